This design comes from an exercise in tuning for small area on the open sky130 flow, not from production work.
At most, simulation tests tie the RTL to the original design; equivalence was not proved.
The runs stand in the order in which they began. Some may have run side by side, so a run need not build on the results above it, and the first need not be the original design.
The series may have gaps, and a smaller design here may also do less where the tests do not look.
No functional check of the RTL was part of runs 2 to 7 and 15. The flow treats the clock pin as an ideal source, which a real chip does not have.

`flow/config.mk`:
```
export PLATFORM = sky130hd
export DESIGN_NAME = led_matrix_top
export DESIGN_NICKNAME = led_matrix_top
export VERILOG_FILES = /design/flow/design.v
export SDC_FILE = /design/flow/constraint.sdc
export NUM_CORES = 4
export LEC_CHECK = 0
export CAP_MARGIN = 20
export CORE_MARGIN = 2
export CORE_UTILIZATION = 50
export PLACE_DENSITY = 0.6
export SLEW_MARGIN = 20
```
`flow/constraint.sdc`:
```
create_clock -name core_clock -period 10.0 [get_ports {clk}]
set_input_delay 2.0000 -clock core_clock [delete_from_list [all_inputs] [get_ports {clk}]]
set_output_delay 2.0000 -clock core_clock [all_outputs]
set_load 0.01 [all_outputs]
```
`flow/design.v`:
```
module EBRController(input  logic clk,
                     input  logic reset,
                     input  logic w_enable,
                     input  logic r_enable,
                     input  logic get_buffer,
                     input  logic [63:0][5:0] y_in,
                     input  logic [4:0] addr,
                     output logic row_valid,
                     output logic [5:0] row_0_pos,
                     output logic [5:0] row_1_pos);
	logic st_clear, st_write;
	logic [63:0][5:0] w_pos, o_pos, d_pos;
	logic w_valid, o_valid, d_valid;
	always_ff @(posedge clk) begin
		if (reset) begin
			st_clear <= 1'b0;
			st_write <= 1'b0;
		end else begin
			st_clear <= ~st_clear & ~st_write & w_enable;
			st_write <= st_clear;
		end
	end
	always_ff @(posedge clk) begin
		if (st_clear) w_valid <= 1'b0;
		if (st_write) begin
			w_valid <= 1'b1;
			w_pos   <= y_in;
		end
	end
	always_ff @(posedge clk)
		if (~st_clear & ~st_write & get_buffer) begin
			o_valid <= w_valid;
			o_pos   <= w_pos;
		end
	always_ff @(posedge clk) begin
		if (r_enable) begin
			row_valid <= d_valid;
			row_0_pos <= d_pos[{1'b0, addr}];
			row_1_pos <= d_pos[{1'b1, addr}];
		end else if (get_buffer) begin
			d_valid <= o_valid;
			d_pos   <= o_pos;
		end
	end
endmodule
module DisplayController(input  logic clk,
                         input  logic reset,
                         input  logic row_valid,
                         input  logic [5:0] row_0_pos,
                         input  logic [5:0] row_1_pos,
                         output logic [4:0] current_addr,
                         output logic blank,
                         output logic latch,
                         output logic r0_out,
                         output logic r1_out,
                         output logic g0_out,
                         output logic g1_out,
                         output logic b0_out,
                         output logic b1_out,
                         output logic out_clk,
                         output logic read_en);
	localparam logic [2:0] M_RESET = 3'd0, M_MEMREAD = 3'd1, M_PWM = 3'd2,
	                       M_INC = 3'd3, M_WAIT = 3'd4, M_MWAIT = 3'd5;
	localparam logic [3:0] C_RESET = 4'd0, C_SHIFT = 4'd1, C_BLANK = 4'd2, C_ADDR = 4'd3,
	                       C_LATCH = 4'd4, C_UNBLANK = 4'd5, C_WAIT = 4'd6, C_INC = 4'd7,
	                       C_CHECK = 4'd8, C_OVF = 4'd9, C_MWAIT = 4'd10;
	logic [2:0] m_state, m_next;
	logic [3:0] c_state, c_next;
	logic [4:0] next_addr;
	logic [3:0] pwm_cnt;
	logic [5:0] count;
	logic col_shift;
	logic pwm_en, pwm_overflow, col_cnt_overflow, col_cnt_en;
	always_comb
		case (m_state)
			M_RESET:   m_next = M_MEMREAD;
			M_MEMREAD: m_next = M_PWM;
			M_PWM:     m_next = pwm_overflow ? M_INC : M_PWM;
			M_INC:     m_next = M_WAIT;
			M_WAIT:    m_next = M_MWAIT;
			M_MWAIT:   m_next = M_MEMREAD;
			default:   m_next = M_RESET;
		endcase
	always_comb
		case (c_state)
			C_RESET:   c_next = pwm_en ? C_ADDR : C_RESET;
			C_ADDR:    c_next = C_SHIFT;
			C_SHIFT:   c_next = col_cnt_overflow ? C_BLANK : C_SHIFT;
			C_BLANK:   c_next = C_LATCH;
			C_LATCH:   c_next = C_UNBLANK;
			C_UNBLANK: c_next = C_WAIT;
			C_WAIT:    c_next = C_INC;
			C_INC:     c_next = C_CHECK;
			C_CHECK:   c_next = (pwm_cnt == 4'd0) ? C_OVF : C_SHIFT;
			C_OVF:     c_next = C_MWAIT;
			C_MWAIT:   c_next = C_ADDR;
			default:   c_next = C_RESET;
		endcase
	assign pwm_en       = m_state == M_PWM;
	assign read_en      = m_state == M_MEMREAD;
	assign pwm_overflow = c_state == C_OVF;
	assign col_cnt_en   = c_state == C_SHIFT;
	assign col_cnt_overflow = count == 6'd63;
	assign latch        = c_state == C_LATCH;
	assign blank        = ~(c_state == C_UNBLANK || c_state == C_WAIT);
	assign out_clk      = col_shift & ~(~blank || c_state == C_LATCH || c_state == C_ADDR);
	always_ff @(posedge clk) begin
		if (reset) begin
			m_state   <= M_RESET;
			c_state   <= C_RESET;
			col_shift <= 1'b0;
			next_addr <= '0;
			pwm_cnt   <= '0;
			count     <= '0;
		end else begin
			m_state   <= m_next;
			c_state   <= c_next;
			col_shift <= col_shift ? ~col_cnt_overflow : col_cnt_en;
			next_addr <= next_addr + (m_state == M_INC);
			pwm_cnt   <= pwm_cnt + (c_state == C_INC);
			count     <= count + col_shift;
		end
	end
	always_ff @(posedge clk) begin
		if (c_state == C_ADDR) current_addr <= next_addr;
		else if (c_state == C_RESET) current_addr <= '0;
	end
	logic hit0, hit1, r_on, g_on, b_on;
	assign hit0 = row_valid & (row_0_pos == count);
	assign hit1 = row_valid & (row_1_pos == count);
	assign r_on = pwm_cnt != 4'd15;
	assign g_on = pwm_cnt < 4'd14;
	assign b_on = pwm_cnt < 4'd5;
	assign r0_out = hit0 & r_on;
	assign r1_out = hit1 & r_on;
	assign g0_out = hit0 & g_on;
	assign g1_out = hit1 & g_on;
	assign b0_out = hit0 & b_on;
	assign b1_out = hit1 & b_on;
endmodule
module led_matrix_top(input  logic clk,
                      input  logic r,
                      input  logic w_enable,
                      input  logic get_buffer,
                      input  logic [383:0] y_in,
                      output logic r0_out,
                      output logic r1_out,
                      output logic g0_out,
                      output logic g1_out,
                      output logic b0_out,
                      output logic b1_out,
                      output logic latch,
                      output logic OE,
                      output logic sck,
                      output logic [4:0] addr);
	logic reset, read_en, row_valid;
	logic [5:0] row_0_pos, row_1_pos;
	assign reset = ~r;
	EBRController FrameBuffer(.clk(clk), .reset(reset), .w_enable(w_enable), .r_enable(read_en),
		.get_buffer(get_buffer), .y_in(y_in), .addr(addr),
		.row_valid(row_valid), .row_0_pos(row_0_pos), .row_1_pos(row_1_pos));
	DisplayController Display(.clk(clk), .reset(reset), .row_valid(row_valid),
		.row_0_pos(row_0_pos), .row_1_pos(row_1_pos), .current_addr(addr), .blank(OE),
		.latch(latch), .r0_out(r0_out), .r1_out(r1_out), .g0_out(g0_out), .g1_out(g1_out),
		.b0_out(b0_out), .b1_out(b1_out), .out_clk(sck), .read_en(read_en));
endmodule
```
`flow/run.sh`:
```
#!/bin/bash
# synth_recipe.tcl (not shown) runs the flow's synth.tcl, then flattens the netlist and writes it again
# the make line also repeats each setting of config.mk as NAME=value (left out here)
make -C /OpenROAD-flow-scripts/flow DESIGN_CONFIG=/design/flow/config.mk WORK_HOME=/design/flow/orfs CLKGATE_MAP_FILE= SYNTH_SCRIPT=/design/flow/synth_recipe.tcl finish
```
==> summary.txt, run 1 <==
# TYPE chip_impl_metric gauge
chip_impl_info{name="outcome",value="timing/DRC/antenna clean"} 1
chip_impl_metric{name="timing.final.setup_violations",unit=""} 0
chip_impl_metric{name="all_layer_gr_usage",unit=""} 0.194
chip_impl_metric{name="crit_required",unit="ns"} 8.00
chip_impl_metric{name="final_layout_size_suffix_gt1_frac",unit=""} 0.0927
chip_impl_metric{name="met2_wire_len",unit="mm"} 40.3
chip_impl_metric{name="max-slew-margin-rel",unit=""} 0.215
chip_impl_metric{name="postCtsSetupRepairBufs",unit=""} 0
chip_impl_metric{name="insertedDiodeCount",unit=""} 0
chip_impl_info{name="synth_top_cell_by_area",value="sky130_fd_sc_hd__edfxtp_1"} 1
chip_impl_info{name="cts_tree",value="yes"} 1
chip_impl_metric{name="routed-wl-met3",unit="mm"} 3.92
chip_impl_metric{name="clock_path_buffers",unit=""} 3
chip_impl_metric{name="detailed_place.area",unit="sq um"} 45200
chip_impl_metric{name="via_density",unit=""} 5.13
chip_impl_metric{name="async_reset_ff_frac",unit=""} 0
chip_impl_metric{name="syn-instance-count",unit=""} 1758
chip_impl_metric{name="grt_pass1_wl",unit="mm"} 114
chip_impl_metric{name="syn_to_final_growth",unit="%"} 22.7
chip_impl_info{name="timing.hold.worst.class",value="register to register"} 1
chip_impl_metric{name="design_area",unit="sq um"} 49100
chip_impl_metric{name="worst_skew_pair.late_latency",unit="ns"} 0.66
chip_impl_metric{name="period_utilisation_layout",unit=""} 0.473
chip_impl_metric{name="synth_top_cell_area_share",unit=""} 0.880
chip_impl_metric{name="core_area",unit="sq um"} 79100
chip_impl_metric{name="clock_skew",unit="ns"} 0.0186
chip_impl_metric{name="drtIter0Drc",unit=""} 1406
chip_impl_metric{name="chipWidth",unit="um"} 287
chip_impl_metric{name="hold_viol_final",unit=""} 0
chip_impl_info{name="critPathLaunch",value="Display.count[3]"} 1
chip_impl_metric{name="synth_sequential_area_ratio",unit=""} 0.893
chip_impl_metric{name="routed_wire_length_per_instance",unit="um"} 23.4
chip_impl_info{name="grt_setup_unrepaired",value="no"} 1
chip_impl_metric{name="hold_slack",unit="ns"} 0.413
chip_impl_metric{name="final_stage_net_count",unit=""} 2635
chip_impl_info{name="post-synth-top-count-cell",value="sky130_fd_sc_hd__edfxtp_1"} 1
chip_impl_metric{name="cap_viol_max_count",unit=""} 0
chip_impl_metric{name="clock_input_transition_at_the_sequential_cells_of_the_worst_setup_and_hold_paths",unit="ns"} 0.06
chip_impl_info{name="timing.rr.start",value="Display.current_addr[0]"} 1
chip_impl_metric{name="synth.lib_cells_used.distinct",unit=""} 42
chip_impl_metric{name="num_rows",unit=""} 103
chip_impl_metric{name="crit_path_max_fanout",unit=""} 5
chip_impl_info{name="worstHoldStart",value="FrameBuffer.o_pos[148]"} 1
chip_impl_info{name="yosys-top-cells-count",value="sky130_fd_sc_hd__edfxtp_1 (1172), sky130_fd_sc_hd__mux2i_1 (193), sky130_fd_sc_hd__a22oi_1 (48)"} 1
chip_impl_info{name="worstSetupEndpointType",value="primary output"} 1
chip_impl_metric{name="pin_count",unit=""} 402
chip_impl_metric{name="detail_route.wirelength.met1",unit="mm"} 32.1
chip_impl_info{name="synth.top_cells.by_area",value="sky130_fd_sc_hd__edfxtp_1 (88%), sky130_fd_sc_hd__mux2i_1 (4.8%), sky130_fd_sc_hd__dfxtp_1 (1.3%), sky130_fd_sc_hd__a22oi_1 (0.90%), sky130_fd_sc_hd__a22o_1 (0.53%)"} 1
chip_impl_metric{name="synth_edf_count",unit=""} 1172
chip_impl_info{name="setup.worst_path.start_class",value="register"} 1
chip_impl_metric{name="tightest_slew",unit="ns"} 1.18
chip_impl_metric{name="htree_num_levels",unit=""} 3
chip_impl_metric{name="drtAntennaViolNets",unit=""} 0
chip_impl_metric{name="final.min_clock_period",unit="ns"} 4.73
chip_impl_metric{name="grt_start_max_net_pins",unit=""} 187
chip_impl_metric{name="yosysWarnings",unit=""} 2
chip_impl_metric{name="netlist_area",unit="sq um"} 40000
chip_impl_metric{name="die_area",unit="sq um"} 82200
chip_impl_metric{name="number_of_pins_with_negative_max_slew_slack_in_the_final_report",unit=""} 0
chip_impl_metric{name="detailedRoute.firstPassIterationCount",unit=""} 7
chip_impl_metric{name="dr_total_vias",unit=""} 17400
chip_impl_info{name="worstSetupPathType",value="register to primary output"} 1
chip_impl_metric{name="numClockSinks",unit=""} 1198
chip_impl_metric{name="post_cts_resized",unit=""} 0
chip_impl_metric{name="vias_in_the_first_global_route",unit=""} 18000
chip_impl_metric{name="wl",unit="mm"} 79.3
chip_impl_metric{name="port_bufs",unit=""} 401
chip_impl_metric{name="place_hpwl",unit="mm"} 51.4
chip_impl_metric{name="cp_data_arrival_time",unit="ns"} 2.73
chip_impl_metric{name="antenna_found_initial",unit=""} 2
chip_impl_metric{name="initial_core_util",unit=""} 0.505
chip_impl_metric{name="place.gp.congestion",unit=""} 0.808
chip_impl_metric{name="drt_drc_violations_left",unit=""} 0
chip_impl_info{name="clockRootBuffer",value="sky130_fd_sc_hd__clkbuf_16"} 1
chip_impl_metric{name="die-height",unit="um"} 287
chip_impl_metric{name="fmaxAchievable",unit="MHz"} 211
chip_impl_metric{name="postCtsHoldBufs",unit=""} 0
chip_impl_metric{name="cts_inserted_buffers",unit=""} 114
chip_impl_info{name="dr.max_layer_used",value="met4"} 1
chip_impl_info{name="postSynth.topFlopCell",value="sky130_fd_sc_hd__edfxtp_1"} 1
chip_impl_metric{name="global_route.overflow_total",unit=""} 0
chip_impl_metric{name="post_synth.cell_area_avg",unit="sq um"} 22.7
chip_impl_metric{name="postSynthRegisterBits",unit=""} 1198
==> final timing paths <==
| path | endpoint | slack [ns] | cells past startpoint |
|---|---|---|---|
| worst min register to register | FrameBuffer.d_pos[148] | 0.41 | 0 |
| worst max register to register | FrameBuffer.row_1_pos[3] | 6.50 | 6 |
| worst max-delay path | b0_out | 5.27 | 5 |
| worst min-delay path | FrameBuffer.d_pos[148] | 0.41 | 0 |
==> worst max-delay path, cell delays in order (launching register included) <==
cell and delay, ns:
sky130_fd_sc_hd__dfxtp_1 0.44, sky130_fd_sc_hd__xnor2_1 0.17, sky130_fd_sc_hd__nand4_1 0.10, sky130_fd_sc_hd__or4_1 0.54, sky130_fd_sc_hd__a211oi_1 0.27, sky130_fd_sc_hd__clkdlybuf4s50_1 0.57
==> registers in the layout, indices dropped and copies added, names as in the netlist <==
| register | flops |
|---|---|
| FrameBuffer.row_1_pos | 6 |
| Display.next_addr | 5 |
| Display.count | 6 |
| FrameBuffer.row_valid | 1 |
| FrameBuffer.row_0_pos | 6 |
| FrameBuffer.d_valid | 1 |
| Display.c_state | 4 |
| FrameBuffer.st_clear | 1 |
| FrameBuffer.w_pos | 384 |
| FrameBuffer.o_valid | 1 |
| Display.m_state | 3 |
| FrameBuffer.d_pos | 384 |
| Display.pwm_cnt | 4 |
| FrameBuffer.o_pos | 384 |
| FrameBuffer.st_write | 1 |
| Display.col_shift | 1 |
| FrameBuffer.w_valid | 1 |
| Display.current_addr | 5 |
==> metrics by stage <==
| step | std cells | TNS, ns | worst slack (ns) | utilization |
|---|---|---|---|---|
| 2_1_floorplan | 1758 | -8305.84 | -21.57 | - |
| 3_3_place_gp | 3175 | 0 | 5.06 | 0.571 |
| 3_5_place_dp | 3175 | 0 | 4.94 | 0.571 |
| 4_1_cts | 3391 | 0 | 5.21 | 0.620 |
| 5_1_grt | 3391 | 0 | 5.09 | 0.620 |
| 6_report | 3391 | 0 | 5.27 | 0.620 |
==> placed cells by master (no fill, tap or decap), types with 25 or more instances in the layout <==
cell,n
sky130_fd_sc_hd__edfxtp_1,1172
sky130_fd_sc_hd__clkdlybuf4s50_1,401
sky130_fd_sc_hd__mux2i_1,193
sky130_fd_sc_hd__clkbuf_16,117
sky130_fd_sc_hd__a22oi_1,48
sky130_fd_sc_hd__nand2_1,31
sky130_fd_sc_hd__a21oi_1,31
sky130_fd_sc_hd__nand3_1,30
sky130_fd_sc_hd__clkinv_2,26
sky130_fd_sc_hd__dfxtp_1,25
==> final cells by class <==
class,count,area (sq um)
Sequential cell,1198,35700
Fill cell,5578,30100
Timing Repair Buffer,422,4230
Multi-Input combinational cell,501,3930
Clock buffer,132,3030
Tap cell,1050,1310
Clock inverter,84,831
Inverter,4,15.0
==> per-layer routing <==
layer | vias up | global-route usage
li1 | 8043 | -
met1 | 8738 | 0.251
met2 | 488 | 0.330
met3 | 132 | 0.0334
met4 | 0 | 0.0734
met5 | - | 0
==> cells by family (layout without fill, tap and decap cells) <==
group	Yosys count	in the layout	synth area share
compound gates	127	127	0.0222
mux	193	193	0.0483
fa+ha+maj	6	6	0.00188
buf+inv	59	642	0.00920
flops	1198	1198	0.893
simple gates	152	152	0.0200
xor+xnor	23	23	0.00504
Power of run 1 is not shown: the default activity estimate is doubtful for this run.
==> inputs of run 2 (changes only) <==
--- a/flow/design.v
+++ b/flow/design.v
@@ -32,11 +32,22 @@
 			o_valid <= w_valid;
 			o_pos   <= w_pos;
 		end
+	logic [31:0] sel;
+	logic [5:0] rd0, rd1;
+	always_comb begin
+		rd0 = '0;
+		rd1 = '0;
+		for (int k = 0; k < 32; k++) begin
+			sel[k] = addr == k[4:0];
+			rd0 = rd0 | ({6{sel[k]}} & d_pos[k]);
+			rd1 = rd1 | ({6{sel[k]}} & d_pos[k+32]);
+		end
+	end
 	always_ff @(posedge clk) begin
 		if (r_enable) begin
 			row_valid <= d_valid;
-			row_0_pos <= d_pos[{1'b0, addr}];
-			row_1_pos <= d_pos[{1'b1, addr}];
+			row_0_pos <= rd0;
+			row_1_pos <= rd1;
 		end else if (get_buffer) begin
 			d_valid <= o_valid;
 			d_pos   <= o_pos;
==> flow/flow/run.sh (new file) <==
#!/bin/bash
# Standard ORFS layout with smaller port buffers and a clock tree built from
# small clock buffers without dummy loads.
set -euo pipefail
bash standard.sh \
  BUFFER_PORTS_ARGS="-buffer_cell sky130_fd_sc_hd__buf_1" \
  CTS_ARGS="-sink_clustering_enable -repair_clock_nets -dont_use_dummy_load -buf_list {sky130_fd_sc_hd__clkbuf_4 sky130_fd_sc_hd__clkbuf_8}" \
  finish > flow.log 2>&1
==> flow/standard.sh (new file) <==
#!/bin/bash
# synth_recipe.tcl (not shown) runs the flow's synth.tcl, then flattens the netlist and writes it again
# the make line also repeats each setting of config.mk as NAME=value (left out here)
make -C /OpenROAD-flow-scripts/flow DESIGN_CONFIG=/design/flow/config.mk WORK_HOME=/design/flow/orfs CLKGATE_MAP_FILE= SYNTH_SCRIPT=/design/flow/synth_recipe.tcl "${@:-finish}"
removed: flow/run.sh
==> run 2 against run 1 <==
  * Still clean on timing, DRC and antenna
  * Sequential share of layout area rose by 6.6 points
  * Design area fell by 8.3%
  * Worst setup slack improved by 0.34 ns
  * Non-clock buffer count rose by 8
  * First-iteration DRC count rose by 26%
  * Die area fell by 1.0%
  * Global-route usage rose by 1.3 points
  * Hold slack got worse by 0.036 ns
  * Core utilization fell by 4.8 points
  * Maximum frequency rose by 7.8%
  * Critical path type unchanged
==> summary.txt, run 2 <==
# TYPE chip_impl_metric gauge
chip_impl_info{name="outcome",value="timing/DRC/antenna clean"} 1
chip_impl_metric{name="all_layer_gr_usage",unit=""} 0.207
chip_impl_info{name="r2r-end",value="FrameBuffer.row_1_pos[0]"} 1
chip_impl_metric{name="synth_top_cell_area_share",unit=""} 0.889
chip_impl_metric{name="postCtsSetupRepairBufs",unit=""} 0
chip_impl_info{name="worstHoldStart",value="FrameBuffer.o_pos[236]"} 1
chip_impl_metric{name="antenna_found_initial",unit=""} 2
chip_impl_metric{name="number_of_pins_with_negative_max_slew_slack_in_the_final_report",unit=""} 0
chip_impl_metric{name="chipWidth",unit="um"} 285
chip_impl_metric{name="core_area",unit="sq um"} 78600
chip_impl_info{name="reg.largest.list",value="FrameBuffer.d_pos x384, FrameBuffer.o_pos x384, FrameBuffer.w_pos x384"} 1
chip_impl_metric{name="wl",unit="mm"} 83.1
chip_impl_metric{name="initial_core_util",unit=""} 0.503
chip_impl_metric{name="clock_skew",unit="ns"} 0.0593
chip_impl_metric{name="port_bufs",unit=""} 401
chip_impl_info{name="crit_path_cell_trace",value="xnor2_1 > nand4_1 > or4_1 > a21oi_1 > buf_1"} 1
chip_impl_metric{name="routed_wire_length_per_instance",unit="um"} 24.7
chip_impl_metric{name="rr_worst_depth",unit=""} 6
chip_impl_metric{name="grt_pass1_wl",unit="mm"} 120
chip_impl_metric{name="worst_hold_path_cell_count",unit=""} 0
chip_impl_metric{name="syn_to_final_growth",unit="%"} 13.7
chip_impl_metric{name="vias_in_the_first_global_route",unit=""} 19000
chip_impl_info{name="synth.top_cells.by_area",value="sky130_fd_sc_hd__edfxtp_1 (89%), sky130_fd_sc_hd__a22oi_1 (1.5%), sky130_fd_sc_hd__dfxtp_1 (1.3%), sky130_fd_sc_hd__mux2i_1 (1.0%), sky130_fd_sc_hd__and3_1 (0.66%)"} 1
chip_impl_metric{name="worst_skew_pair.late_latency",unit="ns"} 0.81
chip_impl_metric{name="final.min_clock_period",unit="ns"} 4.39
chip_impl_info{name="layout.cells.most_common",value="sky130_fd_sc_hd__edfxtp_1"} 1
chip_impl_metric{name="final_cells",unit=""} 3370
chip_impl_metric{name="synth_edf_count",unit=""} 1172
chip_impl_metric{name="synth.lib_cells_used.distinct",unit=""} 66
chip_impl_metric{name="async_reset_ff_frac",unit=""} 0
chip_impl_metric{name="period_utilisation_layout",unit=""} 0.439
chip_impl_metric{name="cts_inserted_buffers",unit=""} 184
chip_impl_metric{name="global_route.overflow_total",unit=""} 0
chip_impl_metric{name="die_area",unit="sq um"} 81400
chip_impl_metric{name="numClockSinks",unit=""} 1198
chip_impl_metric{name="crit_path_max_fanout",unit=""} 6
chip_impl_metric{name="place.gp.congestion",unit=""} 0.797
chip_impl_metric{name="pin_count",unit=""} 402
chip_impl_info{name="synth_top_cell_by_area",value="sky130_fd_sc_hd__edfxtp_1"} 1
chip_impl_info{name="worst_hold_path.endpoint",value="FrameBuffer.d_pos[236]"} 1
chip_impl_metric{name="place_hpwl",unit="mm"} 55.4
chip_impl_info{name="clockRootBuffer",value="sky130_fd_sc_hd__clkbuf_8"} 1
chip_impl_info{name="postSynth.topFlopCell",value="sky130_fd_sc_hd__edfxtp_1"} 1
chip_impl_metric{name="drt_drc_violations_left",unit=""} 0
chip_impl_metric{name="clock_input_transition_at_the_sequential_cells_of_the_worst_setup_and_hold_paths",unit="ns"} 0.06
chip_impl_metric{name="dr_total_vias",unit=""} 17900
chip_impl_info{name="worstSetupEndpointType",value="primary output"} 1
chip_impl_metric{name="detailedRoute.firstPassIterationCount",unit=""} 6
chip_impl_info{name="setup.worst_path.start_class",value="register"} 1
chip_impl_metric{name="tightest_slew",unit="ns"} 1.30
chip_impl_info{name="timing.rr.start",value="Display.current_addr[0]"} 1
chip_impl_info{name="mostFrequentLayoutCells",value="sky130_fd_sc_hd__edfxtp_1 (1172), sky130_fd_sc_hd__buf_1 (401), sky130_fd_sc_hd__clkbuf_8 (184)"} 1
chip_impl_info{name="cts_tree",value="yes"} 1
chip_impl_metric{name="die-height",unit="um"} 285
chip_impl_metric{name="worst_r2r_setup_slack",unit="ns"} 5.78
chip_impl_metric{name="drtIter0Drc",unit=""} 1772
chip_impl_metric{name="via_density",unit=""} 5.31
chip_impl_metric{name="postSynthRegisterBits",unit=""} 1198
chip_impl_metric{name="final_stage_net_count",unit=""} 2714
chip_impl_metric{name="htree_num_levels",unit=""} 4
chip_impl_metric{name="syn-instance-count",unit=""} 1749
chip_impl_metric{name="post_cts_resized",unit=""} 0
chip_impl_info{name="worst_path_max_delay_cell",value="sky130_fd_sc_hd__or4_1"} 1
chip_impl_metric{name="cp_slowest_stage_delay",unit="ns"} 0.53
chip_impl_metric{name="netlist_area",unit="sq um"} 39600
chip_impl_metric{name="num_rows",unit=""} 103
chip_impl_metric{name="clock_path_buffers",unit=""} 3
chip_impl_info{name="timing.hold.worst.class",value="register to register"} 1
chip_impl_metric{name="hold_viol_final",unit=""} 0
chip_impl_metric{name="cap_viol_max_count",unit=""} 0
chip_impl_metric{name="max-slew-margin-rel",unit=""} 0.113
chip_impl_metric{name="postCtsHoldBufs",unit=""} 0
chip_impl_info{name="yosys-top-cells-count",value="sky130_fd_sc_hd__edfxtp_1 (1172), sky130_fd_sc_hd__a22oi_1 (81), sky130_fd_sc_hd__nor2_1 (46)"} 1
chip_impl_info{name="grt_setup_unrepaired",value="no"} 1
chip_impl_info{name="worstSetupPathType",value="register to primary output"} 1
chip_impl_metric{name="dpl.cell_count",unit=""} 3184
chip_impl_metric{name="cp_data_arrival_time",unit="ns"} 2.39
chip_impl_metric{name="grt_start_max_net_pins",unit=""} 169
chip_impl_metric{name="post_synth.cell_area_avg",unit="sq um"} 22.6
chip_impl_metric{name="crit_required",unit="ns"} 8.00
chip_impl_metric{name="timing.final.setup_violations",unit=""} 0
chip_impl_metric{name="synth_sequential_area_ratio",unit=""} 0.902
chip_impl_metric{name="fmaxAchievable",unit="MHz"} 228
chip_impl_metric{name="yosysWarnings",unit=""} 2
chip_impl_metric{name="drtAntennaViolNets",unit=""} 0
chip_impl_info{name="post-synth-top-count-cell",value="sky130_fd_sc_hd__edfxtp_1"} 1
chip_impl_metric{name="final_layout_size_suffix_gt1_frac",unit=""} 0.112
## run 2: cell types whose count changed after synthesis, sizes merged, moves of 12 or more
cell | before | now
nor2 | 12 | 47
a2111oi | 1 | 13
a21oi | 31 | 18
and3 | 1 | 43
mux2i | 193 | 40
buf | 35 | 22
a22o | 24 | 2
mux2 | 0 | 19
a221oi | 0 | 12
a22oi | 48 | 81
## run 2: kinds of logic (layout without fill, tap and decap cells)
kind of cell    count (synthesis)  after routing  synth area share
other cells                     0              2                 0
flops                        1198           1198             0.902
compound gates                169            169            0.0330
simple gates                  241            241            0.0346
mux                            60             60            0.0161
xor+xnor                       25             25           0.00553
buf+inv                        50            619           0.00639
fa+ha+maj                       6              6           0.00190
## run 2: area by class of cell
class | count | area, sq um
Multi-Input combinational cell | 501 | 3650
Sequential cell | 1198 | 35700
Fill cell | 5926 | 33600
Inverter | 5 | 18.8
Tap cell | 1050 | 1310
Timing Repair Buffer | 430 | 1750
Clock buffer | 184 | 2530
Antenna cell | 2 | 5.00
## run 2: how the worst max path moves through the flow
| stage | to | slack [ns] | from | cells after the start |
|---|---|---|---|---|
| floorplan | FrameBuffer.o_pos[0] | -21.57 | FrameBuffer.st_write | 1 |
| global route | r1_out | 5.48 | Display.count[3] | 5 |
| CTS | r1_out | 5.55 | Display.count[3] | 5 |
| finish | r1_out | 5.61 | Display.count[3] | 5 |
| detailed placement | FrameBuffer.o_pos[264] | 5.38 | get_buffer | 4 |
| global placement | FrameBuffer.o_pos[98] | 5.45 | get_buffer | 4 |
## run 2: metrics by stage
stage                     setup TNS, ns  worst slack, ns  area, sq um  hold WS [ns]  utilization
after floorplan                -8305.84           -21.57        39600         0.400            -
after global placement                0             5.45        42400         0.400        0.540
after detailed placement              0             5.38        42400         0.405        0.540
after CTS                             0             5.55        45000         0.365        0.572
after global routing                  0             5.48        45000         0.371        0.572
final                                 0             5.61        45000         0.377        0.572
## run 2: critical path, delay by kind of cell (launching register included)
| kind | cells | cell delay [ns] |
|---|---|---|
| AND/OR/NAND/NOR | 2 | 0.65 |
| AO/OA/AOI/OAI | 1 | 0.20 |
| XOR/XNOR | 1 | 0.16 |
| flip-flops | 1 | 0.45 |
| buffers and inverters | 1 | 0.17 |
## run 2: routing by layer
layer / up-vias / GRT usage / routed length (um)
met2: 616 / 0.346 / 42300
met4: 0 / 0.0692 / 1940
met1: 9012 / 0.273 / 34300
met5: - / 0 / 0
li1: 8131 / - / -
met3: 136 / 0.0428 / 4680
Power of run 2 is not shown: the default activity estimate is doubtful for this run.
==> inputs of run 3 (changes only) <==
--- a/flow/config.mk
+++ b/flow/config.mk
@@ -7,6 +7,6 @@
 export LEC_CHECK = 0
 export CAP_MARGIN = 20
 export CORE_MARGIN = 2
-export CORE_UTILIZATION = 50
-export PLACE_DENSITY = 0.6
+export CORE_UTILIZATION = 70
+export PLACE_DENSITY = 0.8
 export SLEW_MARGIN = 20
==> run 3 against run 2 <==
  * Still clean
  * Wire length fell by 7.1%
  * Cell count fell by 9.0%
  * First-iteration DRC count up 4.4%
  * Clock-buffer cell count shrank 10
  * Maximum frequency rose by 0.92%
  * Critical endpoint unchanged
  * Largest cell class unchanged
  * Highest routed layer unchanged
==> summary.txt, run 3 <==
# TYPE chip_impl_metric gauge
chip_impl_metric{name="final_layout_size_suffix_gt1_frac",unit=""} 0.107
chip_impl_metric{name="number_of_pins_with_negative_max_slew_slack_in_the_final_report",unit=""} 0
chip_impl_metric{name="crit_path_max_fanout",unit=""} 6
chip_impl_metric{name="numClockSinks",unit=""} 1198
chip_impl_metric{name="max-slew-margin-rel",unit=""} 0.240
chip_impl_info{name="yosys-top-cells-count",value="sky130_fd_sc_hd__edfxtp_1 (1172), sky130_fd_sc_hd__a22oi_1 (81), sky130_fd_sc_hd__nor2_1 (46)"} 1
chip_impl_metric{name="syn_to_final_growth",unit="%"} 12.4
chip_impl_metric{name="place.gp.congestion",unit=""} 0.835
chip_impl_info{name="r2r-end",value="FrameBuffer.row_1_pos[0]"} 1
chip_impl_metric{name="grt_start_max_net_pins",unit=""} 188
chip_impl_metric{name="chipWidth",unit="um"} 242
chip_impl_metric{name="place_hpwl",unit="mm"} 51.5
chip_impl_metric{name="antenna_found_initial",unit=""} 4
chip_impl_metric{name="detailed_place.area",unit="sq um"} 42100
chip_impl_metric{name="global_route.overflow_total",unit=""} 0
chip_impl_info{name="synth_top_cell_by_area",value="sky130_fd_sc_hd__edfxtp_1"} 1
chip_impl_metric{name="n_fill_cell",unit=""} 2691
chip_impl_metric{name="synth_sequential_area_ratio",unit=""} 0.902
chip_impl_metric{name="drtAntennaViolNets",unit=""} 0
chip_impl_info{name="clockRootBuffer",value="sky130_fd_sc_hd__clkbuf_8"} 1
chip_impl_info{name="mostFrequentLayoutCells",value="sky130_fd_sc_hd__edfxtp_1 (1172), sky130_fd_sc_hd__buf_1 (401), sky130_fd_sc_hd__clkbuf_8 (174)"} 1
chip_impl_metric{name="post_synth.cell_area_avg",unit="sq um"} 22.6
chip_impl_info{name="synth.top_cells.by_area",value="sky130_fd_sc_hd__edfxtp_1 (89%), sky130_fd_sc_hd__a22oi_1 (1.5%), sky130_fd_sc_hd__dfxtp_1 (1.3%), sky130_fd_sc_hd__mux2i_1 (1.0%), sky130_fd_sc_hd__and3_1 (0.66%)"} 1
chip_impl_metric{name="all_layer_gr_usage",unit=""} 0.272
chip_impl_metric{name="worst_r2r_setup_slack",unit="ns"} 6.10
chip_impl_metric{name="postSynthRegisterBits",unit=""} 1198
chip_impl_info{name="worstSetupEndpointType",value="primary output"} 1
chip_impl_metric{name="syn-instance-count",unit=""} 1749
chip_impl_metric{name="worst_hold_path_cell_count",unit=""} 0
chip_impl_info{name="worst_hold_path.endpoint",value="FrameBuffer.o_pos[29]"} 1
chip_impl_metric{name="drtIter0Drc",unit=""} 1850
chip_impl_metric{name="post_cts_resized",unit=""} 0
chip_impl_metric{name="grt_pass1_wl",unit="mm"} 113
chip_impl_info{name="postSynth.topFlopCell",value="sky130_fd_sc_hd__edfxtp_1"} 1
chip_impl_metric{name="tightest_slew",unit="ns"} 1.14
chip_impl_metric{name="htree_num_levels",unit=""} 4
chip_impl_metric{name="synth_edf_count",unit=""} 1172
chip_impl_metric{name="die-height",unit="um"} 242
chip_impl_info{name="setup.worst_path.start_class",value="register"} 1
chip_impl_metric{name="crit_required",unit="ns"} 8.00
chip_impl_metric{name="cts_inserted_buffers",unit=""} 174
chip_impl_metric{name="rr_worst_depth",unit=""} 7
chip_impl_info{name="post-synth-top-count-cell",value="sky130_fd_sc_hd__edfxtp_1"} 1
chip_impl_info{name="grt_setup_unrepaired",value="no"} 1
chip_impl_metric{name="netlist_area",unit="sq um"} 39600
chip_impl_metric{name="drt_drc_violations_left",unit=""} 0
chip_impl_metric{name="design_area",unit="sq um"} 44500
chip_impl_metric{name="multi_input_area",unit="sq um"} 3640
chip_impl_metric{name="cp_data_arrival_time",unit="ns"} 2.35
chip_impl_info{name="timing.hold.worst.class",value="register to register"} 1
chip_impl_info{name="reg.largest.list",value="FrameBuffer.d_pos x384, FrameBuffer.o_pos x384, FrameBuffer.w_pos x384"} 1
chip_impl_info{name="cts_tree",value="yes"} 1
chip_impl_metric{name="timing.final.setup_violations",unit=""} 0
chip_impl_metric{name="synth_top_cell_area_share",unit=""} 0.889
chip_impl_metric{name="regArea",unit="sq um"} 35700
chip_impl_metric{name="detailedRoute.firstPassIterationCount",unit=""} 5
chip_impl_metric{name="hold_slack",unit="ns"} 0.390
chip_impl_info{name="timing.rr.start",value="Display.current_addr[0]"} 1
chip_impl_metric{name="synth.lib_cells_used.distinct",unit=""} 66
chip_impl_metric{name="yosysWarnings",unit=""} 2
chip_impl_metric{name="clock_input_transition_at_the_sequential_cells_of_the_worst_setup_and_hold_paths",unit="ns"} 0.05
chip_impl_metric{name="via_density",unit=""} 5.99
chip_impl_metric{name="worst_skew_pair.late_latency",unit="ns"} 0.79
chip_impl_metric{name="fmaxAchievable",unit="MHz"} 230
chip_impl_metric{name="routed_wire_length_per_instance",unit="um"} 25.2
chip_impl_info{name="worstSetupPathType",value="register to primary output"} 1
chip_impl_metric{name="num_rows",unit=""} 87
chip_impl_metric{name="period_utilisation_layout",unit=""} 0.435
chip_impl_info{name="outcome",value="timing/DRC/antenna clean"} 1
chip_impl_metric{name="async_reset_ff_frac",unit=""} 0
chip_impl_metric{name="clock_skew",unit="ns"} 0.0520
chip_impl_metric{name="hold_viol_final",unit=""} 0
chip_impl_info{name="layout.cells.most_common",value="sky130_fd_sc_hd__edfxtp_1"} 1
chip_impl_metric{name="wl",unit="mm"} 77.2
chip_impl_metric{name="cap_viol_max_count",unit=""} 0
chip_impl_metric{name="clock_path_buffers",unit=""} 3
chip_impl_metric{name="final_stage_net_count",unit=""} 2704
chip_impl_metric{name="core_area",unit="sq um"} 56200
chip_impl_metric{name="die_area",unit="sq um"} 58500
chip_impl_metric{name="initial_core_util",unit=""} 0.705
chip_impl_metric{name="port_bufs",unit=""} 401
chip_impl_metric{name="postCtsSetupRepairBufs",unit=""} 0
chip_impl_metric{name="postCtsHoldBufs",unit=""} 0
chip_impl_metric{name="pin_count",unit=""} 402
chip_impl_info{name="worstHoldStart",value="FrameBuffer.w_pos[29]"} 1
chip_impl_metric{name="final.min_clock_period",unit="ns"} 4.35
chip_impl_metric{name="vias_in_the_first_global_route",unit=""} 18700
chip_impl_metric{name="dr_total_vias",unit=""} 18400
==> run 3: worst max-delay path by stage <==
| stage | from | slack, ns | cells past startpoint | endpoint |
|---|---|---|---|---|
| 3_5_place_dp | get_buffer | 5.54 | 4 | FrameBuffer.o_pos[158] |
| 6_report | Display.count[3] | 5.65 | 5 | r1_out |
| 5_1_grt | Display.count[3] | 5.52 | 5 | r0_out |
| 4_1_cts | Display.count[3] | 5.60 | 5 | r0_out |
| 3_3_place_gp | get_buffer | 5.68 | 4 | FrameBuffer.o_pos[113] |
| 2_1_floorplan | FrameBuffer.st_write | -21.57 | 1 | FrameBuffer.o_pos[0] |
==> run 3: cell families (layout without fill, tap and decap cells) <==
group	Yosys count	after routing	share of synthesized area
compound gates	169	169	0.0330
simple gates	241	241	0.0346
buf+inv	50	609	0.00639
fa+ha+maj	6	6	0.00190
flops	1198	1198	0.902
xor+xnor	25	25	0.00553
other cells	0	2	0
mux	60	60	0.0161
==> run 3: per-stage QoR <==
| step | std cells | worst slack, ns | utilization | TNS, ns |
|---|---|---|---|---|
| after floorplan | 1749 | -21.57 | - | -8305.84 |
| after global placement | 2890 | 5.68 | 0.749 | 0 |
| after detailed placement | 2890 | 5.54 | 0.749 | 0 |
| after CTS | 3064 | 5.60 | 0.792 | 0 |
| after global routing | 3065 | 5.52 | 0.792 | 0 |
| final | 3066 | 5.65 | 0.792 | 0 |
==> run 3: area by class of cell <==
type                       instances  share of cell area
multi-input combinational        501              0.0819
antenna                            2            0.000113
timing repair buffer             430              0.0395
inverter                           5            0.000422
clock buffer                     174              0.0538
tap                              756              0.0213
sequential                      1198               0.803
==> run 3: worst max-delay path, cell delays in order, from the launching register on <==
cell                      delay (ns)
sky130_fd_sc_hd__dfxtp_1        0.46
sky130_fd_sc_hd__xnor2_1        0.18
sky130_fd_sc_hd__nand4_1        0.10
sky130_fd_sc_hd__or4_1          0.53
sky130_fd_sc_hd__a21oi_1        0.17
sky130_fd_sc_hd__buf_1          0.18
==> run 3: routing by layer <==
| metal | vias up | global-route usage | part of all wire |
|---|---|---|---|
| met2 | 1016 | 0.438 | 0.50 |
| met3 | 140 | 0.0558 | 0.088 |
| li1 | 8104 | - | - |
| met1 | 9095 | 0.375 | 0.38 |
| met4 | 0 | 0.106 | 0.032 |
| met5 | - | 0 | 0 |
Power of run 3 is not shown: the default activity estimate is doubtful for this run.
==> inputs of run 4 (changes only) <==
==> flow/flow/run.sh (replaced) <==
#!/bin/bash
# Standard ORFS layout with smaller port buffers and a clock tree built from
# larger sink clusters of small clock buffers, without dummy loads.
set -euo pipefail
bash standard.sh \
  BUFFER_PORTS_ARGS="-buffer_cell sky130_fd_sc_hd__buf_1" \
  CTS_ARGS="-sink_clustering_enable -repair_clock_nets -dont_use_dummy_load -sink_clustering_size 30 -sink_clustering_max_diameter 80 -buf_list {sky130_fd_sc_hd__clkbuf_8 sky130_fd_sc_hd__clkbuf_16}" \
  finish > flow.log 2>&1
--- a/flow/config.mk
+++ b/flow/config.mk
@@ -7,6 +7,6 @@
 export LEC_CHECK = 0
 export CAP_MARGIN = 20
 export CORE_MARGIN = 2
-export CORE_UTILIZATION = 70
-export PLACE_DENSITY = 0.8
+export CORE_UTILIZATION = 50
+export PLACE_DENSITY = 0.6
 export SLEW_MARGIN = 20
==> run 4 against run 3 <==
  * Still clean on timing, DRC and antenna
  * Maximum frequency rose by 1.8%
  * First-iteration DRC count fell by 4.1%
  * Clock skew fell by 0.0036 ns
  * Cell count rose by 5.5%
  * Die area rose by 39%
  * Worst setup slack improved by 0.077 ns
  * Critical path type unchanged
==> summary.txt, run 4 <==
# TYPE chip_impl_metric gauge
chip_impl_info{name="outcome",value="timing/DRC/antenna clean"} 1
chip_impl_metric{name="grt_pass1_wl",unit="mm"} 117
chip_impl_metric{name="place_hpwl",unit="mm"} 55.4
chip_impl_metric{name="cp_data_arrival_time",unit="ns"} 2.27
chip_impl_metric{name="postCtsSetupRepairBufs",unit=""} 0
chip_impl_metric{name="chipWidth",unit="um"} 285
chip_impl_metric{name="synth_sequential_area_ratio",unit=""} 0.902
chip_impl_metric{name="postCtsHoldBufs",unit=""} 0
chip_impl_metric{name="max-slew-margin-rel",unit=""} 0.130
chip_impl_metric{name="synth_edf_count",unit=""} 1172
chip_impl_metric{name="initial_core_util",unit=""} 0.503
chip_impl_metric{name="syn_to_final_growth",unit="%"} 10.5
chip_impl_metric{name="hold_viol_final",unit=""} 0
chip_impl_info{name="worstSetupEndpointType",value="primary output"} 1
chip_impl_metric{name="crit_required",unit="ns"} 8.00
chip_impl_metric{name="clock_input_transition_at_the_sequential_cells_of_the_worst_setup_and_hold_paths",unit="ns"} 0.10
chip_impl_info{name="cts_tree",value="yes"} 1
chip_impl_info{name="synth_top_cell_by_area",value="sky130_fd_sc_hd__edfxtp_1"} 1
chip_impl_metric{name="drt_drc_violations_left",unit=""} 0
chip_impl_metric{name="layout.core_utilization",unit=""} 0.556
chip_impl_metric{name="postSynthRegisterBits",unit=""} 1198
chip_impl_metric{name="cts_inserted_buffers",unit=""} 50
chip_impl_metric{name="synth_top_cell_area_share",unit=""} 0.889
chip_impl_metric{name="wl",unit="mm"} 81.3
chip_impl_metric{name="cap_viol_max_count",unit=""} 0
chip_impl_metric{name="final.min_clock_period",unit="ns"} 4.27
chip_impl_metric{name="period_utilisation_layout",unit=""} 0.427
chip_impl_info{name="timing.hold.worst.class",value="register to register"} 1
chip_impl_metric{name="number_of_pins_with_negative_max_slew_slack_in_the_final_report",unit=""} 0
chip_impl_metric{name="num_rows",unit=""} 103
chip_impl_metric{name="timing.final.setup_violations",unit=""} 0
chip_impl_metric{name="crit_path_max_fanout",unit=""} 6
chip_impl_metric{name="core_area",unit="sq um"} 78600
chip_impl_metric{name="clock_path_buffers",unit=""} 3
chip_impl_metric{name="detailed_place.area",unit="sq um"} 42400
chip_impl_metric{name="drtIter0Drc",unit=""} 1775
chip_impl_metric{name="htree_num_levels",unit=""} 2
chip_impl_metric{name="global_route.overflow_total",unit=""} 0
chip_impl_info{name="yosys-top-cells-count",value="sky130_fd_sc_hd__edfxtp_1 (1172), sky130_fd_sc_hd__a22oi_1 (81), sky130_fd_sc_hd__nor2_1 (46)"} 1
chip_impl_info{name="postSynth.topFlopCell",value="sky130_fd_sc_hd__edfxtp_1"} 1
chip_impl_metric{name="routed_wire_length_per_instance",unit="um"} 25.1
chip_impl_metric{name="worst_skew_pair.late_latency",unit="ns"} 0.62
chip_impl_info{name="synth.top_cells.by_area",value="sky130_fd_sc_hd__edfxtp_1 (89%), sky130_fd_sc_hd__a22oi_1 (1.5%), sky130_fd_sc_hd__dfxtp_1 (1.3%), sky130_fd_sc_hd__mux2i_1 (1.0%), sky130_fd_sc_hd__and3_1 (0.66%)"} 1
chip_impl_info{name="mostFrequentLayoutCells",value="sky130_fd_sc_hd__edfxtp_1 (1172), sky130_fd_sc_hd__buf_1 (401), sky130_fd_sc_hd__a22oi_1 (81)"} 1
chip_impl_metric{name="vias_in_the_first_global_route",unit=""} 18000
chip_impl_info{name="clockRootBuffer",value="sky130_fd_sc_hd__clkbuf_16"} 1
chip_impl_metric{name="port_bufs",unit=""} 401
chip_impl_metric{name="pin_count",unit=""} 402
chip_impl_metric{name="die-height",unit="um"} 285
chip_impl_metric{name="antenna_found_initial",unit=""} 0
chip_impl_metric{name="synth.lib_cells_used.distinct",unit=""} 66
chip_impl_metric{name="post_synth.cell_area_avg",unit="sq um"} 22.6
chip_impl_metric{name="tightest_slew",unit="ns"} 1.27
chip_impl_info{name="post-synth-top-count-cell",value="sky130_fd_sc_hd__edfxtp_1"} 1
chip_impl_metric{name="all_layer_gr_usage",unit=""} 0.200
chip_impl_metric{name="post_cts_resized",unit=""} 0
chip_impl_metric{name="numClockSinks",unit=""} 1198
chip_impl_metric{name="final_layout_size_suffix_gt1_frac",unit=""} 0.0582
chip_impl_metric{name="design_area",unit="sq um"} 43700
chip_impl_metric{name="dr_total_vias",unit=""} 17300
chip_impl_info{name="worstSetupPathType",value="register to primary output"} 1
chip_impl_metric{name="via_density",unit=""} 5.35
chip_impl_metric{name="detailedRoute.firstPassIterationCount",unit=""} 5
chip_impl_info{name="setup.worst_path.start_class",value="register"} 1
chip_impl_info{name="layout.cells.most_common",value="sky130_fd_sc_hd__edfxtp_1"} 1
chip_impl_metric{name="drtAntennaViolNets",unit=""} 0
chip_impl_metric{name="hold_slack",unit="ns"} 0.373
chip_impl_metric{name="place.gp.congestion",unit=""} 0.797
chip_impl_metric{name="netlist_area",unit="sq um"} 39600
chip_impl_metric{name="async_reset_ff_frac",unit=""} 0
chip_impl_info{name="reg.largest.list",value="FrameBuffer.d_pos x384, FrameBuffer.o_pos x384, FrameBuffer.w_pos x384"} 1
chip_impl_metric{name="clock_skew",unit="ns"} 0.0484
chip_impl_info{name="grt_setup_unrepaired",value="no"} 1
chip_impl_metric{name="grt_start_max_net_pins",unit=""} 169
chip_impl_metric{name="final_stage_net_count",unit=""} 2580
chip_impl_metric{name="fmaxAchievable",unit="MHz"} 234
chip_impl_metric{name="syn-instance-count",unit=""} 1749
chip_impl_metric{name="yosysWarnings",unit=""} 2
chip_impl_metric{name="die_area",unit="sq um"} 81400
==> run 4: cell counts after synthesis <==
Identical to the previous run, type by type.
==> run 4: worst max-delay path, stage by stage (launching register included) <==
cell	delay, ns
sky130_fd_sc_hd__dfxtp_1	0.46
sky130_fd_sc_hd__xnor2_1	0.16
sky130_fd_sc_hd__nand4_1	0.12
sky130_fd_sc_hd__or4_1	0.53
sky130_fd_sc_hd__a21oi_1	0.20
sky130_fd_sc_hd__buf_1	0.17
==> run 4: final timing paths <==
| path | from | end | slack [ns] | cells after the start |
|---|---|---|---|---|
| max | Display.count[3] | r1_out | 5.73 | 5 |
| min | FrameBuffer.w_pos[351] | FrameBuffer.o_pos[351] | 0.37 | 0 |
| max reg2reg | Display.current_addr[0] | FrameBuffer.row_1_pos[0] | 5.85 | 6 |
| min reg2reg | FrameBuffer.w_pos[351] | FrameBuffer.o_pos[351] | 0.37 | 0 |
==> run 4: layout make-up <==
class                           count  area (sq um)
Antenna cell                        2          5.00
Sequential cell                  1198         35700
Fill cell                        6034         34900
Clock buffer                       50          1250
Multi-Input combinational cell    501          3660
Inverter                            5          18.8
Timing Repair Buffer              430          1750
Tap cell                         1050          1310
==> run 4: kinds of logic (layout without fill, tap and decap cells) <==
| logic type | after synthesis | count (layout) | share of synthesized area |
|---|---|---|---|
| compound gates | 169 | 169 | 0.0330 |
| xor+xnor | 25 | 25 | 0.00553 |
| fa+ha+maj | 6 | 6 | 0.00190 |
| buf+inv | 50 | 485 | 0.00639 |
| flops | 1198 | 1198 | 0.902 |
| mux | 60 | 60 | 0.0161 |
| other cells | 0 | 2 | 0 |
| simple gates | 241 | 241 | 0.0346 |
==> run 4: metrics by stage <==
stage                      TNS, ns  setup slack, ns  cells
after CTS                        0             5.70   3234
after detailed placement         0             5.38   3184
after floorplan           -8305.84           -21.57   1749
after global placement           0             5.45   3183
after global routing             0             5.61   3234
final                            0             5.73   3236
==> run 4: metal layers <==
| metal | routed length [um] | vias to the layer above | track usage | share of wire |
|---|---|---|---|---|
| met3 | 4000 | 92 | 0.0256 | 0.049 |
| met4 | 1900 | 0 | 0.0488 | 0.023 |
| met1 | 33900 | 8847 | 0.275 | 0.42 |
| met2 | 41500 | 508 | 0.343 | 0.51 |
| met5 | 0 | - | 0 | 0 |
| li1 | - | 7880 | - | - |
Power of run 4 is not shown: the default activity estimate is doubtful for this run.
==> inputs of run 5 (changes only) <==
==> flow/flow/run.sh (replaced) <==
#!/bin/bash
# Standard ORFS layout with smaller port buffers and a clock tree built from
# larger sink clusters of small clock buffers, without dummy loads.
set -euo pipefail
bash standard.sh \
  BUFFER_PORTS_ARGS="-buffer_cell sky130_fd_sc_hd__buf_1" \
  CTS_ARGS="-sink_clustering_enable -repair_clock_nets -dont_use_dummy_load -sink_clustering_size 20 -sink_clustering_max_diameter 50 -buf_list {sky130_fd_sc_hd__clkbuf_4 sky130_fd_sc_hd__clkbuf_8}" \
  finish > flow.log 2>&1
==> run 5 against run 4 <==
  * Still clean on timing, DRC and antenna
  * Register-to-register slack gained 0.05 ns
  * Synthesized cell count is the same
  * Via count grew 1.4%
  * First-iteration DRC count shrank 1.4%
  * Non-clock buffer count is the same
==> summary.txt, run 5 <==
# TYPE chip_impl_metric gauge
chip_impl_metric{name="period_utilisation_layout",unit=""} 0.434
chip_impl_metric{name="cap_viol_max_count",unit=""} 0
chip_impl_metric{name="post_cts_resized",unit=""} 0
chip_impl_info{name="mostFrequentLayoutCells",value="sky130_fd_sc_hd__edfxtp_1 (1172), sky130_fd_sc_hd__buf_1 (401), sky130_fd_sc_hd__clkbuf_8 (106)"} 1
chip_impl_metric{name="pin_count",unit=""} 402
chip_impl_metric{name="timing.final.setup_violations",unit=""} 0
chip_impl_metric{name="final_stage_net_count",unit=""} 2636
chip_impl_metric{name="routed_wire_length_per_instance",unit="um"} 24.9
chip_impl_metric{name="yosysWarnings",unit=""} 2
chip_impl_info{name="synth.top_cells.by_area",value="sky130_fd_sc_hd__edfxtp_1 (89%), sky130_fd_sc_hd__a22oi_1 (1.5%), sky130_fd_sc_hd__dfxtp_1 (1.3%), sky130_fd_sc_hd__mux2i_1 (1.0%), sky130_fd_sc_hd__and3_1 (0.66%)"} 1
chip_impl_metric{name="final_cells",unit=""} 3291
chip_impl_metric{name="syn_to_final_growth",unit="%"} 11.0
chip_impl_metric{name="dr_total_vias",unit=""} 17600
chip_impl_metric{name="n_fill_cell",unit=""} 6027
chip_impl_metric{name="async_reset_ff_frac",unit=""} 0
chip_impl_metric{name="grt_pass1_wl",unit="mm"} 118
chip_impl_info{name="worstSetupPathType",value="register to primary output"} 1
chip_impl_metric{name="global_route.overflow_total",unit=""} 0
chip_impl_metric{name="drt_drc_violations_left",unit=""} 0
chip_impl_metric{name="wl",unit="mm"} 82.1
chip_impl_info{name="postSynth.topFlopCell",value="sky130_fd_sc_hd__edfxtp_1"} 1
chip_impl_metric{name="postCtsHoldBufs",unit=""} 0
chip_impl_info{name="yosys-top-cells-count",value="sky130_fd_sc_hd__edfxtp_1 (1172), sky130_fd_sc_hd__a22oi_1 (81), sky130_fd_sc_hd__nor2_1 (46)"} 1
chip_impl_metric{name="crit_required",unit="ns"} 8.00
chip_impl_metric{name="dpl.cell_count",unit=""} 3184
chip_impl_metric{name="place.gp.congestion",unit=""} 0.797
chip_impl_metric{name="max-slew-margin-rel",unit=""} 0.128
chip_impl_metric{name="worst_skew_pair.late_latency",unit="ns"} 0.73
chip_impl_metric{name="initial_core_util",unit=""} 0.503
chip_impl_info{name="timing.hold.worst.class",value="register to register"} 1
chip_impl_metric{name="num_rows",unit=""} 103
chip_impl_metric{name="grt_start_max_net_pins",unit=""} 169
chip_impl_metric{name="die_area",unit="sq um"} 81400
chip_impl_metric{name="clock_skew",unit="ns"} 0.0893
chip_impl_metric{name="final_layout_size_suffix_gt1_frac",unit=""} 0.0817
chip_impl_metric{name="synth_sequential_area_ratio",unit=""} 0.902
chip_impl_info{name="worstSetupEndpointType",value="primary output"} 1
chip_impl_metric{name="cts_inserted_buffers",unit=""} 106
chip_impl_info{name="setup.worst_path.start_class",value="register"} 1
chip_impl_metric{name="regArea",unit="sq um"} 35700
chip_impl_metric{name="numClockSinks",unit=""} 1198
chip_impl_metric{name="drtAntennaViolNets",unit=""} 0
chip_impl_metric{name="number_of_pins_with_negative_max_slew_slack_in_the_final_report",unit=""} 0
chip_impl_metric{name="all_layer_gr_usage",unit=""} 0.203
chip_impl_info{name="outcome",value="timing/DRC/antenna clean"} 1
chip_impl_metric{name="final.min_clock_period",unit="ns"} 4.34
chip_impl_metric{name="port_bufs",unit=""} 401
chip_impl_metric{name="htree_num_levels",unit=""} 3
chip_impl_metric{name="place_hpwl",unit="mm"} 55.4
chip_impl_metric{name="clock_path_buffers",unit=""} 3
chip_impl_metric{name="clock_input_transition_at_the_sequential_cells_of_the_worst_setup_and_hold_paths",unit="ns"} 0.07
chip_impl_metric{name="netlist_area",unit="sq um"} 39600
chip_impl_metric{name="tightest_slew",unit="ns"} 1.27
chip_impl_info{name="clockRootBuffer",value="sky130_fd_sc_hd__clkbuf_8"} 1
chip_impl_metric{name="chipWidth",unit="um"} 285
chip_impl_metric{name="fmaxAchievable",unit="MHz"} 231
chip_impl_metric{name="postSynthRegisterBits",unit=""} 1198
chip_impl_metric{name="syn-instance-count",unit=""} 1749
chip_impl_metric{name="antenna_found_initial",unit=""} 8
chip_impl_metric{name="vias_in_the_first_global_route",unit=""} 18500
chip_impl_info{name="cts_tree",value="yes"} 1
chip_impl_metric{name="postCtsSetupRepairBufs",unit=""} 0
chip_impl_metric{name="die-height",unit="um"} 285
chip_impl_metric{name="synth_edf_count",unit=""} 1172
chip_impl_info{name="layout.cells.most_common",value="sky130_fd_sc_hd__edfxtp_1"} 1
chip_impl_info{name="grt_setup_unrepaired",value="no"} 1
chip_impl_metric{name="hold_viol_final",unit=""} 0
chip_impl_metric{name="post_synth.cell_area_avg",unit="sq um"} 22.6
chip_impl_info{name="post-synth-top-count-cell",value="sky130_fd_sc_hd__edfxtp_1"} 1
chip_impl_info{name="reg.largest.list",value="FrameBuffer.d_pos x384, FrameBuffer.o_pos x384, FrameBuffer.w_pos x384"} 1
chip_impl_metric{name="crit_path_max_fanout",unit=""} 6
chip_impl_metric{name="drtIter0Drc",unit=""} 1751
chip_impl_metric{name="cp_data_arrival_time",unit="ns"} 2.34
chip_impl_metric{name="core_area",unit="sq um"} 78600
chip_impl_metric{name="synth_top_cell_area_share",unit=""} 0.889
chip_impl_metric{name="via_density",unit=""} 5.34
chip_impl_metric{name="detailedRoute.firstPassIterationCount",unit=""} 5
chip_impl_metric{name="multi_input_area",unit="sq um"} 3660
chip_impl_metric{name="synth.lib_cells_used.distinct",unit=""} 66
chip_impl_info{name="synth_top_cell_by_area",value="sky130_fd_sc_hd__edfxtp_1"} 1
-- run 5: kinds of logic after synthesis --
family	Yosys count	synth area share
simple gates	241	0.0346
flops	1198	0.902
buf+inv	50	0.00639
mux	60	0.0161
fa+ha+maj	6	0.00190
xor+xnor	25	0.00553
compound gates	169	0.0330
-- run 5: through the flow --
| stage | hold WS (ns) | setup TNS [ns] | instance area (sq um) | worst slack [ns] | utilization |
|---|---|---|---|---|---|
| floorplan | 0.400 | -8305.84 | 39600 | -21.57 | - |
| CTS | 0.380 | 0 | 43900 | 5.60 | 0.559 |
| global route | 0.377 | 0 | 43900 | 5.52 | 0.559 |
| detailed placement | 0.405 | 0 | 42400 | 5.38 | 0.540 |
| global placement | 0.400 | 0 | 42400 | 5.45 | 0.540 |
| finish | 0.384 | 0 | 43900 | 5.66 | 0.559 |
-- run 5: critical path, stage by stage (launching register included) --
cell and delay, ns:
sky130_fd_sc_hd__dfxtp_1 0.45, sky130_fd_sc_hd__xnor2_1 0.15, sky130_fd_sc_hd__nand4_1 0.12, sky130_fd_sc_hd__or4_1 0.53, sky130_fd_sc_hd__a21oi_1 0.20, sky130_fd_sc_hd__buf_1 0.17
-- run 5: final timing paths --
check                          start                       end  slack (ns)  cells past startpoint
min reg2reg    FrameBuffer.w_pos[98]     FrameBuffer.o_pos[98]        0.38                      0
min            FrameBuffer.w_pos[98]     FrameBuffer.o_pos[98]        0.38                      0
max                 Display.count[2]                    r1_out        5.66                      5
max reg2reg  Display.current_addr[0]  FrameBuffer.row_1_pos[0]        5.90                      6
-- run 5: metal layers --
metal / wire length [um] / global-route usage / up-vias
met5: 0 / 0 / -
met4: 3050 / 0.0781 / 0
met3: 5100 / 0.0400 / 158
met2: 40800 / 0.335 / 609
met1: 33100 / 0.269 / 8829
li1: - / - / 7972
-- run 5: layout make-up --
class                   count  share of cell area
multi-input cells         501              0.0832
repair buffers            430              0.0398
inverters                   5            0.000427
diodes                      1           0.0000570
well taps                1050              0.0299
clock buffers             106              0.0332
flip-flops and latches   1198               0.813
Power of run 5 is not shown: the default activity estimate is doubtful for this run.
==> inputs of run 6 (changes only) <==
--- a/flow/design.v
+++ b/flow/design.v
@@ -70,72 +70,54 @@
                          output logic b1_out,
                          output logic out_clk,
                          output logic read_en);
-	localparam logic [2:0] M_RESET = 3'd0, M_MEMREAD = 3'd1, M_PWM = 3'd2,
-	                       M_INC = 3'd3, M_WAIT = 3'd4, M_MWAIT = 3'd5;
-	localparam logic [3:0] C_RESET = 4'd0, C_SHIFT = 4'd1, C_BLANK = 4'd2, C_ADDR = 4'd3,
-	                       C_LATCH = 4'd4, C_UNBLANK = 4'd5, C_WAIT = 4'd6, C_INC = 4'd7,
-	                       C_CHECK = 4'd8, C_OVF = 4'd9, C_MWAIT = 4'd10;
-	logic [2:0] m_state, m_next;
-	logic [3:0] c_state, c_next;
-	logic [4:0] next_addr;
+	localparam logic [3:0] S_R0 = 4'd0, S_R1 = 4'd1, S_R2 = 4'd2, S_ADDR = 4'd3,
+	                       S_SHIFT0 = 4'd4, S_SHIFT = 4'd5, S_BLANK = 4'd6, S_LATCH = 4'd7,
+	                       S_UNBLANK = 4'd8, S_WAIT = 4'd9, S_INC = 4'd10, S_CHECK = 4'd11,
+	                       S_OVF = 4'd12, S_MWAIT = 4'd13;
+	logic [3:0] state, next;
 	logic [3:0] pwm_cnt;
 	logic [5:0] count;
-	logic col_shift;
-	logic pwm_en, pwm_overflow, col_cnt_overflow, col_cnt_en;
+	logic first;	 
 	always_comb
-		case (m_state)
-			M_RESET:   m_next = M_MEMREAD;
-			M_MEMREAD: m_next = M_PWM;
-			M_PWM:     m_next = pwm_overflow ? M_INC : M_PWM;
-			M_INC:     m_next = M_WAIT;
-			M_WAIT:    m_next = M_MWAIT;
-			M_MWAIT:   m_next = M_MEMREAD;
-			default:   m_next = M_RESET;
+		case (state)
+			S_R0:      next = S_R1;
+			S_R1:      next = S_R2;
+			S_R2:      next = S_ADDR;
+			S_ADDR:    next = S_SHIFT0;
+			S_SHIFT0:  next = S_SHIFT;
+			S_SHIFT:   next = (count == 6'd63) ? S_BLANK : S_SHIFT;
+			S_BLANK:   next = S_LATCH;
+			S_LATCH:   next = S_UNBLANK;
+			S_UNBLANK: next = S_WAIT;
+			S_WAIT:    next = S_INC;
+			S_INC:     next = S_CHECK;
+			S_CHECK:   next = (pwm_cnt == 4'd0) ? S_OVF : S_SHIFT0;
+			S_OVF:     next = S_MWAIT;
+			S_MWAIT:   next = S_ADDR;
+			default:   next = S_R0;
 		endcase
-	always_comb
-		case (c_state)
-			C_RESET:   c_next = pwm_en ? C_ADDR : C_RESET;
-			C_ADDR:    c_next = C_SHIFT;
-			C_SHIFT:   c_next = col_cnt_overflow ? C_BLANK : C_SHIFT;
-			C_BLANK:   c_next = C_LATCH;
-			C_LATCH:   c_next = C_UNBLANK;
-			C_UNBLANK: c_next = C_WAIT;
-			C_WAIT:    c_next = C_INC;
-			C_INC:     c_next = C_CHECK;
-			C_CHECK:   c_next = (pwm_cnt == 4'd0) ? C_OVF : C_SHIFT;
-			C_OVF:     c_next = C_MWAIT;
-			C_MWAIT:   c_next = C_ADDR;
-			default:   c_next = C_RESET;
-		endcase
-	assign pwm_en       = m_state == M_PWM;
-	assign read_en      = m_state == M_MEMREAD;
-	assign pwm_overflow = c_state == C_OVF;
-	assign col_cnt_en   = c_state == C_SHIFT;
-	assign col_cnt_overflow = count == 6'd63;
-	assign latch        = c_state == C_LATCH;
-	assign blank        = ~(c_state == C_UNBLANK || c_state == C_WAIT);
-	assign out_clk      = col_shift & ~(~blank || c_state == C_LATCH || c_state == C_ADDR);
 	always_ff @(posedge clk) begin
 		if (reset) begin
-			m_state   <= M_RESET;
-			c_state   <= C_RESET;
-			col_shift <= 1'b0;
-			next_addr <= '0;
-			pwm_cnt   <= '0;
-			count     <= '0;
+			state   <= S_R0;
+			first   <= 1'b1;
+			pwm_cnt <= '0;
+			count   <= '0;
 		end else begin
-			m_state   <= m_next;
-			c_state   <= c_next;
-			col_shift <= col_shift ? ~col_cnt_overflow : col_cnt_en;
-			next_addr <= next_addr + (m_state == M_INC);
-			pwm_cnt   <= pwm_cnt + (c_state == C_INC);
-			count     <= count + col_shift;
+			state   <= next;
+			if (state == S_OVF) first <= 1'b0;
+			pwm_cnt <= pwm_cnt + (state == S_INC);
+			count   <= count + (state == S_SHIFT);
 		end
 	end
 	always_ff @(posedge clk) begin
-		if (c_state == C_ADDR) current_addr <= next_addr;
-		else if (c_state == C_RESET) current_addr <= '0;
+		if (state == S_R0 || state == S_R1 || state == S_R2) current_addr <= '0;
+		else if (state == S_ADDR && !first) current_addr <= current_addr + 5'd1;
 	end
+	assign latch   = state == S_LATCH;
+	assign blank   = ~(state == S_UNBLANK || state == S_WAIT);
+	assign out_clk = state == S_SHIFT;
+	assign read_en = state == S_R1 ||
+	                 (state == S_SHIFT && count == 6'd0 && pwm_cnt == 4'd0 && !first);
 	logic hit0, hit1, r_on, g_on, b_on;
 	assign hit0 = row_valid & (row_0_pos == count);
 	assign hit1 = row_valid & (row_1_pos == count);
==> flow/flow/run.sh (replaced) <==
#!/bin/bash
# Standard ORFS layout with smaller port buffers and a clock tree built from
# larger sink clusters, without dummy loads.
set -euo pipefail
bash standard.sh \
  BUFFER_PORTS_ARGS="-buffer_cell sky130_fd_sc_hd__buf_1" \
  CTS_ARGS="-sink_clustering_enable -repair_clock_nets -dont_use_dummy_load -sink_clustering_size 30 -sink_clustering_max_diameter 60 -buf_list {sky130_fd_sc_hd__clkbuf_16}" \
  finish > flow.log 2>&1
--- a/flow/config.mk
+++ b/flow/config.mk
@@ -7,6 +7,6 @@
 export LEC_CHECK = 0
 export CAP_MARGIN = 20
 export CORE_MARGIN = 2
-export CORE_UTILIZATION = 50
-export PLACE_DENSITY = 0.6
+export CORE_UTILIZATION = 70
+export PLACE_DENSITY = 0.8
 export SLEW_MARGIN = 20
==> run 6 against run 5 <==
  * Still clean
  * Sequential share of layout area grew 1.1 points
  * Core utilization increased by 22 points
  * Clock-buffer cell count shrank 54
  * Register-to-register slack improved by 0.59 ns
  * Cell count fell by 13%
  * Wire length is 6.6% lower
  * Global-route usage increased by 6.5 points
==> summary.txt, run 6 <==
# TYPE chip_impl_metric gauge
chip_impl_info{name="outcome",value="timing/DRC/antenna clean"} 1
chip_impl_metric{name="worst_r2r_setup_slack",unit="ns"} 6.49
chip_impl_metric{name="num_rows",unit=""} 86
chip_impl_metric{name="grt_pass1_wl",unit="mm"} 109
chip_impl_metric{name="htree_num_levels",unit=""} 2
chip_impl_metric{name="dr_total_vias",unit=""} 17600
chip_impl_info{name="layout.cells.most_common",value="sky130_fd_sc_hd__edfxtp_1"} 1
chip_impl_metric{name="hold_viol_final",unit=""} 0
chip_impl_metric{name="max-slew-margin-rel",unit=""} 0.267
chip_impl_info{name="setup.worst_path.start_class",value="register"} 1
chip_impl_metric{name="wl",unit="mm"} 76.6
chip_impl_metric{name="synth_edf_count",unit=""} 1167
chip_impl_info{name="r2r-end",value="FrameBuffer.row_1_pos[3]"} 1
chip_impl_info{name="reg.largest.list",value="FrameBuffer.d_pos x384, FrameBuffer.o_pos x384, FrameBuffer.w_pos x384"} 1
chip_impl_metric{name="crit_required",unit="ns"} 8.00
chip_impl_metric{name="syn-instance-count",unit=""} 1695
chip_impl_metric{name="numClockSinks",unit=""} 1190
chip_impl_metric{name="crit_path_max_fanout",unit=""} 7
chip_impl_info{name="worst_hold_path.endpoint",value="FrameBuffer.o_pos[128]"} 1
chip_impl_metric{name="post_cts_resized",unit=""} 0
chip_impl_metric{name="cts_inserted_buffers",unit=""} 52
chip_impl_metric{name="chipWidth",unit="um"} 241
chip_impl_metric{name="period_utilisation_layout",unit=""} 0.429
chip_impl_metric{name="worst_hold_path_cell_count",unit=""} 0
chip_impl_metric{name="number_of_pins_with_negative_max_slew_slack_in_the_final_report",unit=""} 0
chip_impl_metric{name="port_bufs",unit=""} 401
chip_impl_metric{name="drtIter0Drc",unit=""} 2171
chip_impl_info{name="synth.top_cells.by_area",value="sky130_fd_sc_hd__edfxtp_1 (89%), sky130_fd_sc_hd__dfxtp_1 (1.2%), sky130_fd_sc_hd__mux4_2 (1.1%), sky130_fd_sc_hd__a22oi_1 (1.0%), sky130_fd_sc_hd__mux2i_1 (0.66%)"} 1
chip_impl_metric{name="initial_core_util",unit=""} 0.711
chip_impl_metric{name="syn_to_final_growth",unit="%"} 9.49
chip_impl_metric{name="drtAntennaViolNets",unit=""} 0
chip_impl_metric{name="netlist_area",unit="sq um"} 39300
chip_impl_metric{name="regArea",unit="sq um"} 35500
chip_impl_metric{name="place.gp.congestion",unit=""} 0.818
chip_impl_metric{name="timing.final.setup_violations",unit=""} 0
chip_impl_info{name="worstSetupPathType",value="register to primary output"} 1
chip_impl_metric{name="pin_count",unit=""} 402
chip_impl_metric{name="yosysWarnings",unit=""} 2
chip_impl_metric{name="vias_in_the_first_global_route",unit=""} 17400
chip_impl_info{name="postSynth.topFlopCell",value="sky130_fd_sc_hd__edfxtp_1"} 1
chip_impl_metric{name="postCtsHoldBufs",unit=""} 0
chip_impl_metric{name="die-height",unit="um"} 241
chip_impl_info{name="timing.hold.worst.class",value="register to register"} 1
chip_impl_metric{name="clock_input_transition_at_the_sequential_cells_of_the_worst_setup_and_hold_paths",unit="ns"} 0.10
chip_impl_metric{name="clock_skew",unit="ns"} 0.0757
chip_impl_metric{name="postCtsSetupRepairBufs",unit=""} 0
chip_impl_metric{name="via_density",unit=""} 6.15
chip_impl_info{name="worstSetupEndpointType",value="primary output"} 1
chip_impl_metric{name="final_cells",unit=""} 2857
chip_impl_metric{name="tightest_slew",unit="ns"} 1.10
chip_impl_metric{name="final_stage_net_count",unit=""} 2509
chip_impl_metric{name="final.min_clock_period",unit="ns"} 4.29
chip_impl_metric{name="grt_start_max_net_pins",unit=""} 211
chip_impl_info{name="grt_setup_unrepaired",value="no"} 1
chip_impl_info{name="yosys-top-cells-count",value="sky130_fd_sc_hd__edfxtp_1 (1167), sky130_fd_sc_hd__a22oi_1 (54), sky130_fd_sc_hd__nand3_1 (37)"} 1
chip_impl_info{name="timing.rr.start",value="Display.current_addr[4]"} 1
chip_impl_metric{name="dpl.cell_count",unit=""} 2803
chip_impl_info{name="mostFrequentLayoutCells",value="sky130_fd_sc_hd__edfxtp_1 (1167), sky130_fd_sc_hd__buf_1 (401), sky130_fd_sc_hd__a22oi_1 (54)"} 1
chip_impl_metric{name="core_area",unit="sq um"} 55300
chip_impl_metric{name="detailedPlace.worstSlack",unit="ns"} 5.57
chip_impl_metric{name="rr_worst_depth",unit=""} 6
chip_impl_metric{name="synth.lib_cells_used.distinct",unit=""} 57
chip_impl_metric{name="clock_path_buffers",unit=""} 3
chip_impl_metric{name="routed_wire_length_per_instance",unit="um"} 26.8
chip_impl_metric{name="multi_input_area",unit="sq um"} 3620
chip_impl_info{name="cts_tree",value="yes"} 1
chip_impl_metric{name="post_synth.cell_area_avg",unit="sq um"} 23.2
chip_impl_metric{name="global_route.overflow_total",unit=""} 0
chip_impl_info{name="worstHoldStart",value="FrameBuffer.w_pos[128]"} 1
chip_impl_metric{name="all_layer_gr_usage",unit=""} 0.268
chip_impl_metric{name="postSynthRegisterBits",unit=""} 1190
chip_impl_metric{name="async_reset_ff_frac",unit=""} 0
chip_impl_metric{name="cap_viol_max_count",unit=""} 0
chip_impl_metric{name="timing.final.ws_setup",unit="ns"} 5.71
chip_impl_metric{name="drt_drc_violations_left",unit=""} 0
chip_impl_metric{name="final_layout_size_suffix_gt1_frac",unit=""} 0.0541
chip_impl_metric{name="n_fill_cell",unit=""} 2801
chip_impl_metric{name="finalSetupTns",unit="ns"} 0
chip_impl_metric{name="synth_sequential_area_ratio",unit=""} 0.902
chip_impl_info{name="post-synth-top-count-cell",value="sky130_fd_sc_hd__edfxtp_1"} 1
chip_impl_metric{name="die_area",unit="sq um"} 58100
chip_impl_metric{name="worst_skew_pair.late_latency",unit="ns"} 0.66
chip_impl_metric{name="detailedRoute.firstPassIterationCount",unit=""} 5
chip_impl_info{name="synth_top_cell_by_area",value="sky130_fd_sc_hd__edfxtp_1"} 1
chip_impl_info{name="clockRootBuffer",value="sky130_fd_sc_hd__clkbuf_16"} 1
chip_impl_metric{name="synth_top_cell_area_share",unit=""} 0.891
chip_impl_metric{name="place_hpwl",unit="mm"} 49.7
chip_impl_metric{name="cp_data_arrival_time",unit="ns"} 2.29
chip_impl_metric{name="fmaxAchievable",unit="MHz"} 233
chip_impl_metric{name="insertedDiodeCount",unit=""} 0
chip_impl_metric{name="antenna_found_initial",unit=""} 2
chip_impl_metric{name="layout.core_utilization",unit=""} 0.779
==> run 6: worst max path at each step <==
stage                              start               endpoint  slack [ns]  cells after the start
floorplan           FrameBuffer.st_write   FrameBuffer.o_pos[0]      -21.57                      1
global placement              get_buffer  FrameBuffer.d_pos[49]        5.70                      3
detailed placement            get_buffer  FrameBuffer.d_pos[61]        5.57                      3
CTS                     Display.count[2]                 r0_out        5.71                      5
global route            Display.count[2]                 r0_out        5.58                      5
finish                  Display.count[2]                 r1_out        5.71                      5
==> run 6: worst max-delay path, cell delays in order, from the launching register on <==
cell and delay [ns]:
sky130_fd_sc_hd__dfxtp_1 0.51, sky130_fd_sc_hd__xnor2_1 0.20, sky130_fd_sc_hd__nand4_1 0.11, sky130_fd_sc_hd__or4_1 0.52, sky130_fd_sc_hd__a21oi_1 0.17, sky130_fd_sc_hd__buf_1 0.17
==> run 6: cell families (layout without fill, tap and decap cells) <==
family | Yosys count | count (layout) | synth area share
AO/OA/AOI/OAI | 176 | 176 | 0.0347
XOR/XNOR | 20 | 20 | 0.00445
adder cells (fa/ha/maj) | 10 | 10 | 0.00318
buffers and inverters | 59 | 473 | 0.00725
flip-flops | 1190 | 1190 | 0.902
multiplexers | 60 | 60 | 0.0222
AND/OR/NAND/NOR | 180 | 180 | 0.0259
==> run 6: metrics by stage <==
step	area (sq um)	hold slack [ns]
3_5_place_dp	41700	0.405
5_1_grt	43100	0.391
3_3_place_gp	41700	0.400
2_1_floorplan	39400	0.400
4_1_cts	43000	0.380
6_report	43100	0.380
==> run 6: routing by layer <==
layer | global-route usage | up-vias | part of all wire | wire, um
met1 | 0.372 | 8862 | 0.37 | 28200
met2 | 0.454 | 914 | 0.52 | 39700
met5 | 0 | - | 0.00016 | 12
met3 | 0.0359 | 126 | 0.082 | 6270
li1 | - | 7673 | - | -
met4 | 0.0831 | 2 | 0.031 | 2400
==> run 6: area by class of cell <==
class,instances,area share
timing repair buffer,416,0.0393
inverter,5,0.000436
sequential,1190,0.824
tap,748,0.0217
clock buffer,52,0.0302
multi-input combinational,446,0.0840
Power of run 6 is not shown: the default activity estimate is doubtful for this run.
==> inputs of run 7 (changes only) <==
==> flow/flow/run.sh (replaced) <==
#!/bin/bash
# Standard ORFS layout with smaller port buffers and a clock tree built from
# larger sink clusters, without dummy loads.
set -euo pipefail
bash standard.sh \
  BUFFER_PORTS_ARGS="-buffer_cell sky130_fd_sc_hd__buf_1" \
  CTS_ARGS="-sink_clustering_enable -repair_clock_nets -dont_use_dummy_load -sink_clustering_size 36 -sink_clustering_max_diameter 50 -buf_list {sky130_fd_sc_hd__clkbuf_16}" \
  finish > flow.log 2>&1
==> run 7 against run 6 <==
  * Global-route usage increased by 0.93 points
  * Still clean on timing, DRC and antenna
  * Clock skew increased by 0.0041 ns
  * First-iteration DRC count increased by 2.3%
==> summary.txt, run 7 <==
# TYPE chip_impl_metric gauge
chip_impl_metric{name="num_rows",unit=""} 86
chip_impl_info{name="timing.hold.worst.class",value="register to register"} 1
chip_impl_info{name="outcome",value="timing/DRC/antenna clean"} 1
chip_impl_metric{name="timing.final.setup_violations",unit=""} 0
chip_impl_metric{name="pin_count",unit=""} 402
chip_impl_metric{name="worst_skew_pair.late_latency",unit="ns"} 0.65
chip_impl_metric{name="clock_input_transition_at_the_sequential_cells_of_the_worst_setup_and_hold_paths",unit="ns"} 0.09
chip_impl_metric{name="wl",unit="mm"} 79.7
chip_impl_metric{name="clock_skew",unit="ns"} 0.0798
chip_impl_metric{name="crit_path_max_fanout",unit=""} 7
chip_impl_metric{name="global_route.overflow_total",unit=""} 0
chip_impl_metric{name="place_hpwl",unit="mm"} 49.7
chip_impl_metric{name="die_area",unit="sq um"} 58100
chip_impl_info{name="yosys-top-cells-count",value="sky130_fd_sc_hd__edfxtp_1 (1167), sky130_fd_sc_hd__a22oi_1 (54), sky130_fd_sc_hd__nand3_1 (37)"} 1
chip_impl_info{name="mostFrequentLayoutCells",value="sky130_fd_sc_hd__edfxtp_1 (1167), sky130_fd_sc_hd__buf_1 (401), sky130_fd_sc_hd__clkbuf_16 (75)"} 1
chip_impl_metric{name="via_density",unit=""} 6.20
chip_impl_info{name="setup.worst_path.start_class",value="register"} 1
chip_impl_info{name="worstSetupPathType",value="register to primary output"} 1
chip_impl_metric{name="cp_data_arrival_time",unit="ns"} 2.26
chip_impl_metric{name="port_bufs",unit=""} 401
chip_impl_metric{name="drtAntennaViolNets",unit=""} 0
chip_impl_info{name="synth.top_cells.by_area",value="sky130_fd_sc_hd__edfxtp_1 (89%), sky130_fd_sc_hd__dfxtp_1 (1.2%), sky130_fd_sc_hd__mux4_2 (1.1%), sky130_fd_sc_hd__a22oi_1 (1.0%), sky130_fd_sc_hd__mux2i_1 (0.66%)"} 1
chip_impl_metric{name="post_cts_resized",unit=""} 0
chip_impl_metric{name="n_fill_cell",unit=""} 2709
chip_impl_metric{name="numClockSinks",unit=""} 1190
chip_impl_metric{name="yosysWarnings",unit=""} 2
chip_impl_metric{name="post_synth.cell_area_avg",unit="sq um"} 23.2
chip_impl_info{name="synth_top_cell_by_area",value="sky130_fd_sc_hd__edfxtp_1"} 1
chip_impl_metric{name="postCtsHoldBufs",unit=""} 0
chip_impl_metric{name="finalSetupTns",unit="ns"} 0
chip_impl_metric{name="clock_path_buffers",unit=""} 3
chip_impl_metric{name="htree_num_levels",unit=""} 3
chip_impl_metric{name="hold_viol_final",unit=""} 0
chip_impl_info{name="cts_tree",value="yes"} 1
chip_impl_metric{name="detailed_place.area",unit="sq um"} 41700
chip_impl_metric{name="number_of_pins_with_negative_max_slew_slack_in_the_final_report",unit=""} 0
chip_impl_metric{name="cts_inserted_buffers",unit=""} 75
chip_impl_metric{name="postSynthRegisterBits",unit=""} 1190
chip_impl_metric{name="async_reset_ff_frac",unit=""} 0
chip_impl_metric{name="period_utilisation_layout",unit=""} 0.426
chip_impl_metric{name="routed_wire_length_per_instance",unit="um"} 27.7
chip_impl_metric{name="syn_to_final_growth",unit="%"} 11.0
chip_impl_metric{name="die-height",unit="um"} 241
chip_impl_info{name="grt_setup_unrepaired",value="no"} 1
chip_impl_metric{name="netlist_area",unit="sq um"} 39300
chip_impl_metric{name="grt_pass1_wl",unit="mm"} 112
chip_impl_metric{name="antenna_found_initial",unit=""} 4
chip_impl_metric{name="vias_in_the_first_global_route",unit=""} 17700
chip_impl_metric{name="dr_total_vias",unit=""} 17900
chip_impl_metric{name="synth_top_cell_area_share",unit=""} 0.891
chip_impl_metric{name="dpl.cell_count",unit=""} 2803
chip_impl_metric{name="initial_core_util",unit=""} 0.711
chip_impl_metric{name="hold_slack",unit="ns"} 0.386
chip_impl_metric{name="design_area",unit="sq um"} 43700
chip_impl_metric{name="synth_sequential_area_ratio",unit=""} 0.902
chip_impl_info{name="post-synth-top-count-cell",value="sky130_fd_sc_hd__edfxtp_1"} 1
chip_impl_info{name="clockRootBuffer",value="sky130_fd_sc_hd__clkbuf_16"} 1
chip_impl_metric{name="max-slew-margin-rel",unit=""} 0.234
chip_impl_metric{name="postCtsSetupRepairBufs",unit=""} 0
chip_impl_metric{name="synth_edf_count",unit=""} 1167
chip_impl_metric{name="detailedRoute.firstPassIterationCount",unit=""} 5
chip_impl_metric{name="place.gp.congestion",unit=""} 0.818
chip_impl_metric{name="synth.lib_cells_used.distinct",unit=""} 57
chip_impl_metric{name="all_layer_gr_usage",unit=""} 0.277
chip_impl_metric{name="syn-instance-count",unit=""} 1695
chip_impl_metric{name="grt_start_max_net_pins",unit=""} 211
chip_impl_info{name="layout.cells.most_common",value="sky130_fd_sc_hd__edfxtp_1"} 1
chip_impl_metric{name="final_layout_size_suffix_gt1_frac",unit=""} 0.0643
chip_impl_metric{name="cap_viol_max_count",unit=""} 0
chip_impl_metric{name="tightest_slew",unit="ns"} 1.15
chip_impl_info{name="reg.largest.list",value="FrameBuffer.d_pos x384, FrameBuffer.o_pos x384, FrameBuffer.w_pos x384"} 1
chip_impl_info{name="postSynth.topFlopCell",value="sky130_fd_sc_hd__edfxtp_1"} 1
chip_impl_metric{name="drtIter0Drc",unit=""} 2222
chip_impl_metric{name="core_area",unit="sq um"} 55300
chip_impl_metric{name="final_stage_net_count",unit=""} 2532
chip_impl_metric{name="final_cells",unit=""} 2881
chip_impl_metric{name="crit_required",unit="ns"} 8.00
chip_impl_metric{name="drt_drc_violations_left",unit=""} 0
chip_impl_metric{name="fmaxAchievable",unit="MHz"} 235
chip_impl_info{name="worstSetupEndpointType",value="primary output"} 1
chip_impl_metric{name="final.min_clock_period",unit="ns"} 4.26
chip_impl_metric{name="chipWidth",unit="um"} 241
## run 7: cell counts after synthesis
No cell type changed its count.
## run 7: cell families after synthesis
| family | Yosys count | synth area share |
|---|---|---|
| compound gates | 176 | 0.0347 |
| flops | 1190 | 0.902 |
| simple gates | 180 | 0.0259 |
| fa+ha+maj | 10 | 0.00318 |
| xor+xnor | 20 | 0.00445 |
| buf+inv | 59 | 0.00725 |
| mux | 60 | 0.0222 |
## run 7: path summary, 6_finish.rpt
path	start	endpoint	slack, ns	cells after the start
worst min-delay path	FrameBuffer.w_pos[350]	FrameBuffer.o_pos[350]	0.39	0
worst max register to register	Display.current_addr[3]	FrameBuffer.row_1_pos[3]	6.47	6
worst max-delay path	Display.count[2]	r1_out	5.74	5
worst min register to register	FrameBuffer.w_pos[350]	FrameBuffer.o_pos[350]	0.39	0
## run 7: critical path: stages, from the launching register on
cell and delay (ns):
sky130_fd_sc_hd__dfxtp_1 0.50, sky130_fd_sc_hd__xnor2_1 0.19, sky130_fd_sc_hd__nand4_1 0.10, sky130_fd_sc_hd__or4_1 0.52
sky130_fd_sc_hd__a21oi_1 0.17, sky130_fd_sc_hd__buf_1 0.17
## run 7: final cells by class
type	instances	area, sq um	area share
Antenna cell	1	2.50	0.0000573
Timing Repair Buffer	416	1690	0.0387
Multi-Input combinational cell	446	3620	0.0828
Sequential cell	1190	35500	0.814
Inverter	5	18.8	0.000430
Tap cell	748	936	0.0214
Clock buffer	75	1880	0.0430
## run 7: per-layer routing
metal  vias up  share of wire  GRT usage  wire length (um)
li1       7719              -          -                 -
met3       166          0.087     0.0468              6930
met1      8915           0.36      0.377             28600
met4         2          0.039     0.0986              3070
met5         -        0.00023          0                18
met2      1054           0.52      0.465             41100
## run 7: metrics by stage
step	setup slack (ns)	util
2_1_floorplan	-21.57	-
3_3_place_gp	5.70	0.754
3_5_place_dp	5.57	0.754
4_1_cts	5.75	0.788
5_1_grt	5.62	0.789
6_report	5.74	0.789
Power of run 7 is not shown: the default activity estimate is doubtful for this run.
==> inputs of run 8 (changes only) <==
--- a/flow/design.v
+++ b/flow/design.v
@@ -34,15 +34,9 @@
 		end
 	logic [31:0] sel;
 	logic [5:0] rd0, rd1;
-	always_comb begin
-		rd0 = '0;
-		rd1 = '0;
-		for (int k = 0; k < 32; k++) begin
-			sel[k] = addr == k[4:0];
-			rd0 = rd0 | ({6{sel[k]}} & d_pos[k]);
-			rd1 = rd1 | ({6{sel[k]}} & d_pos[k+32]);
-		end
-	end
+	RowDecode Dec(.addr(addr), .sel(sel));
+	RowSelect Sel0(.sel(sel), .rows(d_pos[31:0]), .row(rd0));
+	RowSelect Sel1(.sel(sel), .rows(d_pos[63:32]), .row(rd1));
 	always_ff @(posedge clk) begin
 		if (r_enable) begin
 			row_valid <= d_valid;
@@ -52,6 +46,16 @@
 			d_valid <= o_valid;
 			d_pos   <= o_pos;
 		end
+	end
+endmodule
+module RowDecode(input logic [4:0] addr, output logic [31:0] sel);
+	always_comb
+		for (int k = 0; k < 32; k++) sel[k] = addr == k[4:0];
+endmodule
+module RowSelect(input logic [31:0] sel, input logic [31:0][5:0] rows, output logic [5:0] row);
+	always_comb begin
+		row = '0;
+		for (int k = 0; k < 32; k++) row = row | ({6{sel[k]}} & rows[k]);
 	end
 endmodule
 module DisplayController(input  logic clk,
==> flow/flow/run.sh (replaced) <==
#!/bin/bash
# Standard ORFS layout with smaller port buffers and a clock tree built from
# larger sink clusters, without dummy loads.
set -euo pipefail
bash standard.sh \
  BUFFER_PORTS_ARGS="-buffer_cell sky130_fd_sc_hd__buf_1" \
  CTS_ARGS="-sink_clustering_enable -repair_clock_nets -dont_use_dummy_load -sink_clustering_size 30 -sink_clustering_max_diameter 60 -buf_list {sky130_fd_sc_hd__clkbuf_16}" \
  finish > flow.log 2>&1
--- a/flow/config.mk
+++ b/flow/config.mk
@@ -10,3 +10,5 @@
 export CORE_UTILIZATION = 70
 export PLACE_DENSITY = 0.8
 export SLEW_MARGIN = 20
+export SYNTH_HIERARCHICAL = 1
+export SYNTH_MINIMUM_KEEP_SIZE = 0
==> run 8 against run 7 <==
  * Area after synthesis is 2.4% lower
  * Global-route usage is 1.1 points lower
  * Clock skew is 0.015 ns lower
  * Die area is 2.3% lower
  * Highest routed layer unchanged
==> summary.txt, run 8 <==
# TYPE chip_impl_metric gauge
chip_impl_info{name="outcome",value="timing/DRC/antenna clean"} 1
chip_impl_metric{name="postSynthRegisterBits",unit=""} 1190
chip_impl_metric{name="syn-instance-count",unit=""} 1621
chip_impl_metric{name="drtAntennaViolNets",unit=""} 0
chip_impl_metric{name="postCtsSetupRepairBufs",unit=""} 0
chip_impl_info{name="clockRootBuffer",value="sky130_fd_sc_hd__clkbuf_16"} 1
chip_impl_metric{name="numClockSinks",unit=""} 1190
chip_impl_metric{name="xor_xnor_share_of_the_synthesized_area",unit=""} 0.00365
chip_impl_info{name="setup.worst_path.start_class",value="primary input"} 1
chip_impl_metric{name="crit_path_max_fanout",unit=""} 136
chip_impl_metric{name="crit_required",unit="ns"} 10.22
chip_impl_metric{name="drt_drc_violations_left",unit=""} 0
chip_impl_metric{name="clock_input_transition_at_the_sequential_cells_of_the_worst_setup_and_hold_paths",unit="ns"} 0.10
chip_impl_metric{name="n_fill_cell",unit=""} 2661
chip_impl_metric{name="yosysWarnings",unit=""} 10
chip_impl_metric{name="layout.core_utilization",unit=""} 0.786
chip_impl_metric{name="core_area",unit="sq um"} 54000
chip_impl_metric{name="worst_skew_pair.late_latency",unit="ns"} 0.63
chip_impl_metric{name="synth.mux.area_fraction",unit=""} 0.000847
chip_impl_metric{name="hold_viol_final",unit=""} 0
chip_impl_metric{name="dpl.cell_count",unit=""} 2745
chip_impl_metric{name="hold_slack",unit="ns"} 0.356
chip_impl_metric{name="period_utilisation_layout",unit=""} 0.412
chip_impl_info{name="postSynth.topFlopCell",value="sky130_fd_sc_hd__edfxtp_1"} 1
chip_impl_metric{name="post_synth.cell_area_avg",unit="sq um"} 23.7
chip_impl_metric{name="die_area",unit="sq um"} 56800
chip_impl_info{name="worstSetupPathType",value="primary input to register"} 1
chip_impl_metric{name="cp_data_arrival_time",unit="ns"} 4.34
chip_impl_metric{name="via_density",unit=""} 6.14
chip_impl_metric{name="vias_in_the_first_global_route",unit=""} 17300
chip_impl_metric{name="cts_inserted_buffers",unit=""} 52
chip_impl_metric{name="antenna_found_initial",unit=""} 3
chip_impl_metric{name="num_rows",unit=""} 85
chip_impl_metric{name="syn_to_final_growth",unit="%"} 10.6
chip_impl_metric{name="synth_edf_count",unit=""} 1167
chip_impl_metric{name="async_reset_ff_frac",unit=""} 0
chip_impl_metric{name="clock_path_buffers",unit=""} 3
chip_impl_info{name="synth.top_cells.by_area",value="sky130_fd_sc_hd__edfxtp_1 (91%), sky130_fd_sc_hd__a22oi_1 (3.7%), sky130_fd_sc_hd__dfxtp_1 (1.2%), sky130_fd_sc_hd__nand4_1 (0.83%), sky130_fd_sc_hd__nor2_1 (0.41%)"} 1
chip_impl_info{name="layout.cells.most_common",value="sky130_fd_sc_hd__edfxtp_1"} 1
chip_impl_metric{name="synth_fa_ha_area_frac",unit=""} 0.00130
chip_impl_info{name="yosys-top-cells-count",value="sky130_fd_sc_hd__edfxtp_1 (1167), sky130_fd_sc_hd__a22oi_1 (190), sky130_fd_sc_hd__nand4_1 (51)"} 1
chip_impl_metric{name="final_cells",unit=""} 2805
chip_impl_metric{name="synth_top_cell_area_share",unit=""} 0.912
chip_impl_metric{name="grt_start_max_net_pins",unit=""} 221
chip_impl_metric{name="final_stage_net_count",unit=""} 2498
chip_impl_metric{name="clock_skew",unit="ns"} 0.0647
chip_impl_metric{name="tightest_slew",unit="ns"} 1.11
chip_impl_info{name="worstSetupEndpointType",value="register"} 1
chip_impl_metric{name="drtIter0Drc",unit=""} 2029
chip_impl_metric{name="die-height",unit="um"} 238
chip_impl_metric{name="cap_viol_max_count",unit=""} 0
chip_impl_metric{name="netlist_area",unit="sq um"} 38400
chip_impl_metric{name="detailedRoute.firstPassIterationCount",unit=""} 5
chip_impl_metric{name="synth.lib_cells_used.distinct",unit=""} 44
chip_impl_metric{name="all_layer_gr_usage",unit=""} 0.266
chip_impl_info{name="cts_tree",value="yes"} 1
chip_impl_metric{name="postCtsHoldBufs",unit=""} 0
chip_impl_info{name="reg.largest.list",value="FrameBuffer.d_pos x384, FrameBuffer.o_pos x384, FrameBuffer.w_pos x384"} 1
chip_impl_metric{name="max-slew-margin-rel",unit=""} 0.262
chip_impl_metric{name="yosys.area_share.simple",unit=""} 0.0252
chip_impl_metric{name="wl",unit="mm"} 74.3
chip_impl_info{name="synth_top_cell_by_area",value="sky130_fd_sc_hd__edfxtp_1"} 1
chip_impl_metric{name="timing.final.setup_violations",unit=""} 0
chip_impl_info{name="timing.hold.worst.class",value="register to register"} 1
chip_impl_metric{name="synth_compound_gate_area_share",unit=""} 0.0420
chip_impl_metric{name="htree_num_levels",unit=""} 2
chip_impl_metric{name="pin_count",unit=""} 402
chip_impl_info{name="synth_top_family_by_area",value="compound AO/OA/AOI/OAI gates"} 1
chip_impl_metric{name="final_layout_size_suffix_gt1_frac",unit=""} 0.0542
chip_impl_metric{name="place.gp.congestion",unit=""} 0.862
chip_impl_info{name="mostFrequentLayoutCells",value="sky130_fd_sc_hd__edfxtp_1 (1167), sky130_fd_sc_hd__buf_1 (401), sky130_fd_sc_hd__a22oi_1 (190)"} 1
chip_impl_metric{name="synth_sequential_area_ratio",unit=""} 0.924
chip_impl_metric{name="final.min_clock_period",unit="ns"} 4.12
chip_impl_info{name="post-synth-top-count-cell",value="sky130_fd_sc_hd__edfxtp_1"} 1
chip_impl_metric{name="post_cts_resized",unit=""} 0
chip_impl_metric{name="number_of_pins_with_negative_max_slew_slack_in_the_final_report",unit=""} 0
chip_impl_metric{name="dr_total_vias",unit=""} 17200
chip_impl_metric{name="fmaxAchievable",unit="MHz"} 243
chip_impl_metric{name="chipWidth",unit="um"} 238
chip_impl_info{name="grt_setup_unrepaired",value="no"} 1
chip_impl_metric{name="place_hpwl",unit="mm"} 49.8
chip_impl_metric{name="routed_wire_length_per_instance",unit="um"} 26.5
chip_impl_metric{name="finalSetupTns",unit="ns"} 0
chip_impl_metric{name="port_bufs",unit=""} 401
chip_impl_metric{name="grt_pass1_wl",unit="mm"} 107
chip_impl_metric{name="initial_core_util",unit=""} 0.711
chip_impl_metric{name="global_route.overflow_total",unit=""} 0
[run 8: path summary, 6_finish.rpt]
path                               start                     end  slack (ns)  depth (start not counted)
setup / recovery              get_buffer  FrameBuffer.d_pos[212]        5.88                          5
hold reg to reg   FrameBuffer.w_pos[297]  FrameBuffer.o_pos[297]        0.36                          0
hold / removal    FrameBuffer.w_pos[297]  FrameBuffer.o_pos[297]        0.36                          0
setup reg to reg        Display.state[3]  FrameBuffer.d_pos[212]        6.26                          8
[run 8: per-layer routing]
| metal | GRT usage | wire, um |
|---|---|---|
| met5 | 0 | 30 |
| met4 | 0.0896 | 2670 |
| met3 | 0.0448 | 6150 |
| met2 | 0.444 | 37700 |
| met1 | 0.367 | 27800 |
[run 8: cells by family after synthesis]
| logic type | Yosys count |
|---|---|
| AO/OA/AOI/OAI | 217 |
| adder cells (fa/ha/maj) | 4 |
| buffers and inverters | 24 |
| multiplexers | 3 |
| flip-flops | 1190 |
| XOR/XNOR | 16 |
| AND/OR/NAND/NOR | 167 |
[run 8: worst max-delay path, stage by stage]
cell and delay, ns:
sky130_fd_sc_hd__buf_1 0.09, sky130_fd_sc_hd__nor2b_4 0.36, sky130_fd_sc_hd__buf_4 0.76, sky130_fd_sc_hd__buf_12 0.43
sky130_fd_sc_hd__buf_16 0.49
[run 8: through the flow]
stage / cell area [sq um] / setup slack [ns]
after floorplan: 38400 / -21.58
after global placement: 41100 / 5.44
after detailed placement: 41100 / 5.32
after CTS: 42400 / 5.93
after global routing: 42500 / 5.69
final: 42500 / 5.88
[run 8: area by class of cell]
| cell class | instances | area, sq um | area share |
|---|---|---|---|
| multi-input combinational | 407 | 2830 | 0.0666 |
| sequential | 1190 | 35500 | 0.836 |
| antenna | 5 | 12.5 | 0.000294 |
| inverter | 9 | 33.8 | 0.000795 |
| timing repair buffer | 446 | 1930 | 0.0455 |
| tap | 696 | 871 | 0.0205 |
| clock buffer | 52 | 1300 | 0.0306 |
[run 8: modules after synthesis (local to each module, per instance)]
module,flip-flops and latches,times used,area (sq um)
RowDecode,0,1,221
DisplayController,20,1,1200
EBRController,1170,1,35100
led_matrix_top,0,1,3.75
RowSelect,0,2,921
Power of run 8 is not shown: the default activity estimate is doubtful for this run.
==> inputs of run 9 (changes only) <==
==> flow/flow/run.sh (replaced) <==
#!/bin/bash
# Standard ORFS layout with smaller port buffers and a clock tree built from
# larger sink clusters, without dummy loads.
set -euo pipefail
bash standard.sh \
  BUFFER_PORTS_ARGS="-buffer_cell sky130_fd_sc_hd__buf_1" \
  CTS_ARGS="-sink_clustering_enable -repair_clock_nets -dont_use_dummy_load -sink_clustering_size 34 -sink_clustering_max_diameter 70 -buf_list {sky130_fd_sc_hd__clkbuf_16}" \
  finish > flow.log 2>&1
--- a/flow/config.mk
+++ b/flow/config.mk
@@ -7,8 +7,8 @@
 export LEC_CHECK = 0
 export CAP_MARGIN = 20
 export CORE_MARGIN = 2
-export CORE_UTILIZATION = 70
-export PLACE_DENSITY = 0.8
+export CORE_UTILIZATION = 80
+export PLACE_DENSITY = 0.88
 export SLEW_MARGIN = 20
 export SYNTH_HIERARCHICAL = 1
 export SYNTH_MINIMUM_KEEP_SIZE = 0
==> run 9 against run 8 <==
  * Still clean
  * Via count increased by 8.4%
  * Non-clock buffer count fell by 4
  * Largest cell class unchanged
  * Global-route usage up 9.5 points
==> summary.txt, run 9 <==
# TYPE chip_impl_metric gauge
chip_impl_metric{name="core_area",unit="sq um"} 47500
chip_impl_metric{name="fmaxAchievable",unit="MHz"} 236
chip_impl_metric{name="finalSetupTns",unit="ns"} 0
chip_impl_metric{name="grt_start_max_net_pins",unit=""} 212
chip_impl_metric{name="cts_inserted_buffers",unit=""} 47
chip_impl_metric{name="number_of_pins_with_negative_max_slew_slack_in_the_final_report",unit=""} 0
chip_impl_info{name="worst_path_max_delay_cell",value="sky130_fd_sc_hd__dfxtp_1"} 1
chip_impl_info{name="mostFrequentLayoutCells",value="sky130_fd_sc_hd__edfxtp_1 (1167), sky130_fd_sc_hd__buf_1 (401), sky130_fd_sc_hd__a22oi_1 (190)"} 1
chip_impl_metric{name="clock_skew",unit="ns"} 0.0456
chip_impl_metric{name="crit_path_max_fanout",unit=""} 6
chip_impl_metric{name="grt_pass1_wl",unit="mm"} 124
chip_impl_metric{name="numClockSinks",unit=""} 1190
chip_impl_metric{name="postCtsSetupRepairBufs",unit=""} 0
chip_impl_info{name="kind_of_cell_adding_the_most_delay_to_the_critical_path",value="simple AND/OR/NAND/NOR gates"} 1
chip_impl_info{name="grt_setup_unrepaired",value="no"} 1
chip_impl_metric{name="final_stage_net_count",unit=""} 2489
chip_impl_metric{name="all_layer_gr_usage",unit=""} 0.361
chip_impl_metric{name="htree_num_levels",unit=""} 2
chip_impl_metric{name="hold_viol_final",unit=""} 0
chip_impl_info{name="crit_path_cell_trace",value="xnor2_1 > nand4_1 > nor3_1 > buf_1"} 1
chip_impl_metric{name="die-height",unit="um"} 223
chip_impl_metric{name="place_hpwl",unit="mm"} 52.6
chip_impl_metric{name="final_cells",unit=""} 2717
chip_impl_info{name="cts_tree",value="yes"} 1
chip_impl_metric{name="cap_viol_max_count",unit=""} 0
chip_impl_metric{name="drt_drc_violations_left",unit=""} 0
chip_impl_metric{name="yosysWarnings",unit=""} 10
chip_impl_metric{name="global_route.overflow_total",unit=""} 0
chip_impl_metric{name="final_layout_size_suffix_gt1_frac",unit=""} 0.0506
chip_impl_metric{name="die_area",unit="sq um"} 49800
chip_impl_metric{name="synth.lib_cells_used.distinct",unit=""} 44
chip_impl_info{name="timing.hold.worst.class",value="register to register"} 1
chip_impl_metric{name="final.min_clock_period",unit="ns"} 4.24
chip_impl_metric{name="dpl.cell_count",unit=""} 2661
chip_impl_metric{name="critPathBufInv",unit=""} 1
chip_impl_metric{name="detailedRoute.firstPassIterationCount",unit=""} 8
chip_impl_metric{name="crit_required",unit="ns"} 8.00
chip_impl_info{name="postSynth.topFlopCell",value="sky130_fd_sc_hd__edfxtp_1"} 1
chip_impl_metric{name="tightest_slew",unit="ns"} 1.12
chip_impl_metric{name="postCtsHoldBufs",unit=""} 0
chip_impl_metric{name="synth_edf_count",unit=""} 1167
chip_impl_metric{name="post_cts_resized",unit=""} 0
chip_impl_metric{name="place.gp.congestion",unit=""} 0.828
chip_impl_metric{name="post_synth.cell_area_avg",unit="sq um"} 23.7
chip_impl_metric{name="vias_in_the_first_global_route",unit=""} 18700
chip_impl_metric{name="synth_top_cell_area_share",unit=""} 0.912
chip_impl_metric{name="port_bufs",unit=""} 401
chip_impl_metric{name="wl",unit="mm"} 87.8
chip_impl_metric{name="layout.core_utilization",unit=""} 0.889
chip_impl_metric{name="antenna_found_initial",unit=""} 14
chip_impl_metric{name="synth_sequential_area_ratio",unit=""} 0.924
chip_impl_metric{name="max-slew-margin-rel",unit=""} 0.250
chip_impl_metric{name="n_fill_cell",unit=""} 1499
chip_impl_info{name="reg.largest.list",value="FrameBuffer.d_pos x384, FrameBuffer.o_pos x384, FrameBuffer.w_pos x384"} 1
chip_impl_metric{name="clock_path_buffers",unit=""} 3
chip_impl_metric{name="syn_to_final_growth",unit="%"} 9.99
chip_impl_metric{name="initial_core_util",unit=""} 0.808
chip_impl_metric{name="num_rows",unit=""} 80
chip_impl_info{name="worstSetupPathType",value="register to primary output"} 1
chip_impl_metric{name="postSynthRegisterBits",unit=""} 1190
chip_impl_metric{name="pin_count",unit=""} 402
chip_impl_metric{name="drtIter0Drc",unit=""} 3185
chip_impl_info{name="outcome",value="timing/DRC/antenna clean"} 1
chip_impl_metric{name="worst_skew_pair.late_latency",unit="ns"} 0.65
chip_impl_metric{name="routed_wire_length_per_instance",unit="um"} 32.3
chip_impl_metric{name="hold_slack",unit="ns"} 0.390
chip_impl_metric{name="cp_data_arrival_time",unit="ns"} 2.24
chip_impl_metric{name="cp_slowest_stage_delay",unit="ns"} 0.54
chip_impl_metric{name="dr_total_vias",unit=""} 18700
chip_impl_info{name="post-synth-top-count-cell",value="sky130_fd_sc_hd__edfxtp_1"} 1
chip_impl_metric{name="drtAntennaViolNets",unit=""} 0
chip_impl_info{name="synth_top_cell_by_area",value="sky130_fd_sc_hd__edfxtp_1"} 1
chip_impl_metric{name="period_utilisation_layout",unit=""} 0.424
chip_impl_info{name="yosys-top-cells-count",value="sky130_fd_sc_hd__edfxtp_1 (1167), sky130_fd_sc_hd__a22oi_1 (190), sky130_fd_sc_hd__nand4_1 (51)"} 1
chip_impl_info{name="clockRootBuffer",value="sky130_fd_sc_hd__clkbuf_16"} 1
chip_impl_info{name="setup.worst_path.start_class",value="register"} 1
chip_impl_metric{name="clock_input_transition_at_the_sequential_cells_of_the_worst_setup_and_hold_paths",unit="ns"} 0.12
chip_impl_metric{name="timing.final.setup_violations",unit=""} 0
chip_impl_info{name="worstSetupEndpointType",value="primary output"} 1
chip_impl_metric{name="async_reset_ff_frac",unit=""} 0
chip_impl_metric{name="netlist_area",unit="sq um"} 38400
chip_impl_info{name="synth.top_cells.by_area",value="sky130_fd_sc_hd__edfxtp_1 (91%), sky130_fd_sc_hd__a22oi_1 (3.7%), sky130_fd_sc_hd__dfxtp_1 (1.2%), sky130_fd_sc_hd__nand4_1 (0.83%), sky130_fd_sc_hd__nor2_1 (0.41%)"} 1
chip_impl_metric{name="via_density",unit=""} 6.87
chip_impl_metric{name="chipWidth",unit="um"} 223
chip_impl_metric{name="syn-instance-count",unit=""} 1621
chip_impl_info{name="layout.cells.most_common",value="sky130_fd_sc_hd__edfxtp_1"} 1
[run 9: cell counts after synthesis]
Identical to the previous run, type by type.
[run 9: area by class of cell]
type,count,area (sq um),area share
antenna,7,17.5,0.000415
clock buffer,47,1180,0.0278
multi-input combinational,407,2830,0.0670
inverter,9,33.8,0.000800
tap,615,769,0.0182
sequential,1190,35500,0.840
timing repair buffer,442,1910,0.0453
[run 9: path summary, 6_finish.rpt]
kind                          start                     end  slack, ns  cells after the start
min reg2reg  FrameBuffer.w_pos[207]  FrameBuffer.o_pos[207]       0.39                      0
max reg2reg        Display.state[3]  FrameBuffer.d_pos[167]       6.70                      7
min          FrameBuffer.w_pos[207]  FrameBuffer.o_pos[207]       0.39                      0
max                Display.count[2]                  r0_out       5.76                      4
[run 9: cells by family (layout without fill, tap and decap cells)]
logic type               Yosys count  count (layout)  share of synthesized area
AO/OA/AOI/OAI                    217             217                     0.0420
XOR/XNOR                          16              16                    0.00365
adder cells (fa/ha/maj)            4               4                    0.00130
buffers and inverters             24             498                    0.00264
flip-flops                      1190            1190                      0.924
multiplexers                       3               3                   0.000847
other                              0               7                          0
AND/OR/NAND/NOR                  167             167                     0.0252
[run 9: Yosys stat by module, one instance, submodules excluded]
module	cell area, sq um	cells	flops+latches	copies in the design
RowDecode	221	47	0	1
DisplayController	1200	145	20	1
led_matrix_top	3.75	1	0	1
RowSelect	921	126	0	2
EBRController	35100	1176	1170	1
[run 9: routing by layer]
layer	wire [um]	global-route usage	up-vias
met4	4840	0.165	14
met2	45000	0.606	1526
met1	28200	0.458	9237
met3	9690	0.0857	272
li1	-	-	7606
met5	92	0	-
[run 9: metrics by stage]
| stage | cell area (sq um) | setup slack [ns] |
|---|---|---|
| 6_report | 42200 | 5.76 |
| 5_1_grt | 42200 | 5.69 |
| 4_1_cts | 42200 | 5.86 |
| 3_5_place_dp | 41000 | 5.32 |
| 3_3_place_gp | 41000 | 5.47 |
| 2_1_floorplan | 38400 | -21.58 |
Power of run 9 is not shown: the default activity estimate is doubtful for this run.
==> inputs of run 10 (changes only) <==
==> flow/flow/run.sh (replaced) <==
#!/bin/bash
# Standard ORFS layout with smaller port buffers and a clock tree built from
# larger sink clusters, without dummy loads.
set -euo pipefail
bash standard.sh \
  BUFFER_PORTS_ARGS="-buffer_cell sky130_fd_sc_hd__buf_1" \
  CTS_ARGS="-sink_clustering_enable -repair_clock_nets -dont_use_dummy_load -sink_clustering_size 30 -sink_clustering_max_diameter 60 -buf_list {sky130_fd_sc_hd__clkbuf_16}" \
  finish > flow.log 2>&1
==> flow/config.mk (replaced) <==
export PLATFORM = sky130hd
export DESIGN_NAME = led_matrix_top
export DESIGN_NICKNAME = led_matrix_top
export VERILOG_FILES = /design/flow/design.v
export SDC_FILE = /design/flow/constraint.sdc
export NUM_CORES = 4
export LEC_CHECK = 0
export CAP_MARGIN = 0
export CORE_MARGIN = 2
export CORE_UTILIZATION = 70
export PLACE_DENSITY = 0.8
export SLEW_MARGIN = 0
export SYNTH_HIERARCHICAL = 1
export SYNTH_MINIMUM_KEEP_SIZE = 0
==> run 10 against run 9 <==
  * Still clean
  * Critical path depth did not move
  * First-iteration DRC count down 41%
  * Wire length decreased by 16%
  * Critical path type is now primary input to register
==> summary.txt, run 10 <==
# TYPE chip_impl_metric gauge
chip_impl_info{name="outcome",value="timing/DRC/antenna clean"} 1
chip_impl_metric{name="detailedRoute.firstPassIterationCount",unit=""} 5
chip_impl_metric{name="global_route.overflow_total",unit=""} 0
chip_impl_metric{name="chipWidth",unit="um"} 238
chip_impl_metric{name="place.gp.congestion",unit=""} 0.862
chip_impl_metric{name="syn_to_final_growth",unit="%"} 10.4
chip_impl_metric{name="finalSetupTns",unit="ns"} 0
chip_impl_metric{name="hold_viol_final",unit=""} 0
chip_impl_metric{name="postCtsHoldBufs",unit=""} 0
chip_impl_metric{name="core_area",unit="sq um"} 54000
chip_impl_info{name="worstSetupPathType",value="primary input to register"} 1
chip_impl_metric{name="dr_total_vias",unit=""} 17200
chip_impl_metric{name="clock_skew",unit="ns"} 0.0624
chip_impl_metric{name="max-slew-margin-rel",unit=""} 0.140
chip_impl_info{name="cts_tree",value="yes"} 1
chip_impl_metric{name="htree_num_levels",unit=""} 2
chip_impl_info{name="worstSetupEndpointType",value="register"} 1
chip_impl_info{name="postSynth.topFlopCell",value="sky130_fd_sc_hd__edfxtp_1"} 1
chip_impl_info{name="setup.worst_path.start_class",value="primary input"} 1
chip_impl_metric{name="die-height",unit="um"} 238
chip_impl_metric{name="post_cts_resized",unit=""} 0
chip_impl_metric{name="timing.final.setup_violations",unit=""} 0
chip_impl_metric{name="cp_data_arrival_time",unit="ns"} 4.23
chip_impl_metric{name="drt_drc_violations_left",unit=""} 0
chip_impl_metric{name="async_reset_ff_frac",unit=""} 0
chip_impl_metric{name="die_area",unit="sq um"} 56800
chip_impl_metric{name="routed_wire_length_per_instance",unit="um"} 26.5
chip_impl_metric{name="num_rows",unit=""} 85
chip_impl_info{name="mostFrequentLayoutCells",value="sky130_fd_sc_hd__edfxtp_1 (1167), sky130_fd_sc_hd__buf_1 (401), sky130_fd_sc_hd__a22oi_1 (190)"} 1
chip_impl_metric{name="final_layout_size_suffix_gt1_frac",unit=""} 0.0528
chip_impl_metric{name="via_density",unit=""} 6.14
chip_impl_metric{name="tightest_slew",unit="ns"} 1.29
chip_impl_metric{name="yosysWarnings",unit=""} 10
chip_impl_metric{name="n_fill_cell",unit=""} 2664
chip_impl_metric{name="port_bufs",unit=""} 401
chip_impl_metric{name="cts_inserted_buffers",unit=""} 52
chip_impl_metric{name="clock_path_buffers",unit=""} 3
chip_impl_metric{name="crit_path_max_fanout",unit=""} 220
chip_impl_metric{name="grt_start_max_net_pins",unit=""} 221
chip_impl_metric{name="all_layer_gr_usage",unit=""} 0.266
chip_impl_metric{name="antenna_found_initial",unit=""} 3
chip_impl_metric{name="synth.lib_cells_used.distinct",unit=""} 44
chip_impl_info{name="synth.top_cells.by_area",value="sky130_fd_sc_hd__edfxtp_1 (91%), sky130_fd_sc_hd__a22oi_1 (3.7%), sky130_fd_sc_hd__dfxtp_1 (1.2%), sky130_fd_sc_hd__nand4_1 (0.83%), sky130_fd_sc_hd__nor2_1 (0.41%)"} 1
chip_impl_info{name="yosys-top-cells-count",value="sky130_fd_sc_hd__edfxtp_1 (1167), sky130_fd_sc_hd__a22oi_1 (190), sky130_fd_sc_hd__nand4_1 (51)"} 1
chip_impl_metric{name="netlist_area",unit="sq um"} 38400
chip_impl_metric{name="synth_top_cell_area_share",unit=""} 0.912
chip_impl_metric{name="synth_edf_count",unit=""} 1167
chip_impl_metric{name="synth_sequential_area_ratio",unit=""} 0.924
chip_impl_metric{name="postCtsSetupRepairBufs",unit=""} 0
chip_impl_info{name="timing.hold.worst.class",value="register to register"} 1
chip_impl_metric{name="initial_core_util",unit=""} 0.711
chip_impl_info{name="grt_setup_unrepaired",value="no"} 1
chip_impl_metric{name="clock_input_transition_at_the_sequential_cells_of_the_worst_setup_and_hold_paths",unit="ns"} 0.10
chip_impl_metric{name="postSynthRegisterBits",unit=""} 1190
chip_impl_metric{name="numClockSinks",unit=""} 1190
chip_impl_metric{name="vias_in_the_first_global_route",unit=""} 17300
chip_impl_info{name="synth_top_cell_by_area",value="sky130_fd_sc_hd__edfxtp_1"} 1
chip_impl_info{name="clockRootBuffer",value="sky130_fd_sc_hd__clkbuf_16"} 1
chip_impl_metric{name="period_utilisation_layout",unit=""} 0.402
chip_impl_metric{name="worst_skew_pair.late_latency",unit="ns"} 0.63
chip_impl_metric{name="final_stage_net_count",unit=""} 2495
chip_impl_metric{name="drtAntennaViolNets",unit=""} 0
chip_impl_metric{name="place_hpwl",unit="mm"} 49.8
chip_impl_metric{name="final.min_clock_period",unit="ns"} 4.02
chip_impl_metric{name="pin_count",unit=""} 402
chip_impl_metric{name="drtIter0Drc",unit=""} 1893
chip_impl_metric{name="grt_pass1_wl",unit="mm"} 107
chip_impl_metric{name="wl",unit="mm"} 74.2
chip_impl_info{name="post-synth-top-count-cell",value="sky130_fd_sc_hd__edfxtp_1"} 1
chip_impl_metric{name="crit_required",unit="ns"} 10.20
chip_impl_metric{name="syn-instance-count",unit=""} 1621
chip_impl_metric{name="number_of_pins_with_negative_max_slew_slack_in_the_final_report",unit=""} 0
chip_impl_metric{name="fmaxAchievable",unit="MHz"} 248
chip_impl_metric{name="cap_viol_max_count",unit=""} 0
chip_impl_info{name="layout.cells.most_common",value="sky130_fd_sc_hd__edfxtp_1"} 1
chip_impl_metric{name="post_synth.cell_area_avg",unit="sq um"} 23.7
chip_impl_info{name="reg.largest.list",value="FrameBuffer.d_pos x384, FrameBuffer.o_pos x384, FrameBuffer.w_pos x384"} 1
==> run 10: per-stage QoR <==
stage	instances	util	area (sq um)	hold slack, ns	setup slack, ns
after floorplan	1621	-	38400	0.400	-21.58
after global placement	2745	0.760	41100	0.401	5.44
after detailed placement	2745	0.760	41100	0.405	5.32
after CTS	2797	0.785	42400	0.363	5.93
after global routing	2798	0.785	42400	0.367	5.77
final	2801	0.785	42400	0.357	5.98
==> run 10: critical path, stage by stage <==
cell                      delay [ns]
sky130_fd_sc_hd__buf_1          0.10
sky130_fd_sc_hd__nor2b_4        0.34
sky130_fd_sc_hd__buf_4          0.76
sky130_fd_sc_hd__buf_12         0.72
==> run 10: routing by layer <==
metal	share of wire	vias to the layer above	global-route usage	wire length [um]
met5	0.00040	-	0	30
met1	0.38	8628	0.367	27900
li1	-	7615	-	-
met3	0.082	135	0.0448	6050
met2	0.51	819	0.444	37600
met4	0.034	4	0.0896	2510
==> run 10: worst paths after layout <==
kind,slack [ns],cells past startpoint,startpoint,endpoint
min reg2reg,0.36,0,FrameBuffer.w_pos[297],FrameBuffer.o_pos[297]
max reg2reg,6.37,7,Display.state[3],FrameBuffer.d_pos[212]
min,0.36,0,FrameBuffer.w_pos[297],FrameBuffer.o_pos[297]
max,5.98,4,get_buffer,FrameBuffer.d_pos[212]
==> run 10: logic make-up after synthesis <==
group,synth area share
AOI/OAI and AO/OA,0.0420
xor gates and xnor gates,0.00365
buffers and inverters,0.00264
DFF,0.924
adders and majority gates,0.00130
muxes,0.000847
and+or+nand+nor,0.0252
==> run 10: area by class of cell <==
cell class | count | area [sq um] | share of cell area
repair buffers | 443 | 1850 | 0.0435
well taps | 696 | 871 | 0.0205
diodes | 4 | 10.0 | 0.000236
flip-flops and latches | 1190 | 35500 | 0.838
multi-input cells | 407 | 2830 | 0.0667
clock buffers | 52 | 1300 | 0.0307
inverters | 9 | 33.8 | 0.000797
==> run 10: per-module statistics from Yosys, one instance, submodules excluded <==
| module | times used | cells |
|---|---|---|
| led_matrix_top | 1 | 1 |
| RowDecode | 1 | 47 |
| EBRController | 1 | 1176 |
| DisplayController | 1 | 145 |
| RowSelect | 2 | 126 |
Power of run 10 is not shown: the default activity estimate is doubtful for this run.
==> inputs of run 11 (changes only) <==
--- a/flow/design.v
+++ b/flow/design.v
@@ -74,66 +74,45 @@
                          output logic b1_out,
                          output logic out_clk,
                          output logic read_en);
-	localparam logic [3:0] S_R0 = 4'd0, S_R1 = 4'd1, S_R2 = 4'd2, S_ADDR = 4'd3,
-	                       S_SHIFT0 = 4'd4, S_SHIFT = 4'd5, S_BLANK = 4'd6, S_LATCH = 4'd7,
-	                       S_UNBLANK = 4'd8, S_WAIT = 4'd9, S_INC = 4'd10, S_CHECK = 4'd11,
-	                       S_OVF = 4'd12, S_MWAIT = 4'd13;
-	logic [3:0] state, next;
+	logic [6:0] t;
 	logic [3:0] pwm_cnt;
-	logic [5:0] count;
 	logic first;	 
-	always_comb
-		case (state)
-			S_R0:      next = S_R1;
-			S_R1:      next = S_R2;
-			S_R2:      next = S_ADDR;
-			S_ADDR:    next = S_SHIFT0;
-			S_SHIFT0:  next = S_SHIFT;
-			S_SHIFT:   next = (count == 6'd63) ? S_BLANK : S_SHIFT;
-			S_BLANK:   next = S_LATCH;
-			S_LATCH:   next = S_UNBLANK;
-			S_UNBLANK: next = S_WAIT;
-			S_WAIT:    next = S_INC;
-			S_INC:     next = S_CHECK;
-			S_CHECK:   next = (pwm_cnt == 4'd0) ? S_OVF : S_SHIFT0;
-			S_OVF:     next = S_MWAIT;
-			S_MWAIT:   next = S_ADDR;
-			default:   next = S_R0;
-		endcase
 	always_ff @(posedge clk) begin
 		if (reset) begin
-			state   <= S_R0;
+			t       <= 7'd59;
 			first   <= 1'b1;
 			pwm_cnt <= '0;
-			count   <= '0;
 		end else begin
-			state   <= next;
-			if (state == S_OVF) first <= 1'b0;
-			pwm_cnt <= pwm_cnt + (state == S_INC);
-			count   <= count + (state == S_SHIFT);
+			if (t == 7'd5) t <= (pwm_cnt == 4'd0) ? 7'd60 : 7'd63;
+			else           t <= t + 7'd1;
+			if (t == 7'd5) first <= 1'b0;
+			pwm_cnt <= pwm_cnt + (t == 7'd4);
 		end
 	end
 	always_ff @(posedge clk) begin
-		if (state == S_R0 || state == S_R1 || state == S_R2) current_addr <= '0;
-		else if (state == S_ADDR && !first) current_addr <= current_addr + 5'd1;
+		if (first && (t == 7'd59 || t == 7'd60 || t == 7'd61)) current_addr <= '0;
+		else if (t == 7'd62 && !first) current_addr <= current_addr + 5'd1;
 	end
-	assign latch   = state == S_LATCH;
-	assign blank   = ~(state == S_UNBLANK || state == S_WAIT);
-	assign out_clk = state == S_SHIFT;
-	assign read_en = state == S_R1 ||
-	                 (state == S_SHIFT && count == 6'd0 && pwm_cnt == 4'd0 && !first);
+	assign latch   = t == 7'd1;
+	assign blank   = ~(t == 7'd2 || t == 7'd3);
+	assign out_clk = t[6];
+	assign read_en = (t == 7'd60 && first) || (t == 7'd64 && pwm_cnt == 4'd0 && !first);
+	PixelColour Colour(.row_valid(row_valid), .row_0_pos(row_0_pos), .row_1_pos(row_1_pos),
+		.count(t[5:0] & {6{t[6]}}), .pwm_cnt(pwm_cnt), .rgb({r0_out, r1_out, g0_out, g1_out, b0_out, b1_out}));
+endmodule
+module PixelColour(input  logic row_valid,
+                   input  logic [5:0] row_0_pos,
+                   input  logic [5:0] row_1_pos,
+                   input  logic [5:0] count,
+                   input  logic [3:0] pwm_cnt,
+                   output logic [5:0] rgb);
 	logic hit0, hit1, r_on, g_on, b_on;
 	assign hit0 = row_valid & (row_0_pos == count);
 	assign hit1 = row_valid & (row_1_pos == count);
 	assign r_on = pwm_cnt != 4'd15;
 	assign g_on = pwm_cnt < 4'd14;
 	assign b_on = pwm_cnt < 4'd5;
-	assign r0_out = hit0 & r_on;
-	assign r1_out = hit1 & r_on;
-	assign g0_out = hit0 & g_on;
-	assign g1_out = hit1 & g_on;
-	assign b0_out = hit0 & b_on;
-	assign b1_out = hit1 & b_on;
+	assign rgb = {hit0 & r_on, hit1 & r_on, hit0 & g_on, hit1 & g_on, hit0 & b_on, hit1 & b_on};
 endmodule
 module led_matrix_top(input  logic clk,
                       input  logic r,
==> run 11 against run 10 <==
  * Synthesized cell count shrank 0.80%
  * Critical endpoint is now g0_out
  * Die area shrank 0.21%
  * Core utilization decreased by 0.17 points
  * Still clean
  * Via count is 0.42% lower
  * First-iteration DRC count is 4.1% lower
  * Sequential share of layout area is essentially flat
  * Worst setup slack got worse by 0.44 ns
  * Maximum frequency decreased by 9.8%
==> summary.txt, run 11 <==
# TYPE chip_impl_metric gauge
chip_impl_metric{name="place_hpwl",unit="mm"} 49.3
chip_impl_info{name="worst_hold_path.endpoint",value="FrameBuffer.o_pos[102]"} 1
chip_impl_info{name="mostFrequentLayoutCells",value="sky130_fd_sc_hd__edfxtp_1 (1167), sky130_fd_sc_hd__buf_1 (401), sky130_fd_sc_hd__a22oi_1 (190)"} 1
chip_impl_info{name="clockRootBuffer",value="sky130_fd_sc_hd__clkbuf_16"} 1
chip_impl_info{name="worstSetupPathType",value="register to primary output"} 1
chip_impl_info{name="reg.largest.list",value="FrameBuffer.d_pos x384, FrameBuffer.o_pos x384, FrameBuffer.w_pos x384"} 1
chip_impl_info{name="timing.hold.worst.class",value="register to register"} 1
chip_impl_metric{name="synth.lib_cells_used.distinct",unit=""} 42
chip_impl_metric{name="multi_input_area",unit="sq um"} 2820
chip_impl_info{name="synth_top_cell_by_area",value="sky130_fd_sc_hd__edfxtp_1"} 1
chip_impl_metric{name="worst_r2r_setup_slack",unit="ns"} 6.47
chip_impl_metric{name="hold_viol_final",unit=""} 0
chip_impl_metric{name="grt_start_max_net_pins",unit=""} 195
chip_impl_metric{name="htree_num_levels",unit=""} 2
chip_impl_metric{name="tightest_slew",unit="ns"} 1.28
chip_impl_metric{name="xor_xnor_share_of_the_synthesized_area",unit=""} 0.00366
chip_impl_metric{name="crit_required",unit="ns"} 8.00
chip_impl_metric{name="initial_core_util",unit=""} 0.709
chip_impl_metric{name="clock_input_transition_at_the_sequential_cells_of_the_worst_setup_and_hold_paths",unit="ns"} 0.11
chip_impl_metric{name="crit_path_max_fanout",unit=""} 13
chip_impl_metric{name="numClockSinks",unit=""} 1187
chip_impl_metric{name="clock_path_buffers",unit=""} 3
chip_impl_info{name="synth_top_family_by_area",value="compound AO/OA/AOI/OAI gates"} 1
chip_impl_metric{name="all_layer_gr_usage",unit=""} 0.272
chip_impl_metric{name="cp_slowest_stage_delay",unit="ns"} 0.55
chip_impl_info{name="yosys-top-cells-count",value="sky130_fd_sc_hd__edfxtp_1 (1167), sky130_fd_sc_hd__a22oi_1 (190), sky130_fd_sc_hd__nand4_1 (51)"} 1
chip_impl_metric{name="max-slew-margin-rel",unit=""} 0.145
chip_impl_info{name="layout.cells.most_common",value="sky130_fd_sc_hd__edfxtp_1"} 1
chip_impl_info{name="worstHoldStart",value="FrameBuffer.w_pos[102]"} 1
chip_impl_info{name="postSynth.topFlopCell",value="sky130_fd_sc_hd__edfxtp_1"} 1
chip_impl_metric{name="design_area",unit="sq um"} 42300
chip_impl_metric{name="place.gp.congestion",unit=""} 0.865
chip_impl_metric{name="async_reset_ff_frac",unit=""} 0
chip_impl_metric{name="vias_in_the_first_global_route",unit=""} 17300
chip_impl_metric{name="syn_to_final_growth",unit="%"} 10.4
chip_impl_metric{name="worst_hold_path_cell_count",unit=""} 0
chip_impl_metric{name="die_area",unit="sq um"} 56600
chip_impl_metric{name="postSynthRegisterBits",unit=""} 1187
chip_impl_metric{name="cts_inserted_buffers",unit=""} 51
chip_impl_metric{name="number_of_pins_with_negative_max_slew_slack_in_the_final_report",unit=""} 0
chip_impl_metric{name="drt_drc_violations_left",unit=""} 0
chip_impl_metric{name="dr_total_vias",unit=""} 17100
chip_impl_info{name="worstSetupEndpointType",value="primary output"} 1
chip_impl_metric{name="core_area",unit="sq um"} 54000
chip_impl_metric{name="final_layout_size_suffix_gt1_frac",unit=""} 0.0507
chip_impl_metric{name="drtAntennaViolNets",unit=""} 0
chip_impl_metric{name="die-height",unit="um"} 238
chip_impl_info{name="grt_setup_unrepaired",value="no"} 1
chip_impl_metric{name="cap_viol_max_count",unit=""} 0
chip_impl_metric{name="syn-instance-count",unit=""} 1608
chip_impl_metric{name="drtIter0Drc",unit=""} 1816
chip_impl_metric{name="period_utilisation_layout",unit=""} 0.446
chip_impl_info{name="synth.top_cells.by_area",value="sky130_fd_sc_hd__edfxtp_1 (91%), sky130_fd_sc_hd__a22oi_1 (3.7%), sky130_fd_sc_hd__dfxtp_1 (1.0%), sky130_fd_sc_hd__nand4_1 (0.83%), sky130_fd_sc_hd__nor2_1 (0.40%)"} 1
chip_impl_info{name="r2r-end",value="FrameBuffer.d_pos[47]"} 1
chip_impl_metric{name="rr_worst_depth",unit=""} 6
chip_impl_metric{name="netlist_area",unit="sq um"} 38300
chip_impl_metric{name="yosysWarnings",unit=""} 10
chip_impl_metric{name="detailedRoute.firstPassIterationCount",unit=""} 7
chip_impl_info{name="worst_path_max_delay_cell",value="sky130_fd_sc_hd__dfxtp_1"} 1
chip_impl_info{name="cts_tree",value="yes"} 1
chip_impl_metric{name="yosys.area_share.simple",unit=""} 0.0254
chip_impl_metric{name="num_rows",unit=""} 85
chip_impl_metric{name="final.min_clock_period",unit="ns"} 4.46
chip_impl_info{name="setup.worst_path.start_class",value="register"} 1
chip_impl_metric{name="chipWidth",unit="um"} 238
chip_impl_metric{name="regArea",unit="sq um"} 35400
chip_impl_info{name="crit_path_cell_trace",value="inv_1 > nor2_1 > xnor2_1 > nand4_1 > nor3_1 > buf_1"} 1
chip_impl_info{name="outcome",value="timing/DRC/antenna clean"} 1
chip_impl_metric{name="timing.final.setup_violations",unit=""} 0
chip_impl_metric{name="clock_skew",unit="ns"} 0.0635
chip_impl_metric{name="final_stage_net_count",unit=""} 2486
chip_impl_metric{name="global_route.overflow_total",unit=""} 0
chip_impl_metric{name="post_synth.cell_area_avg",unit="sq um"} 23.8
chip_impl_metric{name="n_fill_cell",unit=""} 2621
chip_impl_metric{name="synth_fa_ha_area_frac",unit=""} 0.00228
chip_impl_info{name="timing.rr.start",value="Display.t[2]"} 1
chip_impl_metric{name="postCtsSetupRepairBufs",unit=""} 0
chip_impl_metric{name="synth_edf_count",unit=""} 1167
chip_impl_metric{name="port_bufs",unit=""} 401
chip_impl_metric{name="via_density",unit=""} 6.13
chip_impl_metric{name="pin_count",unit=""} 402
chip_impl_metric{name="synth_top_cell_area_share",unit=""} 0.914
chip_impl_metric{name="grt_pass1_wl",unit="mm"} 108
chip_impl_metric{name="synth.mux.area_fraction",unit=""} 0
chip_impl_metric{name="synth_sequential_area_ratio",unit=""} 0.925
chip_impl_metric{name="routed_wire_length_per_instance",unit="um"} 27.0
chip_impl_metric{name="hold_slack",unit="ns"} 0.370
chip_impl_metric{name="worst_skew_pair.late_latency",unit="ns"} 0.64
chip_impl_metric{name="postCtsHoldBufs",unit=""} 0
chip_impl_metric{name="post_cts_resized",unit=""} 0
chip_impl_info{name="post-synth-top-count-cell",value="sky130_fd_sc_hd__edfxtp_1"} 1
chip_impl_metric{name="cp_data_arrival_time",unit="ns"} 2.46
chip_impl_metric{name="antenna_found_initial",unit=""} 12
chip_impl_metric{name="wl",unit="mm"} 75.5
chip_impl_metric{name="detailed_place.area",unit="sq um"} 41000
chip_impl_metric{name="fmaxAchievable",unit="MHz"} 224
chip_impl_metric{name="synth_compound_gate_area_share",unit=""} 0.0417
==> run 11: area by class of cell <==
cell class              instances  share of cell area
repair buffers                439              0.0435
well taps                     696              0.0206
multi-input cells             404              0.0667
flip-flops and latches       1187               0.838
inverters                       8            0.000710
clock buffers                  51              0.0302
diodes                          7            0.000414
==> run 11: per-module statistics from Yosys (local to each module, per instance) <==
module,flops+latches,cell area [sq um],copies in the design
PixelColour,0,181,1
RowSelect,0,921,2
DisplayController,17,935,1
EBRController,1170,35100,1
RowDecode,0,221,1
led_matrix_top,0,3.75,1
==> run 11: cell families (layout without fill, tap and decap cells) <==
family / after synthesis / count (layout)
other: 0 / 7
xor gates and xnor gates: 16 / 16
and+or+nand+nor: 166 / 166
AOI/OAI and AO/OA: 215 / 215
DFF: 1187 / 1187
adders and majority gates: 7 / 7
buffers and inverters: 17 / 498
==> run 11: critical path, delay by kind of cell (launching register included) <==
kind                   cells  cell delay (ns)
XOR/XNOR                   1             0.15
buffers and inverters      2             0.34
AND/OR/NAND/NOR            3             0.80
flip-flops                 1             0.55
==> run 11: how the worst max path moves through the flow <==
stage / end / from / cells past startpoint / slack (ns)
3_5_place_dp: FrameBuffer.o_pos[198] / get_buffer / 4 / 5.48
4_1_cts: g0_out / Display.t[6] / 6 / 5.54
5_1_grt: g0_out / Display.t[6] / 6 / 5.48
3_3_place_gp: FrameBuffer.o_pos[268] / get_buffer / 4 / 5.55
2_1_floorplan: FrameBuffer.o_pos[0] / FrameBuffer.st_write / 1 / -21.58
6_report: g0_out / Display.t[6] / 6 / 5.54
==> run 11: stage by stage <==
stage / setup TNS (ns) / setup slack, ns / utilization / instances
global placement: 0 / 5.55 / 0.759 / 2734
CTS: 0 / 5.54 / 0.783 / 2785
finish: 0 / 5.54 / 0.783 / 2792
detailed placement: 0 / 5.48 / 0.759 / 2734
floorplan: -8307.04 / -21.58 / - / 1608
global route: 0 / 5.48 / 0.783 / 2785
==> run 11: routing by layer <==
metal,vias to the layer above,track usage,wire [um]
met2,831,0.469,39400
met3,118,0.0509,6680
met4,8,0.0843,2080
li1,7582,-,-
met1,8589,0.359,27300
met5,-,0,51
Power of run 11 is not shown: the default activity estimate is doubtful for this run.
==> inputs of run 12 (changes only) <==
--- a/flow/design.v
+++ b/flow/design.v
@@ -52,10 +52,23 @@
 	always_comb
 		for (int k = 0; k < 32; k++) sel[k] = addr == k[4:0];
 endmodule
+module SelectAOI3(input logic [2:0] sel, input logic [2:0] d, output logic y_n);
+	assign y_n = ~|(sel & d);
+endmodule
 module RowSelect(input logic [31:0] sel, input logic [31:0][5:0] rows, output logic [5:0] row);
-	always_comb begin
-		row = '0;
-		for (int k = 0; k < 32; k++) row = row | ({6{sel[k]}} & rows[k]);
+	logic [32:0] sel_x;
+	logic [5:0][32:0] d_x;
+	logic [5:0][10:0] part_n;
+	assign sel_x = {1'b0, sel};
+	for (genvar b = 0; b < 6; b++) begin : g_bit
+		for (genvar k = 0; k < 33; k++) begin : g_row
+			if (k < 32) assign d_x[b][k] = rows[k][b];
+			else        assign d_x[b][k] = 1'b0;
+		end
+		for (genvar g = 0; g < 11; g++) begin : g_grp
+			SelectAOI3 Aoi(.sel(sel_x[3*g +: 3]), .d(d_x[b][3*g +: 3]), .y_n(part_n[b][g]));
+		end
+		assign row[b] = ~&part_n[b];
 	end
 endmodule
 module DisplayController(input  logic clk,
--- a/flow/config.mk
+++ b/flow/config.mk
@@ -5,10 +5,10 @@
 export SDC_FILE = /design/flow/constraint.sdc
 export NUM_CORES = 4
 export LEC_CHECK = 0
-export CAP_MARGIN = 0
+export CAP_MARGIN = 20
 export CORE_MARGIN = 2
 export CORE_UTILIZATION = 70
 export PLACE_DENSITY = 0.8
-export SLEW_MARGIN = 0
+export SLEW_MARGIN = 20
 export SYNTH_HIERARCHICAL = 1
 export SYNTH_MINIMUM_KEEP_SIZE = 0
==> run 12 against run 11 <==
  * Area after synthesis down 0.59%
  * Clock skew down 0.021 ns
  * Critical path type unchanged
  * Clock-buffer cell count up 2
  * Core utilization up 0.061 points
==> summary.txt, run 12 <==
# TYPE chip_impl_metric gauge
chip_impl_metric{name="layout.core_utilization",unit=""} 0.784
chip_impl_metric{name="chipWidth",unit="um"} 237
chip_impl_metric{name="port_bufs",unit=""} 401
chip_impl_info{name="cts_tree",value="yes"} 1
chip_impl_metric{name="via_density",unit=""} 6.27
chip_impl_info{name="worstSetupEndpointType",value="primary output"} 1
chip_impl_metric{name="clock_skew",unit="ns"} 0.0422
chip_impl_metric{name="grt_start_max_net_pins",unit=""} 199
chip_impl_metric{name="die-height",unit="um"} 237
chip_impl_metric{name="final_stage_net_count",unit=""} 2431
chip_impl_metric{name="postSynthRegisterBits",unit=""} 1187
chip_impl_info{name="grt_setup_unrepaired",value="no"} 1
chip_impl_metric{name="synth_sequential_area_ratio",unit=""} 0.930
chip_impl_info{name="reg.largest.list",value="FrameBuffer.d_pos x384, FrameBuffer.o_pos x384, FrameBuffer.w_pos x384"} 1
chip_impl_metric{name="antenna_found_initial",unit=""} 0
chip_impl_metric{name="hold_slack",unit="ns"} 0.370
chip_impl_metric{name="netlist_area",unit="sq um"} 38100
chip_impl_metric{name="syn-instance-count",unit=""} 1538
chip_impl_metric{name="htree_num_levels",unit=""} 2
chip_impl_metric{name="drt_drc_violations_left",unit=""} 0
chip_impl_metric{name="dr_total_vias",unit=""} 17100
chip_impl_metric{name="clock_input_transition_at_the_sequential_cells_of_the_worst_setup_and_hold_paths",unit="ns"} 0.10
chip_impl_info{name="synth_top_cell_by_area",value="sky130_fd_sc_hd__edfxtp_1"} 1
chip_impl_metric{name="cts_inserted_buffers",unit=""} 53
chip_impl_metric{name="routed_wire_length_per_instance",unit="um"} 27.0
chip_impl_metric{name="place.gp.congestion",unit=""} 0.874
chip_impl_metric{name="syn_to_final_growth",unit="%"} 10.7
chip_impl_metric{name="post_synth.cell_area_avg",unit="sq um"} 24.8
chip_impl_metric{name="final_layout_size_suffix_gt1_frac",unit=""} 0.0506
chip_impl_metric{name="die_area",unit="sq um"} 56300
chip_impl_metric{name="vias_in_the_first_global_route",unit=""} 16800
chip_impl_metric{name="drtIter0Drc",unit=""} 2442
chip_impl_metric{name="grt_pass1_wl",unit="mm"} 106
chip_impl_metric{name="detailed_place.area",unit="sq um"} 40800
chip_impl_metric{name="tightest_slew",unit="ns"} 1.22
chip_impl_metric{name="initial_core_util",unit=""} 0.708
chip_impl_metric{name="numClockSinks",unit=""} 1187
chip_impl_metric{name="postCtsHoldBufs",unit=""} 0
chip_impl_metric{name="global_route.overflow_total",unit=""} 0
chip_impl_metric{name="period_utilisation_layout",unit=""} 0.444
chip_impl_metric{name="all_layer_gr_usage",unit=""} 0.266
chip_impl_metric{name="place_hpwl",unit="mm"} 49.4
chip_impl_metric{name="async_reset_ff_frac",unit=""} 0
chip_impl_metric{name="wl",unit="mm"} 73.8
chip_impl_metric{name="postCtsSetupRepairBufs",unit=""} 0
chip_impl_info{name="synth.top_cells.by_area",value="sky130_fd_sc_hd__edfxtp_1 (92%), sky130_fd_sc_hd__a222oi_1 (3.5%), sky130_fd_sc_hd__dfxtp_1 (1.1%), sky130_fd_sc_hd__nand4_1 (0.44%), sky130_fd_sc_hd__nor2_1 (0.40%)"} 1
chip_impl_metric{name="detailedRoute.firstPassIterationCount",unit=""} 8
chip_impl_metric{name="synth_top_cell_area_share",unit=""} 0.920
chip_impl_info{name="timing.hold.worst.class",value="register to register"} 1
chip_impl_metric{name="timing.final.ws_setup",unit="ns"} 5.56
chip_impl_metric{name="clock_path_buffers",unit=""} 3
chip_impl_info{name="setup.worst_path.start_class",value="register"} 1
chip_impl_metric{name="timing.final.setup_violations",unit=""} 0
chip_impl_metric{name="worst_skew_pair.late_latency",unit="ns"} 0.65
chip_impl_info{name="mostFrequentLayoutCells",value="sky130_fd_sc_hd__edfxtp_1 (1167), sky130_fd_sc_hd__buf_1 (401), sky130_fd_sc_hd__a222oi_1 (132)"} 1
chip_impl_info{name="postSynth.topFlopCell",value="sky130_fd_sc_hd__edfxtp_1"} 1
chip_impl_info{name="clockRootBuffer",value="sky130_fd_sc_hd__clkbuf_16"} 1
chip_impl_info{name="yosys-top-cells-count",value="sky130_fd_sc_hd__edfxtp_1 (1167), sky130_fd_sc_hd__a222oi_1 (132), sky130_fd_sc_hd__nor2_1 (41)"} 1
chip_impl_metric{name="cp_data_arrival_time",unit="ns"} 2.44
chip_impl_metric{name="design_area",unit="sq um"} 42200
chip_impl_metric{name="synth_edf_count",unit=""} 1167
chip_impl_metric{name="num_rows",unit=""} 85
chip_impl_metric{name="detailedPlace.worstSlack",unit="ns"} 5.45
chip_impl_info{name="layout.cells.most_common",value="sky130_fd_sc_hd__edfxtp_1"} 1
chip_impl_metric{name="final.min_clock_period",unit="ns"} 4.44
chip_impl_metric{name="pin_count",unit=""} 402
chip_impl_info{name="worstSetupPathType",value="register to primary output"} 1
chip_impl_metric{name="drtAntennaViolNets",unit=""} 0
chip_impl_metric{name="crit_path_max_fanout",unit=""} 13
chip_impl_metric{name="synth.lib_cells_used.distinct",unit=""} 42
chip_impl_metric{name="cap_viol_max_count",unit=""} 0
chip_impl_metric{name="post_cts_resized",unit=""} 0
chip_impl_metric{name="yosysWarnings",unit=""} 9
chip_impl_metric{name="max-slew-margin-rel",unit=""} 0.186
chip_impl_metric{name="hold_viol_final",unit=""} 0
chip_impl_info{name="post-synth-top-count-cell",value="sky130_fd_sc_hd__edfxtp_1"} 1
chip_impl_info{name="outcome",value="timing/DRC/antenna clean"} 1
chip_impl_metric{name="number_of_pins_with_negative_max_slew_slack_in_the_final_report",unit=""} 0
chip_impl_metric{name="core_area",unit="sq um"} 53800
chip_impl_metric{name="fmaxAchievable",unit="MHz"} 225
chip_impl_metric{name="crit_required",unit="ns"} 8.00
## run 12: Yosys stat by module, one instance, submodules excluded
module | cell area (sq um) | flops+latches | copies in the design
RowDecode | 221 | 0 | 1
led_matrix_top | 3.75 | 0 | 1
EBRController | 35100 | 1170 | 1
SelectAOI3 | 10.0 | 0 | 132
DisplayController | 935 | 17 | 1
PixelColour | 181 | 0 | 1
RowSelect | 146 | 0 | 2
## run 12: logic make-up after synthesis
kind of cell / count (synthesis) / synth area share
other cells: 2 / 0.000197
compound gates: 155 / 0.0386
fa+ha+maj: 7 / 0.00230
xor+xnor: 16 / 0.00368
buf+inv: 17 / 0.00227
flops: 1187 / 0.930
simple gates: 154 / 0.0228
## run 12: layout make-up
class | instances | area [sq um]
timing repair buffer | 430 | 1800
antenna | 3 | 7.51
sequential | 1187 | 35400
fill | 2639 | 11600
inverter | 8 | 30.0
clock buffer | 53 | 1330
multi-input combinational | 356 | 2690
tap | 696 | 871
## run 12: path summary, 6_finish.rpt
kind / end / slack, ns / from / cells after the start
max: r0_out / 5.56 / Display.t[6] / 6
min: FrameBuffer.o_pos[110] / 0.37 / FrameBuffer.w_pos[110] / 0
max reg2reg: FrameBuffer.w_pos[364] / 6.92 / FrameBuffer.st_write / 2
min reg2reg: FrameBuffer.o_pos[110] / 0.37 / FrameBuffer.w_pos[110] / 0
## run 12: worst max-delay path, cell delays in order (launching register included)
cell and delay, ns:
sky130_fd_sc_hd__dfxtp_1 0.56, sky130_fd_sc_hd__inv_1 0.17, sky130_fd_sc_hd__nor2_1 0.25, sky130_fd_sc_hd__xnor2_1 0.16, sky130_fd_sc_hd__nand3_1 0.23, sky130_fd_sc_hd__nor3_1 0.27, sky130_fd_sc_hd__buf_1 0.18
## run 12: metal layers
metal  up-vias  share of wire  track usage
met5         -              0            0
met4         0          0.033       0.0898
met3       130          0.090       0.0402
met2       962           0.49        0.428
met1      8581           0.38        0.387
li1       7463              -            -
## run 12: metrics by stage
step           std cells  setup TNS, ns
3_5_place_dp        2676              0
5_1_grt             2730              0
2_1_floorplan       1560       -8307.04
6_report            2733              0
3_3_place_gp        2674              0
4_1_cts             2729              0
Power of run 12 is not shown: the default activity estimate is doubtful for this run.
==> inputs of run 13 (changes only) <==
--- a/flow/config.mk
+++ b/flow/config.mk
@@ -8,6 +8,8 @@
 export CAP_MARGIN = 20
 export CORE_MARGIN = 2
 export CORE_UTILIZATION = 70
+export GPL_ROUTABILITY_DRIVEN = 0
+export GPL_TIMING_DRIVEN = 0
 export PLACE_DENSITY = 0.8
 export SLEW_MARGIN = 20
 export SYNTH_HIERARCHICAL = 1
==> run 13 against run 12 <==
  * Sequential share of layout area down 1.6 points
  * Worst setup slack worse by 0.21 ns
  * Clock-buffer cell count down 2
  * Hold slack better by 0.013 ns
  * Area after synthesis unchanged
  * Die area unchanged
  * Synthesized cell count unchanged
  * Cell count up 2.4%
  * Wire length up 0.63%
  * Global-route usage about the same
  * Critical endpoint is now g0_out
  * Largest cell class unchanged
==> summary.txt, run 13 <==
# TYPE chip_impl_metric gauge
chip_impl_metric{name="synth_edf_count",unit=""} 1167
chip_impl_metric{name="dpl.cell_count",unit=""} 2731
chip_impl_metric{name="netlist_area",unit="sq um"} 38100
chip_impl_metric{name="fmaxAchievable",unit="MHz"} 215
chip_impl_metric{name="numClockSinks",unit=""} 1187
chip_impl_metric{name="syn_to_final_growth",unit="%"} 12.8
chip_impl_info{name="grt_setup_unrepaired",value="no"} 1
chip_impl_metric{name="yosysWarnings",unit=""} 9
chip_impl_info{name="reg.largest.list",value="FrameBuffer.d_pos x384, FrameBuffer.o_pos x384, FrameBuffer.w_pos x384"} 1
chip_impl_metric{name="clock_skew",unit="ns"} 0.0393
chip_impl_metric{name="clock_path_buffers",unit=""} 3
chip_impl_metric{name="all_layer_gr_usage",unit=""} 0.266
chip_impl_metric{name="synth_sequential_area_ratio",unit=""} 0.930
chip_impl_metric{name="chipWidth",unit="um"} 237
chip_impl_metric{name="cts_inserted_buffers",unit=""} 51
chip_impl_metric{name="initial_core_util",unit=""} 0.708
chip_impl_metric{name="async_reset_ff_frac",unit=""} 0
chip_impl_metric{name="htree_num_levels",unit=""} 2
chip_impl_metric{name="core_area",unit="sq um"} 53800
chip_impl_info{name="timing.hold.worst.class",value="register to register"} 1
chip_impl_metric{name="crit_path_max_fanout",unit=""} 10
chip_impl_metric{name="dr_total_vias",unit=""} 17200
chip_impl_metric{name="synth_fa_ha_area_frac",unit=""} 0.00230
chip_impl_info{name="synth_top_family_by_area",value="compound AO/OA/AOI/OAI gates"} 1
chip_impl_metric{name="synth.mux.area_fraction",unit=""} 0
chip_impl_metric{name="synth_top_cell_area_share",unit=""} 0.920
chip_impl_metric{name="postCtsHoldBufs",unit=""} 0
chip_impl_metric{name="tightest_slew",unit="ns"} 1.11
chip_impl_metric{name="crit_required",unit="ns"} 8.00
chip_impl_info{name="postSynth.topFlopCell",value="sky130_fd_sc_hd__edfxtp_1"} 1
chip_impl_metric{name="xor_xnor_share_of_the_synthesized_area",unit=""} 0.00368
chip_impl_info{name="clockRootBuffer",value="sky130_fd_sc_hd__clkbuf_16"} 1
chip_impl_metric{name="die-height",unit="um"} 237
chip_impl_metric{name="cp_data_arrival_time",unit="ns"} 2.65
chip_impl_metric{name="yosys.area_share.simple",unit=""} 0.0228
chip_impl_metric{name="via_density",unit=""} 6.16
chip_impl_info{name="synth.top_cells.by_area",value="sky130_fd_sc_hd__edfxtp_1 (92%), sky130_fd_sc_hd__a222oi_1 (3.5%), sky130_fd_sc_hd__dfxtp_1 (1.1%), sky130_fd_sc_hd__nand4_1 (0.44%), sky130_fd_sc_hd__nor2_1 (0.40%)"} 1
chip_impl_metric{name="post_cts_resized",unit=""} 0
chip_impl_info{name="post-synth-top-count-cell",value="sky130_fd_sc_hd__edfxtp_1"} 1
chip_impl_metric{name="grt_start_max_net_pins",unit=""} 69
chip_impl_metric{name="cap_viol_max_count",unit=""} 0
chip_impl_metric{name="detailed_place.area",unit="sq um"} 41600
chip_impl_info{name="cts_tree",value="yes"} 1
chip_impl_metric{name="worst_skew_pair.late_latency",unit="ns"} 0.63
chip_impl_info{name="worstSetupEndpointType",value="primary output"} 1
chip_impl_metric{name="drtIter0Drc",unit=""} 2271
chip_impl_metric{name="final_cells",unit=""} 2799
chip_impl_info{name="yosys-top-cells-count",value="sky130_fd_sc_hd__edfxtp_1 (1167), sky130_fd_sc_hd__a222oi_1 (132), sky130_fd_sc_hd__nor2_1 (41)"} 1
chip_impl_metric{name="syn-instance-count",unit=""} 1538
chip_impl_metric{name="pin_count",unit=""} 402
chip_impl_info{name="setup.worst_path.start_class",value="register"} 1
chip_impl_metric{name="clock_input_transition_at_the_sequential_cells_of_the_worst_setup_and_hold_paths",unit="ns"} 0.10
chip_impl_metric{name="layout.core_utilization",unit=""} 0.798
chip_impl_info{name="synth_top_cell_by_area",value="sky130_fd_sc_hd__edfxtp_1"} 1
chip_impl_metric{name="hold_viol_final",unit=""} 0
chip_impl_metric{name="final_layout_size_suffix_gt1_frac",unit=""} 0.0796
chip_impl_metric{name="place_hpwl",unit="mm"} 52.8
chip_impl_metric{name="synth.lib_cells_used.distinct",unit=""} 42
chip_impl_metric{name="num_rows",unit=""} 85
chip_impl_info{name="mostFrequentLayoutCells",value="sky130_fd_sc_hd__edfxtp_1 (1167), sky130_fd_sc_hd__buf_1 (401), sky130_fd_sc_hd__a222oi_1 (132)"} 1
chip_impl_metric{name="timing.final.setup_violations",unit=""} 0
chip_impl_metric{name="post_synth.cell_area_avg",unit="sq um"} 24.8
chip_impl_metric{name="global_route.overflow_total",unit=""} 0
chip_impl_metric{name="detailedRoute.firstPassIterationCount",unit=""} 8
chip_impl_info{name="layout.cells.most_common",value="sky130_fd_sc_hd__edfxtp_1"} 1
chip_impl_metric{name="drtAntennaViolNets",unit=""} 0
chip_impl_metric{name="postCtsSetupRepairBufs",unit=""} 0
chip_impl_metric{name="port_bufs",unit=""} 401
chip_impl_metric{name="wl",unit="mm"} 74.3
chip_impl_metric{name="postSynthRegisterBits",unit=""} 1187
chip_impl_metric{name="synth_compound_gate_area_share",unit=""} 0.0386
chip_impl_metric{name="n_fill_cell",unit=""} 2586
chip_impl_info{name="outcome",value="timing/DRC/antenna clean"} 1
chip_impl_metric{name="antenna_found_initial",unit=""} 16
chip_impl_metric{name="vias_in_the_first_global_route",unit=""} 17200
chip_impl_metric{name="max-slew-margin-rel",unit=""} 0.260
chip_impl_metric{name="die_area",unit="sq um"} 56300
chip_impl_metric{name="design_area",unit="sq um"} 43000
chip_impl_metric{name="final_stage_net_count",unit=""} 2483
chip_impl_info{name="worstSetupPathType",value="register to primary output"} 1
chip_impl_metric{name="hold_slack",unit="ns"} 0.383
chip_impl_metric{name="final.min_clock_period",unit="ns"} 4.65
chip_impl_metric{name="grt_pass1_wl",unit="mm"} 107
chip_impl_metric{name="routed_wire_length_per_instance",unit="um"} 26.5
chip_impl_metric{name="period_utilisation_layout",unit=""} 0.465
chip_impl_metric{name="drt_drc_violations_left",unit=""} 0
chip_impl_metric{name="number_of_pins_with_negative_max_slew_slack_in_the_final_report",unit=""} 0
[run 13: cell counts after synthesis]
No cell type changed its count.
[run 13: critical path, cell delays in order, from the launching register on]
cell and delay, ns:
sky130_fd_sc_hd__dfxtp_1 0.39, sky130_fd_sc_hd__clkbuf_1 0.36, sky130_fd_sc_hd__inv_1 0.16, sky130_fd_sc_hd__nor2_1 0.26
sky130_fd_sc_hd__xnor2_1 0.17, sky130_fd_sc_hd__nand3_1 0.20, sky130_fd_sc_hd__nor3_1 0.26, sky130_fd_sc_hd__buf_1 0.24
[run 13: worst paths after layout]
| kind | from | end | slack [ns] | cells past startpoint |
|---|---|---|---|---|
| worst max-delay path | Display.t[6] | g0_out | 5.35 | 7 |
| worst min-delay path | FrameBuffer.w_pos[350] | FrameBuffer.o_pos[350] | 0.38 | 0 |
| worst min register to register | FrameBuffer.w_pos[350] | FrameBuffer.o_pos[350] | 0.38 | 0 |
| worst max register to register | Display.current_addr[2] | FrameBuffer.row_0_pos[1] | 6.46 | 6 |
[run 13: layout make-up]
type | count | area, sq um | area share
sequential | 1187 | 35400 | 0.825
multi-input combinational | 356 | 2730 | 0.0636
timing repair buffer | 475 | 2510 | 0.0585
clock buffer | 51 | 1280 | 0.0297
tap | 696 | 871 | 0.0203
buffer | 9 | 56.3 | 0.00131
antenna | 17 | 42.5 | 0.000990
inverter | 8 | 30.0 | 0.000699
[run 13: cells by family after synthesis]
family	after synthesis
AOI/OAI and AO/OA	155
xor gates and xnor gates	16
adders and majority gates	7
buffers and inverters	17
DFF	1187
other	2
and+or+nand+nor	154
[run 13: Yosys stat by module (local to each module, per instance), excerpt]
module             cells  flip-flops and latches
DisplayController    106                      17
EBRController       1176                    1170
PixelColour           26                       0
RowDecode             47                       0
RowSelect             25                       0
SelectAOI3             1                       0
[run 13: layer usage]
layer | vias to the layer above | track usage | part of all wire
li1 | 7595 | - | -
met1 | 8565 | 0.370 | 0.37
met2 | 942 | 0.438 | 0.50
met3 | 134 | 0.0451 | 0.090
met4 | 2 | 0.0962 | 0.033
met5 | - | 0 | 0.00026
[run 13: through the flow]
| step | setup slack, ns | setup TNS [ns] |
|---|---|---|
| 5_1_grt | 5.17 | 0 |
| 3_5_place_dp | 5.28 | 0 |
| 2_1_floorplan | -21.58 | -8307.04 |
| 4_1_cts | 5.35 | 0 |
| 6_report | 5.35 | 0 |
| 3_3_place_gp | -32.37 | - |
Power of run 13 is not shown: the default activity estimate is doubtful for this run.
==> inputs of run 14 (changes only) <==
--- a/flow/config.mk
+++ b/flow/config.mk
@@ -7,10 +7,8 @@
 export LEC_CHECK = 0
 export CAP_MARGIN = 20
 export CORE_MARGIN = 2
-export CORE_UTILIZATION = 70
-export GPL_ROUTABILITY_DRIVEN = 0
-export GPL_TIMING_DRIVEN = 0
-export PLACE_DENSITY = 0.8
+export CORE_UTILIZATION = 76
+export PLACE_DENSITY = 0.85
 export SLEW_MARGIN = 20
 export SYNTH_HIERARCHICAL = 1
 export SYNTH_MINIMUM_KEEP_SIZE = 0
==> run 14 against run 13 <==
  * Still clean
  * Core utilization increased by 4.6 points
  * Wire length grew 7.7%
  * Sequential share of layout area grew 1.7 points
  * Register-to-register slack got worse by 0.42 ns
  * Hold slack got worse by 0.015 ns
  * Clock-buffer cell count up 1
  * Synthesized cell count unchanged
  * Area after synthesis is the same
  * Worst setup slack worse by 0.042 ns
  * Design area shrank 2.0%
  * Die area down 7.8%
  * Sequential cell count stayed put
  * Largest cell class unchanged
  * Highest routed layer is now met4
==> summary.txt, run 14 <==
# TYPE chip_impl_metric gauge
chip_impl_metric{name="core_area",unit="sq um"} 49900
chip_impl_info{name="mostFrequentLayoutCells",value="sky130_fd_sc_hd__edfxtp_1 (1167), sky130_fd_sc_hd__buf_1 (401), sky130_fd_sc_hd__a222oi_1 (132)"} 1
chip_impl_metric{name="tightest_slew",unit="ns"} 1.16
chip_impl_metric{name="drtIter0Drc",unit=""} 3144
chip_impl_metric{name="detailedRoute.firstPassIterationCount",unit=""} 8
chip_impl_metric{name="pin_count",unit=""} 402
chip_impl_metric{name="cap_viol_max_count",unit=""} 0
chip_impl_metric{name="place_hpwl",unit="mm"} 50.3
chip_impl_info{name="reg.largest.list",value="FrameBuffer.d_pos x384, FrameBuffer.o_pos x384, FrameBuffer.w_pos x384"} 1
chip_impl_metric{name="grt_start_max_net_pins",unit=""} 200
chip_impl_metric{name="cts_inserted_buffers",unit=""} 52
chip_impl_info{name="layout.cells.most_common",value="sky130_fd_sc_hd__edfxtp_1"} 1
chip_impl_info{name="cts_tree",value="yes"} 1
chip_impl_metric{name="clock_path_buffers",unit=""} 3
chip_impl_metric{name="netlist_area",unit="sq um"} 38100
chip_impl_metric{name="initial_core_util",unit=""} 0.764
chip_impl_metric{name="final_layout_size_suffix_gt1_frac",unit=""} 0.0487
chip_impl_info{name="postSynth.topFlopCell",value="sky130_fd_sc_hd__edfxtp_1"} 1
chip_impl_info{name="timing.hold.worst.class",value="register to register"} 1
chip_impl_metric{name="timing.final.setup_violations",unit=""} 0
chip_impl_metric{name="worst_r2r_setup_slack",unit="ns"} 6.04
chip_impl_info{name="yosys-top-cells-count",value="sky130_fd_sc_hd__edfxtp_1 (1167), sky130_fd_sc_hd__a222oi_1 (132), sky130_fd_sc_hd__nor2_1 (41)"} 1
chip_impl_info{name="post-synth-top-count-cell",value="sky130_fd_sc_hd__edfxtp_1"} 1
chip_impl_metric{name="clock_skew",unit="ns"} 0.0549
chip_impl_info{name="synth_top_cell_by_area",value="sky130_fd_sc_hd__edfxtp_1"} 1
chip_impl_info{name="worstSetupPathType",value="register to primary output"} 1
chip_impl_metric{name="die_area",unit="sq um"} 51900
chip_impl_metric{name="routed_wire_length_per_instance",unit="um"} 29.6
chip_impl_metric{name="drtAntennaViolNets",unit=""} 0
chip_impl_metric{name="num_rows",unit=""} 82
chip_impl_metric{name="yosysWarnings",unit=""} 9
chip_impl_metric{name="fmaxAchievable",unit="MHz"} 213
chip_impl_metric{name="antenna_found_initial",unit=""} 3
chip_impl_metric{name="via_density",unit=""} 6.56
chip_impl_metric{name="numClockSinks",unit=""} 1187
chip_impl_info{name="worstHoldStart",value="FrameBuffer.w_pos[147]"} 1
chip_impl_metric{name="worst_hold_path_cell_count",unit=""} 0
chip_impl_metric{name="cp_data_arrival_time",unit="ns"} 2.69
chip_impl_info{name="synth.top_cells.by_area",value="sky130_fd_sc_hd__edfxtp_1 (92%), sky130_fd_sc_hd__a222oi_1 (3.5%), sky130_fd_sc_hd__dfxtp_1 (1.1%), sky130_fd_sc_hd__nand4_1 (0.44%), sky130_fd_sc_hd__nor2_1 (0.40%)"} 1
chip_impl_metric{name="n_fill_cell",unit=""} 2059
chip_impl_metric{name="globalRouteMet3Util",unit=""} 0.0458
chip_impl_metric{name="clock_input_transition_at_the_sequential_cells_of_the_worst_setup_and_hold_paths",unit="ns"} 0.10
chip_impl_metric{name="number_of_pins_with_negative_max_slew_slack_in_the_final_report",unit=""} 0
chip_impl_metric{name="syn_to_final_growth",unit="%"} 10.5
chip_impl_metric{name="die-height",unit="um"} 228
chip_impl_metric{name="post_cts_resized",unit=""} 0
chip_impl_metric{name="chipWidth",unit="um"} 228
chip_impl_metric{name="wl",unit="mm"} 80.0
chip_impl_metric{name="crit_required",unit="ns"} 8.00
chip_impl_metric{name="postSynthRegisterBits",unit=""} 1187
chip_impl_metric{name="max-slew-margin-rel",unit=""} 0.225
chip_impl_metric{name="rr_worst_depth",unit=""} 6
chip_impl_metric{name="dr_total_vias",unit=""} 17700
chip_impl_info{name="global_route.peak_usage_layer",value="met2"} 1
chip_impl_metric{name="drt_drc_violations_left",unit=""} 0
chip_impl_info{name="outcome",value="timing/DRC/antenna clean"} 1
chip_impl_metric{name="final.min_clock_period",unit="ns"} 4.69
chip_impl_metric{name="port_bufs",unit=""} 401
chip_impl_metric{name="crit_path_max_fanout",unit=""} 13
chip_impl_metric{name="synth_top_cell_area_share",unit=""} 0.920
chip_impl_metric{name="gr-usage-met1",unit=""} 0.433
chip_impl_info{name="worstSetupEndpointType",value="primary output"} 1
chip_impl_metric{name="place.gp.congestion",unit=""} 0.867
chip_impl_metric{name="worst_skew_pair.late_latency",unit="ns"} 0.63
chip_impl_metric{name="htree_num_levels",unit=""} 2
chip_impl_metric{name="grt_util_met2",unit=""} 0.519
chip_impl_metric{name="all_layer_gr_usage",unit=""} 0.309
chip_impl_metric{name="hold_viol_final",unit=""} 0
chip_impl_metric{name="syn-instance-count",unit=""} 1538
chip_impl_metric{name="synth_edf_count",unit=""} 1167
chip_impl_metric{name="final_stage_net_count",unit=""} 2429
chip_impl_info{name="timing.rr.start",value="Display.t[2]"} 1
chip_impl_metric{name="global_route.overflow_total",unit=""} 0
chip_impl_metric{name="post_synth.cell_area_avg",unit="sq um"} 24.8
chip_impl_metric{name="grt_pass1_wl",unit="mm"} 114
chip_impl_metric{name="synth.lib_cells_used.distinct",unit=""} 42
chip_impl_metric{name="postCtsSetupRepairBufs",unit=""} 0
chip_impl_metric{name="synth_sequential_area_ratio",unit=""} 0.930
chip_impl_info{name="setup.worst_path.start_class",value="register"} 1
chip_impl_info{name="worst_hold_path.endpoint",value="FrameBuffer.o_pos[147]"} 1
chip_impl_metric{name="hold_slack",unit="ns"} 0.369
chip_impl_info{name="r2r-end",value="FrameBuffer.d_pos[178]"} 1
chip_impl_metric{name="postCtsHoldBufs",unit=""} 0
chip_impl_metric{name="vias_in_the_first_global_route",unit=""} 17400
chip_impl_info{name="grt_setup_unrepaired",value="no"} 1
chip_impl_metric{name="async_reset_ff_frac",unit=""} 0
chip_impl_info{name="clockRootBuffer",value="sky130_fd_sc_hd__clkbuf_16"} 1
chip_impl_metric{name="period_utilisation_layout",unit=""} 0.469
==> run 14: worst max-delay path, cell delays in order, from the launching register on <==
cell and delay [ns]:
sky130_fd_sc_hd__dfxtp_1 0.61, sky130_fd_sc_hd__inv_1 0.17, sky130_fd_sc_hd__nor2_1 0.32, sky130_fd_sc_hd__xnor2_1 0.20, sky130_fd_sc_hd__nand3_1 0.26, sky130_fd_sc_hd__nor3_1 0.31
sky130_fd_sc_hd__buf_1 0.19
==> run 14: per-module statistics from Yosys (local to each module, per instance) <==
module             cells inside  times used  flops+latches
EBRController              1176           1           1170
DisplayController           106           1             17
RowDecode                    47           1              0
PixelColour                  26           1              0
RowSelect                    25           2              0
SelectAOI3                    1         132              0
led_matrix_top                1           1              0
==> run 14: worst max path at each step <==
stage          cells after the start  slack [ns]                 start                     end
3_3_place_gp                       4        5.38            get_buffer  FrameBuffer.d_pos[166]
2_1_floorplan                      1      -21.58  FrameBuffer.st_write    FrameBuffer.o_pos[0]
5_1_grt                            6        5.27          Display.t[6]                  g1_out
4_1_cts                            6        5.38          Display.t[6]                  g1_out
3_5_place_dp                       4        5.26            get_buffer  FrameBuffer.d_pos[166]
6_report                           6        5.31          Display.t[6]                  g1_out
==> run 14: layout make-up <==
class,count,area [sq um],area share
inverter,8,30.0,0.000713
clock buffer,52,1300,0.0309
tap,672,841,0.0200
multi-input combinational,356,2690,0.0638
antenna,2,5.00,0.000119
sequential,1187,35400,0.842
timing repair buffer,429,1800,0.0427
==> run 14: kinds of logic after synthesis <==
logic type / count (synthesis) / share of synthesized area
flip-flops: 1187 / 0.930
AO/OA/AOI/OAI: 155 / 0.0386
adder cells (fa/ha/maj): 7 / 0.00230
AND/OR/NAND/NOR: 154 / 0.0228
buffers and inverters: 17 / 0.00227
other: 2 / 0.000197
XOR/XNOR: 16 / 0.00368
==> run 14: stage by stage <==
step	cells	setup slack, ns	area [sq um]	util	setup TNS, ns
floorplan	1560	-21.58	38200	-	-8307.04
global placement	2650	5.38	40700	0.817	0
detailed placement	2650	5.26	40700	0.817	0
CTS	2702	5.38	42000	0.843	0
global route	2704	5.27	42100	0.844	0
finish	2706	5.31	42100	0.844	0
==> run 14: per-layer routing <==
layer | routed length [um] | part of all wire
met2 | 41600 | 0.52
met4 | 2700 | 0.034
met5 | 0 | 0
met1 | 27300 | 0.34
met3 | 8430 | 0.11
Power of run 14 is not shown: the default activity estimate is doubtful for this run.
==> inputs of run 15 (changes only) <==
--- a/flow/design.v
+++ b/flow/design.v
@@ -11,6 +11,7 @@
 	logic st_clear, st_write;
 	logic [63:0][5:0] w_pos, o_pos, d_pos;
 	logic w_valid, o_valid, d_valid;
+	logic o_load, d_load;
 	always_ff @(posedge clk) begin
 		if (reset) begin
 			st_clear <= 1'b0;
@@ -22,31 +23,22 @@
 	end
 	always_ff @(posedge clk) begin
 		if (st_clear) w_valid <= 1'b0;
-		if (st_write) begin
-			w_valid <= 1'b1;
-			w_pos   <= y_in;
-		end
+		if (st_write) w_valid <= 1'b1;
 	end
-	always_ff @(posedge clk)
-		if (~st_clear & ~st_write & get_buffer) begin
-			o_valid <= w_valid;
-			o_pos   <= w_pos;
-		end
+	HoldReg #(.N(384)) WBuf(.clk(clk), .load(st_write), .hold(~st_write), .d(y_in), .q(w_pos));
+	assign o_load = ~st_clear & ~st_write & get_buffer;
+	HoldReg #(.N(385)) OBuf(.clk(clk), .load(o_load), .hold(~o_load),
+		.d({w_valid, w_pos}), .q({o_valid, o_pos}));
+	assign d_load = ~r_enable & get_buffer;
+	HoldReg #(.N(385)) DBuf(.clk(clk), .load(d_load), .hold(~d_load),
+		.d({o_valid, o_pos}), .q({d_valid, d_pos}));
 	logic [31:0] sel;
 	logic [5:0] rd0, rd1;
 	RowDecode Dec(.addr(addr), .sel(sel));
 	RowSelect Sel0(.sel(sel), .rows(d_pos[31:0]), .row(rd0));
 	RowSelect Sel1(.sel(sel), .rows(d_pos[63:32]), .row(rd1));
-	always_ff @(posedge clk) begin
-		if (r_enable) begin
-			row_valid <= d_valid;
-			row_0_pos <= rd0;
-			row_1_pos <= rd1;
-		end else if (get_buffer) begin
-			d_valid <= o_valid;
-			d_pos   <= o_pos;
-		end
-	end
+	HoldReg #(.N(13)) RowRegs(.clk(clk), .load(r_enable), .hold(~r_enable),
+		.d({d_valid, rd1, rd0}), .q({row_valid, row_1_pos, row_0_pos}));
 endmodule
 module RowDecode(input logic [4:0] addr, output logic [31:0] sel);
 	always_comb
@@ -70,6 +62,14 @@
 		end
 		assign row[b] = ~&part_n[b];
 	end
+endmodule
+module HoldReg #(parameter N = 1) (input  logic clk,
+                                   input  logic load,
+                                   input  logic hold,
+                                   input  logic [N-1:0] d,
+                                   output logic [N-1:0] q);
+	always_ff @(posedge clk)
+		q <= ({N{load}} & d) | ({N{hold}} & q);
 endmodule
 module DisplayController(input  logic clk,
                          input  logic reset,
--- a/flow/config.mk
+++ b/flow/config.mk
@@ -7,8 +7,8 @@
 export LEC_CHECK = 0
 export CAP_MARGIN = 20
 export CORE_MARGIN = 2
-export CORE_UTILIZATION = 76
-export PLACE_DENSITY = 0.85
+export CORE_UTILIZATION = 70
+export PLACE_DENSITY = 0.8
 export SLEW_MARGIN = 20
 export SYNTH_HIERARCHICAL = 1
 export SYNTH_MINIMUM_KEEP_SIZE = 0
==> run 15 against run 14 <==
  * Core utilization fell by 10 points
  * Highest routed layer is now met5
  * Critical path depth is the same
  * Clock skew is 0.0068 ns lower
  * Worst setup slack got worse by 0.21 ns
  * Design area down 3.2%
  * Sequential cell count is the same
  * Hold slack improved by 0.11 ns
  * Cell count is 45% higher
  * Non-clock buffer count is 11 higher
  * Register-to-register slack got worse by 0.65 ns
  * Area after synthesis rose by 1.7%
==> summary.txt, run 15 <==
# TYPE chip_impl_metric gauge
chip_impl_metric{name="synth_top_cell_area_share",unit=""} 0.613
chip_impl_metric{name="post_cts_resized",unit=""} 0
chip_impl_metric{name="yosysWarnings",unit=""} 12
chip_impl_info{name="critPathLaunch",value="get_buffer"} 1
chip_impl_info{name="synth.top_cells.by_area",value="sky130_fd_sc_hd__dfxtp_1 (61%), sky130_fd_sc_hd__a22o_1 (26%), sky130_fd_sc_hd__buf_6 (3.8%), sky130_fd_sc_hd__a222oi_1 (3.4%), sky130_fd_sc_hd__buf_2 (1.7%)"} 1
chip_impl_metric{name="worst_r2r_setup_slack",unit="ns"} 5.39
chip_impl_metric{name="synth_edf_count",unit=""} 0
chip_impl_metric{name="dr_total_vias",unit=""} 26800
chip_impl_metric{name="synth_sequential_area_ratio",unit=""} 0.613
chip_impl_info{name="clockRootBuffer",value="sky130_fd_sc_hd__clkbuf_16"} 1
chip_impl_info{name="synth_top_cell_by_area",value="sky130_fd_sc_hd__dfxtp_1"} 1
chip_impl_metric{name="vias_in_the_first_global_route",unit=""} 25500
chip_impl_metric{name="drtAntennaViolNets",unit=""} 0
chip_impl_metric{name="place_hpwl",unit="mm"} 65.7
chip_impl_metric{name="grt_pass1_wl",unit="mm"} 149
chip_impl_info{name="post-synth-top-count-cell",value="sky130_fd_sc_hd__dfxtp_1"} 1
chip_impl_metric{name="syn-instance-count",unit=""} 2970
chip_impl_info{name="outcome",value="timing/DRC/antenna clean"} 1
chip_impl_metric{name="hold_viol_final",unit=""} 0
chip_impl_metric{name="final.min_clock_period",unit="ns"} 4.90
chip_impl_metric{name="postCtsSetupRepairBufs",unit=""} 0
chip_impl_metric{name="htree_num_levels",unit=""} 2
chip_impl_info{name="worstSetupEndpointType",value="register"} 1
chip_impl_metric{name="timing.final.setup_violations",unit=""} 0
chip_impl_metric{name="netlist_area",unit="sq um"} 38800
chip_impl_metric{name="cts_inserted_buffers",unit=""} 51
chip_impl_metric{name="core_area",unit="sq um"} 54900
chip_impl_metric{name="pin_count",unit=""} 402
chip_impl_metric{name="initial_core_util",unit=""} 0.706
chip_impl_metric{name="rr_worst_depth",unit=""} 8
chip_impl_metric{name="num_rows",unit=""} 86
chip_impl_info{name="grt_setup_unrepaired",value="no"} 1
chip_impl_info{name="worstSetupPathType",value="primary input to register"} 1
chip_impl_metric{name="final_layout_size_suffix_gt1_frac",unit=""} 0.0339
chip_impl_metric{name="tightest_slew",unit="ns"} 1.15
chip_impl_metric{name="cp_slowest_stage_delay",unit="ns"} 0.95
chip_impl_metric{name="final_cells",unit=""} 3918
chip_impl_metric{name="fmaxAchievable",unit="MHz"} 204
chip_impl_metric{name="finalSetupTns",unit="ns"} 0
chip_impl_metric{name="global_route.overflow_total",unit=""} 0
chip_impl_metric{name="worst_skew_pair.late_latency",unit="ns"} 0.65
chip_impl_metric{name="routed_wire_length_per_instance",unit="um"} 25.1
chip_impl_info{name="crit_path_cell_trace",value="buf_1 > nor2b_4 > buf_4 > buf_4 > buf_4 > a22o_1"} 1
chip_impl_info{name="path_common_cell",value="sky130_fd_sc_hd__buf_4"} 1
chip_impl_metric{name="detailedRoute.firstPassIterationCount",unit=""} 8
chip_impl_metric{name="final_stage_net_count",unit=""} 3611
chip_impl_info{name="mostFrequentLayoutCells",value="sky130_fd_sc_hd__dfxtp_1 (1186), sky130_fd_sc_hd__a22o_1 (1164), sky130_fd_sc_hd__buf_1 (401)"} 1
chip_impl_metric{name="critPathBufInv",unit=""} 4
chip_impl_metric{name="clock_skew",unit="ns"} 0.0481
chip_impl_metric{name="cp_data_arrival_time",unit="ns"} 5.46
chip_impl_metric{name="die_area",unit="sq um"} 57300
chip_impl_metric{name="via_density",unit=""} 6.83
chip_impl_metric{name="grt_start_max_net_pins",unit=""} 202
chip_impl_metric{name="chipWidth",unit="um"} 239
chip_impl_metric{name="insertedDiodeCount",unit=""} 0
chip_impl_info{name="r2r-end",value="FrameBuffer.DBuf.q[233]"} 1
chip_impl_info{name="worst_path_max_delay_cell",value="sky130_fd_sc_hd__buf_4"} 1
chip_impl_info{name="reg.largest.list",value="FrameBuffer.DBuf.q x385, FrameBuffer.OBuf.q x385, FrameBuffer.WBuf.q x384"} 1
chip_impl_metric{name="syn_to_final_growth",unit="%"} 5.13
chip_impl_metric{name="all_layer_gr_usage",unit=""} 0.332
chip_impl_metric{name="postCtsHoldBufs",unit=""} 0
chip_impl_metric{name="dpl.cell_count",unit=""} 3862
chip_impl_metric{name="period_utilisation_layout",unit=""} 0.490
chip_impl_metric{name="post_synth.cell_area_avg",unit="sq um"} 13.1
chip_impl_metric{name="synth.lib_cells_used.distinct",unit=""} 45
chip_impl_metric{name="cap_viol_max_count",unit=""} 0
chip_impl_metric{name="antenna_found_initial",unit=""} 1
chip_impl_metric{name="levels_on_crit_path",unit=""} 6
chip_impl_metric{name="place.gp.congestion",unit=""} 0.889
chip_impl_metric{name="crit_required",unit="ns"} 10.56
chip_impl_metric{name="drtIter0Drc",unit=""} 2963
chip_impl_metric{name="port_bufs",unit=""} 401
chip_impl_metric{name="numClockSinks",unit=""} 1187
chip_impl_metric{name="die-height",unit="um"} 239
chip_impl_metric{name="clock_input_transition_at_the_sequential_cells_of_the_worst_setup_and_hold_paths",unit="ns"} 0.09
chip_impl_info{name="timing.rr.start",value="Display.t[2]"} 1
chip_impl_info{name="kind_of_cell_adding_the_most_delay_to_the_critical_path",value="buffers and inverters"} 1
chip_impl_metric{name="wl",unit="mm"} 98.5
chip_impl_metric{name="crit_path_max_fanout",unit=""} 100
chip_impl_info{name="timing.hold.worst.class",value="register to register"} 1
chip_impl_info{name="setup.worst_path.start_class",value="primary input"} 1
chip_impl_metric{name="async_reset_ff_frac",unit=""} 0
chip_impl_info{name="postSynth.topFlopCell",value="sky130_fd_sc_hd__dfxtp_1"} 1
chip_impl_info{name="layout.cells.most_common",value="sky130_fd_sc_hd__dfxtp_1"} 1
chip_impl_metric{name="clock_path_buffers",unit=""} 3
chip_impl_info{name="yosys-top-cells-count",value="sky130_fd_sc_hd__dfxtp_1 (1187), sky130_fd_sc_hd__a22o_1 (1164), sky130_fd_sc_hd__a222oi_1 (132), sky130_fd_sc_hd__buf_2 (132), sky130_fd_sc_hd__buf_6 (131)"} 1
chip_impl_metric{name="number_of_pins_with_negative_max_slew_slack_in_the_final_report",unit=""} 0
chip_impl_metric{name="max-slew-margin-rel",unit=""} 0.234
chip_impl_metric{name="postSynthRegisterBits",unit=""} 1187
chip_impl_info{name="cts_tree",value="yes"} 1
chip_impl_info{name="cp_capture_point",value="FrameBuffer.DBuf.q[233]"} 1
chip_impl_metric{name="drt_drc_violations_left",unit=""} 0
[run 15: final cells by class]
| class | count | area (sq um) |
|---|---|---|
| Clock buffer | 51 | 1280 |
| Timing Repair Buffer | 440 | 1870 |
| Multi-Input combinational cell | 1525 | 12900 |
| Inverter | 11 | 56.3 |
| Sequential cell | 1187 | 23800 |
| Fill cell | 3697 | 14100 |
| Tap cell | 704 | 881 |
[run 15: per-module statistics from Yosys, one instance, submodules excluded, excerpt]
| module | area, sq um | times used | flip-flops and latches |
|---|---|---|---|
| DisplayController | 935 | 1 | 17 |
| RowSelect | 146 | 2 | 0 |
| EBRController | 124 | 1 | 3 |
| led_matrix_top | 3.75 | 1 | 0 |
| RowDecode | 221 | 1 | 0 |
| PixelColour | 181 | 1 | 0 |
| SelectAOI3 | 10.0 | 132 | 0 |
[run 15: logic make-up after synthesis]
| family | Yosys count | share of synthesized area |
|---|---|---|
| compound gates | 1322 | 0.302 |
| xor+xnor | 16 | 0.00361 |
| fa+ha+maj | 7 | 0.00226 |
| buf+inv | 280 | 0.0567 |
| flops | 1187 | 0.613 |
| other cells | 2 | 0.000194 |
| simple gates | 156 | 0.0227 |
[run 15: how the worst min path moves through the flow]
stage          slack (ns)                     from  cells after the start                       to
6_report             0.48  FrameBuffer.DBuf.q[113]                      1  FrameBuffer.DBuf.q[113]
5_1_grt              0.49  FrameBuffer.OBuf.q[135]                      1  FrameBuffer.OBuf.q[135]
4_1_cts              0.47  FrameBuffer.OBuf.q[180]                      1  FrameBuffer.DBuf.q[180]
3_5_place_dp         0.45   FrameBuffer.DBuf.q[37]                      1   FrameBuffer.DBuf.q[37]
3_3_place_gp         0.45  FrameBuffer.DBuf.q[122]                      1  FrameBuffer.DBuf.q[122]
2_1_floorplan        0.44    FrameBuffer.DBuf.q[0]                      1    FrameBuffer.DBuf.q[0]
[run 15: per-layer routing]
layer	track usage	share of wire	up-vias
met1	0.472	0.43	13300
met4	0.114	0.033	2
li1	-	-	12300
met2	0.528	0.47	1074
met5	0	0.000051	-
met3	0.0394	0.071	145
[run 15: through the flow]
stage                     hold slack [ns]  setup WS, ns  area [sq um]  utilization
after floorplan                     0.438          6.47         38900            -
after global placement              0.451          4.71         39400        0.718
after detailed placement            0.453          4.58         39400        0.718
after CTS                           0.469          5.18         40700        0.741
after global routing                0.489          4.95         40800        0.743
final                               0.476          5.10         40800        0.743
Power of run 15 is not shown: the default activity estimate is doubtful for this run.
==> inputs of run 16 (changes only) <==
--- a/flow/design.v
+++ b/flow/design.v
@@ -48,18 +48,16 @@
 	assign y_n = ~|(sel & d);
 endmodule
 module RowSelect(input logic [31:0] sel, input logic [31:0][5:0] rows, output logic [5:0] row);
-	logic [32:0] sel_x;
-	logic [5:0][32:0] d_x;
+	logic [5:0][31:0] d_t;
 	logic [5:0][10:0] part_n;
-	assign sel_x = {1'b0, sel};
 	for (genvar b = 0; b < 6; b++) begin : g_bit
-		for (genvar k = 0; k < 33; k++) begin : g_row
-			if (k < 32) assign d_x[b][k] = rows[k][b];
-			else        assign d_x[b][k] = 1'b0;
+		for (genvar k = 0; k < 32; k++) begin : g_row
+			assign d_t[b][k] = rows[k][b];
 		end
-		for (genvar g = 0; g < 11; g++) begin : g_grp
-			SelectAOI3 Aoi(.sel(sel_x[3*g +: 3]), .d(d_x[b][3*g +: 3]), .y_n(part_n[b][g]));
+		for (genvar g = 0; g < 10; g++) begin : g_grp
+			SelectAOI3 Aoi(.sel(sel[3*g +: 3]), .d(d_t[b][3*g +: 3]), .y_n(part_n[b][g]));
 		end
+		SelectAOI3 AoiLast(.sel(sel[31:29]), .d(d_t[b][31:29]), .y_n(part_n[b][10]));
 		assign row[b] = ~&part_n[b];
 	end
 endmodule
==> run 16 against run 15 <==
  * Core utilization is 0.064 points lower
  * Clock-buffer cell count is 3 higher
  * Cell count is 0.79% lower
  * Wire length down 0.26%
  * Sequential share of layout area rose by 0.050 points
  * Sequential cell count stayed put
  * Non-clock buffer count down 10
  * Critical path type is now register to register
  * Design area barely moved
  * Register-to-register slack got worse by 0.84 ns
==> summary.txt, run 16 <==
# TYPE chip_impl_metric gauge
chip_impl_info{name="outcome",value="timing/DRC/antenna clean"} 1
chip_impl_metric{name="timing.final.setup_violations",unit=""} 0
chip_impl_metric{name="all_layer_gr_usage",unit=""} 0.331
chip_impl_metric{name="die_area",unit="sq um"} 57300
chip_impl_metric{name="final_stage_net_count",unit=""} 3580
chip_impl_info{name="synth_top_cell_by_area",value="sky130_fd_sc_hd__dfxtp_1"} 1
chip_impl_metric{name="hold_slack",unit="ns"} 0.437
chip_impl_metric{name="synth.lib_cells_used.distinct",unit=""} 44
chip_impl_metric{name="worst_r2r_setup_slack",unit="ns"} 4.55
chip_impl_metric{name="clock_path_buffers",unit=""} 3
chip_impl_metric{name="pin_count",unit=""} 402
chip_impl_metric{name="vias_in_the_first_global_route",unit=""} 25300
chip_impl_metric{name="postSynthRegisterBits",unit=""} 1187
chip_impl_metric{name="wl",unit="mm"} 98.2
chip_impl_info{name="grt_setup_unrepaired",value="no"} 1
chip_impl_metric{name="chipWidth",unit="um"} 239
chip_impl_info{name="postSynth.topFlopCell",value="sky130_fd_sc_hd__dfxtp_1"} 1
chip_impl_metric{name="postCtsHoldBufs",unit=""} 0
chip_impl_metric{name="dpl.cell_count",unit=""} 3826
chip_impl_metric{name="rr_worst_depth",unit=""} 9
chip_impl_metric{name="syn_to_final_growth",unit="%"} 5.06
chip_impl_metric{name="max-slew-margin-rel",unit=""} 0.199
chip_impl_metric{name="synth_sequential_area_ratio",unit=""} 0.613
chip_impl_info{name="post-synth-top-count-cell",value="sky130_fd_sc_hd__dfxtp_1"} 1
chip_impl_metric{name="htree_num_levels",unit=""} 2
chip_impl_metric{name="core_area",unit="sq um"} 54900
chip_impl_metric{name="regArea",unit="sq um"} 23800
chip_impl_metric{name="final_layout_size_suffix_gt1_frac",unit=""} 0.0342
chip_impl_metric{name="period_utilisation_layout",unit=""} 0.545
chip_impl_info{name="worstHoldStart",value="FrameBuffer.WBuf.q[359]"} 1
chip_impl_info{name="r2r-end",value="FrameBuffer.DBuf.q[160]"} 1
chip_impl_metric{name="grt_pass1_wl",unit="mm"} 147
chip_impl_metric{name="finalSetupTns",unit="ns"} 0
chip_impl_metric{name="post_synth.cell_area_avg",unit="sq um"} 13.1
chip_impl_metric{name="post_cts_resized",unit=""} 0
chip_impl_metric{name="drtAntennaViolNets",unit=""} 0
chip_impl_metric{name="final.min_clock_period",unit="ns"} 5.45
chip_impl_metric{name="cts_inserted_buffers",unit=""} 54
chip_impl_metric{name="n_fill_cell",unit=""} 3755
chip_impl_metric{name="port_bufs",unit=""} 401
chip_impl_info{name="timing.rr.start",value="Display.t[2]"} 1
chip_impl_metric{name="dr_total_vias",unit=""} 26700
chip_impl_info{name="critPathLaunch",value="Display.t[2]"} 1
chip_impl_metric{name="clock_skew",unit="ns"} 0.0661
chip_impl_info{name="mostFrequentLayoutCells",value="sky130_fd_sc_hd__dfxtp_1 (1186), sky130_fd_sc_hd__a22o_1 (1164), sky130_fd_sc_hd__buf_1 (401)"} 1
chip_impl_metric{name="detailedRoute.firstPassIterationCount",unit=""} 8
chip_impl_metric{name="drtIter0Drc",unit=""} 3188
chip_impl_metric{name="detailedPlace.worstSlack",unit="ns"} 4.45
chip_impl_info{name="timing.hold.worst.class",value="register to register"} 1
chip_impl_metric{name="cp_data_arrival_time",unit="ns"} 6.02
chip_impl_info{name="worstSetupPathType",value="register to register"} 1
chip_impl_info{name="worst_hold_path.endpoint",value="FrameBuffer.OBuf.q[359]"} 1
chip_impl_metric{name="num_rows",unit=""} 86
chip_impl_info{name="worstSetupEndpointType",value="register"} 1
chip_impl_metric{name="worst_hold_path_cell_count",unit=""} 1
chip_impl_info{name="synth.top_cells.by_area",value="sky130_fd_sc_hd__dfxtp_1 (61%), sky130_fd_sc_hd__a22o_1 (26%), sky130_fd_sc_hd__buf_6 (3.8%), sky130_fd_sc_hd__a222oi_1 (3.4%), sky130_fd_sc_hd__buf_2 (1.7%)"} 1
chip_impl_info{name="yosys-top-cells-count",value="sky130_fd_sc_hd__dfxtp_1 (1187), sky130_fd_sc_hd__a22o_1 (1164), sky130_fd_sc_hd__a222oi_1 (132), sky130_fd_sc_hd__buf_2 (132), sky130_fd_sc_hd__buf_6 (131)"} 1
chip_impl_metric{name="async_reset_ff_frac",unit=""} 0
chip_impl_info{name="layout.cells.most_common",value="sky130_fd_sc_hd__dfxtp_1"} 1
chip_impl_metric{name="drt_drc_violations_left",unit=""} 0
chip_impl_metric{name="multi_input_area",unit="sq um"} 12800
chip_impl_metric{name="synth_top_cell_area_share",unit=""} 0.613
chip_impl_metric{name="fmaxAchievable",unit="MHz"} 183
chip_impl_metric{name="numClockSinks",unit=""} 1187
chip_impl_metric{name="timing.final.ws_setup",unit="ns"} 4.55
chip_impl_metric{name="via_density",unit=""} 6.87
chip_impl_metric{name="crit_required",unit="ns"} 10.57
chip_impl_info{name="clockRootBuffer",value="sky130_fd_sc_hd__clkbuf_16"} 1
chip_impl_metric{name="antenna_found_initial",unit=""} 3
chip_impl_metric{name="postCtsSetupRepairBufs",unit=""} 0
chip_impl_metric{name="die-height",unit="um"} 239
chip_impl_info{name="cts_tree",value="yes"} 1
chip_impl_metric{name="hold_viol_final",unit=""} 0
chip_impl_metric{name="yosysWarnings",unit=""} 12
chip_impl_metric{name="tightest_slew",unit="ns"} 1.20
chip_impl_metric{name="grt_start_max_net_pins",unit=""} 263
chip_impl_metric{name="worst_skew_pair.late_latency",unit="ns"} 0.66
chip_impl_metric{name="syn-instance-count",unit=""} 2968
chip_impl_metric{name="crit_path_max_fanout",unit=""} 186
chip_impl_metric{name="number_of_pins_with_negative_max_slew_slack_in_the_final_report",unit=""} 0
chip_impl_metric{name="place_hpwl",unit="mm"} 65.3
chip_impl_info{name="setup.worst_path.start_class",value="register"} 1
chip_impl_metric{name="global_route.overflow_total",unit=""} 0
chip_impl_metric{name="insertedDiodeCount",unit=""} 0
chip_impl_metric{name="clock_input_transition_at_the_sequential_cells_of_the_worst_setup_and_hold_paths",unit="ns"} 0.10
chip_impl_metric{name="netlist_area",unit="sq um"} 38800
chip_impl_metric{name="routed_wire_length_per_instance",unit="um"} 25.3
chip_impl_metric{name="initial_core_util",unit=""} 0.706
chip_impl_metric{name="place.gp.congestion",unit=""} 0.922
chip_impl_metric{name="cap_viol_max_count",unit=""} 0
chip_impl_info{name="reg.largest.list",value="FrameBuffer.DBuf.q x385, FrameBuffer.OBuf.q x385, FrameBuffer.WBuf.q x384"} 1
chip_impl_metric{name="synth_edf_count",unit=""} 0
chip_impl_metric{name="final_cells",unit=""} 3887
==> run 16: routing by layer <==
metal / vias to the layer above / global-route usage / routed length [um]
met5: - / 0 / 27
met4: 4 / 0.146 / 4180
met3: 186 / 0.0473 / 7250
met2: 1099 / 0.518 / 45000
met1: 13200 / 0.461 / 41700
li1: 12200 / - / -
==> run 16: area by class of cell <==
| class | instances | area share |
|---|---|---|
| Sequential cell | 1187 | 0.584 |
| Multi-Input combinational cell | 1501 | 0.315 |
| Timing Repair Buffer | 430 | 0.0450 |
| Clock buffer | 54 | 0.0332 |
| Tap cell | 704 | 0.0216 |
| Inverter | 11 | 0.00138 |
==> run 16: cell families (layout without fill, tap and decap cells) <==
group	Yosys count	count (layout)	synth area share
adders and majority gates	7	7	0.00226
buffers and inverters	280	495	0.0567
xor gates and xnor gates	16	16	0.00362
AOI/OAI and AO/OA	1322	1322	0.302
and+or+nand+nor	156	156	0.0227
DFF	1187	1187	0.613
==> run 16: Yosys stat by module, one instance, submodules excluded, a selection <==
module / flops+latches / copies in the design / cells inside / area [sq um]
DisplayController: 17 / 1 / 106 / 935
led_matrix_top: 0 / 1 / 1 / 3.75
EBRController: 3 / 1 / 14 / 124
PixelColour: 0 / 1 / 26 / 181
RowDecode: 0 / 1 / 47 / 221
RowSelect: 0 / 2 / 24 / 143
SelectAOI3: 0 / 132 / 1 / 10.0
==> run 16: worst max-delay path by stage <==
stage                                          to  slack, ns  depth (start not counted)
after floorplan                            g0_out       6.47                          6
after global placement    FrameBuffer.DBuf.q[317]       4.60                          6
after detailed placement  FrameBuffer.DBuf.q[303]       4.45                          6
after CTS                 FrameBuffer.DBuf.q[341]       4.69                          8
after global routing      FrameBuffer.DBuf.q[160]       4.25                          9
final                     FrameBuffer.DBuf.q[160]       4.55                          9
==> run 16: metrics by stage <==
step                      cell area [sq um]   util
final                                 40700  0.742
after global routing                  40700  0.742
after CTS                             40600  0.740
after detailed placement              39200  0.715
after global placement                39200  0.715
after floorplan                       38800      -
==> run 16: worst max-delay path: stages (launching register included) <==
cell and delay (ns):
sky130_fd_sc_hd__dfxtp_1 0.42, sky130_fd_sc_hd__or4_1 0.58, sky130_fd_sc_hd__nor4_1 0.27, sky130_fd_sc_hd__o21a_1 0.63, sky130_fd_sc_hd__nor2b_4 0.29, sky130_fd_sc_hd__buf_16 0.25, sky130_fd_sc_hd__inv_8 0.66, sky130_fd_sc_hd__buf_4 0.92
sky130_fd_sc_hd__buf_4 0.88, sky130_fd_sc_hd__a22o_1 0.23
Power of run 16 is not shown: the default activity estimate is doubtful for this run.
==> inputs of run 17 (changes only) <==
--- a/flow/config.mk
+++ b/flow/config.mk
@@ -6,6 +6,8 @@
 export NUM_CORES = 4
 export LEC_CHECK = 0
 export CAP_MARGIN = 20
+export CELL_PAD_IN_SITES_DETAIL_PLACEMENT = 0
+export CELL_PAD_IN_SITES_GLOBAL_PLACEMENT = 0
 export CORE_MARGIN = 2
 export CORE_UTILIZATION = 70
 export PLACE_DENSITY = 0.8
==> run 17 against run 16 <==
  * First-iteration DRC count stayed put
  * Design area stayed put
  * Worst setup slack stayed put
  * Hold slack stayed put
  * Critical endpoint unchanged
==> summary.txt, run 17 <==
# TYPE chip_impl_metric gauge
chip_impl_info{name="outcome",value="timing/DRC/antenna clean"} 1
chip_impl_metric{name="via_density",unit=""} 6.87
chip_impl_metric{name="final_stage_net_count",unit=""} 3580
chip_impl_metric{name="drt_drc_violations_left",unit=""} 0
chip_impl_metric{name="wl",unit="mm"} 98.2
chip_impl_metric{name="htree_num_levels",unit=""} 2
chip_impl_metric{name="synth_edf_count",unit=""} 0
chip_impl_metric{name="crit_required",unit="ns"} 10.57
chip_impl_info{name="mostFrequentLayoutCells",value="sky130_fd_sc_hd__dfxtp_1 (1186), sky130_fd_sc_hd__a22o_1 (1164), sky130_fd_sc_hd__buf_1 (401)"} 1
chip_impl_metric{name="postCtsHoldBufs",unit=""} 0
chip_impl_metric{name="final_layout_size_suffix_gt1_frac",unit=""} 0.0342
chip_impl_metric{name="core_area",unit="sq um"} 54900
chip_impl_metric{name="post_synth.cell_area_avg",unit="sq um"} 13.1
chip_impl_metric{name="final.min_clock_period",unit="ns"} 5.45
chip_impl_metric{name="hold_slack",unit="ns"} 0.437
chip_impl_metric{name="met2_wire_len",unit="mm"} 45.0
chip_impl_metric{name="crit_path_max_fanout",unit=""} 186
chip_impl_metric{name="clock_input_transition_at_the_sequential_cells_of_the_worst_setup_and_hold_paths",unit="ns"} 0.10
chip_impl_metric{name="port_bufs",unit=""} 401
chip_impl_metric{name="all_layer_gr_usage",unit=""} 0.331
chip_impl_metric{name="synth_top_cell_area_share",unit=""} 0.613
chip_impl_metric{name="initial_core_util",unit=""} 0.706
chip_impl_metric{name="die-height",unit="um"} 239
chip_impl_info{name="synth_top_family_by_area",value="compound AO/OA/AOI/OAI gates"} 1
chip_impl_info{name="timing.hold.worst.class",value="register to register"} 1
chip_impl_metric{name="async_reset_ff_frac",unit=""} 0
chip_impl_metric{name="cp_data_arrival_time",unit="ns"} 6.02
chip_impl_metric{name="tightest_slew",unit="ns"} 1.20
chip_impl_metric{name="period_utilisation_layout",unit=""} 0.545
chip_impl_metric{name="cts_inserted_buffers",unit=""} 54
chip_impl_metric{name="synth_compound_gate_area_share",unit=""} 0.302
chip_impl_metric{name="netlist_area",unit="sq um"} 38800
chip_impl_metric{name="global_route.overflow_total",unit=""} 0
chip_impl_metric{name="clock_path_buffers",unit=""} 3
chip_impl_info{name="post-synth-top-count-cell",value="sky130_fd_sc_hd__dfxtp_1"} 1
chip_impl_info{name="synth_top_cell_by_area",value="sky130_fd_sc_hd__dfxtp_1"} 1
chip_impl_metric{name="hold_viol_final",unit=""} 0
chip_impl_metric{name="num_rows",unit=""} 86
chip_impl_metric{name="routed-wl-met3",unit="mm"} 7.25
chip_impl_metric{name="syn_to_final_growth",unit="%"} 5.06
chip_impl_info{name="worstSetupPathType",value="register to register"} 1
chip_impl_metric{name="detail_route.wirelength.met1",unit="mm"} 41.7
chip_impl_metric{name="die_area",unit="sq um"} 57300
chip_impl_metric{name="numClockSinks",unit=""} 1187
chip_impl_metric{name="postCtsSetupRepairBufs",unit=""} 0
chip_impl_metric{name="clock_skew",unit="ns"} 0.0661
chip_impl_metric{name="antenna_found_initial",unit=""} 3
chip_impl_metric{name="max-slew-margin-rel",unit=""} 0.199
chip_impl_metric{name="worst_r2r_setup_slack",unit="ns"} 4.55
chip_impl_metric{name="place.gp.congestion",unit=""} 0.922
chip_impl_info{name="postSynth.topFlopCell",value="sky130_fd_sc_hd__dfxtp_1"} 1
chip_impl_metric{name="yosys.area_share.simple",unit=""} 0.0227
chip_impl_metric{name="timing.final.setup_violations",unit=""} 0
chip_impl_metric{name="pin_count",unit=""} 402
chip_impl_info{name="worstSetupEndpointType",value="register"} 1
chip_impl_metric{name="grt_start_max_net_pins",unit=""} 263
chip_impl_info{name="grt_setup_unrepaired",value="no"} 1
chip_impl_metric{name="place_hpwl",unit="mm"} 65.3
chip_impl_metric{name="worst_skew_pair.late_latency",unit="ns"} 0.66
chip_impl_metric{name="drtIter0Drc",unit=""} 3188
chip_impl_metric{name="xor_xnor_share_of_the_synthesized_area",unit=""} 0.00362
chip_impl_metric{name="grt_pass1_wl",unit="mm"} 147
chip_impl_metric{name="chipWidth",unit="um"} 239
chip_impl_metric{name="synth_fa_ha_area_frac",unit=""} 0.00226
chip_impl_metric{name="dr_total_vias",unit=""} 26700
chip_impl_metric{name="synth.lib_cells_used.distinct",unit=""} 44
chip_impl_metric{name="detailedRoute.firstPassIterationCount",unit=""} 8
chip_impl_metric{name="number_of_pins_with_negative_max_slew_slack_in_the_final_report",unit=""} 0
chip_impl_metric{name="postSynthRegisterBits",unit=""} 1187
chip_impl_info{name="clockRootBuffer",value="sky130_fd_sc_hd__clkbuf_16"} 1
chip_impl_metric{name="synth.mux.area_fraction",unit=""} 0
chip_impl_metric{name="vias_in_the_first_global_route",unit=""} 25300
chip_impl_metric{name="cap_viol_max_count",unit=""} 0
chip_impl_metric{name="insertedDiodeCount",unit=""} 0
chip_impl_info{name="synth.top_cells.by_area",value="sky130_fd_sc_hd__dfxtp_1 (61%), sky130_fd_sc_hd__a22o_1 (26%), sky130_fd_sc_hd__buf_6 (3.8%), sky130_fd_sc_hd__a222oi_1 (3.4%), sky130_fd_sc_hd__buf_2 (1.7%)"} 1
chip_impl_info{name="setup.worst_path.start_class",value="register"} 1
chip_impl_metric{name="synth_sequential_area_ratio",unit=""} 0.613
chip_impl_metric{name="fmaxAchievable",unit="MHz"} 183
chip_impl_info{name="yosys-top-cells-count",value="sky130_fd_sc_hd__dfxtp_1 (1187), sky130_fd_sc_hd__a22o_1 (1164), sky130_fd_sc_hd__a222oi_1 (132), sky130_fd_sc_hd__buf_2 (132), sky130_fd_sc_hd__buf_6 (131)"} 1
chip_impl_metric{name="finalSetupTns",unit="ns"} 0
chip_impl_metric{name="syn-instance-count",unit=""} 2968
chip_impl_info{name="layout.cells.most_common",value="sky130_fd_sc_hd__dfxtp_1"} 1
chip_impl_info{name="cts_tree",value="yes"} 1
chip_impl_info{name="reg.largest.list",value="FrameBuffer.DBuf.q x385, FrameBuffer.OBuf.q x385, FrameBuffer.WBuf.q x384"} 1
chip_impl_info{name="dr.max_layer_used",value="met5"} 1
chip_impl_metric{name="routed_wire_length_per_instance",unit="um"} 25.3
chip_impl_metric{name="yosysWarnings",unit=""} 12
chip_impl_metric{name="post_cts_resized",unit=""} 0
chip_impl_metric{name="drtAntennaViolNets",unit=""} 0
-- run 17: worst max-delay path: stages, from the launching register on --
cell	delay (ns)
sky130_fd_sc_hd__dfxtp_1	0.42
sky130_fd_sc_hd__or4_1	0.58
sky130_fd_sc_hd__nor4_1	0.27
sky130_fd_sc_hd__o21a_1	0.63
sky130_fd_sc_hd__nor2b_4	0.29
sky130_fd_sc_hd__buf_16	0.25
sky130_fd_sc_hd__inv_8	0.66
sky130_fd_sc_hd__buf_4	0.92
sky130_fd_sc_hd__buf_4	0.88
sky130_fd_sc_hd__a22o_1	0.23
-- run 17: through the flow --
stage,utilization,instance area (sq um),cells,worst slack [ns]
final,0.742,40700,3887,4.55
after global routing,0.742,40700,3887,4.25
after CTS,0.740,40600,3880,4.69
after detailed placement,0.715,39200,3826,4.45
after global placement,0.715,39200,3826,4.60
after floorplan,-,38800,2968,6.47
-- run 17: worst paths after layout --
check / startpoint / endpoint / cells past startpoint
max: Display.t[2] / FrameBuffer.DBuf.q[160] / 9
min reg2reg: FrameBuffer.WBuf.q[359] / FrameBuffer.OBuf.q[359] / 1
max reg2reg: Display.t[2] / FrameBuffer.DBuf.q[160] / 9
min: FrameBuffer.WBuf.q[359] / FrameBuffer.OBuf.q[359] / 1
-- run 17: cell families after synthesis --
group | count (synthesis)
AOI/OAI and AO/OA | 1322
DFF | 1187
buffers and inverters | 280
and+or+nand+nor | 156
xor gates and xnor gates | 16
adders and majority gates | 7
-- run 17: area by class of cell --
type,count,area [sq um]
multi-input combinational,1501,12800
timing repair buffer,430,1830
inverter,11,56.3
fill,3755,14200
sequential,1187,23800
clock buffer,54,1350
tap,704,881
-- run 17: per-module statistics from Yosys (local to each module, per instance), a selection --
module             copies in the design  flops+latches  area, sq um  cells
PixelColour                           1              0          181     26
SelectAOI3                          132              0         10.0      1
RowDecode                             1              0          221     47
EBRController                         1              3          124     14
DisplayController                     1             17          935    106
led_matrix_top                        1              0         3.75      1
RowSelect                             2              0          143     24
-- run 17: layer usage --
layer | global-route usage | vias up
met1 | 0.461 | 13200
met5 | 0 | -
met4 | 0.146 | 4
met2 | 0.518 | 1099
li1 | - | 12200
met3 | 0.0473 | 186
Power of run 17 is not shown: the default activity estimate is doubtful for this run.

==> what the ideal ports hide <==
No port has a modelled driver above. Below, the same layouts with a new extraction and two added sets of constraints.
Step 1 sets driving cells, clkbuf_16 on the clock port and buf_2 on the other inputs (assumed; they add their load-dependent delay and slew).
Step 2 times the ports against the registers' clock, not the clock port: input delays grow and output delays shrink by t, the midpoint of the rising clock arrivals with the driver on.
a / b / c = ideal / step 1 / step 2; a / b = the first two.
run	shift t [ns]	setup WS [ns]	worst slew at a driven data input, ns
run 1	0.720	5.270 / 5.204 / 4.940	0.06
run 2	0.849	5.611 / 5.542 / 5.407	0.05
run 3	0.820	5.651 / 5.593 / 5.407	0.12
run 4	0.676	5.728 / 5.660 / 5.424	0.05
run 5	0.747	5.664 / 5.602 / 5.400	0.05
run 6	0.679	5.712 / 5.649 / 5.989	0.10
run 7	0.675	5.745 / 5.679 / 5.938	0.11
run 8	0.655	5.880 / 5.861 / 5.205	0.09
run 9	0.695	5.758 / 5.695 / 5.456	0.13
run 10	0.655	5.976 / 5.953 / 5.299	0.09
run 11	0.677	5.537 / 5.476 / 5.181	0.10
run 12	0.678	5.561 / 5.499 / 5.516	0.08
run 13	0.665	5.347 / 5.287 / 5.226	0.10
run 14	0.675	5.306 / 5.242 / 5.209	0.06
run 15	0.686	5.099 / 5.091 / 4.416	0.10
run 16	0.681	4.547 / 4.547 / 4.289	0.05
run 17	0.681	4.547 / 4.547 / 4.289	0.05
After both steps setup and hold are still met in every run listed. For run 15, which loses most, drivers alone change the setup slack by -0.008 ns; drivers and shift together by -0.683 ns.
